Background: an optimization exercise with open tools, aiming at small area. Do not read the settings as production practice.
At most, simulation tests tie the RTL to the original design; equivalence was not proved.
Runs are listed by start time; runs that overlapped did not see each other's results, and the first one shown may already differ from the original design.
Not every run is shown, and edits may drop behaviour that the tests do not exercise.
No functional check of the RTL was part of runs 3 to 5. The clock port is modelled as an ideal driver; clocking choices that lean on that would not hold on a real chip.

--- flow/config.mk ---
export PLATFORM = sky130hd
export DESIGN_NAME = uart_core
export DESIGN_NICKNAME = uart_core
export VERILOG_FILES = /design/flow/design.v
export SDC_FILE = /design/flow/constraint.sdc
export NUM_CORES = 4
export LEC_CHECK = 0
export CAP_MARGIN = 20
export CORE_MARGIN = 2
export CORE_UTILIZATION = 40
export SLEW_MARGIN = 20
--- flow/constraint.sdc ---
create_clock -name core_clock -period 20.0 [get_ports {clk}]
set_input_delay 4.0000 -clock core_clock [delete_from_list [all_inputs] [get_ports {clk}]]
set_output_delay 4.0000 -clock core_clock [all_outputs]
set_load 0.01 [all_outputs]
--- flow/design.v ---
module baud_gen (
    input  wire clk,
    input  wire rst_n,
    input  wire [15:0] i_divisor, 		 
    output wire rx_tick,
    output wire tx_tick
);
    reg [15:0] count_reg;
    reg [3:0] tick_cnt;
    reg rx_reg;
    reg tx_reg;
    always @(posedge clk or negedge rst_n) begin
    	if(!rst_n) begin
    		count_reg <= 0;
    		rx_reg <= 1'b0;
    	end else begin
    		if(count_reg >= (i_divisor - 16'd1)) begin
    			count_reg <= 0;
    			rx_reg <= 1'b1;
    		end else begin
    			count_reg <= count_reg + 1;
    			rx_reg <= 1'b0;
    		end
    	end
    end
    always @(posedge clk or negedge rst_n) begin
    	if(!rst_n) begin
    		tick_cnt <= 0;
    		tx_reg <= 0;
    	end else if(rx_tick) begin
    		tick_cnt <= tick_cnt + 1;
    		if(tick_cnt == 4'd15) begin
    			tx_reg <= 1'b1;
    		end else begin
    			tx_reg <= 1'b0;
    		end
    	end else begin
    		tx_reg <= 1'b0;
    	end
    end
    assign rx_tick = rx_reg;
    assign tx_tick = tx_reg;
endmodule
module fifo #(
    parameter DATA_WIDTH = 8,
    parameter ADDR_WIDTH = 4,
    parameter ALMOST_FULL_THRESH = 14
)(
    input  wire clk,
    input  wire rst_n,
    input  wire i_wr_en,
    input  wire [DATA_WIDTH-1:0] i_wr_data,
    output wire o_full,
    output wire o_almost_full, 
    input  wire i_rd_en,
    output wire [DATA_WIDTH-1:0] o_rd_data,
    output wire o_empty
);
    reg [DATA_WIDTH-1:0] mem [0:(1<<ADDR_WIDTH)-1]; 	 
    reg [ADDR_WIDTH-1:0] wr_ptr, rd_ptr;
    reg [ADDR_WIDTH:0] count; 
    always @(posedge clk or negedge rst_n) begin
        if (!rst_n) wr_ptr <= 0;
        else if (i_wr_en && !o_full) begin
            mem[wr_ptr] <= i_wr_data;
            wr_ptr <= wr_ptr + 1;
        end
    end
    always @(posedge clk or negedge rst_n) begin
        if (!rst_n) rd_ptr <= 0;
        else if (i_rd_en && !o_empty) begin
            rd_ptr <= rd_ptr + 1;
        end
    end
    always @(posedge clk or negedge rst_n) begin
        if (!rst_n) count <= 0;
        else begin
            case ({i_wr_en && !o_full, i_rd_en && !o_empty})
                2'b10: count <= count + 1;
                2'b01: count <= count - 1;
                default: count <= count;
            endcase
        end
    end
    assign o_rd_data     = mem[rd_ptr];
    assign o_full        = (count == (1 << ADDR_WIDTH));
    assign o_empty       = (count == 0);
    assign o_almost_full = (count >= ALMOST_FULL_THRESH);
endmodule
module uart_tx (
	input wire clk,     
	input wire rst_n,   
    input wire tx_tick,
	input wire [1:0] i_num_bit_data,
	input wire i_parity_en,
	input wire i_parity_type,
	input wire [7:0] i_data,
	input wire i_tx_start,
	output reg o_tx_done,
	input wire i_cts_n,
	output reg o_tx_serial
);
	localparam IDLE = 3'd0;
	localparam START = 3'd1;
	localparam DATA = 3'd2;
	localparam PARITY = 3'd3;
	localparam STOP = 3'd4;
	reg [2:0] state, next_state;
	reg [2:0] bit_cnt;
	reg [7:0] shift_reg;
	reg tx_reg, tx_next;
	reg parity_bit;
	wire [2:0] bit_limit = 3'd4 + {1'b0, i_num_bit_data};
	always @(posedge clk or negedge rst_n) begin
		if(!rst_n) begin
			state <= IDLE;
			tx_reg <= 1'b1;
			shift_reg <= 0;
			bit_cnt <= 0;
			o_tx_serial <= 1'b1;
			parity_bit <= 0;
		end else begin
			state <= next_state;
			tx_reg <= tx_next;
			o_tx_serial <= tx_reg;
			if(state == IDLE && i_tx_start && !i_cts_n) begin
				shift_reg <= i_data;
				case (i_num_bit_data)
					2'b00: parity_bit <= (^i_data[4:0]) ^ i_parity_type;
					2'b01: parity_bit <= (^i_data[5:0]) ^ i_parity_type;
					2'b10: parity_bit <= (^i_data[6:0]) ^ i_parity_type;
					2'b11: parity_bit <= (^i_data[7:0]) ^ i_parity_type;
				endcase
			end else if(state == START) begin
				bit_cnt <= 0;
			end else if(state == DATA && tx_tick) begin
				shift_reg <= shift_reg >> 1; 	 
				bit_cnt <= bit_cnt + 1;
			end
		end
	end
	always @(*) begin
		next_state = state;
		tx_next = tx_reg;
		o_tx_done = 1'b0;      
		case(state)
			IDLE: begin
				tx_next = 1'b1;
				if(i_tx_start && !i_cts_n) begin
					next_state = START;
				end
			end
			START: begin
				if(tx_tick) begin
					tx_next = 1'b0;
					next_state = DATA;
				end
			end
			DATA: begin
                if(tx_tick) begin
                    tx_next = shift_reg[0];
                    if(bit_cnt == bit_limit) begin
                        if(i_parity_en) begin
                            next_state = PARITY;
                        end else begin
                            next_state = STOP;
                        end
                    end
                end
			end
			PARITY: begin
                if(tx_tick) begin
                    tx_next = parity_bit;
                    next_state = STOP;
                end
			end
			STOP: begin
                if(tx_tick) begin
                    tx_next = 1'b1;
                    next_state = IDLE;
                    o_tx_done = 1'b1;
                end
			end
			default: next_state = IDLE;
	   endcase
    end
endmodule
module uart_rx (
    input  wire       clk,
    input  wire       rst_n,
    input  wire       rx_tick,        
    input  wire [1:0] i_num_bit_data,
    input  wire       i_parity_en,
    input  wire       i_parity_type,
    input  wire       i_rx_serial,
    output reg [7:0]  o_data,
    output reg        o_rx_done,
    output reg        o_parity_err
);
    localparam IDLE = 3'd0; 
    localparam START = 3'd1;
    localparam DATA = 3'd2;
    localparam PARITY=3'd3; 
    localparam STOP=3'd4;
    reg [2:0] state, next_state;
    reg [3:0] tick_cnt;
    reg [3:0] bit_cnt;
    reg [7:0] shift_reg;
    reg       calc_parity;
    wire      expected_parity;
    reg [1:0] sync_reg;
    wire      rx_synced;
    wire [3:0] bit_limit = 4'd4 + {2'b00, i_num_bit_data};
    always @(posedge clk or negedge rst_n) begin
        if(!rst_n) sync_reg <= 2'b11;
        else sync_reg <= {sync_reg[0], i_rx_serial};
    end
    assign rx_synced = sync_reg[1];
    assign expected_parity = i_parity_type ? ~calc_parity : calc_parity;
    always @(posedge clk or negedge rst_n) begin
        if(!rst_n) begin
            state <= IDLE;
            tick_cnt <= 0;
            bit_cnt <= 0;
            shift_reg <= 0;
            o_data <= 0;
            o_rx_done <= 0;
            o_parity_err <= 0;
            calc_parity <= 0;
        end else begin
            state <= next_state;
            if(state == IDLE) tick_cnt <= 0;
            else if(next_state == START && state == IDLE) tick_cnt <= 0; 
            else if(next_state == DATA && state == START) tick_cnt <= 0;
            else if(rx_tick) tick_cnt <= tick_cnt + 1; 
            if(state == IDLE || state == START) bit_cnt <= 0;
            if(state == DATA && rx_tick && tick_cnt == 7) begin
                shift_reg <= {rx_synced, shift_reg[7:1]};
                if(bit_cnt == 0) calc_parity <= rx_synced;
                else              calc_parity <= calc_parity ^ rx_synced;
            end
            if(state == DATA && rx_tick && tick_cnt == 15) begin
                bit_cnt <= bit_cnt + 1;
            end
            if(state == PARITY && rx_tick && tick_cnt == 7) begin
                o_parity_err <= (rx_synced != expected_parity);
            end
            if(state == IDLE) o_parity_err <= 0;
            o_rx_done <= (state == STOP && rx_tick && tick_cnt == 15);
            if(state == STOP && rx_tick && tick_cnt == 15) begin
                case (i_num_bit_data)
                    2'b00: o_data <= {3'b0, shift_reg[7:3]};
                    2'b01: o_data <= {2'b0, shift_reg[7:2]};
                    2'b10: o_data <= {1'b0, shift_reg[7:1]};
                    2'b11: o_data <= shift_reg;
                endcase
            end
        end
    end
    always @(state or rx_synced or rx_tick or tick_cnt or bit_cnt or bit_limit or i_parity_en) begin
        next_state = state;
        case (state)
            IDLE:   if(rx_synced == 1'b0) next_state = START;
            START: begin
                if (rx_tick && tick_cnt == 15) 
                    next_state = DATA;
                else
                    next_state = START;
            end
            DATA:   if(rx_tick && tick_cnt == 15) begin
                        if(bit_cnt == bit_limit) 
                            next_state = i_parity_en ? PARITY : STOP;
                    end
            PARITY: if(rx_tick && tick_cnt == 15) next_state = STOP;
            STOP:   if(rx_tick && tick_cnt == 15) next_state = IDLE;
        endcase
    end
endmodule
module uart_core (
    input  wire        clk,
    input  wire        rst_n,
    input  wire [15:0] i_divisor,        
    input  wire [1:0]  i_num_bit_data,   
    input  wire        i_parity_en,      
    input  wire        i_parity_type,    
    input  wire [7:0]  i_cpu_txd,        
    input  wire        i_tx_wr,          
    output wire        o_tx_full,        
    output wire [7:0]  o_cpu_rxd,        
    input  wire        i_rx_rd,          
    output wire        o_rx_empty,       
    output wire        o_parity_err,     
    output wire        o_pedev_txd,      
    input  wire        i_pedev_rxd,      
    input  wire        i_cts_n,          
    output wire        o_rts_n           
);
    wire tx_tick;  
    wire rx_tick;  
    wire [7:0] tx_fifo_out;
    wire       tx_fifo_empty;
    wire       tx_done_tick;     
    wire [7:0] rx_data_out;      
    wire       rx_done_tick;     
    wire       rx_fifo_almost_full;  
    baud_gen u_baud_gen (
        .clk        (clk),
        .rst_n      (rst_n),
        .i_divisor  (i_divisor),
        .rx_tick    (rx_tick),
        .tx_tick    (tx_tick)
    );
    fifo #(
        .DATA_WIDTH(8), 
        .ADDR_WIDTH(4),        
        .ALMOST_FULL_THRESH(14)
    ) u_tx_fifo (
        .clk            (clk),
        .rst_n          (rst_n),
        .i_wr_en        (i_tx_wr),
        .i_wr_data      (i_cpu_txd),
        .o_full         (o_tx_full),
        .o_almost_full  (),  
        .i_rd_en        (tx_done_tick),  
        .o_rd_data      (tx_fifo_out),
        .o_empty        (tx_fifo_empty)
    );
    uart_tx u_uart_tx (
        .clk            (clk),
        .rst_n          (rst_n),
        .tx_tick        (tx_tick),
        .i_num_bit_data (i_num_bit_data),
        .i_parity_en    (i_parity_en),
        .i_parity_type  (i_parity_type),
        .i_data         (tx_fifo_out),
        .i_tx_start     (!tx_fifo_empty),  
        .o_tx_done      (tx_done_tick),    
        .i_cts_n        (i_cts_n),
        .o_tx_serial    (o_pedev_txd)
    );
    uart_rx u_uart_rx (
        .clk            (clk),
        .rst_n          (rst_n),
        .rx_tick        (rx_tick),
        .i_num_bit_data (i_num_bit_data),
        .i_parity_en    (i_parity_en),
        .i_parity_type  (i_parity_type),
        .i_rx_serial    (i_pedev_rxd),
        .o_data         (rx_data_out),
        .o_rx_done      (rx_done_tick),    
        .o_parity_err   (o_parity_err)
    );
    fifo #(
        .DATA_WIDTH(8), 
        .ADDR_WIDTH(4),        
        .ALMOST_FULL_THRESH(14)
    ) u_rx_fifo (
        .clk            (clk),
        .rst_n          (rst_n),
        .i_wr_en        (rx_done_tick),
        .i_wr_data      (rx_data_out),
        .o_full         (),                
        .o_almost_full  (rx_fifo_almost_full),  
        .i_rd_en        (i_rx_rd),
        .o_rd_data      (o_cpu_rxd),
        .o_empty        (o_rx_empty)
    );
    assign o_rts_n = rx_fifo_almost_full;
endmodule
--- flow/run.sh ---
#!/bin/bash
# synth_recipe.tcl (not shown) runs the flow's synth.tcl, then flattens the netlist and writes it again
# the make line also repeats each setting of config.mk as NAME=value (left out here)
make -C /OpenROAD-flow-scripts/flow DESIGN_CONFIG=/design/flow/config.mk WORK_HOME=/design/flow/orfs CLKGATE_MAP_FILE= SYNTH_SCRIPT=/design/flow/synth_recipe.tcl finish
==> results of run 1 <==
-- synthesized netlist by cell type, types with 5 or more instances --
library cell	instances
nand4_1	10
a21o_1	13
a222oi_1	11
o21ai_0	63
nand2_1	122
xor2_1	21
a21oi_1	50
xnor2_1	42
o22ai_1	11
edfxtp_1	256
inv_1	40
a221oi_1	23
clkbuf_1	31
buf_6	7
nand2b_1	10
mux2i_1	23
mux2_2	14
a21oi_2	10
a22oi_1	22
nor3_1	19
buf_1	10
a211oi_1	6
nor2b_1	9
nor4_1	8
buf_2	9
o211ai_1	5
nand3_1	52
nor2_1	75
dfrtp_1	93
and2_1	5
buf_4	8
a22o_1	12
and3_1	5
a31oi_1	12
ha_1	47
o21ai_1	11
-- metal layers --
metal  track usage  vias to the layer above
met5             0                        -
met4        0.0401                        0
met3        0.0237                       52
met2         0.277                      252
met1         0.237                     4899
li1              -                     4676
-- stage by stage --
| stage | hold slack [ps] | setup WS [ps] | std cells | util |
|---|---|---|---|---|
| floorplan | 345 | 13300 | 1225 | - |
| global placement | 370 | 12660 | 1739 | 0.430 |
| detailed placement | 366 | 12640 | 1741 | 0.431 |
| CTS | 384 | 12690 | 1813 | 0.463 |
| global route | 386 | 12450 | 1814 | 0.464 |
| finish | 379 | 12720 | 1814 | 0.464 |
-- cells by family (layout without fill, tap and decap cells) --
group                    Yosys count  after routing  synth area share
XOR/XNOR                          65             65            0.0375
buffers and inverters            106            177            0.0312
flip-flops                       353            353             0.643
AO/OA/AOI/OAI                    287            287             0.126
multiplexers                      41             41            0.0297
adder cells (fa/ha/maj)           49             49            0.0399
AND/OR/NAND/NOR                  324            324            0.0925
-- worst max path at each step --
stage | endpoint | slack, ps | depth (start not counted)
floorplan | u_baud_gen.count_reg[10] | 13300 | 13
global placement | u_baud_gen.rx_reg | 12660 | 13
detailed placement | u_baud_gen.rx_reg | 12640 | 13
CTS | o_cpu_rxd[7] | 12690 | 7
global route | o_cpu_rxd[7] | 12450 | 7
finish | o_cpu_rxd[4] | 12720 | 6
-- cell type report --
cell class                      count  area, um2
Sequential cell                   353      10100
Tap cell                          518        648
Timing Repair Buffer               64        601
Clock buffer                       52       1050
Clock inverter                     20        213
Multi-Input combinational cell    766       5160
Fill cell                        3469      20800
Inverter                           41        154
-- worst max-delay path, cell delays in order, from the launching register on --
cell and delay (ps):
dfrtp_1 400, ha_1 630, buf_4 370, a221oi_1 150, mux4_2 470, a31oi_1 180, clkdlybuf4s50_1 550
==> notes.md, run 1 <==
* Layout area overhead at 14.1%
* Final period util at 0.364
* Tmin final at 7280 ps
* Ant diodes at 0
* Commonest non-fill, non-tap cells in the layout: 256 x edfxtp_1, 122 x nand2_1, 92 x dfrtp_1
* Clk_skew at 33.3 ps
* Antenna viol nets, final at 0
* DR WL met3 at 1570 um
* Register area share after synthesis at 0.643
* Total CTS buffers at 39
* Highest Signal Layer: met4
* F_max at 0.137 GHz
* Yosys top cell by area: edfxtp_1
* Std-Cell Rows at 72
* Netlist cell types at 74
* Initial antenna violation count at 0
* Cell area after layout at 18000 um2
* Final Hold Vio Count at 0
* Cells after Synth at 1225
* Via/cell ratio at 5.45
* Flop-to-flop setup slack at 16600 ps
* HP Start: u_uart_tx.tx_reg
* Post-DP HPWL at 21500 um
* Cts hold-fix bufs at 0
* Core ar. at 38700 um2
* Clock Pin Slew Worst Setup and Hold Paths at 60 ps
* CP endpoint kind: output port
* Asr flop ratio synth at 0.275
* Initial Utilization at 0.406
* Post-synth top area share at 0.488
* H-tree levels at 2
* Max Root-Sink Buffers at 3
* Commonest non-fill, non-tap cell in the layout: edfxtp_1
* Primary FF master, synth: edfxtp_1
* Die footprint at 40900 um2
* # clock sinks at 353
* Syn avg cell area at 12.8 um2
* Post-synthesis cell area at 15700 um2
* Slew @ Worst Pin at 1080 ps
* Drt first pass iters at 5
* DR vias at 9879
* # DRC at 0
* Share of cells above drive strength 1 at 0.0988
* Clock latency on the worst-skew pair at 540 ps
* RSZ-0062 raised after global routing: false
* Worst-case reg-to-reg path depth at 10
* Largest cells by area after synthesis: edfxtp_1 49%, dfrtp_1 15%, ha_1 3.7%, nand2_1 2.9%, xnor2_1 2.3%
* Die width at 202 um
* Max Slew Vio Count at 0
* R2r endpoint: u_uart_tx.parity_bit
* First-pass GRT wire length at 54700 um
* DR WL met2 at 16700 um
* Die Y-Extent at 202 um
* Worst EP arrival at 3280 ps
* Worst r2r src: u_tx_fifo.rd_ptr[0]
* Postcts setup bufs at 0
* Status: complete, no violations
* Hold path endpoint: u_uart_tx.o_tx_serial
* CP Max Fanout at 17
* GRT overflow at 0
* Gpl congestion at 0.801
* Worst setup path class: flop to output port
* Largest net degree at the start of global routing at 56
* Wl on met1 at 15500 um
* Initial DRC count at 801
* Syn nets at 1308
* # resized after CTS at 0
* Post-synth EDFFs at 256
* Vias in the first global route at 9769
* Critical Path Source: u_rx_fifo.rd_ptr[0]
* Drt wl/cell at 19.0 um
* YS warnings at 5
* Nets@finish at 1348
* Slew headroom at 0.278
* Setup TNS at 0 ps
* All-layer global routing usage at 0.168
* DRT Wirelength at 34400 um
* Port Buffers at 46
* DP Area at 16700 um2
* Setup violations, final at 0
* Max_cap viols at 0
* Hold Crit Class: flop to flop
* Yosys reg bits at 353
* Worst setup SP type: flop
* I/O Pins at 47
* WP data required at 16000 ps
* CTS tree: done
* Hold depth at 0
* Root Driver: clkbuf_16
Power of run 1 is not shown: the default activity estimate is doubtful for this run.
==> run 2: changes to the inputs <==
==> flow/design.v (replaced) <==
module baud_gen (
    input  wire        clk,
    input  wire        rst_n,
    input  wire [15:0] i_divisor,
    output reg         rx_tick,
    output reg         tx_tick
);
    reg  [15:0] count;
    reg  [3:0]  tick_cnt;
    wire [15:0] count_inc = count + 16'd1;
    wire        wrap = (count_inc == i_divisor);
    always @(posedge clk or negedge rst_n) begin
        if (!rst_n) begin
            count    <= 16'd0;
            rx_tick  <= 1'b0;
            tick_cnt <= 4'd0;
            tx_tick  <= 1'b0;
        end else begin
            count    <= wrap ? 16'd0 : count_inc;
            rx_tick  <= wrap;
            if (rx_tick) tick_cnt <= tick_cnt + 4'd1;
            tx_tick  <= rx_tick & (tick_cnt == 4'd15);
        end
    end
endmodule
module fifo (
    input  wire       clk,
    input  wire       rst_n,
    input  wire       i_wr_en,
    input  wire [7:0] i_wr_data,
    input  wire       i_rd_en,
    output wire [7:0] o_rd_data,
    output wire       o_full,
    output wire       o_almost_full,
    output wire       o_empty
);
    reg  [127:0] mem;
    reg  [4:0]   nq;
    wire [4:0]   head = ~nq;
    assign o_empty       = ~nq[4];
    assign o_full        = (nq == 5'd16);
    assign o_almost_full = nq[4] & (nq[3:0] < 4'd3);
    wire do_wr = i_wr_en & ~o_full;
    wire do_rd = i_rd_en & ~o_empty;
    always @(posedge clk)
        if (do_wr) mem <= {mem[119:0], i_wr_data};
    always @(posedge clk or negedge rst_n) begin
        if (!rst_n) nq <= 5'd0;
        else if (do_wr & ~do_rd) nq <= nq - 5'd1;
        else if (do_rd & ~do_wr) nq <= nq + 5'd1;
    end
    assign o_rd_data = mem[head[3:0]*8 +: 8];
endmodule
module uart_tx (
    input  wire       clk,
    input  wire       rst_n,
    input  wire       tx_tick,
    input  wire [1:0] i_num_bit_data,
    input  wire       i_parity_en,
    input  wire       i_parity_type,
    input  wire [7:0] i_data,
    input  wire       i_tx_start,
    output wire       o_tx_done,
    input  wire       i_cts_n,
    output reg        o_tx_serial
);
    reg  [3:0] st;
    reg        parity;
    wire data_bit = i_data[st[2:0]];
    wire last     = st[3] & st[2] & (st[1:0] == i_num_bit_data);
    wire tx_line  = st[3] ? data_bit : (~st[1] | (st[0] & parity));
    assign o_tx_done = tx_tick & ((st == 4'b0011) | (last & ~i_parity_en));
    always @(posedge clk or negedge rst_n) begin
        if (!rst_n) begin
            st          <= 4'b0000;
            o_tx_serial <= 1'b1;
        end else begin
            o_tx_serial <= tx_line;
            if (st == 4'b0000) begin
                if (i_tx_start & ~i_cts_n) st <= 4'b0001;
            end else if (tx_tick) begin
                if (st == 4'b0001)      st <= 4'b0010;
                else if (st == 4'b0010) st <= 4'b1000;
                else if (st == 4'b0011) st <= 4'b0000;
                else if (last)          st <= i_parity_en ? 4'b0011 : 4'b0000;
                else                    st <= st + 4'd1;
            end
        end
    end
    always @(posedge clk) begin
        if (st[3:1] == 3'b000)     parity <= i_parity_type;
        else if (st[3] & tx_tick)  parity <= parity ^ data_bit;
    end
endmodule
module uart_rx (
    input  wire       clk,
    input  wire       rst_n,
    input  wire       rx_tick,
    input  wire [1:0] i_num_bit_data,
    input  wire       i_parity_en,
    input  wire       i_parity_type,
    input  wire       i_rx_serial,
    output reg  [7:0] o_data,
    output reg        o_rx_done,
    output reg        o_parity_err
);
    reg [1:0] sync_reg;
    reg [3:0] st;
    reg [3:0] tick_cnt;
    reg       parity;
    wire      rx   = sync_reg[1];
    wire      mid  = rx_tick & (tick_cnt == 4'd7);
    wire      endb = rx_tick & (tick_cnt == 4'd15);
    wire      last = st[2] & (st[1:0] == i_num_bit_data);
    wire [2:0] top = {1'b1, i_num_bit_data};
    always @(posedge clk or negedge rst_n) begin
        if (!rst_n) begin
            sync_reg     <= 2'b11;
            st           <= 4'b0000;
            o_rx_done    <= 1'b0;
            o_parity_err <= 1'b0;
        end else begin
            sync_reg  <= {sync_reg[0], i_rx_serial};
            o_rx_done <= (st == 4'b0011) & endb;
            if (st == 4'b0000) o_parity_err <= 1'b0;
            else if (st == 4'b0010 && mid) o_parity_err <= rx ^ parity ^ i_parity_type;
            if (st == 4'b0000) begin
                if (!rx) st <= 4'b0001;
            end else if (endb) begin
                if (st == 4'b0001)      st <= 4'b1000;
                else if (st == 4'b0010) st <= 4'b0011;
                else if (st == 4'b0011) st <= 4'b0000;
                else if (last)          st <= i_parity_en ? 4'b0010 : 4'b0011;
                else                    st <= st + 4'd1;
            end
        end
    end
    wire [8:0] ext = {1'b0, o_data};
    integer i;
    always @(posedge clk) begin
        if (st == 4'b0000) begin
            tick_cnt <= 4'd0;
            parity   <= 1'b0;
        end else if (rx_tick) begin
            tick_cnt <= tick_cnt + 4'd1;
        end
        if (st[3] && mid) begin
            parity <= parity ^ rx;
            for (i = 0; i < 8; i = i + 1)
                if (i == top)      o_data[i] <= rx;
                else if (i > top)  o_data[i] <= 1'b0;
                else               o_data[i] <= ext[i + 1];
        end
    end
endmodule
module uart_core (
    input  wire        clk,
    input  wire        rst_n,
    input  wire [15:0] i_divisor,
    input  wire [1:0]  i_num_bit_data,
    input  wire        i_parity_en,
    input  wire        i_parity_type,
    input  wire [7:0]  i_cpu_txd,
    input  wire        i_tx_wr,
    output wire        o_tx_full,
    output wire [7:0]  o_cpu_rxd,
    input  wire        i_rx_rd,
    output wire        o_rx_empty,
    output wire        o_parity_err,
    output wire        o_pedev_txd,
    input  wire        i_pedev_rxd,
    input  wire        i_cts_n,
    output wire        o_rts_n
);
    wire       tx_tick, rx_tick;
    wire [7:0] tx_fifo_out;
    wire       tx_fifo_empty;
    wire       tx_done_tick;
    wire [7:0] rx_data_out;
    wire       rx_done_tick;
    baud_gen u_baud_gen (
        .clk(clk), .rst_n(rst_n), .i_divisor(i_divisor),
        .rx_tick(rx_tick), .tx_tick(tx_tick)
    );
    fifo u_tx_fifo (
        .clk(clk), .rst_n(rst_n),
        .i_wr_en(i_tx_wr), .i_wr_data(i_cpu_txd),
        .i_rd_en(tx_done_tick), .o_rd_data(tx_fifo_out),
        .o_full(o_tx_full), .o_almost_full(), .o_empty(tx_fifo_empty)
    );
    uart_tx u_uart_tx (
        .clk(clk), .rst_n(rst_n), .tx_tick(tx_tick),
        .i_num_bit_data(i_num_bit_data), .i_parity_en(i_parity_en),
        .i_parity_type(i_parity_type),
        .i_data(tx_fifo_out), .i_tx_start(!tx_fifo_empty), .o_tx_done(tx_done_tick),
        .i_cts_n(i_cts_n), .o_tx_serial(o_pedev_txd)
    );
    uart_rx u_uart_rx (
        .clk(clk), .rst_n(rst_n), .rx_tick(rx_tick),
        .i_num_bit_data(i_num_bit_data), .i_parity_en(i_parity_en),
        .i_parity_type(i_parity_type), .i_rx_serial(i_pedev_rxd),
        .o_data(rx_data_out), .o_rx_done(rx_done_tick), .o_parity_err(o_parity_err)
    );
    fifo u_rx_fifo (
        .clk(clk), .rst_n(rst_n),
        .i_wr_en(rx_done_tick), .i_wr_data(rx_data_out),
        .i_rd_en(i_rx_rd), .o_rd_data(o_cpu_rxd),
        .o_full(), .o_almost_full(o_rts_n), .o_empty(o_rx_empty)
    );
endmodule
==> notes.md, run 2 <==
* Yosys reg bits at 315 (was 353)
* Core ar. at 33400 um2 (was 38700 um2)
* DR vias at 6823 (was 9879)
* Worst setup path class: flop to output port (unchanged)
* Die Y-Extent at 188 um (was 202 um)
* Max Slew Vio Count at 0 (unchanged)
* First-pass GRT wire length at 37200 um (was 54700 um)
* Largest cells by area after synthesis: edfxtp_1 59%, mux4_2 9.8%, dfrtp_1 7.8%, xnor2_1 1.8%, ha_1 1.8% (was edfxtp_1 49%, dfrtp_1 15%, ha_1 3.7%, nand2_1 2.9%, xnor2_1 2.3%)
* Largest net degree at the start of global routing at 85 (was 56)
* # DRC at 0 (unchanged)
* Share of cells above drive strength 1 at 0.167 (was 0.0988)
* GRT overflow at 0 (unchanged)
* Clk_skew at 22.3 ps (was 33.3 ps)
* Wl on met1 at 11100 um (was 15500 um)
* Initial antenna violation count at 1 (was 0)
* Layout area overhead at 14.1% (about the same)
* H-tree levels at 2 (unchanged)
* Max_cap viols at 0 (unchanged)
* Slew headroom at 0.339 (was 0.278)
* Clock latency on the worst-skew pair at 510 ps (was 540 ps)
* Final Hold Vio Count at 0 (unchanged)
* Die width at 188 um (was 202 um)
* Area of the multi-input gates at 4060 um2 (was 5160 um2)
* I/O Pins at 47 (unchanged)
* Yosys top cell by area: edfxtp_1 (unchanged)
* Fillers at 2840 (was 3469)
* Post-synth EDFFs at 266 (was 256)
* Slew @ Worst Pin at 991 ps (was 1080 ps)
* Flop-to-flop setup slack at 16320 ps (was 16600 ps)
* Gpl congestion at 0.791 (was 0.801)
* Via/cell ratio at 5.24 (was 5.45)
* Hold Crit Class: flop to flop (unchanged)
* Drt wl/cell at 17.3 um (was 19.0 um)
* Post-synthesis cell area at 13500 um2 (was 15700 um2)
* Register area share after synthesis at 0.679 (was 0.643)
* DR WL met3 at 910 um (was 1570 um)
* RSZ-0062 raised after global routing: false (unchanged)
* YS warnings at 4 (was 5)
* Syn avg cell area at 17.5 um2 (was 12.8 um2)
* CP endpoint kind: output port (unchanged)
* Asr flop ratio synth at 0.143 (was 0.275)
* Initial DRC count at 522 (was 801)
* Postcts setup bufs at 0 (unchanged)
* Vias in the first global route at 6918 (was 9769)
* Initial Utilization at 0.405 (was 0.406)
* Worst EP arrival at 3150 ps (was 3280 ps)
* Commonest non-fill, non-tap cell in the layout: edfxtp_1 (unchanged)
* Clock Pin Slew Worst Setup and Hold Paths at 60 ps (about the same)
* Seq. cell area at 9200 um2 (was 10100 um2)
* CTS tree: done (unchanged)
* CP Max Fanout at 29 (was 17)
* # resized after CTS at 0 (unchanged)
* Setup violations, final at 0 (unchanged)
* Commonest non-fill, non-tap cells in the layout: 266 x edfxtp_1, 59 x mux4_2, 45 x clkdlybuf4s50_1 (was 256 x edfxtp_1, 122 x nand2_1, 92 x dfrtp_1)
* Cells after Synth at 774 (was 1225)
* Primary FF master, synth: edfxtp_1 (unchanged)
* WP data required at 16000 ps (about the same)
* Cts hold-fix bufs at 0 (unchanged)
* Status: complete, no violations (unchanged)
* Nets@finish at 882 (was 1348)
* Most frequent cells after synthesis: 266 x edfxtp_1, 59 x mux4_2, 42 x dfrtp_1, 34 x nand2_1, 28 x xnor2_1 (was 256 x edfxtp_1, 122 x nand2_1, 93 x dfrtp_1, 75 x nor2_1, 63 x o21ai_0)
* Antenna viol nets, final at 0 (unchanged)
* Post-DP HPWL at 13800 um (was 21500 um)
* Tmin final at 7150 ps (was 7280 ps)
* Port Buffers at 46 (unchanged)
* Root Driver: clkbuf_16 (unchanged)
* Netlist cell types at 74 (unchanged)
* Drt first pass iters at 6 (was 5)
* Die footprint at 35300 um2 (was 40900 um2)
* DRT Wirelength at 22500 um (was 34400 um)
* DR WL met2 at 10100 um (was 16700 um)
* Worst setup SP type: flop (unchanged)
* Setup TNS at 0 ps (unchanged)
* # clock sinks at 315 (was 353)
* Highest Signal Layer: met5 (was met4)
* Syn nets at 829 (was 1308)
* All-layer global routing usage at 0.130 (was 0.168)
* Max Root-Sink Buffers at 3 (unchanged)
* Std-Cell Rows at 67 (was 72)
* Final period util at 0.357 (was 0.364)
* Total CTS buffers at 34 (was 39)
* Post-synth top area share at 0.590 (was 0.488)
* F_max at 0.140 GHz (was 0.137 GHz)
* Cell with the most instances after synthesis: edfxtp_1 (unchanged)
* Biggest regs: u_rx_fifo.mem: 128 flops, u_tx_fifo.mem: 128 flops, u_baud_gen.count: 16 flops
-- run 2: cell types whose count changed after synthesis, moves of 13 or more --
cell and delta:
dfrtp_1 -51, a21oi_1 -39, mux4_2 +56, o21ai_0 -42
a22oi_1 -20, nor3_1 -15, nand3_1 -40, ha_1 -28
clkbuf_1 -13, xnor2_1 -14, nor2_1 -49, nand2_1 -88
inv_1 -22, a221oi_1 -19
-- run 2: worst max-delay path: stages, from the launching register on --
cell and delay (ps):
dfrtp_2 500, buf_4 530, mux4_2 590, mux4_2 470
clkdlybuf4s50_1 530
-- run 2: final timing paths --
path	from	to	cells past startpoint
worst max-delay path	u_rx_fifo.nq[0]	o_cpu_rxd[3]	4
worst min register to register	u_uart_rx.sync_reg[0]	u_uart_rx.sync_reg[1]	0
worst min-delay path	u_uart_rx.sync_reg[0]	u_uart_rx.sync_reg[1]	0
min in group asynchronous	rst_n	u_baud_gen.count[14]	1
max in group asynchronous	rst_n	u_uart_rx.sync_reg[1]	2
worst max register to register	u_tx_fifo.nq[3]	u_tx_fifo.nq[4]	13
-- run 2: kinds of logic after synthesis --
family                     synth area share
AOI/OAI and AO/OA                    0.0478
xor gates and xnor gates             0.0396
adders and majority gates            0.0205
buffers and inverters                0.0222
DFF                                   0.679
muxes                                 0.132
and+or+nand+nor                      0.0586
-- run 2: area by class of cell --
class	count	area share
multi-input combinational	402	0.263
clock inverter	15	0.00639
sequential	315	0.595
inverter	19	0.00461
clock buffer	45	0.0597
tap	448	0.0363
antenna	2	0.000324
timing repair buffer	55	0.0346
-- run 2: per-stage QoR --
stage	utilization	cells	hold WS (ps)	area, um2	setup slack [ps]
floorplan	-	774	345	13500	8390
global route	0.462	1299	365	15500	12660
global placement	0.431	1238	359	14400	13090
finish	0.462	1301	363	15500	12850
detailed placement	0.431	1239	355	14400	13030
CTS	0.462	1299	362	15400	12770
-- run 2: metal layers --
metal  vias up  GRT usage
met4         2     0.0406
met1      3492      0.191
li1       3192          -
met3        35     0.0251
met5         -          0
met2       102      0.196
Power of run 2 is not shown: the default activity estimate is doubtful for this run.
==> run 3: changes to the inputs <==
--- a/flow/design.v
+++ b/flow/design.v
@@ -2,22 +2,20 @@
     input  wire        clk,
     input  wire        rst_n,
     input  wire [15:0] i_divisor,
-    output reg         rx_tick,
+    output wire        rx_tick,
     output reg         tx_tick
 );
     reg  [15:0] count;
     reg  [3:0]  tick_cnt;
-    wire [15:0] count_inc = count + 16'd1;
-    wire        wrap = (count_inc == i_divisor);
+    wire        reload = &count[15:1];
+    assign rx_tick = reload & ~count[0];
     always @(posedge clk or negedge rst_n) begin
         if (!rst_n) begin
-            count    <= 16'd0;
-            rx_tick  <= 1'b0;
+            count    <= 16'hffff;
             tick_cnt <= 4'd0;
             tx_tick  <= 1'b0;
         end else begin
-            count    <= wrap ? 16'd0 : count_inc;
-            rx_tick  <= wrap;
+            count    <= reload ? ~i_divisor : count + 16'd1;
             if (rx_tick) tick_cnt <= tick_cnt + 4'd1;
             tx_tick  <= rx_tick & (tick_cnt == 4'd15);
         end
--- a/flow/config.mk
+++ b/flow/config.mk
@@ -8,4 +8,5 @@
 export CAP_MARGIN = 20
 export CORE_MARGIN = 2
 export CORE_UTILIZATION = 40
+export CTS_BUF_LIST = sky130_fd_sc_hd__clkbuf_4
 export SLEW_MARGIN = 20
==> notes.md, run 3 <==
* Hold WS at 369 ps (was 363 ps)
* Fin cells at 1326 (was 1301)
* Setup violations, final at 0 (unchanged)
* Post-synth EDFFs at 266 (unchanged)
* Post-synthesis cell area at 13000 um2 (was 13500 um2)
* Initial antenna violation count at 1 (unchanged)
* Cell total after placement at 1191 (was 1239)
* Clock Pin Slew Worst Setup and Hold Paths at 70 ps (was 60 ps)
* Die footprint at 33900 um2 (was 35300 um2)
* Worst-case reg-to-reg path depth at 11 (was 13)
* Register area share after synthesis at 0.708 (was 0.679)
* Worst EP arrival at 3280 ps (was 3150 ps)
* # DRC at 0 (unchanged)
* DRT Wirelength at 22300 um (was 22500 um)
* Slew headroom at 0.405 (was 0.339)
* Asr flop ratio synth at 0.140 (was 0.143)
* CP Max Fanout at 23 (was 29)
* H-tree levels at 3 (was 2)
* Primary FF master, synth: edfxtp_1 (unchanged)
* # clock sinks at 314 (was 315)
* Biggest regs: u_rx_fifo.mem: 128 flops, u_tx_fifo.mem: 128 flops, u_baud_gen.count: 16 flops (unchanged)
* Via/cell ratio at 5.08 (was 5.24)
* # resized after CTS at 0 (unchanged)
* Cells after Synth at 733 (was 774)
* Drt first pass iters at 6 (unchanged)
* Netlist cell types at 56 (was 74)
* Port Buffers at 46 (unchanged)
* Tmin final at 7280 ps (was 7150 ps)
* Gpl congestion at 0.783 (was 0.791)
* Yosys reg bits at 314 (was 315)
* F_max at 0.137 GHz (was 0.140 GHz)
* DR vias at 6739 (was 6823)
* Die width at 184 um (was 188 um)
* Share of cells above drive strength 1 at 0.246 (was 0.167)
* Postcts setup bufs at 0 (unchanged)
* Setup TNS at 0 ps (unchanged)
* Worst r2r src: u_tx_fifo.nq[3] (unchanged)
* CP endpoint kind: output port (unchanged)
* Commonest non-fill, non-tap cells in the layout: 266 x edfxtp_1, 116 x clkbuf_4, 56 x mux4_2 (was 266 x edfxtp_1, 59 x mux4_2, 45 x clkdlybuf4s50_1)
* Layout area overhead at 14.6% (was 14.1%)
* Hold path endpoint: u_uart_rx.sync_reg[1] (unchanged)
* Clock latency on the worst-skew pair at 700 ps (was 510 ps)
* Vias in the first global route at 7099 (was 6918)
* Hold Crit Class: flop to flop (unchanged)
* Worst setup path class: flop to output port (unchanged)
* YS warnings at 4 (unchanged)
* CTS tree: done (unchanged)
* Cell with the most instances after synthesis: edfxtp_1 (unchanged)
* Root Driver: clkbuf_4 (was clkbuf_16)
* Post-DP HPWL at 13100 um (was 13800 um)
* Drt wl/cell at 16.8 um (was 17.3 um)
* Max_cap viols at 0 (unchanged)
* RSZ-0062 raised after global routing: false (unchanged)
* Core ar. at 31800 um2 (was 33400 um2)
* Final Hold Vio Count at 0 (unchanged)
* Slew @ Worst Pin at 893 ps (was 991 ps)
* Flop-to-flop setup slack at 16420 ps (was 16320 ps)
* HP Start: u_uart_rx.sync_reg[0] (unchanged)
* All-layer global routing usage at 0.136 (was 0.130)
* Most frequent cells after synthesis: 266 x edfxtp_1, 56 x mux4_2, 44 x nor2_1, 36 x nand2_1, 33 x a21oi_1 (was 266 x edfxtp_1, 59 x mux4_2, 42 x dfrtp_1, 34 x nand2_1, 28 x xnor2_1)
* Final period util at 0.364 (was 0.357)
* Syn avg cell area at 17.7 um2 (was 17.5 um2)
* Largest net degree at the start of global routing at 94 (was 85)
* Post-synth top area share at 0.615 (was 0.590)
* Nets@finish at 896 (was 882)
* Max Slew Vio Count at 0 (unchanged)
* First-pass GRT wire length at 36300 um (was 37200 um)
* Clk_skew at 43.9 ps (was 22.3 ps)
* Commonest non-fill, non-tap cell in the layout: edfxtp_1 (unchanged)
* Antenna viol nets, final at 0 (unchanged)
* Largest cells by area after synthesis: edfxtp_1 61%, mux4_2 9.7%, dfrtp_1 4.8%, dfstp_2 3.8%, mux4_1 2.2% (was edfxtp_1 59%, mux4_2 9.8%, dfrtp_1 7.8%, xnor2_1 1.8%, ha_1 1.8%)
* Die Y-Extent at 184 um (was 188 um)
* I/O Pins at 47 (unchanged)
* Cts hold-fix bufs at 0 (unchanged)
* Worst setup SP type: flop (unchanged)
* Status: complete, no violations (unchanged)
* Max Root-Sink Buffers at 3 (unchanged)
* Total CTS buffers at 83 (was 34)
* Initial Utilization at 0.409 (was 0.405)
* Syn nets at 788 (was 829)
* Initial DRC count at 424 (was 522)
* Yosys top cell by area: edfxtp_1 (unchanged)
* Hold depth at 0 (unchanged)
* GRT overflow at 0 (unchanged)
* Std-Cell Rows at 65 (was 67)
* WP data required at 16000 ps (about the same)
* R2r endpoint: u_tx_fifo.nq[4] (unchanged)
==> run 3: worst max path at each step <==
stage                     depth (start not counted)               to         startpoint
after global routing                              4     o_cpu_rxd[5]    u_rx_fifo.nq[1]
after detailed placement                         13  u_tx_fifo.nq[4]  i_num_bit_data[1]
after CTS                                         4     o_cpu_rxd[5]    u_rx_fifo.nq[1]
final                                             4     o_cpu_rxd[5]    u_rx_fifo.nq[1]
after floorplan                                  10  u_tx_fifo.nq[4]            i_tx_wr
after global placement                           13  u_tx_fifo.nq[4]  i_num_bit_data[1]
==> run 3: final cells by class <==
type	count	area, um2
clock inverters	18	96.3
diodes	1	2.50
well taps	435	544
clock buffers	116	871
multi-input cells	368	3580
inverters	19	71.3
flip-flops and latches	314	9200
fillers	2723	16900
repair buffers	55	527
==> run 3: per-layer routing <==
| layer | vias to the layer above | global-route usage | part of all wire |
|---|---|---|---|
| met2 | 135 | 0.200 | 0.46 |
| met3 | 33 | 0.0371 | 0.050 |
| met4 | 0 | 0.0650 | 0.018 |
| met1 | 3417 | 0.190 | 0.47 |
| li1 | 3154 | - | - |
| met5 | - | 0 | 0 |
==> run 3: through the flow <==
stage / util / worst slack [ps] / cell area (um2)
finish: 0.468 / 12720 / 14900
global route: 0.468 / 12570 / 14900
CTS: 0.468 / 12610 / 14900
detailed placement: 0.438 / 13050 / 13900
global placement: 0.438 / 13120 / 13900
floorplan: - / 8410 / 13000
==> run 3: critical path, stage by stage (launching register included) <==
cell,delay [ps]
dfrtp_1,770
buf_4,440
mux4_2,370
mux4_2,510
clkdlybuf4s50_1,500
==> run 3: kinds of logic after synthesis <==
group / after synthesis / share of synthesized area
compound gates: 83 / 0.0402
xor+xnor: 36 / 0.0243
fa+ha+maj: 21 / 0.0214
buf+inv: 51 / 0.0176
flops: 314 / 0.708
mux: 91 / 0.138
simple gates: 137 / 0.0506
Power of run 3 is not shown: the default activity estimate is doubtful for this run.
==> run 4: changes to the inputs <==
--- a/flow/config.mk
+++ b/flow/config.mk
@@ -8,5 +8,6 @@
 export CAP_MARGIN = 20
 export CORE_MARGIN = 2
 export CORE_UTILIZATION = 40
-export CTS_BUF_LIST = sky130_fd_sc_hd__clkbuf_4
+export CTS_BUF_LIST = sky130_fd_sc_hd__clkbuf_8
+export CTS_CLUSTER_SIZE = 30
 export SLEW_MARGIN = 20
==> notes.md, run 4 <==
* Antenna viol nets, final at 0 (unchanged)
* DRT Wirelength at 22100 um (was 22300 um)
* RSZ-0062 raised after global routing: false (unchanged)
* # clock sinks at 314 (unchanged)
* DR WL met3 at 992 um (was 1110 um)
* Area of the multi-input gates at 3580 um2 (unchanged)
* Post-synthesis cell area at 13000 um2 (unchanged)
* Commonest non-fill, non-tap cell in the layout: edfxtp_1 (unchanged)
* Highest Signal Layer: met4 (unchanged)
* Postcts setup bufs at 0 (unchanged)
* H-tree levels at 2 (was 3)
* Final period util at 0.357 (was 0.364)
* CP dominant cell by count: mux4_2 (unchanged)
* Yosys reg bits at 314 (unchanged)
* Critical path's top delay family: buffers and inverters (unchanged)
* Crit-path cells: buf_4 > mux4_2 > mux4_2 > clkdlybuf4s50_1 (unchanged)
* Seq. cell area at 9200 um2 (unchanged)
* First-pass GRT wire length at 36100 um (was 36300 um)
* Syn nets at 788 (unchanged)
* # resized after CTS at 0 (unchanged)
* Clk_skew at 27.1 ps (was 43.9 ps)
* Vias in the first global route at 6848 (was 7099)
* Port Buffers at 46 (unchanged)
* Yosys top cell by area: edfxtp_1 (unchanged)
* CP max stage delay at 760 ps (was 770 ps)
* Wl on met1 at 10600 um (was 10500 um)
* Cell with the most instances after synthesis: edfxtp_1 (unchanged)
* Worst path bufs/invs at 2 (unchanged)
* HP Start: u_uart_rx.sync_reg[0] (unchanged)
* Worst setup SP type: flop (unchanged)
* Gpl congestion at 0.783 (unchanged)
* Post-synth EDFFs at 266 (unchanged)
* Slew @ Worst Pin at 908 ps (was 893 ps)
* DR vias at 6546 (was 6739)
* Max_cap viols at 0 (unchanged)
* Status: complete, no violations (unchanged)
* Flop-to-flop setup slack at 16450 ps (was 16420 ps)
* Die width at 184 um (unchanged)
* Layout area overhead at 14.1% (was 14.6%)
* Root Driver: clkbuf_8 (was clkbuf_4)
* Commonest non-fill, non-tap cells in the layout: 266 x edfxtp_1, 56 x mux4_2, 54 x clkbuf_8 (was 266 x edfxtp_1, 116 x clkbuf_4, 56 x mux4_2)
* WP data required at 16000 ps (about the same)
* Die footprint at 33900 um2 (unchanged)
* Ant diodes at 0 (was 1)
* Via/cell ratio at 5.10 (was 5.08)
* Register area share after synthesis at 0.708 (unchanged)
* CP endpoint kind: output port (unchanged)
* Setup TNS at 0 ps (unchanged)
* Setup violations, final at 0 (unchanged)
* I/O Pins at 47 (unchanged)
* Worst setup path class: flop to output port (unchanged)
* Worst r2r src: u_rx_fifo.nq[1] (was u_tx_fifo.nq[3])
* GRT overflow at 0 (unchanged)
* Max Root-Sink Buffers at 3 (unchanged)
* # DRC at 0 (unchanged)
* Netlist cell types at 56 (unchanged)
* Asr flop ratio synth at 0.140 (unchanged)
* Final Hold Vio Count at 0 (unchanged)
* Largest net degree at the start of global routing at 94 (unchanged)
* Cts hold-fix bufs at 0 (unchanged)
* All-layer global routing usage at 0.135 (was 0.136)
* Core ar. at 31800 um2 (unchanged)
* Tmin final at 7150 ps (was 7280 ps)
* Nets@finish at 863 (was 896)
* Hold depth at 0 (unchanged)
* Share of cells above drive strength 1 at 0.188 (was 0.246)
* Biggest regs: u_rx_fifo.mem: 128 flops, u_tx_fifo.mem: 128 flops, u_baud_gen.count: 16 flops (unchanged)
* CP max-delay cell: dfrtp_1 (unchanged)
* F_max at 0.140 GHz (was 0.137 GHz)
* Drt first pass iters at 4 (was 6)
* Hold Crit Class: flop to flop (unchanged)
* Largest cells by area after synthesis: edfxtp_1 61%, mux4_2 9.7%, dfrtp_1 4.8%, dfstp_2 3.8%, mux4_1 2.2% (unchanged)
* Initial DRC count at 465 (was 424)
* CTS tree: done (unchanged)
* Post-synth top area share at 0.615 (unchanged)
* Most frequent cells after synthesis: 266 x edfxtp_1, 56 x mux4_2, 44 x nor2_1, 36 x nand2_1, 33 x a21oi_1 (unchanged)
* Syn avg cell area at 17.7 um2 (unchanged)
* Slew headroom at 0.394 (was 0.405)
* R2r endpoint: u_rx_fifo.nq[4] (was u_tx_fifo.nq[4])
* Primary FF master, synth: edfxtp_1 (unchanged)
* Fillers at 2713 (was 2723)
* Drt wl/cell at 17.2 um (was 16.8 um)
* Initial Utilization at 0.409 (unchanged)
* Hold path endpoint: u_uart_rx.sync_reg[1] (unchanged)
* Worst-case reg-to-reg path depth at 11 (unchanged)
* Fin util at 0.466 (was 0.468)
* Worst EP arrival at 3150 ps (was 3280 ps)
* Total CTS buffers at 50 (was 83)
* CP Max Fanout at 23 (unchanged)
* Clock Pin Slew Worst Setup and Hold Paths at 60 ps (was 70 ps)
* YS warnings at 4 (unchanged)
* Die Y-Extent at 184 um (unchanged)
* Cells after Synth at 733 (unchanged)
* Std-Cell Rows at 65 (unchanged)
* Post-DP HPWL at 13100 um (unchanged)
* Initial antenna violation count at 0 (was 1)
* Max Slew Vio Count at 0 (unchanged)
* Clock latency on the worst-skew pair at 590 ps (was 700 ps)
* DR WL met2 at 10000 um (was 10300 um)
-- run 4: cell counts after synthesis --
Identical to the previous run, type by type.
-- run 4: layout make-up --
cell class	count	share of cell area
Sequential cell	314	0.620
Clock buffer	54	0.0501
Inverter	19	0.00481
Clock inverter	39	0.0111
Tap cell	435	0.0367
Multi-Input combinational cell	368	0.241
Timing Repair Buffer	55	0.0355
-- run 4: layer usage --
layer | global-route usage | up-vias
met5 | 0 | -
met4 | 0.0502 | 0
met3 | 0.0332 | 37
met2 | 0.200 | 113
met1 | 0.192 | 3341
li1 | - | 3055
-- run 4: worst max-delay path by stage --
| stage | from | endpoint | slack (ps) | cells after the start |
|---|---|---|---|---|
| after floorplan | i_tx_wr | u_tx_fifo.nq[4] | 8410 | 10 |
| after global placement | i_num_bit_data[1] | u_tx_fifo.nq[4] | 13120 | 13 |
| after detailed placement | i_num_bit_data[1] | u_tx_fifo.nq[4] | 13050 | 13 |
| after CTS | u_rx_fifo.nq[1] | o_cpu_rxd[5] | 12750 | 4 |
| after global routing | u_rx_fifo.nq[1] | o_cpu_rxd[5] | 12710 | 4 |
| final | u_rx_fifo.nq[1] | o_cpu_rxd[5] | 12850 | 4 |
-- run 4: through the flow --
stage	hold slack (ps)	instances	worst slack, ps	cell area [um2]
finish	360	1284	12850	14800
global route	362	1284	12710	14800
CTS	359	1284	12750	14800
detailed placement	347	1191	13050	13900
global placement	346	1191	13120	13900
floorplan	345	733	8410	13000
-- run 4: cells by family after synthesis --
| logic type | Yosys count | synth area share |
|---|---|---|
| AO/OA/AOI/OAI | 83 | 0.0402 |
| XOR/XNOR | 36 | 0.0243 |
| adder cells (fa/ha/maj) | 21 | 0.0214 |
| buffers and inverters | 51 | 0.0176 |
| flip-flops | 314 | 0.708 |
| multiplexers | 91 | 0.138 |
| AND/OR/NAND/NOR | 137 | 0.0506 |
-- run 4: worst reg2reg max path, stage by stage, from the launching register on --
cell	delay, ps
dfrtp_1	760
buf_4	440
o31a_2	800
ha_1	360
inv_1	110
fa_1	400
inv_1	70
a21o_1	100
a21oi_1	70
xnor2_1	140
nor2_1	70
xnor2_1	120
Power of run 4 is not shown: the default activity estimate is doubtful for this run.
==> run 5: changes to the inputs <==
--- a/flow/design.v
+++ b/flow/design.v
@@ -7,15 +7,15 @@
 );
     reg  [15:0] count;
     reg  [3:0]  tick_cnt;
-    wire        reload = &count[15:1];
-    assign rx_tick = reload & ~count[0];
+    wire        reload = ~|count[15:1];
+    assign rx_tick = reload & count[0];
     always @(posedge clk or negedge rst_n) begin
         if (!rst_n) begin
-            count    <= 16'hffff;
+            count    <= 16'd0;
             tick_cnt <= 4'd0;
             tx_tick  <= 1'b0;
         end else begin
-            count    <= reload ? ~i_divisor : count + 16'd1;
+            count    <= reload ? i_divisor : count - 16'd1;
             if (rx_tick) tick_cnt <= tick_cnt + 4'd1;
             tx_tick  <= rx_tick & (tick_cnt == 4'd15);
         end
==> flow/flow/run.sh (new file) <==
#!/bin/bash
# Standard layout with smaller port buffers and a clock tree without dummy loads.
set -euo pipefail
export BUFFER_PORTS_ARGS="-buffer_cell sky130_fd_sc_hd__buf_1"
export CTS_ARGS="-sink_clustering_enable -repair_clock_nets -dont_use_dummy_load -buf_list {sky130_fd_sc_hd__clkbuf_4 sky130_fd_sc_hd__clkbuf_8} -sink_clustering_size 20 -sink_clustering_max_diameter 80"
bash standard.sh > standard.log 2>&1
==> flow/standard.sh (new file) <==
#!/bin/bash
# synth_recipe.tcl (not shown) runs the flow's synth.tcl, then flattens the netlist and writes it again
# the make line also repeats each setting of config.mk as NAME=value (left out here)
make -C /OpenROAD-flow-scripts/flow DESIGN_CONFIG=/design/flow/config.mk WORK_HOME=/design/flow/orfs CLKGATE_MAP_FILE= SYNTH_SCRIPT=/design/flow/synth_recipe.tcl "${@:-finish}"
--- a/flow/config.mk
+++ b/flow/config.mk
@@ -8,6 +8,4 @@
 export CAP_MARGIN = 20
 export CORE_MARGIN = 2
 export CORE_UTILIZATION = 40
-export CTS_BUF_LIST = sky130_fd_sc_hd__clkbuf_8
-export CTS_CLUSTER_SIZE = 30
 export SLEW_MARGIN = 20
removed: flow/run.sh
==> notes.md, run 5 <==
* R2r endpoint: u_tx_fifo.nq[4] (was u_rx_fifo.nq[4])
* Register area share after synthesis at 0.705 (was 0.708)
* Max Slew Vio Count at 0 (unchanged)
* CP endpoint kind: output port (unchanged)
* Drt wl/cell at 17.7 um (was 17.2 um)
* Largest cells by area after synthesis: edfxtp_1 61%, mux4_2 12%, dfrtp_1 7.9%, ha_1 1.8%, nand2_1 1.4% (was edfxtp_1 61%, mux4_2 9.7%, dfrtp_1 4.8%, dfstp_2 3.8%, mux4_1 2.2%)
* Cells after Synth at 729 (was 733)
* Vias in the first global route at 6552 (was 6848)
* Initial DRC count at 395 (was 465)
* Clock latency on the worst-skew pair at 560 ps (was 590 ps)
* Clk_skew at 55.3 ps (was 27.1 ps)
* F_max at 0.146 GHz (was 0.140 GHz)
* Max Root-Sink Buffers at 3 (unchanged)
* Worst-case reg-to-reg path depth at 14 (was 11)
* Postcts setup bufs at 0 (unchanged)
* Post-DP HPWL at 13100 um (about the same)
* Root Driver: clkbuf_8 (unchanged)
* Initial Utilization at 0.403 (was 0.409)
* Die width at 184 um (about the same)
* Yosys top cell by area: edfxtp_1 (unchanged)
* Hold Crit Class: flop to flop (unchanged)
* Critical Path Source: u_rx_fifo.nq[0] (was u_rx_fifo.nq[1])
* Asr flop ratio synth at 0.140 (unchanged)
* Status: complete, no violations (unchanged)
* DR vias at 6299 (was 6546)
* Commonest non-fill, non-tap cell in the layout: edfxtp_1 (unchanged)
* # resized after CTS at 0 (unchanged)
* CP Max Fanout at 28 (was 23)
* Via/cell ratio at 5.19 (was 5.10)
* CTS tree: done (unchanged)
* Netlist cell types at 63 (was 56)
* Cts hold-fix bufs at 0 (unchanged)
* Nets@finish at 828 (was 863)
* Worst setup path class: flop to output port (unchanged)
* Primary FF master, synth: edfxtp_1 (unchanged)
* Syn nets at 784 (was 788)
* Worst r2r src: u_tx_fifo.nq[0] (was u_rx_fifo.nq[1])
* DP Area at 13600 um2 (was 13900 um2)
* Post-synthesis cell area at 13000 um2 (about the same)
* WP data required at 16000 ps (about the same)
* Setup TNS at 0 ps (unchanged)
* GRT overflow at 0 (unchanged)
* Worst setup SP type: flop (unchanged)
* Area of the multi-input gates at 3580 um2 (about the same)
* YS warnings at 4 (unchanged)
* Slew headroom at 0.426 (was 0.394)
* Ant diodes at 0 (unchanged)
* Layout area overhead at 7.02% (was 14.1%)
* Yosys reg bits at 314 (unchanged)
* Slew @ Worst Pin at 862 ps (was 908 ps)
* Worst EP arrival at 2830 ps (was 3150 ps)
* Final Hold Vio Count at 0 (unchanged)
* RSZ-0062 raised after global routing: false (unchanged)
* Seq. cell area at 9180 um2 (was 9200 um2)
* Post-synth top area share at 0.614 (was 0.615)
* DRT Wirelength at 21400 um (was 22100 um)
* Gpl congestion at 0.780 (was 0.783)
* H-tree levels at 1 (was 2)
* Drt first pass iters at 4 (unchanged)
* # clock sinks at 314 (unchanged)
* Biggest regs: u_rx_fifo.mem: 128 flops, u_tx_fifo.mem: 128 flops, u_baud_gen.count: 16 flops (unchanged)
* Clock Pin Slew Worst Setup and Hold Paths at 120 ps (was 60 ps)
* Port Buffers at 46 (unchanged)
* Fillers at 2851 (was 2713)
* Max_cap viols at 0 (unchanged)
* Initial antenna violation count at 0 (unchanged)
* Most frequent cells after synthesis: 266 x edfxtp_1, 68 x mux4_2, 49 x nand2_1, 41 x dfrtp_1, 34 x o21ai_0 (was 266 x edfxtp_1, 56 x mux4_2, 44 x nor2_1, 36 x nand2_1, 33 x a21oi_1)
* Antenna viol nets, final at 0 (unchanged)
* Share of cells above drive strength 1 at 0.150 (was 0.188)
* Final period util at 0.342 (was 0.357)
* Cell area after layout at 13900 um2 (was 14800 um2)
* Total CTS buffers at 20 (was 50)
* Cell with the most instances after synthesis: edfxtp_1 (unchanged)
* Std-Cell Rows at 66 (was 65)
* Tmin final at 6830 ps (was 7150 ps)
* # DRC at 0 (unchanged)
* Flop-to-flop setup slack at 16320 ps (was 16450 ps)
* All-layer global routing usage at 0.129 (was 0.135)
* Commonest non-fill, non-tap cells in the layout: 266 x edfxtp_1, 68 x mux4_2, 49 x nand2_1 (was 266 x edfxtp_1, 56 x mux4_2, 54 x clkbuf_8)
* Syn avg cell area at 17.8 um2 (was 17.7 um2)
* Largest net degree at the start of global routing at 73 (was 94)
* CP endpoint: o_cpu_rxd[1] (was o_cpu_rxd[5])
* Core ar. at 32300 um2 (was 31800 um2)
* Die footprint at 34000 um2 (was 33900 um2)
* Post-synth EDFFs at 266 (unchanged)
* First-pass GRT wire length at 35000 um (was 36100 um)
* Die Y-Extent at 184 um (about the same)
* I/O Pins at 47 (unchanged)
* Setup violations, final at 0 (unchanged)
[run 5: changes by cell type after synthesis, sizes merged, moves of 4 or more]
cell	before	now
a21oi	33	11
a22oi	5	9
dfrtp	25	41
dfstp	19	3
mux2	7	3
mux2i	17	9
mux4	67	72
nand2	36	49
nand3	14	7
nor2	44	26
o21ai	14	35
xnor2	23	19
[run 5: worst min path at each step]
stage	from	end	slack, ps	cells after the start
floorplan	u_uart_rx.sync_reg[0]	u_uart_rx.sync_reg[1]	350	0
global placement	u_uart_rx.sync_reg[0]	u_uart_rx.sync_reg[1]	350	0
detailed placement	u_uart_rx.sync_reg[0]	u_uart_rx.sync_reg[1]	350	0
CTS	u_uart_rx.sync_reg[0]	u_uart_rx.sync_reg[1]	360	0
global route	u_uart_rx.sync_reg[0]	u_uart_rx.sync_reg[1]	370	0
finish	u_uart_rx.sync_reg[0]	u_uart_rx.sync_reg[1]	360	0
[run 5: per-layer routing]
layer | share of wire | track usage
met2 | 0.45 | 0.199
met1 | 0.49 | 0.191
met3 | 0.036 | 0.0204
met4 | 0.020 | 0.0342
met5 | 0 | 0
[run 5: kinds of logic (layout without fill, tap and decap cells)]
group / Yosys count / in the layout / synth area share
muxes: 84 / 84 / 0.135
buffers and inverters: 56 / 98 / 0.0201
xor gates and xnor gates: 35 / 35 / 0.0236
DFF: 314 / 314 / 0.705
adders and majority gates: 21 / 21 / 0.0214
AOI/OAI and AO/OA: 92 / 92 / 0.0460
and+or+nand+nor: 127 / 127 / 0.0487
[run 5: worst max-delay path: stages, from the launching register on]
cell and delay, ps:
dfrtp_2 540, buf_4 530, mux4_2 570, mux4_2 510, buf_1 150
[run 5: per-stage QoR]
step | hold WS (ps) | cells | util | setup slack [ps]
2_1_floorplan | 345 | 729 | - | 8400
3_3_place_gp | 347 | 1193 | 0.423 | 13550
3_5_place_dp | 347 | 1193 | 0.423 | 13500
4_1_cts | 362 | 1213 | 0.431 | 13050
5_1_grt | 373 | 1213 | 0.431 | 12960
6_report | 361 | 1213 | 0.431 | 13170
[run 5: area by class of cell]
| cell class | count | share of cell area |
|---|---|---|
| tap | 442 | 0.0397 |
| sequential | 314 | 0.659 |
| clock buffer | 20 | 0.0198 |
| multi-input combinational | 359 | 0.257 |
| timing repair buffer | 57 | 0.0184 |
| inverter | 21 | 0.00566 |
Power of run 5 is not shown: the default activity estimate is doubtful for this run.
==> run 6: changes to the inputs <==
--- a/flow/design.v
+++ b/flow/design.v
@@ -27,6 +27,8 @@
     input  wire       i_wr_en,
     input  wire [7:0] i_wr_data,
     input  wire       i_rd_en,
+    input  wire [2:0] i_bit_sel,
+    output wire       o_rd_bit,
     output wire [7:0] o_rd_data,
     output wire       o_full,
     output wire       o_almost_full,
@@ -48,6 +50,7 @@
         else if (do_rd & ~do_wr) nq <= nq + 5'd1;
     end
     assign o_rd_data = mem[head[3:0]*8 +: 8];
+    assign o_rd_bit  = mem[{head[3:0], i_bit_sel}];
 endmodule
 module uart_tx (
     input  wire       clk,
@@ -56,7 +59,8 @@
     input  wire [1:0] i_num_bit_data,
     input  wire       i_parity_en,
     input  wire       i_parity_type,
-    input  wire [7:0] i_data,
+    input  wire       i_data_bit,
+    output wire [2:0] o_bit_sel,
     input  wire       i_tx_start,
     output wire       o_tx_done,
     input  wire       i_cts_n,
@@ -64,7 +68,8 @@
 );
     reg  [3:0] st;
     reg        parity;
-    wire data_bit = i_data[st[2:0]];
+    assign o_bit_sel = st[2:0];
+    wire data_bit = i_data_bit;
     wire last     = st[3] & st[2] & (st[1:0] == i_num_bit_data);
     wire tx_line  = st[3] ? data_bit : (~st[1] | (st[0] & parity));
     assign o_tx_done = tx_tick & ((st == 4'b0011) | (last & ~i_parity_en));
@@ -171,7 +176,8 @@
     output wire        o_rts_n
 );
     wire       tx_tick, rx_tick;
-    wire [7:0] tx_fifo_out;
+    wire       tx_bit;
+    wire [2:0] tx_bit_sel;
     wire       tx_fifo_empty;
     wire       tx_done_tick;
     wire [7:0] rx_data_out;
@@ -183,14 +189,14 @@
     fifo u_tx_fifo (
         .clk(clk), .rst_n(rst_n),
         .i_wr_en(i_tx_wr), .i_wr_data(i_cpu_txd),
-        .i_rd_en(tx_done_tick), .o_rd_data(tx_fifo_out),
+        .i_rd_en(tx_done_tick), .o_rd_data(), .i_bit_sel(tx_bit_sel), .o_rd_bit(tx_bit),
         .o_full(o_tx_full), .o_almost_full(), .o_empty(tx_fifo_empty)
     );
     uart_tx u_uart_tx (
         .clk(clk), .rst_n(rst_n), .tx_tick(tx_tick),
         .i_num_bit_data(i_num_bit_data), .i_parity_en(i_parity_en),
         .i_parity_type(i_parity_type),
-        .i_data(tx_fifo_out), .i_tx_start(!tx_fifo_empty), .o_tx_done(tx_done_tick),
+        .i_data_bit(tx_bit), .o_bit_sel(tx_bit_sel), .i_tx_start(!tx_fifo_empty), .o_tx_done(tx_done_tick),
         .i_cts_n(i_cts_n), .o_tx_serial(o_pedev_txd)
     );
     uart_rx u_uart_rx (
@@ -202,7 +208,7 @@
     fifo u_rx_fifo (
         .clk(clk), .rst_n(rst_n),
         .i_wr_en(rx_done_tick), .i_wr_data(rx_data_out),
-        .i_rd_en(i_rx_rd), .o_rd_data(o_cpu_rxd),
+        .i_rd_en(i_rx_rd), .o_rd_data(o_cpu_rxd), .i_bit_sel(3'd0), .o_rd_bit(),
         .o_full(), .o_almost_full(o_rts_n), .o_empty(o_rx_empty)
     );
 endmodule
==> flow/flow/run.sh (replaced) <==
#!/bin/bash
# Standard layout with smaller port buffers and a clock tree without dummy loads.
set -euo pipefail
export BUFFER_PORTS_ARGS="-buffer_cell sky130_fd_sc_hd__buf_1"
export CTS_ARGS="-sink_clustering_enable -repair_clock_nets -dont_use_dummy_load -buf_list {sky130_fd_sc_hd__clkbuf_16} -sink_clustering_size 30 -sink_clustering_max_diameter 80"
bash standard.sh > standard.log 2>&1
==> notes.md, run 6 <==
* # clock sinks at 314 (unchanged)
* All-layer global routing usage at 0.125 (was 0.129)
* WP data required at 16000 ps (about the same)
* Post-synth top area share at 0.616 (was 0.614)
* Clk_skew at 67.7 ps (was 55.3 ps)
* Nets@finish at 820 (was 828)
* Worst-case reg-to-reg path depth at 14 (unchanged)
* Largest net degree at the start of global routing at 79 (was 73)
* Max_cap viols at 0 (unchanged)
* RSZ-0062 raised after global routing: false (unchanged)
* Status: complete, no violations (unchanged)
* Asr flop ratio synth at 0.140 (unchanged)
* Hold WS at 375 ps (was 361 ps)
* Die footprint at 33900 um2 (was 34000 um2)
* Cells after Synth at 725 (was 729)
* # DRC at 0 (unchanged)
* DRT Wirelength at 20700 um (was 21400 um)
* Primary FF master, synth: edfxtp_1 (unchanged)
* Tmin final at 6880 ps (was 6830 ps)
* Register area share after synthesis at 0.708 (was 0.705)
* Post-synthesis cell area at 13000 um2 (about the same)
* Hold Crit Class: flop to flop (unchanged)
* Initial antenna violation count at 0 (unchanged)
* Syn nets at 780 (was 784)
* Clock Pin Slew Worst Setup and Hold Paths at 110 ps (was 120 ps)
* F_max at 0.145 GHz (was 0.146 GHz)
* Antenna viol nets, final at 0 (unchanged)
* Postcts setup bufs at 0 (unchanged)
* Total CTS buffers at 16 (was 20)
* Initial Utilization at 0.409 (was 0.403)
* Slew @ Worst Pin at 980 ps (was 862 ps)
* Port Buffers at 46 (unchanged)
* YS warnings at 4 (unchanged)
* Largest cells by area after synthesis: edfxtp_1 62%, mux4_2 8.9%, dfrtp_1 7.9%, mux4_1 3.0%, ha_1 1.8% (was edfxtp_1 61%, mux4_2 12%, dfrtp_1 7.9%, ha_1 1.8%, nand2_1 1.4%)
* Most frequent cells after synthesis: 266 x edfxtp_1, 51 x mux4_2, 41 x dfrtp_1, 37 x nor2_1, 34 x nand2_1 (was 266 x edfxtp_1, 68 x mux4_2, 49 x nand2_1, 41 x dfrtp_1, 34 x o21ai_0)
* Post-synth EDFFs at 266 (unchanged)
* CP endpoint kind: output port (unchanged)
* Setup TNS at 0 ps (unchanged)
* Vias in the first global route at 6343 (was 6552)
* CTS tree: done (unchanged)
* Worst setup path class: flop to output port (unchanged)
* Final Hold Vio Count at 0 (unchanged)
* Syn avg cell area at 17.9 um2 (was 17.8 um2)
* CP Max Fanout at 26 (was 28)
* Core ar. at 31700 um2 (was 32300 um2)
* Hold depth at 0 (unchanged)
* First-pass GRT wire length at 33700 um (was 35000 um)
* Initial DRC count at 463 (was 395)
* Netlist cell types at 54 (was 63)
* Setup violations, final at 0 (unchanged)
* Via/cell ratio at 5.36 (was 5.19)
* Drt first pass iters at 4 (unchanged)
* Cell total after placement at 1149 (was 1193)
* Cts hold-fix bufs at 0 (unchanged)
* Commonest non-fill, non-tap cell in the layout: edfxtp_1 (unchanged)
* Clock latency on the worst-skew pair at 520 ps (was 560 ps)
* Worst EP arrival at 2880 ps (was 2830 ps)
* Fin cells at 1165 (was 1213)
* Ant diodes at 0 (unchanged)
* H-tree levels at 1 (unchanged)
* Die Y-Extent at 184 um (about the same)
* Fillers at 2794 (was 2851)
* Root Driver: clkbuf_16 (was clkbuf_8)
* Die width at 184 um (about the same)
* Post-DP HPWL at 12800 um (was 13100 um)
* Std-Cell Rows at 65 (was 66)
* Gpl congestion at 0.748 (was 0.780)
* Share of cells above drive strength 1 at 0.117 (was 0.150)
* Max Root-Sink Buffers at 3 (unchanged)
* Drt wl/cell at 17.8 um (was 17.7 um)
* Layout area overhead at 7.31% (was 7.02%)
* Yosys reg bits at 314 (unchanged)
* Biggest regs: u_rx_fifo.mem: 128 flops, u_tx_fifo.mem: 128 flops, u_baud_gen.count: 16 flops (unchanged)
* Slew headroom at 0.347 (was 0.426)
* # resized after CTS at 0 (unchanged)
* Cell with the most instances after synthesis: edfxtp_1 (unchanged)
* Final period util at 0.344 (was 0.342)
* Commonest non-fill, non-tap cells in the layout: 266 x edfxtp_1, 51 x mux4_2, 45 x buf_1 (was 266 x edfxtp_1, 68 x mux4_2, 49 x nand2_1)
* GRT overflow at 0 (unchanged)
* Yosys top cell by area: edfxtp_1 (unchanged)
* DR vias at 6248 (was 6299)
* I/O Pins at 47 (unchanged)
* Max Slew Vio Count at 0 (unchanged)
* Worst setup SP type: flop (unchanged)
-- run 6: changes by cell type after synthesis, sizes merged, moves of 7 or more --
cell   delta
nand2    -15
mux2i     +7
a21oi    +17
o21ai    -15
nor2     +11
-- run 6: path summary, 6_finish.rpt --
| kind | startpoint | slack [ps] | to |
|---|---|---|---|
| max in group asynchronous | rst_n | 15980 | u_baud_gen.tick_cnt[0] |
| hold / removal | u_uart_rx.sync_reg[0] | 370 | u_uart_rx.sync_reg[1] |
| setup reg to reg | u_tx_fifo.nq[2] | 16610 | u_tx_fifo.nq[4] |
| min in group asynchronous | rst_n | 3550 | u_baud_gen.count[8] |
| hold reg to reg | u_uart_rx.sync_reg[0] | 370 | u_uart_rx.sync_reg[1] |
| setup / recovery | u_rx_fifo.nq[0] | 13120 | o_cpu_rxd[2] |
-- run 6: routing by layer --
layer,vias up,GRT usage,share of wire
li1,2931,-,-
met1,3186,0.181,0.48
met2,102,0.199,0.46
met3,29,0.0198,0.038
met4,0,0.0314,0.021
met5,-,0,0
-- run 6: area by class of cell --
cell class / count / area, um2 / area share
multi-input cells: 356 / 3510 / 0.252
flip-flops and latches: 314 / 9180 / 0.660
inverters: 22 / 82.6 / 0.00594
clock buffers: 16 / 400 / 0.0288
repair buffers: 55 / 241 / 0.0174
well taps: 402 / 503 / 0.0362
-- run 6: logic make-up (layout without fill, tap and decap cells) --
kind of cell,after synthesis,in the layout,synth area share
xor+xnor,34,34,0.0230
buf+inv,55,93,0.0225
flops,314,314,0.708
compound gates,95,95,0.0465
simple gates,121,121,0.0450
mux,85,85,0.134
fa+ha+maj,21,21,0.0214
-- run 6: metrics by stage --
step                      setup WS [ps]  area (um2)  utilization
after CTS                         13040       13900        0.439
after floorplan                    8410       13000            -
final                             13120       13900        0.439
after detailed placement          13570       13500        0.426
after global routing              12940       13900        0.439
after global placement            13630       13500        0.426
-- run 6: critical path: stages (launching register included) --
cell     delay, ps
dfrtp_2        580
buf_4          510
mux4_2         570
mux4_2         530
buf_1          150
Power of run 6 is not shown: the default activity estimate is doubtful for this run.
==> run 7: changes to the inputs <==
==> flow/flow/run.sh (replaced) <==
#!/bin/bash
# Standard layout with smaller port buffers and a clock tree without dummy loads.
set -euo pipefail
export BUFFER_PORTS_ARGS="-buffer_cell sky130_fd_sc_hd__buf_1"
export CTS_ARGS="-sink_clustering_enable -repair_clock_nets -dont_use_dummy_load -buf_list {sky130_fd_sc_hd__clkbuf_8} -sink_clustering_size 16 -sink_clustering_max_diameter 60"
bash standard.sh > standard.log 2>&1
==> notes.md, run 7 <==
* Status: complete, no violations (unchanged)
* Final period util at 0.348 (was 0.344)
* Worst setup path class: flop to output port (unchanged)
* Cells after Synth at 725 (unchanged)
* GRT overflow at 0 (unchanged)
* Netlist cell types at 54 (unchanged)
* Tmin final at 6950 ps (was 6880 ps)
* Biggest regs: u_rx_fifo.mem: 128 flops, u_tx_fifo.mem: 128 flops, u_baud_gen.count: 16 flops (unchanged)
* Clock Pin Slew Worst Setup and Hold Paths at 100 ps (was 110 ps)
* Seq. cell area at 9180 um2 (unchanged)
* Nets@finish at 833 (was 820)
* Clock latency on the worst-skew pair at 590 ps (was 520 ps)
* Cts hold-fix bufs at 0 (unchanged)
* Die width at 184 um (unchanged)
* F_max at 0.144 GHz (was 0.145 GHz)
* Worst setup SP type: flop (unchanged)
* # DRC at 0 (unchanged)
* Die Y-Extent at 184 um (unchanged)
* CP dominant cell by count: mux4_2 (unchanged)
* Drt wl/cell at 17.8 um (about the same)
* Setup violations, final at 0 (unchanged)
* Max Slew Vio Count at 0 (unchanged)
* Largest net degree at the start of global routing at 79 (unchanged)
* Yosys top cell by area: edfxtp_1 (unchanged)
* Final Hold Vio Count at 0 (unchanged)
* RSZ-0062 raised after global routing: false (unchanged)
* Postcts setup bufs at 0 (unchanged)
* Critical path's top delay family: multiplexers (unchanged)
* Hold WS at 361 ps (was 375 ps)
* Asr flop ratio synth at 0.140 (unchanged)
* Crit-path cells: buf_4 > mux4_2 > mux4_2 > buf_1 (unchanged)
* Initial DRC count at 483 (was 463)
* Initial antenna violation count at 0 (unchanged)
* Syn avg cell area at 17.9 um2 (unchanged)
* Hold depth at 0 (unchanged)
* Worst-case reg-to-reg path depth at 14 (unchanged)
* Total CTS buffers at 29 (was 16)
* Share of cells above drive strength 1 at 0.131 (was 0.117)
* Port Buffers at 46 (unchanged)
* Layout area overhead at 7.30% (was 7.31%)
* Most frequent cells after synthesis: 266 x edfxtp_1, 51 x mux4_2, 41 x dfrtp_1, 37 x nor2_1, 34 x nand2_1 (unchanged)
* WP depth at 4 (unchanged)
* Clk_skew at 78.0 ps (was 67.7 ps)
* DRT Wirelength at 21000 um (was 20700 um)
* Worst path bufs/invs at 2 (unchanged)
* YS warnings at 4 (unchanged)
* Register area share after synthesis at 0.708 (unchanged)
* CP max-delay cell: dfrtp_2 (unchanged)
* Flop-to-flop setup slack at 16620 ps (was 16610 ps)
* Core ar. at 31700 um2 (unchanged)
* Fillers at 2799 (was 2794)
* CP endpoint kind: output port (unchanged)
* Ant diodes at 0 (unchanged)
* Initial Utilization at 0.409 (unchanged)
* Setup TNS at 0 ps (unchanged)
* First-pass GRT wire length at 34300 um (was 33700 um)
* Commonest non-fill, non-tap cells in the layout: 266 x edfxtp_1, 51 x mux4_2, 45 x buf_1 (unchanged)
* Root Driver: clkbuf_8 (was clkbuf_16)
* CP Max Fanout at 26 (unchanged)
* Slew @ Worst Pin at 971 ps (was 980 ps)
* Cell with the most instances after synthesis: edfxtp_1 (unchanged)
* Slew headroom at 0.353 (was 0.347)
* Antenna viol nets, final at 0 (unchanged)
* Primary FF master, synth: edfxtp_1 (unchanged)
* Post-synthesis cell area at 13000 um2 (unchanged)
* All-layer global routing usage at 0.127 (was 0.125)
* Post-synth top area share at 0.616 (unchanged)
* Commonest non-fill, non-tap cell in the layout: edfxtp_1 (unchanged)
* Hold Crit Class: flop to flop (unchanged)
* Post-DP HPWL at 12800 um (unchanged)
* I/O Pins at 47 (unchanged)
* Std-Cell Rows at 65 (unchanged)
* Max_cap viols at 0 (unchanged)
* Max Root-Sink Buffers at 3 (unchanged)
* Syn nets at 780 (unchanged)
* CTS tree: done (unchanged)
* Yosys reg bits at 314 (unchanged)
* H-tree levels at 1 (unchanged)
* Die footprint at 33900 um2 (unchanged)
* Drt first pass iters at 4 (unchanged)
* Largest cells by area after synthesis: edfxtp_1 62%, mux4_2 8.9%, dfrtp_1 7.9%, mux4_1 3.0%, ha_1 1.8% (unchanged)
* WP data required at 16000 ps (about the same)
* Worst EP arrival at 2950 ps (was 2880 ps)
* Via/cell ratio at 5.32 (was 5.36)
* Gpl congestion at 0.748 (unchanged)
* DR vias at 6271 (was 6248)
* CP max stage delay at 580 ps (about the same)
* Vias in the first global route at 6403 (was 6343)
* Post-synth EDFFs at 266 (unchanged)
* Area of the multi-input gates at 3510 um2 (unchanged)
* # clock sinks at 314 (unchanged)
* # resized after CTS at 0 (unchanged)
==> run 7: metrics by stage <==
| step | instances | area, um2 | util | worst slack (ps) |
|---|---|---|---|---|
| detailed placement | 1149 | 13500 | 0.426 | 13570 |
| CTS | 1178 | 13900 | 0.439 | 12940 |
| finish | 1178 | 13900 | 0.439 | 13050 |
| global placement | 1149 | 13500 | 0.426 | 13630 |
| floorplan | 725 | 13000 | - | 8410 |
| global route | 1178 | 13900 | 0.439 | 12840 |
==> run 7: layer usage <==
layer	wire length, um	GRT usage
met4	518	0.0358
met2	9630	0.198
met5	0	0
met3	977	0.0220
met1	9830	0.185
==> run 7: cell type report <==
cell class	count	share of cell area
clock buffers	29	0.0287
inverters	22	0.00594
multi-input cells	356	0.252
flip-flops and latches	314	0.660
well taps	402	0.0362
repair buffers	55	0.0174
==> run 7: path summary, 6_finish.rpt <==
path	startpoint	endpoint
worst max register to register	u_tx_fifo.nq[2]	u_tx_fifo.nq[4]
worst min register to register	u_uart_rx.sync_reg[0]	u_uart_rx.sync_reg[1]
min in group asynchronous	rst_n	u_baud_gen.count[9]
worst max-delay path	u_rx_fifo.nq[0]	o_cpu_rxd[2]
max in group asynchronous	rst_n	u_uart_tx.st[0]
worst min-delay path	u_uart_rx.sync_reg[0]	u_uart_rx.sync_reg[1]
==> run 7: worst reg2reg max path, delay by kind of cell (launching register included) <==
| kind | cells | cell delay, ps |
|---|---|---|
| DFF | 1 | 480 |
| xor gates and xnor gates | 2 | 250 |
| buffers and inverters | 4 | 780 |
| AOI/OAI and AO/OA | 2 | 300 |
| adders and majority gates | 2 | 580 |
| and+or+nand+nor | 4 | 860 |
==> run 7: logic make-up (layout without fill, tap and decap cells) <==
group,after synthesis,in the layout,synth area share
flops,314,314,0.708
simple gates,121,121,0.0450
mux,85,85,0.134
xor+xnor,34,34,0.0230
fa+ha+maj,21,21,0.0214
compound gates,95,95,0.0465
buf+inv,55,106,0.0225
Power of run 7 is not shown: the default activity estimate is doubtful for this run.
==> run 8: changes to the inputs <==
--- a/flow/design.v
+++ b/flow/design.v
@@ -105,7 +105,7 @@
     input  wire       i_rx_serial,
     output reg  [7:0] o_data,
     output reg        o_rx_done,
-    output reg        o_parity_err
+    output wire       o_parity_err
 );
     reg [1:0] sync_reg;
     reg [3:0] st;
@@ -116,17 +116,16 @@
     wire      endb = rx_tick & (tick_cnt == 4'd15);
     wire      last = st[2] & (st[1:0] == i_num_bit_data);
     wire [2:0] top = {1'b1, i_num_bit_data};
+    assign o_parity_err = i_parity_en & (parity ^ i_parity_type) &
+                          ((st == 4'b0010 && tick_cnt[3]) || st == 4'b0011 || o_rx_done);
     always @(posedge clk or negedge rst_n) begin
         if (!rst_n) begin
             sync_reg     <= 2'b11;
             st           <= 4'b0000;
             o_rx_done    <= 1'b0;
-            o_parity_err <= 1'b0;
         end else begin
             sync_reg  <= {sync_reg[0], i_rx_serial};
             o_rx_done <= (st == 4'b0011) & endb;
-            if (st == 4'b0000) o_parity_err <= 1'b0;
-            else if (st == 4'b0010 && mid) o_parity_err <= rx ^ parity ^ i_parity_type;
             if (st == 4'b0000) begin
                 if (!rx) st <= 4'b0001;
             end else if (endb) begin
@@ -147,8 +146,9 @@
         end else if (rx_tick) begin
             tick_cnt <= tick_cnt + 4'd1;
         end
+        if ((st[3] || st == 4'b0010) && mid)
+            parity <= parity ^ rx;
         if (st[3] && mid) begin
-            parity <= parity ^ rx;
             for (i = 0; i < 8; i = i + 1)
                 if (i == top)      o_data[i] <= rx;
                 else if (i > top)  o_data[i] <= 1'b0;
==> flow/flow/run.sh (replaced) <==
#!/bin/bash
# Standard layout with smaller port buffers and a clock tree without dummy loads.
set -euo pipefail
export BUFFER_PORTS_ARGS="-buffer_cell sky130_fd_sc_hd__buf_1"
export CTS_ARGS="-sink_clustering_enable -repair_clock_nets -dont_use_dummy_load -buf_list {sky130_fd_sc_hd__clkbuf_4 sky130_fd_sc_hd__clkbuf_8} -sink_clustering_size 20 -sink_clustering_max_diameter 80"
bash standard.sh > standard.log 2>&1
==> notes.md, run 8 <==
* I/O Pins at 47 (unchanged)
* # resized after CTS at 0 (unchanged)
* Layout area overhead at 6.99% (was 7.30%)
* Clock Pin Slew Worst Setup and Hold Paths at 120 ps (was 100 ps)
* Post-DP HPWL at 13000 um (was 12800 um)
* Clock latency on the worst-skew pair at 560 ps (was 590 ps)
* CP dominant cell by count: buf_1 (was mux4_2)
* Cts hold-fix bufs at 0 (unchanged)
* Vias in the first global route at 6477 (was 6403)
* H-tree levels at 1 (unchanged)
* Final period util at 0.428 (was 0.348)
* Biggest regs: u_rx_fifo.mem: 128 flops, u_tx_fifo.mem: 128 flops, u_baud_gen.count: 16 flops (unchanged)
* Yosys reg bits at 313 (was 314)
* Nets@finish at 825 (was 833)
* Die Y-Extent at 184 um (about the same)
* Share of cells above drive strength 1 at 0.164 (was 0.131)
* Initial antenna violation count at 0 (unchanged)
* CP max-delay cell: buf_1 (was dfrtp_2)
* Worst EP arrival at 4570 ps (was 2950 ps)
* F_max at 0.117 GHz (was 0.144 GHz)
* Pre-CTS setup slack at 11440 ps (was 13570 ps)
* Fillers at 2753 (was 2799)
* Cell area after layout at 13800 um2 (was 13900 um2)
* Std-Cell Rows at 65 (unchanged)
* Primary FF master, synth: edfxtp_1 (unchanged)
* Hold Crit Class: flop to flop (unchanged)
* GRT overflow at 0 (unchanged)
* Drt first pass iters at 4 (unchanged)
* Max Slew Vio Count at 0 (unchanged)
* Postcts setup bufs at 0 (unchanged)
* All-layer global routing usage at 0.127 (about the same)
* Tmin final at 8570 ps (was 6950 ps)
* Largest net degree at the start of global routing at 71 (was 79)
* DR vias at 6228 (was 6271)
* Post-synthesis cell area at 12900 um2 (was 13000 um2)
* Cells after Synth at 722 (was 725)
* Die footprint at 33700 um2 (was 33900 um2)
* Slew headroom at 0.381 (was 0.353)
* Gpl congestion at 0.755 (was 0.748)
* Most frequent cells after synthesis: 266 x edfxtp_1, 69 x mux4_2, 41 x nor2_1, 40 x dfrtp_1, 32 x nand2_1 (was 266 x edfxtp_1, 51 x mux4_2, 41 x dfrtp_1, 37 x nor2_1, 34 x nand2_1)
* Max Root-Sink Buffers at 3 (unchanged)
* CTS tree: done (unchanged)
* First-pass GRT wire length at 34400 um (was 34300 um)
* Initial Utilization at 0.408 (was 0.409)
* CP max stage delay at 170 ps (was 580 ps)
* Initial DRC count at 540 (was 483)
* Crit-path cells: buf_1 > xor2_1 > nand2_1 > nor2_1 > buf_1 (was buf_4 > mux4_2 > mux4_2 > buf_1)
* Max_cap viols at 0 (unchanged)
* Status: complete, no violations (unchanged)
* Largest cells by area after synthesis: edfxtp_1 62%, mux4_2 12%, dfrtp_1 7.8%, ha_1 1.8%, xnor2_1 1.4% (was edfxtp_1 62%, mux4_2 8.9%, dfrtp_1 7.9%, mux4_1 3.0%, ha_1 1.8%)
* Total CTS buffers at 20 (was 29)
* Commonest non-fill, non-tap cell in the layout: edfxtp_1 (unchanged)
* Register area share after synthesis at 0.709 (was 0.708)
* Root Driver: clkbuf_8 (unchanged)
* Final Hold Vio Count at 0 (unchanged)
* CP Max Fanout at 2 (was 26)
* Commonest non-fill, non-tap cells in the layout: 266 x edfxtp_1, 69 x mux4_2, 45 x buf_1 (was 266 x edfxtp_1, 51 x mux4_2, 45 x buf_1)
* Post-synth top area share at 0.619 (was 0.616)
* Cell with the most instances after synthesis: edfxtp_1 (unchanged)
* WP data required at 16000 ps (about the same)
* Slew @ Worst Pin at 926 ps (was 971 ps)
* Syn avg cell area at 17.9 um2 (about the same)
* Worst setup path class: primary input to output port (was flop to output port)
* Port Buffers at 46 (unchanged)
* DP Area at 13500 um2 (about the same)
* Yosys top cell by area: edfxtp_1 (unchanged)
* Die width at 184 um (about the same)
* Post-synth EDFFs at 266 (unchanged)
* Antenna viol nets, final at 0 (unchanged)
* Ant diodes at 0 (unchanged)
* Setup TNS at 0 ps (unchanged)
* Syn nets at 777 (was 780)
* Setup ws final at 11430 ps (was 13050 ps)
* Setup violations, final at 0 (unchanged)
* DRT Wirelength at 20800 um (was 21000 um)
* Core ar. at 31600 um2 (was 31700 um2)
* Clk_skew at 67.8 ps (was 78.0 ps)
* Via/cell ratio at 5.32 (about the same)
* Hold WS at 366 ps (was 361 ps)
* # DRC at 0 (unchanged)
* YS warnings at 4 (unchanged)
* Netlist cell types at 60 (was 54)
* CP endpoint kind: output port (unchanged)
* Asr flop ratio synth at 0.137 (was 0.140)
* Worst setup SP type: primary input (was flop)
* # clock sinks at 313 (was 314)
* Drt wl/cell at 17.8 um (about the same)
* RSZ-0062 raised after global routing: false (unchanged)
-- run 8: cell count changes after synthesis, sizes merged, moves of 4 or more --
cell | previous run | this run
nor2 | 37 | 43
o221ai | 6 | 0
buf | 15 | 11
xor2 | 10 | 14
o21a | 5 | 0
a22oi | 8 | 4
-- run 8: cell type report --
type	count	area [um2]	area share
Tap cell	402	503	0.0365
Clock buffer	20	275	0.0200
Timing Repair Buffer	57	256	0.0186
Multi-Input combinational cell	358	3540	0.256
Sequential cell	313	9150	0.663
Inverter	20	75.1	0.00544
-- run 8: through the flow --
step,utilization,instances
global placement,0.427,1150
floorplan,-,722
CTS,0.436,1170
detailed placement,0.427,1150
finish,0.436,1170
global route,0.436,1170
-- run 8: final timing paths --
path	startpoint	end	slack (ps)	cells after the start
worst min register to register	u_uart_rx.sync_reg[0]	u_uart_rx.sync_reg[1]	370	0
worst max register to register	u_tx_fifo.nq[0]	u_tx_fifo.nq[4]	16390	13
min in group asynchronous	rst_n	u_uart_rx.o_rx_done	3500	2
max in group asynchronous	rst_n	u_uart_tx.st[0]	16070	2
worst min-delay path	u_uart_rx.sync_reg[0]	u_uart_rx.sync_reg[1]	370	0
worst max-delay path	i_parity_type	o_parity_err	11430	5
-- run 8: cell families (layout without fill, tap and decap cells) --
group / after synthesis / count (layout) / share of synthesized area
fa+ha+maj: 21 / 21 / 0.0215
xor+xnor: 35 / 35 / 0.0238
mux: 87 / 87 / 0.135
buf+inv: 51 / 97 / 0.0171
flops: 313 / 313 / 0.709
compound gates: 81 / 81 / 0.0392
simple gates: 134 / 134 / 0.0541
-- run 8: metal layers --
metal	share of wire	vias up	GRT usage
li1	-	2911	-
met3	0.044	18	0.0234
met5	0	-	0
met2	0.46	102	0.200
met4	0.011	0	0.0237
met1	0.48	3197	0.188
-- run 8: critical path, delay by kind of cell --
kind | cells | cell delay, ps
buffers and inverters | 2 | 280
xor gates and xnor gates | 1 | 140
and+or+nand+nor | 2 | 150
Power of run 8 is not shown: the default activity estimate is doubtful for this run.
==> run 9: changes to the inputs <==
==> flow/flow/run.sh (replaced) <==
#!/bin/bash
# Standard layout with smaller port buffers and a clock tree without dummy loads.
set -euo pipefail
export BUFFER_PORTS_ARGS="-buffer_cell sky130_fd_sc_hd__buf_1"
export CTS_ARGS="-sink_clustering_enable -repair_clock_nets -dont_use_dummy_load -buf_list {sky130_fd_sc_hd__clkbuf_8} -sink_clustering_size 16 -sink_clustering_max_diameter 60"
bash standard.sh > standard.log 2>&1
--- a/flow/config.mk
+++ b/flow/config.mk
@@ -7,5 +7,5 @@
 export LEC_CHECK = 0
 export CAP_MARGIN = 20
 export CORE_MARGIN = 2
-export CORE_UTILIZATION = 40
+export CORE_UTILIZATION = 65
 export SLEW_MARGIN = 20
==> notes.md, run 9 <==
* Status: complete, no violations (unchanged)
* Worst setup path class: primary input to output port (unchanged)
* All-layer global routing usage at 0.203 (was 0.127)
* YS warnings at 4 (unchanged)
* Cts hold-fix bufs at 0 (unchanged)
* DR vias at 6379 (was 6228)
* Setup TNS at 0 ps (unchanged)
* Root Driver: clkbuf_8 (unchanged)
* CP endpoint kind: output port (unchanged)
* CTS tree: done (unchanged)
* Post-synthesis cell area at 12900 um2 (unchanged)
* Max Slew Vio Count at 0 (unchanged)
* Asr flop ratio synth at 0.137 (unchanged)
* Gpl congestion at 0.875 (was 0.755)
* Slew headroom at 0.376 (was 0.381)
* Layout area overhead at 6.05% (was 6.99%)
* Total CTS buffers at 24 (was 20)
* Drt wl/cell at 19.9 um (was 17.8 um)
* Most frequent cells after synthesis: 266 x edfxtp_1, 69 x mux4_2, 41 x nor2_1, 40 x dfrtp_1, 32 x nand2_1 (unchanged)
* Vias in the first global route at 6497 (was 6477)
* Nets@finish at 828 (was 825)
* Crit-path cells: buf_1 > xor2_1 > nand2_1 > nor2_1 > buf_1 (unchanged)
* Std-Cell Rows at 51 (was 65)
* Ant diodes at 0 (unchanged)
* Tmin final at 8650 ps (was 8570 ps)
* Netlist cell types at 60 (unchanged)
* Die Y-Extent at 145 um (was 184 um)
* Via/cell ratio at 6.16 (was 5.32)
* Initial DRC count at 460 (was 540)
* Commonest non-fill, non-tap cells in the layout: 266 x edfxtp_1, 69 x mux4_2, 45 x buf_1 (unchanged)
* CP dominant cell by count: buf_1 (unchanged)
* H-tree levels at 1 (unchanged)
* Clock latency on the worst-skew pair at 540 ps (was 560 ps)
* Final Hold Vio Count at 0 (unchanged)
* Post-synth EDFFs at 266 (unchanged)
* Initial Utilization at 0.663 (was 0.408)
* RSZ-0062 raised after global routing: false (unchanged)
* # DRC at 0 (unchanged)
* Commonest non-fill, non-tap cell in the layout: edfxtp_1 (unchanged)
* Worst EP arrival at 4650 ps (was 4570 ps)
* Post-DP HPWL at 13300 um (was 13000 um)
* Post-synth top area share at 0.619 (unchanged)
* Primary FF master, synth: edfxtp_1 (unchanged)
* Largest net degree at the start of global routing at 92 (was 71)
* WP data required at 16000 ps (about the same)
* Cells after Synth at 722 (unchanged)
* Cell total after placement at 1012 (was 1150)
* Die footprint at 21000 um2 (was 33700 um2)
* Final period util at 0.432 (was 0.428)
* Hold Crit Class: flop to flop (unchanged)
* Clock Pin Slew Worst Setup and Hold Paths at 60 ps (was 120 ps)
* CP Max Fanout at 2 (unchanged)
* Die width at 145 um (was 184 um)
* Max Root-Sink Buffers at 3 (unchanged)
* Antenna viol nets, final at 0 (unchanged)
* Share of cells above drive strength 1 at 0.167 (was 0.164)
* DRT Wirelength at 20600 um (was 20800 um)
* Clk_skew at 34.1 ps (was 67.8 ps)
* I/O Pins at 47 (unchanged)
* First-pass GRT wire length at 33200 um (was 34400 um)
* Core ar. at 19500 um2 (was 31600 um2)
* Yosys reg bits at 313 (unchanged)
* CP max stage delay at 170 ps (about the same)
* Slew @ Worst Pin at 936 ps (was 926 ps)
* Port Buffers at 46 (unchanged)
* F_max at 0.116 GHz (was 0.117 GHz)
* CP max-delay cell: buf_1 (unchanged)
* # resized after CTS at 0 (unchanged)
* Register area share after synthesis at 0.709 (unchanged)
* Initial antenna violation count at 0 (unchanged)
* Setup violations, final at 0 (unchanged)
* Fin util at 0.703 (was 0.436)
* Largest cells by area after synthesis: edfxtp_1 62%, mux4_2 12%, dfrtp_1 7.8%, ha_1 1.8%, xnor2_1 1.4% (unchanged)
* Postcts setup bufs at 0 (unchanged)
* Cell with the most instances after synthesis: edfxtp_1 (unchanged)
* Syn avg cell area at 17.9 um2 (unchanged)
* GRT overflow at 0 (unchanged)
* Biggest regs: u_rx_fifo.mem: 128 flops, u_tx_fifo.mem: 128 flops, u_baud_gen.count: 16 flops (unchanged)
* Fillers at 1282 (was 2753)
* Drt first pass iters at 4 (unchanged)
* Max_cap viols at 0 (unchanged)
* Fin cells at 1036 (was 1170)
* Yosys top cell by area: edfxtp_1 (unchanged)
* Syn nets at 777 (unchanged)
* # clock sinks at 313 (unchanged)
* Worst setup SP type: primary input (unchanged)
run 9: worst paths after layout:
check	depth (start not counted)	start	to	slack (ps)
worst max-delay path	5	i_parity_type	o_parity_err	11350
worst min-delay path	0	u_uart_rx.sync_reg[0]	u_uart_rx.sync_reg[1]	360
worst max register to register	13	u_tx_fifo.nq[0]	u_tx_fifo.nq[4]	16440
worst min register to register	0	u_uart_rx.sync_reg[0]	u_uart_rx.sync_reg[1]	360
max in group asynchronous	2	rst_n	u_uart_rx.o_rx_done	16070
min in group asynchronous	2	rst_n	u_baud_gen.count[14]	3530
run 9: metrics by stage:
stage | worst slack, ps | hold WS [ps] | cell area (um2)
2_1_floorplan | 8390 | 345 | 12900
5_1_grt | 11290 | 361 | 13700
3_5_place_dp | 11360 | 351 | 13300
6_report | 11350 | 358 | 13700
3_3_place_gp | 11380 | 349 | 13300
4_1_cts | 11360 | 360 | 13700
run 9: per-layer routing:
layer | GRT usage | vias up | share of wire
li1 | - | 2918 | -
met1 | 0.302 | 3270 | 0.45
met2 | 0.325 | 157 | 0.48
met3 | 0.0303 | 34 | 0.042
met4 | 0.0542 | 0 | 0.025
met5 | 0 | - | 0
run 9: cell families after synthesis:
logic type	share of synthesized area
multiplexers	0.135
adder cells (fa/ha/maj)	0.0215
AND/OR/NAND/NOR	0.0541
XOR/XNOR	0.0238
AO/OA/AOI/OAI	0.0392
buffers and inverters	0.0171
flip-flops	0.709
run 9: worst max-delay path, delay by kind of cell:
family                 cells  cell delay (ps)
XOR/XNOR                   1              160
buffers and inverters      2              320
AND/OR/NAND/NOR            2              170
run 9: cell type report:
type                    instances  area [um2]  area share
flip-flops and latches        313        9150       0.669
inverters                      20        75.1     0.00549
repair buffers                 56         253      0.0185
well taps                     265         332      0.0242
clock buffers                  24         330      0.0242
multi-input cells             358        3540       0.259
Power of run 9 is not shown: the default activity estimate is doubtful for this run.
==> run 10: changes to the inputs <==
==> flow/flow/run.sh (replaced) <==
#!/bin/bash
# Standard layout with smaller port buffers and a clock tree without dummy loads.
set -euo pipefail
export BUFFER_PORTS_ARGS="-buffer_cell sky130_fd_sc_hd__buf_1"
export CTS_ARGS="-sink_clustering_enable -repair_clock_nets -dont_use_dummy_load -buf_list {sky130_fd_sc_hd__clkbuf_16} -sink_clustering_size 36 -sink_clustering_max_diameter 100"
bash standard.sh > standard.log 2>&1
==> notes.md, run 10 <==
* Biggest regs: u_rx_fifo.mem: 128 flops, u_tx_fifo.mem: 128 flops, u_baud_gen.count: 16 flops (unchanged)
* Final Hold Vio Count at 0 (unchanged)
* DR vias at 6313 (was 6379)
* Yosys top cell by area: edfxtp_1 (unchanged)
* I/O Pins at 47 (unchanged)
* HP Start: u_uart_rx.sync_reg[0] (unchanged)
* Max Slew Vio Count at 0 (unchanged)
* Die footprint at 21000 um2 (unchanged)
* Drt wl/cell at 19.7 um (was 19.9 um)
* Initial Utilization at 0.663 (unchanged)
* Fillers at 1287 (was 1282)
* Tmin final at 8640 ps (was 8650 ps)
* # DRC at 0 (unchanged)
* Fin cells at 1024 (was 1036)
* F_max at 0.116 GHz (about the same)
* Critical Path Source: i_parity_type (unchanged)
* Register area share after synthesis at 0.709 (unchanged)
* CTS tree: done (unchanged)
* Std-Cell Rows at 51 (unchanged)
* CP Max Fanout at 2 (unchanged)
* DR WL met2 at 9740 um (was 9920 um)
* Cells after Synth at 722 (unchanged)
* # clock sinks at 313 (unchanged)
* Commonest non-fill, non-tap cell in the layout: edfxtp_1 (unchanged)
* Wl on met1 at 9060 um (was 9290 um)
* Total CTS buffers at 12 (was 24)
* Post-synth top area share at 0.619 (unchanged)
* Post-DP HPWL at 13300 um (unchanged)
* Clock latency on the worst-skew pair at 490 ps (was 540 ps)
* Final period util at 0.432 (about the same)
* Max Root-Sink Buffers at 3 (unchanged)
* Clk_skew at 47.7 ps (was 34.1 ps)
* Primary FF master, synth: edfxtp_1 (unchanged)
* Asr flop ratio synth at 0.137 (unchanged)
* Initial antenna violation count at 0 (unchanged)
* Max_cap viols at 0 (unchanged)
* Post-synthesis cell area at 12900 um2 (unchanged)
* Antenna viol nets, final at 0 (unchanged)
* Simple-Gate Fraction of Synth Area at 0.0541 (unchanged)
* # resized after CTS at 0 (unchanged)
* Largest family of logic cells by synthesized area: multiplexers (unchanged)
* Most frequent cells after synthesis: 266 x edfxtp_1, 69 x mux4_2, 41 x nor2_1, 40 x dfrtp_1, 32 x nand2_1 (unchanged)
* Post-synth EDFFs at 266 (unchanged)
* Adder-Cell Fraction of Synth Area at 0.0215 (unchanged)
* DRT Wirelength at 20100 um (was 20600 um)
* Netlist cell types at 60 (unchanged)
* Hold Crit Class: flop to flop (unchanged)
* Syn nets at 777 (unchanged)
* CP dominant cell by count: buf_1 (unchanged)
* YS warnings at 4 (unchanged)
* Clock Pin Slew Worst Setup and Hold Paths at 120 ps (was 60 ps)
* Cell with the most instances after synthesis: edfxtp_1 (unchanged)
* Commonest non-fill, non-tap cells in the layout: 266 x edfxtp_1, 69 x mux4_2, 45 x buf_1 (unchanged)
* Largest cells by area after synthesis: edfxtp_1 62%, mux4_2 12%, dfrtp_1 7.8%, ha_1 1.8%, xnor2_1 1.4% (unchanged)
* Gpl congestion at 0.875 (unchanged)
* Cts hold-fix bufs at 0 (unchanged)
* Slew headroom at 0.373 (was 0.376)
* Worst setup path class: primary input to output port (unchanged)
* Worst path bufs/invs at 2 (unchanged)
* Die Y-Extent at 145 um (unchanged)
* Root Driver: clkbuf_16 (was clkbuf_8)
* CP max stage delay at 170 ps (about the same)
* First-pass GRT wire length at 32700 um (was 33200 um)
* Ant diodes at 0 (unchanged)
* Initial DRC count at 454 (was 460)
* CP endpoint kind: output port (unchanged)
* Port Buffers at 46 (unchanged)
* Core ar. at 19500 um2 (unchanged)
* Worst EP arrival at 4640 ps (was 4650 ps)
* Nets@finish at 816 (was 828)
* Synth Area in Compound Gates at 0.0392 (unchanged)
* RSZ-0062 raised after global routing: false (unchanged)
* Drt first pass iters at 4 (unchanged)
* Yosys reg bits at 313 (unchanged)
* All-layer global routing usage at 0.200 (was 0.203)
* Slew @ Worst Pin at 940 ps (was 936 ps)
* CP max-delay cell: buf_1 (unchanged)
* Worst r2r src: u_tx_fifo.nq[0] (unchanged)
* Vias in the first global route at 6408 (was 6497)
* GRT overflow at 0 (unchanged)
* Synth Area in XOR/XNOR at 0.0238 (unchanged)
* Highest Signal Layer: met4 (unchanged)
* Setup TNS at 0 ps (unchanged)
* Crit-path cells: buf_1 > xor2_1 > nand2_1 > nor2_1 > buf_1 (unchanged)
* Worst setup SP type: primary input (unchanged)
* Share of cells above drive strength 1 at 0.154 (was 0.167)
* Setup violations, final at 0 (unchanged)
* Mux cell area share after synthesis at 0.135 (unchanged)
* Die width at 145 um (unchanged)
* Largest net degree at the start of global routing at 92 (unchanged)
* Postcts setup bufs at 0 (unchanged)
* Status: complete, no violations (unchanged)
* Layout area overhead at 5.82% (was 6.05%)
* Cell total after placement at 1012 (unchanged)
* Syn avg cell area at 17.9 um2 (unchanged)
* H-tree levels at 1 (unchanged)
* Critical path's top delay family: buffers and inverters (unchanged)
* WP data required at 16000 ps (about the same)
* DR WL met3 at 874 um (was 862 um)
* Via/cell ratio at 6.17 (was 6.16)
[run 10: cell counts after synthesis]
Identical to the previous run, type by type.
[run 10: per-stage QoR]
stage	area (um2)	utilization	setup slack, ps	hold slack [ps]
2_1_floorplan	12900	-	8390	345
3_3_place_gp	13300	0.686	11380	349
3_5_place_dp	13300	0.686	11360	351
4_1_cts	13600	0.701	11360	369
5_1_grt	13600	0.701	11290	370
6_report	13600	0.701	11360	367
[run 10: cells by family after synthesis]
kind of cell	count (synthesis)
AO/OA/AOI/OAI	81
XOR/XNOR	35
adder cells (fa/ha/maj)	21
buffers and inverters	51
flip-flops	313
multiplexers	87
AND/OR/NAND/NOR	134
[run 10: worst register-to-register path: cells and delay by family (launching register included)]
kind / cells / cell delay, ps
AOI/OAI and AO/OA: 2 / 180
adders and majority gates: 2 / 770
DFF: 1 / 730
buffers and inverters: 4 / 1020
xor gates and xnor gates: 2 / 290
and+or+nand+nor: 3 / 510
[run 10: path summary, 6_finish.rpt]
| path | to | slack (ps) | cells past startpoint |
|---|---|---|---|
| max | o_parity_err | 11360 | 5 |
| min | u_uart_rx.sync_reg[1] | 370 | 0 |
| max reg2reg | u_tx_fifo.nq[4] | 16390 | 13 |
| min reg2reg | u_uart_rx.sync_reg[1] | 370 | 0 |
| max in group asynchronous | u_uart_tx.st[0] | 16040 | 2 |
| min in group asynchronous | u_baud_gen.count[12] | 3570 | 2 |
[run 10: metal layers]
metal | up-vias | global-route usage
met4 | 0 | 0.0501
met2 | 159 | 0.322
met3 | 29 | 0.0286
met1 | 3229 | 0.297
met5 | - | 0
li1 | 2896 | -
[run 10: area by class of cell]
cell class	instances	area, um2	area share
tap	265	332	0.0243
timing repair buffer	56	253	0.0185
clock buffer	12	300	0.0220
multi-input combinational	358	3540	0.259
inverter	20	75.1	0.00550
sequential	313	9150	0.670
Power of run 10 is not shown: the default activity estimate is doubtful for this run.
==> run 11: changes to the inputs <==
==> flow/flow/run.sh (replaced) <==
#!/bin/bash
# Standard layout with smaller port buffers and a clock tree without dummy loads.
set -euo pipefail
export BUFFER_PORTS_ARGS="-buffer_cell sky130_fd_sc_hd__buf_1"
export CTS_ARGS="-sink_clustering_enable -repair_clock_nets -dont_use_dummy_load -buf_list {sky130_fd_sc_hd__clkbuf_8} -sink_clustering_size 18 -sink_clustering_max_diameter 60"
bash standard.sh > standard.log 2>&1
==> notes.md, run 11 <==
* Status: complete, no violations (unchanged)
* Worst path bufs/invs at 2 (unchanged)
* H-tree levels at 1 (unchanged)
* Clock Pin Slew Worst Setup and Hold Paths at 60 ps (was 120 ps)
* Biggest regs: u_rx_fifo.mem: 128 flops, u_tx_fifo.mem: 128 flops, u_baud_gen.count: 16 flops (unchanged)
* Std-Cell Rows at 51 (unchanged)
* Share of cells above drive strength 1 at 0.167 (was 0.154)
* Netlist cell types at 60 (unchanged)
* Critical path's top delay family: buffers and inverters (unchanged)
* F_max at 0.116 GHz (about the same)
* Synth Area in XOR/XNOR at 0.0238 (unchanged)
* Setup TNS at 0 ps (unchanged)
* Layout area overhead at 6.05% (was 5.82%)
* Commonest non-fill, non-tap cell in the layout: edfxtp_1 (unchanged)
* Syn nets at 777 (unchanged)
* Die width at 145 um (unchanged)
* Primary FF master, synth: edfxtp_1 (unchanged)
* Postcts setup bufs at 0 (unchanged)
* Post-synthesis cell area at 12900 um2 (unchanged)
* Mux cell area share after synthesis at 0.135 (unchanged)
* RSZ-0062 raised after global routing: false (unchanged)
* Simple-Gate Fraction of Synth Area at 0.0541 (unchanged)
* CTS tree: done (unchanged)
* First-pass GRT wire length at 33000 um (was 32700 um)
* Synth Area in Compound Gates at 0.0392 (unchanged)
* Port Buffers at 46 (unchanged)
* WP data required at 16000 ps (about the same)
* Worst setup path class: primary input to output port (unchanged)
* Ant diodes at 0 (unchanged)
* Die footprint at 21000 um2 (unchanged)
* Drt wl/cell at 19.7 um (about the same)
* Yosys top cell by area: edfxtp_1 (unchanged)
* Worst EP arrival at 4640 ps (about the same)
* Gpl congestion at 0.875 (unchanged)
* Fillers at 1289 (was 1287)
* CP endpoint kind: output port (unchanged)
* Hold WS at 359 ps (was 367 ps)
* Nets@finish at 828 (was 816)
* # resized after CTS at 0 (unchanged)
* Final period util at 0.432 (about the same)
* Register area share after synthesis at 0.709 (unchanged)
* Crit-path cells: buf_1 > xor2_1 > nand2_1 > nor2_1 > buf_1 (unchanged)
* Setup violations, final at 0 (unchanged)
* Slew headroom at 0.371 (was 0.373)
* Max Root-Sink Buffers at 3 (unchanged)
* Core ar. at 19500 um2 (unchanged)
* Yosys reg bits at 313 (unchanged)
* Root Driver: clkbuf_8 (was clkbuf_16)
* Slew @ Worst Pin at 944 ps (was 940 ps)
* I/O Pins at 47 (unchanged)
* Worst setup SP type: primary input (unchanged)
* # clock sinks at 313 (unchanged)
* # DRC at 0 (unchanged)
* DR vias at 6378 (was 6313)
* Cts hold-fix bufs at 0 (unchanged)
* Largest cells by area after synthesis: edfxtp_1 62%, mux4_2 12%, dfrtp_1 7.8%, ha_1 1.8%, xnor2_1 1.4% (unchanged)
* Max Slew Vio Count at 0 (unchanged)
* Antenna viol nets, final at 0 (unchanged)
* Initial Utilization at 0.663 (unchanged)
* GRT overflow at 0 (unchanged)
* Post-DP HPWL at 13300 um (unchanged)
* Post-synth EDFFs at 266 (unchanged)
* Initial antenna violation count at 0 (unchanged)
* All-layer global routing usage at 0.203 (was 0.200)
* Most frequent cells after synthesis: 266 x edfxtp_1, 69 x mux4_2, 41 x nor2_1, 40 x dfrtp_1, 32 x nand2_1 (unchanged)
* Cell with the most instances after synthesis: edfxtp_1 (unchanged)
* Clock latency on the worst-skew pair at 550 ps (was 490 ps)
* Largest net degree at the start of global routing at 92 (unchanged)
* Cells after Synth at 722 (unchanged)
* Max_cap viols at 0 (unchanged)
* Hold Crit Class: flop to flop (unchanged)
* Asr flop ratio synth at 0.137 (unchanged)
* Via/cell ratio at 6.16 (was 6.17)
* YS warnings at 4 (unchanged)
* Die Y-Extent at 145 um (unchanged)
* CP Max Fanout at 2 (unchanged)
* DRT Wirelength at 20400 um (was 20100 um)
* Post-synth top area share at 0.619 (unchanged)
* Syn avg cell area at 17.9 um2 (unchanged)
* Commonest non-fill, non-tap cells in the layout: 266 x edfxtp_1, 69 x mux4_2, 45 x buf_1 (unchanged)
* Clk_skew at 53.6 ps (was 47.7 ps)
* Cell total after placement at 1012 (unchanged)
* CP dominant cell by count: buf_1 (unchanged)
* Largest family of logic cells by synthesized area: multiplexers (unchanged)
* Total CTS buffers at 24 (was 12)
* Adder-Cell Fraction of Synth Area at 0.0215 (unchanged)
* Vias in the first global route at 6530 (was 6408)
* CP max-delay cell: buf_1 (unchanged)
* Tmin final at 8640 ps (about the same)
* Fin cells at 1036 (was 1024)
* Final Hold Vio Count at 0 (unchanged)
* CP max stage delay at 170 ps (about the same)
* Initial DRC count at 468 (was 454)
* Drt first pass iters at 5 (was 4)
* Fin util at 0.703 (was 0.701)
-- run 11: per-stage QoR --
stage / worst slack, ps / area, um2
global route: 11290 / 13700
global placement: 11380 / 13300
CTS: 11360 / 13700
finish: 11360 / 13700
floorplan: 8390 / 12900
detailed placement: 11360 / 13300
-- run 11: metal layers --
layer	vias to the layer above	GRT usage	wire, um
met3	30	0.0336	1020
met2	185	0.328	9900
met1	3250	0.295	9080
met5	-	0	0
li1	2913	-	-
met4	0	0.0506	427
-- run 11: cells by family (layout without fill, tap and decap cells) --
kind of cell	Yosys count	count (layout)
AND/OR/NAND/NOR	134	134
multiplexers	87	87
buffers and inverters	51	100
XOR/XNOR	35	35
flip-flops	313	313
adder cells (fa/ha/maj)	21	21
AO/OA/AOI/OAI	81	81
-- run 11: final timing paths --
check	start	end	slack, ps	depth (start not counted)
min in group asynchronous	rst_n	u_rx_fifo.nq[4]	3520	2
max	i_parity_type	o_parity_err	11360	5
min reg2reg	u_uart_rx.sync_reg[0]	u_uart_rx.sync_reg[1]	360	0
max reg2reg	u_tx_fifo.nq[0]	u_tx_fifo.nq[4]	16390	13
min	u_uart_rx.sync_reg[0]	u_uart_rx.sync_reg[1]	360	0
max in group asynchronous	rst_n	u_tx_fifo.nq[4]	16060	2
-- run 11: layout make-up --
type | instances | area (um2) | area share
flip-flops and latches | 313 | 9150 | 0.669
multi-input cells | 358 | 3540 | 0.259
well taps | 265 | 332 | 0.0242
clock buffers | 24 | 330 | 0.0242
repair buffers | 56 | 253 | 0.0185
inverters | 20 | 75.1 | 0.00549
-- run 11: worst reg2reg max path, cell delays in order, from the launching register on --
cell and delay (ps):
dfrtp_1 720, inv_1 290, and4_1 320, nor2b_4 110
buf_4 530, ha_1 370, inv_1 120, fa_1 410
inv_1 80, a21o_1 110, a21oi_1 70, xnor2_1 140
nor2_1 60, xor2_1 140
Power of run 11 is not shown: the default activity estimate is doubtful for this run.
==> run 12: changes to the inputs <==
--- a/flow/design.v
+++ b/flow/design.v
@@ -104,7 +104,7 @@
     input  wire       i_parity_type,
     input  wire       i_rx_serial,
     output reg  [7:0] o_data,
-    output reg        o_rx_done,
+    output wire       o_rx_done,
     output wire       o_parity_err
 );
     reg [1:0] sync_reg;
@@ -116,22 +116,22 @@
     wire      endb = rx_tick & (tick_cnt == 4'd15);
     wire      last = st[2] & (st[1:0] == i_num_bit_data);
     wire [2:0] top = {1'b1, i_num_bit_data};
+    wire      idle = ~st[3] & ~st[1] & ~st[0];
+    assign o_rx_done = st[2] & ~st[3];
     assign o_parity_err = i_parity_en & (parity ^ i_parity_type) &
                           ((st == 4'b0010 && tick_cnt[3]) || st == 4'b0011 || o_rx_done);
     always @(posedge clk or negedge rst_n) begin
         if (!rst_n) begin
             sync_reg     <= 2'b11;
             st           <= 4'b0000;
-            o_rx_done    <= 1'b0;
         end else begin
             sync_reg  <= {sync_reg[0], i_rx_serial};
-            o_rx_done <= (st == 4'b0011) & endb;
-            if (st == 4'b0000) begin
-                if (!rx) st <= 4'b0001;
+            if (idle) begin
+                st <= rx ? 4'b0000 : 4'b0001;
             end else if (endb) begin
                 if (st == 4'b0001)      st <= 4'b1000;
                 else if (st == 4'b0010) st <= 4'b0011;
-                else if (st == 4'b0011) st <= 4'b0000;
+                else if (st == 4'b0011) st <= 4'b0100;
                 else if (last)          st <= i_parity_en ? 4'b0010 : 4'b0011;
                 else                    st <= st + 4'd1;
             end
@@ -140,7 +140,7 @@
     wire [8:0] ext = {1'b0, o_data};
     integer i;
     always @(posedge clk) begin
-        if (st == 4'b0000) begin
+        if (idle) begin
             tick_cnt <= 4'd0;
             parity   <= 1'b0;
         end else if (rx_tick) begin
==> flow/flow/run.sh (replaced) <==
#!/bin/bash
# Standard layout with smaller port buffers and a clock tree without dummy loads.
set -euo pipefail
export BUFFER_PORTS_ARGS="-buffer_cell sky130_fd_sc_hd__buf_1"
export CTS_ARGS="-sink_clustering_enable -repair_clock_nets -dont_use_dummy_load -buf_list {sky130_fd_sc_hd__clkbuf_8} -sink_clustering_size 22 -sink_clustering_max_diameter 40"
bash standard.sh > standard.log 2>&1
==> notes.md, run 12 <==
* DR vias at 6564 (was 6378)
* YS warnings at 4 (unchanged)
* Critical Path Source: i_parity_type (unchanged)
* Tmin final at 8630 ps (was 8640 ps)
* Clk_skew at 47.4 ps (was 53.6 ps)
* Largest family of logic cells by synthesized area: multiplexers (unchanged)
* RSZ-0062 raised after global routing: false (unchanged)
* CP endpoint kind: output port (unchanged)
* Mux cell area share after synthesis at 0.133 (was 0.135)
* Slew headroom at 0.319 (was 0.371)
* Post-synth top area share at 0.619 (about the same)
* Die Y-Extent at 145 um (about the same)
* Max Slew Vio Count at 0 (unchanged)
* CP max-delay cell: nor4b_1 (was buf_1)
* Worst EP arrival at 4630 ps (was 4640 ps)
* Clock latency on the worst-skew pair at 520 ps (was 550 ps)
* Die footprint at 21000 um2 (about the same)
* Yosys reg bits at 312 (was 313)
* Final Hold Vio Count at 0 (unchanged)
* Worst r2r src: u_tx_fifo.nq[1] (was u_tx_fifo.nq[0])
* Fillers at 1245 (was 1289)
* Total CTS buffers at 36 (was 24)
* Commonest non-fill, non-tap cells in the layout: 266 x edfxtp_1, 60 x mux4_2, 45 x buf_1 (was 266 x edfxtp_1, 69 x mux4_2, 45 x buf_1)
* Setup TNS at 0 ps (unchanged)
* Asr flop ratio synth at 0.135 (was 0.137)
* Std-Cell Rows at 51 (unchanged)
* Drt wl/cell at 20.0 um (was 19.7 um)
* Postcts setup bufs at 0 (unchanged)
* Share of cells above drive strength 1 at 0.156 (was 0.167)
* Synth Area in Compound Gates at 0.0441 (was 0.0392)
* Hold Crit Class: flop to flop (unchanged)
* CP dominant cell by count: buf_1 (unchanged)
* Worst setup SP type: primary input (unchanged)
* First-pass GRT wire length at 34700 um (was 33000 um)
* Ant diodes at 0 (unchanged)
* Post-synth EDFFs at 266 (unchanged)
* Layout area overhead at 7.12% (was 6.05%)
* Commonest non-fill, non-tap cell in the layout: edfxtp_1 (unchanged)
* Die width at 145 um (about the same)
* Final period util at 0.432 (about the same)
* Cts hold-fix bufs at 0 (unchanged)
* All-layer global routing usage at 0.208 (was 0.203)
* CP max stage delay at 220 ps (was 170 ps)
* Initial DRC count at 489 (was 468)
* Port Buffers at 46 (unchanged)
* Initial antenna violation count at 0 (unchanged)
* Cells after Synth at 740 (was 722)
* Clock Pin Slew Worst Setup and Hold Paths at 50 ps (was 60 ps)
* Primary FF master, synth: edfxtp_1 (unchanged)
* Simple-Gate Fraction of Synth Area at 0.0533 (was 0.0541)
* Netlist cell types at 63 (was 60)
* Crit-path cells: buf_1 > xnor2_1 > nor4b_1 > buf_1 (was buf_1 > xor2_1 > nand2_1 > nor2_1 > buf_1)
* WP data required at 16000 ps (about the same)
* Worst setup path class: primary input to output port (unchanged)
* HP Start: u_uart_rx.sync_reg[0] (unchanged)
* Syn avg cell area at 17.4 um2 (was 17.9 um2)
* Most frequent cells after synthesis: 266 x edfxtp_1, 60 x mux4_2, 39 x dfrtp_1, 38 x nor2_1, 31 x mux2i_1 (was 266 x edfxtp_1, 69 x mux4_2, 41 x nor2_1, 40 x dfrtp_1, 32 x nand2_1)
* Vias in the first global route at 6728 (was 6530)
* Post-synthesis cell area at 12900 um2 (about the same)
* Gpl congestion at 0.886 (was 0.875)
* Slew @ Worst Pin at 1020 ps (was 944 ps)
* H-tree levels at 2 (was 1)
* Nets@finish at 849 (was 828)
* R2r endpoint: u_tx_fifo.nq[4] (unchanged)
* DRT Wirelength at 21200 um (was 20400 um)
* CP endpoint: o_parity_err (unchanged)
* Core ar. at 19500 um2 (unchanged)
* Initial Utilization at 0.663 (about the same)
* GRT overflow at 0 (unchanged)
* Cell with the most instances after synthesis: edfxtp_1 (unchanged)
* Flop-to-flop setup slack at 16240 ps (was 16390 ps)
* CTS tree: done (unchanged)
* Adder-Cell Fraction of Synth Area at 0.0206 (was 0.0215)
* Setup violations, final at 0 (unchanged)
* # resized after CTS at 0 (unchanged)
* Max_cap viols at 0 (unchanged)
* I/O Pins at 47 (unchanged)
* Worst-case reg-to-reg path depth at 13 (unchanged)
* Drt first pass iters at 5 (unchanged)
* Synth Area in XOR/XNOR at 0.0231 (was 0.0238)
* Biggest regs: u_rx_fifo.mem: 128 flops, u_tx_fifo.mem: 128 flops, u_baud_gen.count: 16 flops (unchanged)
* Antenna viol nets, final at 0 (unchanged)
* # clock sinks at 312 (was 313)
* Post-DP HPWL at 13600 um (was 13300 um)
* Register area share after synthesis at 0.707 (was 0.709)
* Root Driver: clkbuf_8 (unchanged)
* Status: complete, no violations (unchanged)
* Syn nets at 794 (was 777)
* Via/cell ratio at 6.20 (was 6.16)
* Max Root-Sink Buffers at 3 (unchanged)
* CP Max Fanout at 2 (unchanged)
* Largest net degree at the start of global routing at 95 (was 92)
* Largest cells by area after synthesis: edfxtp_1 62%, mux4_2 10%, dfrtp_1 7.6%, mux2i_1 2.4%, ha_1 1.7% (was edfxtp_1 62%, mux4_2 12%, dfrtp_1 7.8%, ha_1 1.8%, xnor2_1 1.4%)
* Hold depth at 0 (unchanged)
* Yosys top cell by area: edfxtp_1 (unchanged)
* # DRC at 0 (unchanged)
* F_max at 0.116 GHz (about the same)
[run 12: how the worst min path moves through the flow]
stage	end	slack (ps)
after floorplan	u_uart_rx.sync_reg[1]	350
after global placement	u_uart_rx.sync_reg[1]	350
after detailed placement	u_uart_rx.sync_reg[1]	350
after CTS	u_uart_rx.sync_reg[1]	360
after global routing	u_uart_rx.sync_reg[1]	360
final	u_uart_rx.sync_reg[1]	360
[run 12: cell type report]
class	instances	area [um2]	area share
tap	265	332	0.0240
sequential	312	9130	0.660
timing repair buffer	55	245	0.0177
inverter	21	78.8	0.00570
clock buffer	36	495	0.0358
multi-input combinational	369	3550	0.257
[run 12: kinds of logic after synthesis]
group	after synthesis
AO/OA/AOI/OAI	89
XOR/XNOR	34
adder cells (fa/ha/maj)	20
buffers and inverters	59
flip-flops	312
multiplexers	96
AND/OR/NAND/NOR	130
[run 12: routing by layer]
| metal | vias to the layer above | track usage | routed length, um |
|---|---|---|---|
| li1 | 2997 | - | - |
| met1 | 3348 | 0.307 | 9470 |
| met2 | 190 | 0.328 | 10300 |
| met3 | 29 | 0.0374 | 1090 |
| met4 | 0 | 0.0574 | 334 |
| met5 | - | 0 | 0 |
[run 12: through the flow]
stage / hold slack (ps) / setup slack (ps) / cells / util / cell area (um2)
2_1_floorplan: 345 / 6950 / 740 / - / 12900
3_3_place_gp: 349 / 11370 / 1022 / 0.685 / 13300
3_5_place_dp: 350 / 11360 / 1022 / 0.685 / 13300
4_1_cts: 358 / 11350 / 1058 / 0.710 / 13800
5_1_grt: 359 / 11300 / 1058 / 0.710 / 13800
6_report: 356 / 11370 / 1058 / 0.710 / 13800
[run 12: critical path, delay by kind of cell]
family	cells	cell delay, ps
buffers and inverters	2	290
AND/OR/NAND/NOR	1	220
XOR/XNOR	1	130
Power of run 12 is not shown: the default activity estimate is doubtful for this run.
==> run 13: changes to the inputs <==
==> flow/flow/run.sh (replaced) <==
#!/bin/bash
# Standard layout with smaller port buffers and a clock tree without dummy loads.
set -euo pipefail
export BUFFER_PORTS_ARGS="-buffer_cell sky130_fd_sc_hd__buf_1"
export CTS_ARGS="-sink_clustering_enable -repair_clock_nets -dont_use_dummy_load -buf_list {sky130_fd_sc_hd__clkbuf_8} -sink_clustering_size 20 -sink_clustering_max_diameter 50"
bash standard.sh > standard.log 2>&1
==> notes.md, run 13 <==
* Yosys reg bits at 312 (unchanged)
* Port Buffers at 46 (unchanged)
* I/O Pins at 47 (unchanged)
* Fillers at 1265 (was 1245)
* First-pass GRT wire length at 34500 um (was 34700 um)
* Commonest non-fill, non-tap cell in the layout: edfxtp_1 (unchanged)
* Syn nets at 794 (unchanged)
* Core ar. at 19500 um2 (unchanged)
* All-layer global routing usage at 0.205 (was 0.208)
* Status: complete, no violations (unchanged)
* Worst setup path class: primary input to output port (unchanged)
* Initial antenna violation count at 0 (unchanged)
* Worst setup SP type: primary input (unchanged)
* Clock latency on the worst-skew pair at 570 ps (was 520 ps)
* # clock sinks at 312 (unchanged)
* Hold Crit Class: flop to flop (unchanged)
* Post-synthesis cell area at 12900 um2 (unchanged)
* Gpl congestion at 0.886 (unchanged)
* Max_cap viols at 0 (unchanged)
* Clk_skew at 46.3 ps (was 47.4 ps)
* CP Max Fanout at 2 (unchanged)
* YS warnings at 4 (unchanged)
* Cells after Synth at 740 (unchanged)
* Postcts setup bufs at 0 (unchanged)
* Post-synth top area share at 0.619 (unchanged)
* Drt first pass iters at 5 (unchanged)
* Cell with the most instances after synthesis: edfxtp_1 (unchanged)
* # DRC at 0 (unchanged)
* DRT Wirelength at 21100 um (was 21200 um)
* Largest net degree at the start of global routing at 95 (unchanged)
* Max Root-Sink Buffers at 3 (unchanged)
* Post-synth EDFFs at 266 (unchanged)
* Asr flop ratio synth at 0.135 (unchanged)
* Cts hold-fix bufs at 0 (unchanged)
* Register area share after synthesis at 0.707 (unchanged)
* Share of cells above drive strength 1 at 0.148 (was 0.156)
* Yosys top cell by area: edfxtp_1 (unchanged)
* H-tree levels at 1 (was 2)
* Initial Utilization at 0.663 (unchanged)
* Die footprint at 21000 um2 (unchanged)
* Total CTS buffers at 28 (was 36)
* Layout area overhead at 6.27% (was 7.12%)
* Root Driver: clkbuf_8 (unchanged)
* RSZ-0062 raised after global routing: false (unchanged)
* Setup violations, final at 0 (unchanged)
* Most frequent cells after synthesis: 266 x edfxtp_1, 60 x mux4_2, 39 x dfrtp_1, 38 x nor2_1, 31 x mux2i_1 (unchanged)
* CP endpoint kind: output port (unchanged)
* Final period util at 0.432 (about the same)
* DR vias at 6518 (was 6564)
* WP data required at 16000 ps (about the same)
* Clock Pin Slew Worst Setup and Hold Paths at 80 ps (was 50 ps)
* Max Slew Vio Count at 0 (unchanged)
* Initial DRC count at 617 (was 489)
* Std-Cell Rows at 51 (unchanged)
* Commonest non-fill, non-tap cells in the layout: 266 x edfxtp_1, 60 x mux4_2, 45 x buf_1 (unchanged)
* # resized after CTS at 0 (unchanged)
* GRT overflow at 0 (unchanged)
* Tmin final at 8630 ps (about the same)
* Drt wl/cell at 20.1 um (was 20.0 um)
* Nets@finish at 841 (was 849)
* Biggest regs: u_rx_fifo.mem: 128 flops, u_tx_fifo.mem: 128 flops, u_baud_gen.count: 16 flops (unchanged)
* Largest cells by area after synthesis: edfxtp_1 62%, mux4_2 10%, dfrtp_1 7.6%, mux2i_1 2.4%, ha_1 1.7% (unchanged)
* Syn avg cell area at 17.4 um2 (unchanged)
* Post-DP HPWL at 13600 um (unchanged)
* Antenna viol nets, final at 0 (unchanged)
* Worst EP arrival at 4630 ps (about the same)
* Slew headroom at 0.328 (was 0.319)
* Via/cell ratio at 6.21 (was 6.20)
* Ant diodes at 0 (unchanged)
* Primary FF master, synth: edfxtp_1 (unchanged)
* Netlist cell types at 63 (unchanged)
* Vias in the first global route at 6656 (was 6728)
* Final Hold Vio Count at 0 (unchanged)
* F_max at 0.116 GHz (about the same)
* Slew @ Worst Pin at 1010 ps (was 1020 ps)
* Die Y-Extent at 145 um (unchanged)
* Setup TNS at 0 ps (unchanged)
* CTS tree: done (unchanged)
* Die width at 145 um (unchanged)
[run 13: path summary, 6_finish.rpt]
| kind | slack, ps | end | cells past startpoint | start |
|---|---|---|---|---|
| max in group asynchronous | 15770 | u_rx_fifo.nq[0] | 1 | rst_n |
| setup reg to reg | 16240 | u_tx_fifo.nq[4] | 13 | u_tx_fifo.nq[1] |
| hold reg to reg | 360 | u_uart_rx.sync_reg[1] | 0 | u_uart_rx.sync_reg[0] |
| min in group asynchronous | 3560 | u_baud_gen.count[9] | 1 | rst_n |
| hold / removal | 360 | u_uart_rx.sync_reg[1] | 0 | u_uart_rx.sync_reg[0] |
| setup / recovery | 11370 | o_parity_err | 4 | i_parity_type |
[run 13: final cells by class]
| type | count | area [um2] | area share |
|---|---|---|---|
| multi-input cells | 369 | 3550 | 0.259 |
| repair buffers | 55 | 245 | 0.0179 |
| well taps | 265 | 332 | 0.0242 |
| clock buffers | 28 | 385 | 0.0281 |
| flip-flops and latches | 312 | 9130 | 0.665 |
| inverters | 21 | 78.8 | 0.00575 |
[run 13: logic make-up after synthesis]
group                    share of synthesized area
adder cells (fa/ha/maj)                     0.0206
buffers and inverters                       0.0191
flip-flops                                   0.707
multiplexers                                 0.133
AO/OA/AOI/OAI                               0.0441
AND/OR/NAND/NOR                             0.0533
XOR/XNOR                                    0.0231
[run 13: worst max-delay path, cell delays in order]
cell,delay (ps)
buf_1,100
xnor2_1,130
nor4b_1,220
buf_1,190
[run 13: per-stage QoR]
step	cell area [um2]	setup slack (ps)	utilization	std cells	hold slack [ps]
floorplan	12900	6950	-	740	345
global placement	13300	11370	0.685	1022	349
detailed placement	13300	11360	0.685	1022	350
CTS	13700	11350	0.705	1050	363
global route	13700	11300	0.705	1050	364
finish	13700	11370	0.705	1050	361
[run 13: metal layers]
metal / GRT usage / up-vias / share of wire
met4: 0.0406 / 0 / 0.016
met5: 0 / - / 0
li1: - / 2969 / -
met2: 0.329 / 195 / 0.48
met1: 0.308 / 3322 / 0.44
met3: 0.0346 / 32 / 0.057
Power of run 13 is not shown: the default activity estimate is doubtful for this run.
==> run 14: changes to the inputs <==
==> flow/flow/run.sh (replaced) <==
#!/bin/bash
# Standard layout with smaller port buffers and a clock tree without dummy loads.
set -euo pipefail
export BUFFER_PORTS_ARGS="-buffer_cell sky130_fd_sc_hd__buf_1"
export CTS_ARGS="-sink_clustering_enable -repair_clock_nets -dont_use_dummy_load -buf_list {sky130_fd_sc_hd__clkbuf_8} -sink_clustering_size 18 -sink_clustering_max_diameter 60"
bash standard.sh > standard.log 2>&1
==> notes.md, run 14 <==
* Setup violations, final at 0 (unchanged)
* Largest cells by area after synthesis: edfxtp_1 62%, mux4_2 10%, dfrtp_1 7.6%, mux2i_1 2.4%, ha_1 1.7% (unchanged)
* Flop-to-flop setup slack at 16290 ps (was 16240 ps)
* Share of cells above drive strength 1 at 0.141 (was 0.148)
* Core ar. at 19500 um2 (unchanged)
* Max_cap viols at 0 (unchanged)
* Yosys reg bits at 312 (unchanged)
* Cts hold-fix bufs at 0 (unchanged)
* Die Y-Extent at 145 um (unchanged)
* Status: complete, no violations (unchanged)
* Clock latency on the worst-skew pair at 540 ps (was 570 ps)
* # clock sinks at 312 (unchanged)
* Postcts setup bufs at 0 (unchanged)
* Vias in the first global route at 6587 (was 6656)
* Worst-case reg-to-reg path depth at 13 (unchanged)
* CP max-delay cell: nor4b_1 (unchanged)
* Worst setup SP type: primary input (unchanged)
* Die footprint at 21000 um2 (unchanged)
* Worst EP arrival at 4640 ps (was 4630 ps)
* Layout area overhead at 5.63% (was 6.27%)
* Port Buffers at 46 (unchanged)
* Asr flop ratio synth at 0.135 (unchanged)
* CTS tree: done (unchanged)
* Max Slew Vio Count at 0 (unchanged)
* F_max at 0.116 GHz (about the same)
* DRT Wirelength at 20900 um (was 21100 um)
* Seq. cell area at 9130 um2 (unchanged)
* Via/cell ratio at 6.25 (was 6.21)
* # DRC at 0 (unchanged)
* Slew headroom at 0.320 (was 0.328)
* Syn avg cell area at 17.4 um2 (unchanged)
* Area of the multi-input gates at 3550 um2 (unchanged)
* Drt first pass iters at 5 (unchanged)
* CP endpoint kind: output port (unchanged)
* Initial antenna violation count at 0 (unchanged)
* Slew @ Worst Pin at 1020 ps (was 1010 ps)
* DR vias at 6529 (was 6518)
* All-layer global routing usage at 0.205 (about the same)
* Initial DRC count at 598 (was 617)
* Initial Utilization at 0.663 (unchanged)
* GRT overflow at 0 (unchanged)
* Nets@finish at 835 (was 841)
* CP Max Fanout at 2 (unchanged)
* Hold depth at 0 (unchanged)
* Post-synth EDFFs at 266 (unchanged)
* Total CTS buffers at 22 (was 28)
* Root Driver: clkbuf_8 (unchanged)
* Final period util at 0.432 (about the same)
* Hold Crit Class: flop to flop (unchanged)
* Primary FF master, synth: edfxtp_1 (unchanged)
* Antenna viol nets, final at 0 (unchanged)
* Cells after Synth at 740 (unchanged)
* Std-Cell Rows at 51 (unchanged)
* Netlist cell types at 63 (unchanged)
* Setup TNS at 0 ps (unchanged)
* Clock Pin Slew Worst Setup and Hold Paths at 90 ps (was 80 ps)
* Post-DP HPWL at 13600 um (unchanged)
* Commonest non-fill, non-tap cells in the layout: 266 x edfxtp_1, 60 x mux4_2, 45 x buf_1 (unchanged)
* Worst setup path class: primary input to output port (unchanged)
* H-tree levels at 1 (unchanged)
* Cell with the most instances after synthesis: edfxtp_1 (unchanged)
* CP max stage delay at 230 ps (was 220 ps)
* Final Hold Vio Count at 0 (unchanged)
* I/O Pins at 47 (unchanged)
* R2r endpoint: u_tx_fifo.nq[4] (unchanged)
* Register area share after synthesis at 0.707 (unchanged)
* CP endpoint: o_parity_err (unchanged)
* Pre-CTS setup slack at 11360 ps (unchanged)
* # resized after CTS at 0 (unchanged)
* WP data required at 16000 ps (about the same)
* Worst r2r src: u_tx_fifo.nq[1] (unchanged)
* First-pass GRT wire length at 34400 um (was 34500 um)
* Tmin final at 8640 ps (was 8630 ps)
* Largest net degree at the start of global routing at 95 (unchanged)
* Syn nets at 794 (unchanged)
* Post-synthesis cell area at 12900 um2 (unchanged)
* RSZ-0062 raised after global routing: false (unchanged)
* Critical Path Source: i_parity_type (unchanged)
* Max Root-Sink Buffers at 3 (unchanged)
* Yosys top cell by area: edfxtp_1 (unchanged)
* Cell area after layout at 13600 um2 (was 13700 um2)
* Ant diodes at 0 (unchanged)
* YS warnings at 4 (unchanged)
* DP Area at 13300 um2 (unchanged)
* Drt wl/cell at 20.1 um (about the same)
* Biggest regs: u_rx_fifo.mem: 128 flops, u_tx_fifo.mem: 128 flops, u_baud_gen.count: 16 flops (unchanged)
* Post-synth top area share at 0.619 (unchanged)
* Most frequent cells after synthesis: 266 x edfxtp_1, 60 x mux4_2, 39 x dfrtp_1, 38 x nor2_1, 31 x mux2i_1 (unchanged)
* Commonest non-fill, non-tap cell in the layout: edfxtp_1 (unchanged)
* Hold WS at 362 ps (was 361 ps)
* CP dominant cell by count: buf_1 (unchanged)
* Setup ws final at 11360 ps (was 11370 ps)
* Gpl congestion at 0.886 (unchanged)
* Crit-path cells: buf_1 > xnor2_1 > nor4b_1 > buf_1 (unchanged)
* Clk_skew at 21.4 ps (was 46.3 ps)
* Fillers at 1263 (was 1265)
* Die width at 145 um (unchanged)
## run 14: cell counts after synthesis
No cell type changed its count.
## run 14: routing by layer
layer | global-route usage | share of wire
met5 | 0 | 0
met4 | 0.0386 | 0.016
met1 | 0.310 | 0.44
met3 | 0.0330 | 0.057
met2 | 0.326 | 0.48
## run 14: cell type report
type | count | share of cell area
Tap cell | 265 | 0.0243
Sequential cell | 312 | 0.669
Clock buffer | 22 | 0.0222
Multi-Input combinational cell | 369 | 0.260
Inverter | 21 | 0.00578
Timing Repair Buffer | 55 | 0.0180
## run 14: logic make-up after synthesis
family / after synthesis / share of synthesized area
flops: 312 / 0.707
fa+ha+maj: 20 / 0.0206
buf+inv: 59 / 0.0191
compound gates: 89 / 0.0441
xor+xnor: 34 / 0.0231
mux: 96 / 0.133
simple gates: 130 / 0.0533
## run 14: worst min path at each step
stage                           from               endpoint  slack (ps)
2_1_floorplan  u_uart_rx.sync_reg[0]  u_uart_rx.sync_reg[1]         350
3_3_place_gp   u_uart_rx.sync_reg[0]  u_uart_rx.sync_reg[1]         350
3_5_place_dp   u_uart_rx.sync_reg[0]  u_uart_rx.sync_reg[1]         350
4_1_cts        u_uart_rx.sync_reg[0]  u_uart_rx.sync_reg[1]         360
5_1_grt        u_uart_rx.sync_reg[0]  u_uart_rx.sync_reg[1]         370
6_report       u_uart_rx.sync_reg[0]  u_uart_rx.sync_reg[1]         360
## run 14: critical path, delay by kind of cell
family        cells  cell delay [ps]
xor+xnor          1              130
buf+inv           2              290
simple gates      1              230
## run 14: stage by stage
step,utilization,cells
floorplan,-,740
global placement,0.685,1022
detailed placement,0.685,1022
CTS,0.700,1044
global route,0.701,1044
finish,0.701,1044
Power of run 14 is not shown: the default activity estimate is doubtful for this run.
==> run 15: changes to the inputs <==
==> flow/flow/run.sh (replaced) <==
#!/bin/bash
# Standard layout with smaller port buffers and a clock tree without dummy loads.
set -euo pipefail
export BUFFER_PORTS_ARGS="-buffer_cell sky130_fd_sc_hd__buf_1"
export CTS_ARGS="-sink_clustering_enable -repair_clock_nets -dont_use_dummy_load -buf_list {sky130_fd_sc_hd__clkbuf_16} -sink_clustering_size 30 -sink_clustering_max_diameter 60"
bash standard.sh > standard.log 2>&1
==> notes.md, run 15 <==
* Worst EP arrival at 4630 ps (was 4640 ps)
* Largest net degree at the start of global routing at 95 (unchanged)
* CP max-delay cell: nor4b_1 (unchanged)
* Initial Utilization at 0.663 (unchanged)
* First-pass GRT wire length at 34500 um (was 34400 um)
* Post-DP HPWL at 13600 um (unchanged)
* Largest cells by area after synthesis: edfxtp_1 62%, mux4_2 10%, dfrtp_1 7.6%, mux2i_1 2.4%, ha_1 1.7% (unchanged)
* Setup violations, final at 0 (unchanged)
* H-tree levels at 1 (unchanged)
* Port Buffers at 46 (unchanged)
* Hold WS at 358 ps (was 362 ps)
* Total CTS buffers at 20 (was 22)
* CP dominant cell by count: buf_1 (unchanged)
* DRT Wirelength at 21100 um (was 20900 um)
* Worst setup path class: primary input to output port (unchanged)
* Drt wl/cell at 20.3 um (was 20.1 um)
* Post-synthesis cell area at 12900 um2 (unchanged)
* Nets@finish at 833 (was 835)
* Pre-CTS setup slack at 11360 ps (unchanged)
* Yosys top cell by area: edfxtp_1 (unchanged)
* Worst setup SP type: primary input (unchanged)
* Slew headroom at 0.323 (was 0.320)
* YS warnings at 4 (unchanged)
* Area of the multi-input gates at 3550 um2 (unchanged)
* Antenna viol nets, final at 0 (unchanged)
* WP data required at 16000 ps (about the same)
* Slew @ Worst Pin at 1020 ps (about the same)
* Initial antenna violation count at 0 (unchanged)
* Cts hold-fix bufs at 0 (unchanged)
* Via/cell ratio at 6.24 (was 6.25)
* Register area share after synthesis at 0.707 (unchanged)
* Syn nets at 794 (unchanged)
* Setup TNS at 0 ps (unchanged)
* Vias in the first global route at 6585 (was 6587)
* Share of cells above drive strength 1 at 0.139 (was 0.141)
* Syn avg cell area at 17.4 um2 (unchanged)
* Commonest non-fill, non-tap cell in the layout: edfxtp_1 (unchanged)
* Tmin final at 8630 ps (was 8640 ps)
* Max Root-Sink Buffers at 3 (unchanged)
* Clock Pin Slew Worst Setup and Hold Paths at 60 ps (was 90 ps)
* Initial DRC count at 624 (was 598)
* DR vias at 6504 (was 6529)
* Cells after Synth at 740 (unchanged)
* All-layer global routing usage at 0.206 (was 0.205)
* Netlist cell types at 63 (unchanged)
* Fillers at 1242 (was 1263)
* F_max at 0.116 GHz (about the same)
* Asr flop ratio synth at 0.135 (unchanged)
* Setup ws final at 11370 ps (was 11360 ps)
* Die Y-Extent at 145 um (unchanged)
* Ant diodes at 0 (unchanged)
* Critical path's top delay family: buffers and inverters (unchanged)
* Layout area overhead at 7.16% (was 5.63%)
* Die footprint at 21000 um2 (unchanged)
* Commonest non-fill, non-tap cells in the layout: 266 x edfxtp_1, 60 x mux4_2, 45 x buf_1 (unchanged)
* CP endpoint kind: output port (unchanged)
* Root Driver: clkbuf_16 (was clkbuf_8)
* Cell with the most instances after synthesis: edfxtp_1 (unchanged)
* Most frequent cells after synthesis: 266 x edfxtp_1, 60 x mux4_2, 39 x dfrtp_1, 38 x nor2_1, 31 x mux2i_1 (unchanged)
* Yosys reg bits at 312 (unchanged)
* Max_cap viols at 0 (unchanged)
* Core ar. at 19500 um2 (unchanged)
* Postcts setup bufs at 0 (unchanged)
* Gpl congestion at 0.886 (unchanged)
* Crit-path cells: buf_1 > xnor2_1 > nor4b_1 > buf_1 (unchanged)
* Post-synth top area share at 0.619 (unchanged)
* I/O Pins at 47 (unchanged)
* Final period util at 0.432 (about the same)
* Post-synth EDFFs at 266 (unchanged)
* RSZ-0062 raised after global routing: false (unchanged)
* Worst path bufs/invs at 2 (unchanged)
* # DRC at 0 (unchanged)
* Std-Cell Rows at 51 (unchanged)
* GRT overflow at 0 (unchanged)
* Seq. cell area at 9130 um2 (unchanged)
* Clk_skew at 25.2 ps (was 21.4 ps)
* Final Hold Vio Count at 0 (unchanged)
* # clock sinks at 312 (unchanged)
* CP Max Fanout at 2 (unchanged)
* CP max stage delay at 220 ps (was 230 ps)
* # resized after CTS at 0 (unchanged)
* Primary FF master, synth: edfxtp_1 (unchanged)
* Die width at 145 um (unchanged)
* Hold Crit Class: flop to flop (unchanged)
* Status: complete, no violations (unchanged)
* CTS tree: done (unchanged)
* Biggest regs: u_rx_fifo.mem: 128 flops, u_tx_fifo.mem: 128 flops, u_baud_gen.count: 16 flops (unchanged)
* Clock latency on the worst-skew pair at 510 ps (was 540 ps)
* Drt first pass iters at 5 (unchanged)
* Max Slew Vio Count at 0 (unchanged)
[run 15: changes by cell type in the layout (fill, tap and decap cells not counted)]
cell       change
clkbuf_8      -22
clkbuf_16     +20
[run 15: area by class of cell]
class | count | area share
inverter | 21 | 0.00570
tap | 265 | 0.0240
timing repair buffer | 55 | 0.0177
sequential | 312 | 0.660
multi-input combinational | 369 | 0.257
clock buffer | 20 | 0.0362
[run 15: metrics by stage]
stage / cells / util / area [um2]
final: 1042 / 0.711 / 13800
after global routing: 1042 / 0.711 / 13800
after CTS: 1042 / 0.711 / 13800
after detailed placement: 1022 / 0.685 / 13300
after global placement: 1022 / 0.685 / 13300
after floorplan: 740 / - / 12900
[run 15: layer usage]
metal  vias up  track usage  part of all wire
li1       2968            -                 -
met1      3328        0.306              0.45
met2       172        0.329              0.48
met3        36       0.0333             0.049
met4         0       0.0500             0.021
met5         -            0                 0
[run 15: cells by family after synthesis]
logic type                 Yosys count  share of synthesized area
xor gates and xnor gates            34                     0.0231
adders and majority gates           20                     0.0206
DFF                                312                      0.707
AOI/OAI and AO/OA                   89                     0.0441
buffers and inverters               59                     0.0191
and+or+nand+nor                    130                     0.0533
muxes                               96                      0.133
[run 15: path summary, 6_finish.rpt]
check                      slack [ps]                     to                  start  depth (start not counted)
max in group asynchronous       15700        u_uart_tx.st[1]                  rst_n                          1
setup reg to reg                16270        u_tx_fifo.nq[4]        u_tx_fifo.nq[1]                         13
hold / removal                    360  u_uart_rx.sync_reg[1]  u_uart_rx.sync_reg[0]                          0
hold reg to reg                   360  u_uart_rx.sync_reg[1]  u_uart_rx.sync_reg[0]                          0
min in group asynchronous        3630        u_rx_fifo.nq[1]                  rst_n                          1
setup / recovery                11370           o_parity_err          i_parity_type                          4
Power of run 15 is not shown: the default activity estimate is doubtful for this run.
==> run 16: changes to the inputs <==
--- a/flow/design.v
+++ b/flow/design.v
@@ -44,10 +44,17 @@
     wire do_rd = i_rd_en & ~o_empty;
     always @(posedge clk)
         if (do_wr) mem <= {mem[119:0], i_wr_data};
+    wire       chg = do_wr ^ do_rd;
+    reg  [4:0] tog;
+    integer k;
+    always @(*) begin
+        tog[0] = chg;
+        for (k = 1; k < 5; k = k + 1)
+            tog[k] = tog[k-1] & (nq[k-1] ~^ do_rd);
+    end
     always @(posedge clk or negedge rst_n) begin
         if (!rst_n) nq <= 5'd0;
-        else if (do_wr & ~do_rd) nq <= nq - 5'd1;
-        else if (do_rd & ~do_wr) nq <= nq + 5'd1;
+        else nq <= nq ^ tog;
     end
     assign o_rd_data = mem[head[3:0]*8 +: 8];
     assign o_rd_bit  = mem[{head[3:0], i_bit_sel}];
==> flow/flow/run.sh (replaced) <==
#!/bin/bash
# Standard layout with smaller port buffers and a clock tree without dummy loads.
set -euo pipefail
export BUFFER_PORTS_ARGS="-buffer_cell sky130_fd_sc_hd__buf_1"
export CTS_ARGS="-sink_clustering_enable -repair_clock_nets -dont_use_dummy_load -buf_list {sky130_fd_sc_hd__clkbuf_8} -sink_clustering_size 18 -sink_clustering_max_diameter 60"
bash standard.sh > standard.log 2>&1
==> notes.md, run 16 <==
* Tmin final at 8640 ps (was 8630 ps)
* Flop-to-flop setup slack at 16480 ps (was 16270 ps)
* Post-DP HPWL at 12600 um (was 13600 um)
* Fillers at 1274 (was 1242)
* All-layer global routing usage at 0.195 (was 0.206)
* Clock Pin Slew Worst Setup and Hold Paths at 100 ps (was 60 ps)
* # clock sinks at 312 (unchanged)
* CP Max Fanout at 2 (unchanged)
* Slew @ Worst Pin at 938 ps (was 1020 ps)
* Worst setup path class: primary input to output port (unchanged)
* Clock latency on the worst-skew pair at 540 ps (was 510 ps)
* Initial antenna violation count at 0 (unchanged)
* R2r endpoint: u_rx_fifo.mem[97] (was u_tx_fifo.nq[4])
* Syn nets at 749 (was 794)
* Ant diodes at 0 (unchanged)
* CP endpoint kind: output port (unchanged)
* Register area share after synthesis at 0.718 (was 0.707)
* Core ar. at 19300 um2 (was 19500 um2)
* Commonest non-fill, non-tap cells in the layout: 266 x edfxtp_1, 71 x mux4_2, 45 x buf_1 (was 266 x edfxtp_1, 60 x mux4_2, 45 x buf_1)
* Most frequent cells after synthesis: 266 x edfxtp_1, 71 x mux4_2, 42 x nor2_1, 40 x nand2_1, 39 x dfrtp_1 (was 266 x edfxtp_1, 60 x mux4_2, 39 x dfrtp_1, 38 x nor2_1, 31 x mux2i_1)
* Die Y-Extent at 144 um (was 145 um)
* Die footprint at 20700 um2 (was 21000 um2)
* DP Area at 13100 um2 (was 13300 um2)
* Largest net degree at the start of global routing at 80 (was 95)
* Status: complete, no violations (unchanged)
* Post-synth EDFFs at 266 (unchanged)
* Netlist cell types at 58 (was 63)
* DRT Wirelength at 19700 um (was 21100 um)
* Final Hold Vio Count at 0 (unchanged)
* GRT overflow at 0 (unchanged)
* Die width at 144 um (was 145 um)
* Hold Crit Class: flop to flop (unchanged)
* Syn avg cell area at 18.0 um2 (was 17.4 um2)
* YS warnings at 4 (unchanged)
* Worst-case reg-to-reg path depth at 5 (was 13)
* Cell with the most instances after synthesis: edfxtp_1 (unchanged)
* Hold path endpoint: u_uart_rx.sync_reg[1] (unchanged)
* HP Start: u_uart_rx.sync_reg[0] (unchanged)
* Via/cell ratio at 6.11 (was 6.24)
* I/O Pins at 47 (unchanged)
* Layout area overhead at 5.88% (was 7.16%)
* Yosys reg bits at 312 (unchanged)
* DR vias at 6207 (was 6504)
* WP data required at 16000 ps (about the same)
* # DRC at 0 (unchanged)
* Vias in the first global route at 6120 (was 6585)
* Post-synth top area share at 0.629 (was 0.619)
* Asr flop ratio synth at 0.135 (unchanged)
* Hold depth at 0 (unchanged)
* Setup violations, final at 0 (unchanged)
* Max Slew Vio Count at 0 (unchanged)
* Antenna viol nets, final at 0 (unchanged)
* Root Driver: clkbuf_8 (was clkbuf_16)
* Drt first pass iters at 4 (was 5)
* Yosys top cell by area: edfxtp_1 (unchanged)
* Worst EP arrival at 4640 ps (was 4630 ps)
* F_max at 0.116 GHz (about the same)
* Cts hold-fix bufs at 0 (unchanged)
* Post-synthesis cell area at 12700 um2 (was 12900 um2)
* Commonest non-fill, non-tap cell in the layout: edfxtp_1 (unchanged)
* Final period util at 0.432 (about the same)
* Nets@finish at 797 (was 833)
* Initial DRC count at 464 (was 624)
* Share of cells above drive strength 1 at 0.161 (was 0.139)
* Worst r2r src: u_rx_fifo.nq[0] (was u_tx_fifo.nq[1])
* Max Root-Sink Buffers at 3 (unchanged)
* Postcts setup bufs at 0 (unchanged)
* Setup TNS at 0 ps (unchanged)
* H-tree levels at 1 (unchanged)
* Cell area after layout at 13500 um2 (was 13800 um2)
* Total CTS buffers at 23 (was 20)
* Max_cap viols at 0 (unchanged)
* Slew headroom at 0.375 (was 0.323)
* Biggest regs: u_rx_fifo.mem: 128 flops, u_tx_fifo.mem: 128 flops, u_baud_gen.count: 16 flops (unchanged)
* # resized after CTS at 0 (unchanged)
* Drt wl/cell at 19.4 um (was 20.3 um)
* Worst setup SP type: primary input (unchanged)
* Clk_skew at 41.6 ps (was 25.2 ps)
* Gpl congestion at 0.906 (was 0.886)
* RSZ-0062 raised after global routing: false (unchanged)
* Primary FF master, synth: edfxtp_1 (unchanged)
* Cells after Synth at 705 (was 740)
* Std-Cell Rows at 51 (unchanged)
* CTS tree: done (unchanged)
* Largest cells by area after synthesis: edfxtp_1 63%, mux4_2 13%, dfrtp_1 7.7%, xnor2_1 1.8%, nor2_1 1.2% (was edfxtp_1 62%, mux4_2 10%, dfrtp_1 7.6%, mux2i_1 2.4%, ha_1 1.7%)
* Port Buffers at 46 (unchanged)
* Initial Utilization at 0.657 (was 0.663)
* First-pass GRT wire length at 31500 um (was 34500 um)
[run 16: layout make-up]
| cell class | count | area (um2) | share of cell area |
|---|---|---|---|
| multi-input cells | 344 | 3370 | 0.251 |
| repair buffers | 54 | 234 | 0.0174 |
| clock buffers | 23 | 317 | 0.0235 |
| flip-flops and latches | 312 | 9130 | 0.678 |
| well taps | 265 | 332 | 0.0246 |
| inverters | 18 | 70.1 | 0.00521 |
[run 16: worst max-delay path by stage]
| stage | startpoint | end | slack (ps) |
|---|---|---|---|
| final | i_parity_type | o_parity_err | 11360 |
| after global routing | i_parity_type | o_parity_err | 11310 |
| after CTS | i_parity_type | o_parity_err | 11350 |
| after detailed placement | i_parity_type | o_parity_err | 11360 |
| after global placement | i_parity_type | o_parity_err | 11370 |
| after floorplan | u_rx_fifo.nq[3] | u_rx_fifo.nq[4] | 7480 |
[run 16: routing by layer]
layer	wire length [um]	global-route usage	vias to the layer above
met1	9040	0.294	3175
met4	353	0.0470	0
met3	901	0.0317	26
li1	-	-	2854
met2	9420	0.307	152
met5	0	0	-
[run 16: critical path: stages]
cell and delay (ps):
buf_1 100, xnor2_1 130, nor4b_1 220, buf_1 190
[run 16: logic make-up (layout without fill, tap and decap cells)]
group	count (synthesis)	count (layout)	share of synthesized area
multiplexers	83	83	0.136
XOR/XNOR	35	35	0.0241
AO/OA/AOI/OAI	82	82	0.0409
adder cells (fa/ha/maj)	10	10	0.00985
AND/OR/NAND/NOR	134	134	0.0537
flip-flops	312	312	0.718
buffers and inverters	49	95	0.0177
[run 16: through the flow]
stage	hold WS (ps)	setup slack, ps	instances	util
after global routing	368	11310	1016	0.696
final	363	11360	1016	0.696
after floorplan	345	7480	705	-
after global placement	347	11370	993	0.679
after detailed placement	348	11360	993	0.679
after CTS	365	11350	1016	0.696
Power of run 16 is not shown: the default activity estimate is doubtful for this run.
==> run 17: changes to the inputs <==
==> flow/flow/run.sh (replaced) <==
#!/bin/bash
# Standard layout with smaller port buffers, a clock tree without dummy
# loads, and logic cells downsized to the smallest drive after floorplan.
set -euo pipefail
export BUFFER_PORTS_ARGS="-buffer_cell sky130_fd_sc_hd__buf_1"
export CTS_ARGS="-sink_clustering_enable -repair_clock_nets -dont_use_dummy_load -buf_list {sky130_fd_sc_hd__clkbuf_8} -sink_clustering_size 18 -sink_clustering_max_diameter 60"
export ORFS_RESULTS="$PWD/orfs/results/$FLOW_PLATFORM/uart_core/base"
bash standard.sh floorplan > standard_floorplan.log 2>&1
openroad -no_init -exit flow/downsize.tcl > downsize.log 2>&1
bash standard.sh > standard.log 2>&1
==> flow/flow/downsize.tcl (new file) <==
# Replace logic cells that synthesis gave a larger drive strength than
# needed by the smallest variant of the same function; placement's
# repair_design later buffers any net that then needs it.
set results $::env(ORFS_RESULTS)
read_db $results/2_floorplan.odb
read_liberty $::env(FLOW_HOME)/platforms/sky130hd/lib/sky130_fd_sc_hd__tt_025C_1v80.lib
set n 0
set saved 0
foreach inst [get_cells *] {
  set ref [get_property $inst ref_name]
  if {![regexp {^(sky130_fd_sc_hd__\w+)_(\d+)$} $ref -> base drv]} continue
  if {$drv <= 1} continue
  if {[regexp {clkbuf|clkinv|tap|decap|fill|conb} $base]} continue
  set a0 [get_property [get_lib_cells */$ref] area]
  foreach d {0 1} {
    set cand [get_lib_cells -quiet */${base}_$d]
    if {[llength $cand] == 0} continue
    set a1 [get_property $cand area]
    if {$a1 < $a0} {
      puts "[get_full_name $inst] $ref -> ${base}_$d"
      replace_cell $inst $cand
      incr n
      set saved [expr {$saved + $a0 - $a1}]
      break
    }
  }
}
puts "downsized $n cells, [format %.1f $saved] um2"
write_db $results/2_floorplan.odb
==> notes.md, run 17 <==
* Status: complete, no violations (unchanged)
* CTS tree: done (unchanged)
* Initial Utilization at 0.657 (unchanged)
* Initial DRC count at 462 (was 464)
* Die Y-Extent at 144 um (unchanged)
* Ant diodes at 0 (unchanged)
* Synth Area in XOR/XNOR at 0.0241 (unchanged)
* Fin util at 0.695 (was 0.696)
* I/O Pins at 47 (unchanged)
* Worst path bufs/invs at 2 (unchanged)
* Antenna viol nets, final at 0 (unchanged)
* Initial antenna violation count at 0 (unchanged)
* Std-Cell Rows at 51 (unchanged)
* Vias in the first global route at 6321 (was 6120)
* Post-synth EDFFs at 266 (unchanged)
* Final Hold Vio Count at 0 (unchanged)
* Worst r2r src: u_baud_gen.count[5] (was u_rx_fifo.nq[0])
* Total CTS buffers at 25 (was 23)
* Primary FF master, synth: edfxtp_1 (unchanged)
* Syn nets at 749 (unchanged)
* Port Buffers at 46 (unchanged)
* HP Start: u_uart_rx.sync_reg[0] (unchanged)
* H-tree levels at 1 (unchanged)
* CP endpoint kind: output port (unchanged)
* Die footprint at 20700 um2 (unchanged)
* Worst setup SP type: primary input (unchanged)
* Max Root-Sink Buffers at 3 (unchanged)
* CP Max Fanout at 2 (unchanged)
* Yosys reg bits at 312 (unchanged)
* Cells after Synth at 705 (unchanged)
* DRT Wirelength at 19900 um (was 19700 um)
* Critical path's top delay family: buffers and inverters (unchanged)
* WP data required at 16000 ps (about the same)
* Slew headroom at 0.357 (was 0.375)
* Root Driver: clkbuf_8 (unchanged)
* Simple-Gate Fraction of Synth Area at 0.0537 (unchanged)
* Share of cells above drive strength 1 at 0.158 (was 0.161)
* Biggest regs: u_rx_fifo.mem: 128 flops, u_tx_fifo.mem: 128 flops, u_baud_gen.count: 16 flops (unchanged)
* Die width at 144 um (unchanged)
* Worst setup path class: primary input to output port (unchanged)
* F_max at 0.116 GHz (about the same)
* Layout area overhead at 5.74% (was 5.88%)
* Crit-path cells: buf_1 > xnor2_1 > nor4b_1 > buf_1 (unchanged)
* Tmin final at 8630 ps (was 8640 ps)
* Most frequent cells after synthesis: 266 x edfxtp_1, 71 x mux4_2, 42 x nor2_1, 40 x nand2_1, 39 x dfrtp_1 (unchanged)
* Max Slew Vio Count at 0 (unchanged)
* RSZ-0062 raised after global routing: false (unchanged)
* Final period util at 0.431 (was 0.432)
* Post-synthesis cell area at 12700 um2 (unchanged)
* GRT overflow at 0 (unchanged)
* Largest net degree at the start of global routing at 82 (was 80)
* Setup violations, final at 0 (unchanged)
* Clock Pin Slew Worst Setup and Hold Paths at 100 ps (about the same)
* Gpl congestion at 0.880 (was 0.906)
* Max_cap viols at 0 (unchanged)
* Nets@finish at 801 (was 797)
* Synth Area in Compound Gates at 0.0409 (unchanged)
* Largest family of logic cells by synthesized area: multiplexers (unchanged)
* Fin cells at 1020 (was 1016)
* First-pass GRT wire length at 32400 um (was 31500 um)
* Drt first pass iters at 5 (was 4)
* Netlist cell types at 58 (unchanged)
* Via/cell ratio at 6.12 (was 6.11)
* YS warnings at 4 (unchanged)
* Yosys top cell by area: edfxtp_1 (unchanged)
* Drt wl/cell at 19.5 um (was 19.4 um)
* Asr flop ratio synth at 0.135 (unchanged)
* CP max-delay cell: nor4b_1 (unchanged)
* Clk_skew at 71.3 ps (was 41.6 ps)
* All-layer global routing usage at 0.199 (was 0.195)
* Critical Path Source: i_parity_type (unchanged)
* Largest cells by area after synthesis: edfxtp_1 63%, mux4_2 13%, dfrtp_1 7.7%, xnor2_1 1.8%, nor2_1 1.2% (unchanged)
* Core ar. at 19300 um2 (unchanged)
* CP max stage delay at 220 ps (about the same)
* Hold Crit Class: flop to flop (unchanged)
* Register area share after synthesis at 0.718 (unchanged)
* Mux cell area share after synthesis at 0.136 (unchanged)
* Post-synth top area share at 0.629 (unchanged)
* Worst EP arrival at 4630 ps (was 4640 ps)
* Cell with the most instances after synthesis: edfxtp_1 (unchanged)
* Commonest non-fill, non-tap cell in the layout: edfxtp_1 (unchanged)
* Commonest non-fill, non-tap cells in the layout: 266 x edfxtp_1, 71 x mux4_2, 45 x buf_1 (unchanged)
* Post-DP HPWL at 12600 um (about the same)
* # clock sinks at 312 (unchanged)
* Postcts setup bufs at 0 (unchanged)
* # resized after CTS at 0 (unchanged)
* # DRC at 0 (unchanged)
* Cts hold-fix bufs at 0 (unchanged)
* Slew @ Worst Pin at 965 ps (was 938 ps)
* CP dominant cell by count: buf_1 (unchanged)
* Clock latency on the worst-skew pair at 560 ps (was 540 ps)
* Setup TNS at 0 ps (unchanged)
* Cell total after placement at 994 (was 993)
* Adder-Cell Fraction of Synth Area at 0.00985 (unchanged)
* Syn avg cell area at 18.0 um2 (unchanged)
* DR vias at 6245 (was 6207)
==> run 17: worst paths after layout <==
path	end	slack (ps)	cells past startpoint
setup / recovery	o_parity_err	11370	4
hold / removal	u_uart_rx.sync_reg[1]	340	0
setup reg to reg	u_uart_rx.st[2]	16750	6
hold reg to reg	u_uart_rx.sync_reg[1]	340	0
max in group asynchronous	u_baud_gen.count[13]	16050	2
min in group asynchronous	u_rx_fifo.nq[4]	3500	2
==> run 17: cell type report <==
class                      count  area, um2
tap                          265        332
inverter                      18       70.1
clock buffer                  25        344
timing repair buffer          56        256
fill                        1307       5900
sequential                   312       9130
multi-input combinational    344       3310
==> run 17: layer usage <==
metal	vias up	track usage	share of wire
met2	152	0.331	0.50
met3	30	0.0267	0.037
met5	-	0	0
met1	3205	0.285	0.45
li1	2858	-	-
met4	0	0.0511	0.018
==> run 17: worst reg2reg max path: stages (launching register included) <==
cell and delay [ps]:
dfrtp_1 430, or4_1 600, nor3_1 390, nand4_1 170, nor2_1 630, nand4_1 440
a311o_1 460
==> run 17: metrics by stage <==
stage	setup WS [ps]	hold slack (ps)	area, um2
after floorplan	7480	345	12700
after global placement	11360	357	13100
after detailed placement	11360	356	13100
after CTS	11360	344	13400
after global routing	11330	340	13400
final	11370	340	13400
==> run 17: cell families (layout without fill, tap and decap cells) <==
kind of cell / Yosys count / after routing
flip-flops: 312 / 312
AND/OR/NAND/NOR: 134 / 134
multiplexers: 83 / 83
AO/OA/AOI/OAI: 82 / 82
buffers and inverters: 49 / 99
XOR/XNOR: 35 / 35
adder cells (fa/ha/maj): 10 / 10
Power of run 17 is not shown: the default activity estimate is doubtful for this run.
==> run 18: changes to the inputs <==
==> flow/flow/run.sh (replaced) <==
#!/bin/bash
# Standard layout with smaller port buffers and a clock tree without dummy loads.
set -euo pipefail
export BUFFER_PORTS_ARGS="-buffer_cell sky130_fd_sc_hd__buf_1"
export CTS_ARGS="-sink_clustering_enable -repair_clock_nets -dont_use_dummy_load -buf_list {sky130_fd_sc_hd__clkbuf_8} -sink_clustering_size 20 -sink_clustering_max_diameter 70"
bash standard.sh > standard.log 2>&1
removed: flow/flow/downsize.tcl
==> notes.md, run 18 <==
* Status: complete, no violations (unchanged)
* Postcts setup bufs at 0 (unchanged)
* CP endpoint: o_parity_err (unchanged)
* Clk_skew at 24.5 ps (was 71.3 ps)
* Post-DP HPWL at 12600 um (about the same)
* Asr flop ratio synth at 0.135 (unchanged)
* Area of the multi-input gates at 3370 um2 (was 3310 um2)
* Antenna viol nets, final at 0 (unchanged)
* Cell with the most instances after synthesis: edfxtp_1 (unchanged)
* Vias in the first global route at 6082 (was 6321)
* Share of cells above drive strength 1 at 0.157 (was 0.158)
* Nets@finish at 793 (was 801)
* # clock sinks at 312 (unchanged)
* Die width at 144 um (unchanged)
* Drt wl/cell at 19.5 um (about the same)
* RSZ-0062 raised after global routing: false (unchanged)
* DR WL met3 at 753 um (was 746 um)
* Tmin final at 8640 ps (was 8630 ps)
* # resized after CTS at 0 (unchanged)
* Post-synthesis cell area at 12700 um2 (unchanged)
* Max Root-Sink Buffers at 3 (unchanged)
* Synth Area in XOR/XNOR at 0.0241 (unchanged)
* Synth Area in Compound Gates at 0.0409 (unchanged)
* CTS tree: done (unchanged)
* Root Driver: clkbuf_8 (unchanged)
* I/O Pins at 47 (unchanged)
* Largest family of logic cells by synthesized area: multiplexers (unchanged)
* R2r endpoint: u_rx_fifo.mem[32] (was u_uart_rx.st[2])
* Final Hold Vio Count at 0 (unchanged)
* Worst setup SP type: primary input (unchanged)
* Max_cap viols at 0 (unchanged)
* Commonest non-fill, non-tap cell in the layout: edfxtp_1 (unchanged)
* Syn avg cell area at 18.0 um2 (unchanged)
* Worst r2r src: u_rx_fifo.nq[0] (was u_baud_gen.count[5])
* Largest cells by area after synthesis: edfxtp_1 63%, mux4_2 13%, dfrtp_1 7.7%, xnor2_1 1.8%, nor2_1 1.2% (unchanged)
* Core ar. at 19300 um2 (unchanged)
* Mux cell area share after synthesis at 0.136 (unchanged)
* Drt first pass iters at 4 (was 5)
* Biggest regs: u_rx_fifo.mem: 128 flops, u_tx_fifo.mem: 128 flops, u_baud_gen.count: 16 flops (unchanged)
* Ant diodes at 0 (unchanged)
* Worst path bufs/invs at 2 (unchanged)
* Most frequent cells after synthesis: 266 x edfxtp_1, 71 x mux4_2, 42 x nor2_1, 40 x nand2_1, 39 x dfrtp_1 (unchanged)
* DRT Wirelength at 19700 um (was 19900 um)
* WP depth at 4 (unchanged)
* Slew headroom at 0.374 (was 0.357)
* Highest Signal Layer: met4 (unchanged)
* Std-Cell Rows at 51 (unchanged)
* Worst EP arrival at 4640 ps (was 4630 ps)
* Die footprint at 20700 um2 (unchanged)
* Hold depth at 0 (unchanged)
* Setup TNS at 0 ps (unchanged)
* Crit-path cells: buf_1 > xnor2_1 > nor4b_1 > buf_1 (unchanged)
* Hold WS at 365 ps (was 340 ps)
* Cts hold-fix bufs at 0 (unchanged)
* GRT overflow at 0 (unchanged)
* Netlist cell types at 58 (unchanged)
* Clock latency on the worst-skew pair at 530 ps (was 560 ps)
* CP max-delay cell: nor4b_1 (unchanged)
* F_max at 0.116 GHz (about the same)
* Setup violations, final at 0 (unchanged)
* Total CTS buffers at 19 (was 25)
* Slew @ Worst Pin at 938 ps (was 965 ps)
* Wl on met1 at 9150 um (was 8890 um)
* CP endpoint kind: output port (unchanged)
* CP max stage delay at 220 ps (about the same)
* Adder-Cell Fraction of Synth Area at 0.00985 (unchanged)
* Die Y-Extent at 144 um (unchanged)
* Initial Utilization at 0.657 (unchanged)
* Post-synth EDFFs at 266 (unchanged)
* WP data required at 16000 ps (about the same)
* Max Slew Vio Count at 0 (unchanged)
* Largest net degree at the start of global routing at 80 (was 82)
* Seq. cell area at 9130 um2 (unchanged)
* Worst setup path class: primary input to output port (unchanged)
* Post-synth top area share at 0.629 (unchanged)
* # DRC at 0 (unchanged)
* Initial antenna violation count at 0 (unchanged)
* Worst-case reg-to-reg path depth at 5 (was 6)
* Hold Crit Class: flop to flop (unchanged)
* H-tree levels at 1 (unchanged)
* YS warnings at 4 (unchanged)
* Flop-to-flop setup slack at 16460 ps (was 16750 ps)
* Critical Path Source: i_parity_type (unchanged)
* CP dominant cell by count: buf_1 (unchanged)
* All-layer global routing usage at 0.193 (was 0.199)
* Gpl congestion at 0.906 (was 0.880)
* DR vias at 6167 (was 6245)
* Critical path's top delay family: buffers and inverters (unchanged)
* Layout area overhead at 5.45% (was 5.74%)
* First-pass GRT wire length at 31300 um (was 32400 um)
* Syn nets at 749 (unchanged)
* Simple-Gate Fraction of Synth Area at 0.0537 (unchanged)
* Initial DRC count at 428 (was 462)
* Primary FF master, synth: edfxtp_1 (unchanged)
* Commonest non-fill, non-tap cells in the layout: 266 x edfxtp_1, 71 x mux4_2, 45 x buf_1 (unchanged)
* Fillers at 1275 (was 1307)
* Via/cell ratio at 6.09 (was 6.12)
* CP Max Fanout at 2 (unchanged)
* Clock Pin Slew Worst Setup and Hold Paths at 110 ps (was 100 ps)
* Cells after Synth at 705 (unchanged)
* Register area share after synthesis at 0.718 (unchanged)
* Final period util at 0.432 (was 0.431)
* DR WL met2 at 9470 um (was 9930 um)
* Port Buffers at 46 (unchanged)
* Yosys top cell by area: edfxtp_1 (unchanged)
* Yosys reg bits at 312 (unchanged)
-- run 18: layer usage --
| metal | GRT usage | vias up |
|---|---|---|
| met1 | 0.293 | 3164 |
| li1 | - | 2850 |
| met3 | 0.0280 | 27 |
| met5 | 0 | - |
| met2 | 0.307 | 126 |
| met4 | 0.0423 | 0 |
-- run 18: stage by stage --
step | cells | util | worst slack (ps) | cell area, um2
2_1_floorplan | 705 | - | 7480 | 12700
3_3_place_gp | 993 | 0.679 | 11370 | 13100
3_5_place_dp | 993 | 0.679 | 11360 | 13100
4_1_cts | 1012 | 0.693 | 11350 | 13400
5_1_grt | 1012 | 0.693 | 11310 | 13400
6_report | 1012 | 0.693 | 11360 | 13400
-- run 18: cell families after synthesis --
| group | after synthesis |
|---|---|
| xor gates and xnor gates | 35 |
| adders and majority gates | 10 |
| AOI/OAI and AO/OA | 82 |
| DFF | 312 |
| muxes | 83 |
| and+or+nand+nor | 134 |
| buffers and inverters | 49 |
-- run 18: layout make-up --
class                   instances  area share
clock buffers                  19      0.0195
multi-input cells             344       0.252
inverters                      18     0.00523
flip-flops and latches        312       0.681
repair buffers                 54      0.0175
well taps                     265      0.0248
-- run 18: how the worst min path moves through the flow --
stage,start,endpoint,slack (ps)
after CTS,u_uart_rx.sync_reg[0],u_uart_rx.sync_reg[1],370
after floorplan,u_uart_rx.sync_reg[0],u_uart_rx.sync_reg[1],350
after global routing,u_uart_rx.sync_reg[0],u_uart_rx.sync_reg[1],370
final,u_uart_rx.sync_reg[0],u_uart_rx.sync_reg[1],370
after detailed placement,u_uart_rx.sync_reg[0],u_uart_rx.sync_reg[1],350
after global placement,u_uart_rx.sync_reg[0],u_uart_rx.sync_reg[1],350
-- run 18: worst register-to-register path, stage by stage (launching register included) --
cell and delay, ps:
dfrtp_2 660, buf_4 500, nor2_1 210, a311oi_4 320, buf_4 590, buf_4 890
Power of run 18 is not shown: the default activity estimate is doubtful for this run.

afterwards: timing with drivers on the ports:
Ports are ideal in the flow. The routed layouts listed here were re-timed in OpenROAD.
Step 1: set_driving_cell puts a clkbuf_16 on clk and a buf_2 on each other input, an assumption about the parent block.
Step 2, shift: input delay + t, output delay - t, t = (earliest + latest rising clock arrival at the registers) / 2. This alone moves slack from input paths to output paths.
a / b / c = ideal / step 1 / step 2; a / b = the first two.
run | shift t [ns] | slack for setup (ns) | hold slack, ns | pins driven straight from the clock port
run 1 | 0.578 | 12.721 / 12.672 / 12.625 | 0.379 / 0.379 / 0.379 | 1
run 2 | 0.549 | 12.854 / 12.798 / 13.052 | 0.363 / 0.363 / 0.363 | 1
run 3 | 0.726 | 12.718 / 12.674 / 13.020 | 0.369 / 0.369 / 0.369 | 1
run 4 | 0.619 | 12.854 / 12.806 / 12.995 | 0.360 / 0.360 / 0.360 | 1
run 5 | 0.579 | 13.166 / 13.121 / 13.568 | 0.361 / 0.361 / 0.361 | 1
run 6 | 0.530 | 13.117 / 13.069 / 13.587 | 0.375 / 0.375 / 0.375 | 1
run 7 | 0.590 | 13.050 / 13.008 / 13.571 | 0.361 / 0.361 / 0.361 | 1
run 8 | 0.570 | 11.432 / 11.408 / 11.408 | 0.366 / 0.366 / 0.366 | 1
run 9 | 0.563 | 11.354 / 11.332 / 11.332 | 0.358 / 0.358 / 0.358 | 1
run 10 | 0.513 | 11.365 / 11.343 / 11.343 | 0.367 / 0.367 / 0.367 | 1
run 11 | 0.564 | 11.358 / 11.336 / 11.336 | 0.359 / 0.359 / 0.359 | 1
run 12 | 0.542 | 11.366 / 11.347 / 11.347 | 0.356 / 0.356 / 0.356 | 1
run 13 | 0.592 | 11.366 / 11.347 / 11.347 | 0.361 / 0.361 / 0.361 | 1
run 14 | 0.566 | 11.365 / 11.345 / 11.345 | 0.362 / 0.362 / 0.362 | 1
run 15 | 0.551 | 11.366 / 11.347 / 11.347 | 0.358 / 0.358 / 0.358 | 1
run 16 | 0.565 | 11.359 / 11.337 / 11.337 | 0.363 / 0.363 / 0.363 | 1
run 17 | 0.567 | 11.374 / 11.353 / 11.353 | 0.340 / 0.340 / 0.340 | 1
run 18 | 0.557 | 11.359 / 11.337 / 11.337 | 0.365 / 0.365 / 0.365 | 1
After both steps setup and hold are still met in every run listed. For run 1, which loses most, drivers alone change the setup slack by -0.049 ns; drivers and shift together by -0.096 ns.
